Background: an optimization exercise with open tools, aiming at small area, a short achievable clock period and few clock cycles per item. Do not read the settings as production practice. Where RTL was checked, it was by simulation tests only, not by an equivalence proof against the original. Order is by start time. A run may have started before the one above it ended, and the first run may already hold edits. Not every run is shown, and edits may drop behaviour that the tests do not exercise. No functional check of the RTL was part of runs 3 to 6, 12, 15, 18, 24 and 26.

### design.v
module demosaic(clk, reset, in_en, data_in, wr_r, addr_r, wdata_r, rdata_r, wr_g, addr_g, wdata_g, rdata_g, wr_b, addr_b, wdata_b, rdata_b, done);
input clk;
input reset;
input in_en;
input [7:0] data_in;
output reg wr_r;
output reg [13:0] addr_r;
output reg [7:0] wdata_r;
input [7:0] rdata_r;
output reg wr_g;
output reg [13:0] addr_g;
output reg [7:0] wdata_g;
input [7:0] rdata_g;
output reg wr_b;
output reg [13:0] addr_b;
output reg [7:0] wdata_b;
input [7:0] rdata_b;
output reg done;
localparam INIT = 0;
localparam READ_DATA = 1;
localparam Bilinear = 2;
localparam type_a = 3;
localparam type_b = 4;
localparam type_c = 5;
localparam type_d = 6;
localparam dobeter = 7;
localparam FINISH = 8;
reg [3:0] state, nextState;
reg [13:0] center;  
reg [2:0] counter; 
reg [9:0] r_Sum, g_Sum, b_Sum;  
wire [6:0] x_add1,x_minus1,y_add1,y_minus1;
wire [13:0] center_delay;
assign center_delay = center - 14'd1;
assign x_add1 = center_delay[13:7] + 7'd1;
assign x_minus1 = center_delay[13:7] - 7'd1;
assign y_add1 = center_delay[6:0] + 7'd1 ;
assign y_minus1 = center_delay[6:0] - 7'd1;
always @(posedge clk or posedge reset) begin
	if(reset) state <= INIT;
	else state <= nextState;
end
always @(*) begin
	case (state)
		INIT: nextState = (in_en)? READ_DATA : INIT;
		READ_DATA: nextState = (center == 14'd16383)? Bilinear : READ_DATA;
		Bilinear:begin
			if ( center==14'd16383 ) begin 
				nextState = FINISH;
			end
			else if ( center[13:7]==7'd0 || center[13:7]==7'd127 || center[6:0]==7'd0 || center[6:0]==7'd127 ) begin 
				nextState = Bilinear;
			end
			else if ( center[7]==1'd1 && center[0]==1'd0 ) begin 
				nextState = type_b;
			end
			else if ( center[7]==1'd0 && center[0]==1'd0 ) begin 
				nextState = type_d;
			end
			else if ( center[7]==1'd1 && center[0]==1'd1 ) begin 
				nextState = type_a;
			end
			else if ( center[7]==1'd0 && center[0]==1'd1 ) begin 
				nextState = type_c;
			end
			else begin
				nextState = Bilinear;
			end
		end
		type_b: nextState = (counter == 3'd5)? Bilinear : type_b;
		type_d: nextState = (counter == 3'd3)? Bilinear : type_d;
		type_a: nextState = (counter == 3'd3)? Bilinear : type_a;
		type_c: nextState = (counter == 3'd5)? Bilinear : type_c;
		FINISH: nextState = FINISH;
		default: nextState = INIT;
	endcase
end
always @(posedge clk or posedge reset) begin
	if (reset) begin
		done <= 1'd0;
		wr_r <= 1'd0;
		wr_g <= 1'd0;
		wr_b <= 1'd0;
		addr_r <= 14'd0;
		addr_g <= 14'd0;
		addr_b <= 14'd0;
		wdata_r <= 8'd0;
		wdata_g <= 8'd0;
		wdata_b <= 8'd0;
		center <= {7'd0 , 7'd0};
		counter <= 3'd0;
		r_Sum <= 9'd0; 
		g_Sum <= 9'd0; 
		b_Sum <= 9'd0; 
	end
	else begin
		case (state)
			INIT:begin
				if (in_en) begin
					done <= 1'd0;
				end
				wr_g <= 1'd1;
				addr_g <= 14'd0;
				wdata_g <= data_in;
			end
			READ_DATA:begin
				wr_r <= 1'd0;
				wr_g <= 1'd0;
				wr_b <= 1'd0;
				addr_r <= 14'd0;
				addr_g <= 14'd0;
				addr_b <= 14'd0;
				wdata_r <= 8'd0;
				wdata_g <= 8'd0;
				wdata_b <= 8'd0;
				if (center==14'd0) begin
					center <= 14'd2;
					wr_r <= 1'd1;
					addr_r <= 14'd1;
					wdata_r <= data_in;
				end
				else begin
					if ( (center[7]==1'd0 && center[0]==1'd0) || (center[7]==1'd1 && center[0]==1'd1) ) begin
						wr_g <= 1'd1;
						addr_g <= center;
						wdata_g <= data_in;
					end
					else if ( center[7]==1'd1 ) begin
						wr_b <= 1'd1;
						addr_b <= center;
						wdata_b <= data_in;
					end
					else begin
						wr_r <= 1'd1;
						addr_r <= center;
						wdata_r <= data_in;
					end
					center <= center + 14'd1;
				end
			end
			Bilinear: begin
				wr_r <= 1'd0;
				wr_g <= 1'd0;
				wr_b <= 1'd0;
				counter <= 3'd0;
				center <= center + 14'd1;
				r_Sum <= 10'd0;
				g_Sum <= 10'd0;
				b_Sum <= 10'd0;
			end
			type_b: begin
				wr_r <= 1'd0;
				wr_g <= 1'd0;
				wr_b <= 1'd0;
				addr_r <= 14'd0;
				addr_g <= 14'd0;
				addr_b <= 14'd0;
				wdata_r <= 8'd0;
				wdata_g <= 8'd0;
				wdata_b <= 8'd0;
				if ( counter==3'd0 ) begin
					r_Sum <= 1'd0;
					g_Sum <= 1'd0;
					addr_r <= {x_minus1, y_minus1};
					addr_g <= {x_minus1, center_delay[6:0]};
				end
				else if ( counter==3'd1 ) begin
					r_Sum <= rdata_r;
					g_Sum <= rdata_g;
					addr_r <= {x_add1, y_minus1};
					addr_g <= {x_add1, center_delay[6:0]};
				end
				else if ( counter==3'd2 ) begin
					r_Sum <= r_Sum + rdata_r;
					g_Sum <= g_Sum + rdata_g;
					addr_r <= {x_minus1, y_add1};
					addr_g <= {center_delay[13:7], y_minus1};
				end
				else if ( counter==3'd3 ) begin
					r_Sum <= r_Sum + rdata_r;
					g_Sum <= g_Sum + rdata_g;
					addr_r <= {x_add1, y_add1};
					addr_g <= {center_delay[13:7], y_add1};
				end
				else if ( counter==3'd4 ) begin
					wr_r <= 1'd1;
					addr_r <= center_delay;
					wdata_r <= (r_Sum + rdata_r)>>2;
					wr_g <= 1'd1;
					addr_g <= center_delay;
					wdata_g <= (g_Sum + rdata_g)>>2;
				end
				counter <= counter + 3'd1;
			end
			type_d: begin
				wr_r <= 1'd0;
				wr_g <= 1'd0;
				wr_b <= 1'd0;
				addr_r <= 14'd0;
				addr_g <= 14'd0;
				addr_b <= 14'd0;
				wdata_r <= 8'd0;
				wdata_g <= 8'd0;
				wdata_b <= 8'd0;
				if ( counter==3'd0 ) begin
					r_Sum <= 1'd0;
					b_Sum <= 1'd0;
					addr_r <= {center_delay[13:7], y_minus1};
					addr_b <= {x_minus1, center_delay[6:0]};
				end
				else if ( counter==3'd1 ) begin
					r_Sum <= rdata_r;
					b_Sum <= rdata_b;
					addr_r <= {center_delay[13:7], y_add1};
					addr_b <= {x_add1, center_delay[6:0]};
				end
				else if ( counter==3'd2 ) begin
					wr_r <= 1'd1;
					addr_r <= center_delay;
					wdata_r <= (r_Sum + rdata_r)>>1;
					wr_b <= 1'd1;
					addr_b <= center_delay;
					wdata_b <= (b_Sum + rdata_b)>>1;
				end
				counter <= counter + 3'd1;
			end
			type_a: begin
				wr_r <= 1'd0;
				wr_g <= 1'd0;
				wr_b <= 1'd0;
				addr_r <= 14'd0;
				addr_g <= 14'd0;
				addr_b <= 14'd0;
				wdata_r <= 8'd0;
				wdata_g <= 8'd0;
				wdata_b <= 8'd0;
				if ( counter==3'd0 ) begin
					r_Sum <= 1'd0;
					b_Sum <= 1'd0;
					addr_r <= {x_minus1, center_delay[6:0]};
					addr_b <= {center_delay[13:7], y_minus1};
				end
				else if ( counter==3'd1 ) begin
					r_Sum <= rdata_r;
					b_Sum <= rdata_b;
					addr_r <= {x_add1, center_delay[6:0]};
					addr_b <= {center_delay[13:7], y_add1};
				end
				else if ( counter==3'd2 ) begin
					wr_r <= 1'd1;
					addr_r <= center_delay;
					wdata_r <= (r_Sum + rdata_r)>>1;
					wr_b <= 1'd1;
					addr_b <= center_delay;
					wdata_b <= (b_Sum + rdata_b)>>1;
				end
				counter <= counter + 3'd1;
			end
			type_c: begin
				wr_r <= 1'd0;
				wr_g <= 1'd0;
				wr_b <= 1'd0;
				addr_r <= 14'd0;
				addr_g <= 14'd0;
				addr_b <= 14'd0;
				wdata_r <= 8'd0;
				wdata_g <= 8'd0;
				wdata_b <= 8'd0;
				if ( counter==3'd0 ) begin
					g_Sum <= 1'd0;
					b_Sum <= 1'd0;
					addr_g <= {x_minus1, center_delay[6:0]};
					addr_b <= {x_minus1, y_minus1};
				end
				else if ( counter==3'd1 ) begin
					g_Sum <= rdata_g;
					b_Sum <= rdata_b;
					addr_g <= {x_add1, center_delay[6:0]};
					addr_b <= {x_add1, y_minus1};
				end
				else if ( counter==3'd2 ) begin
					g_Sum <= g_Sum + rdata_g;
					b_Sum <= b_Sum + rdata_b;
					addr_g <= {center_delay[13:7], y_minus1};
					addr_b <= {x_minus1, y_add1};
				end
				else if ( counter==3'd3 ) begin
					g_Sum <= g_Sum + rdata_g;
					b_Sum <= b_Sum + rdata_b;
					addr_g <= {center_delay[13:7], y_add1};
					addr_b <= {x_add1, y_add1};
				end
				else if ( counter==3'd4 ) begin
					wr_g <= 1'd1;
					addr_g <= center_delay;
					wdata_g <= (g_Sum + rdata_g)>>2;
					wr_b <= 1'd1;
					addr_b <= center_delay;
					wdata_b <= (b_Sum + rdata_b)>>2;
				end
				counter <= counter + 3'd1;
			end
			FINISH: begin
				done <= 1'd1;
			end
		endcase
	end
end
endmodule
### run.sh
#!/bin/bash
# synth_recipe.tcl (not shown) runs the flow's synth.tcl, then flattens the netlist and writes it again
# the make line also repeats each setting of config.mk as NAME=value (left out here)
make -C /OpenROAD-flow-scripts/flow DESIGN_CONFIG=/design/flow/config.mk WORK_HOME=/design/flow/orfs CLKGATE_MAP_FILE= SYNTH_SCRIPT=/design/flow/synth_recipe.tcl finish
### config.mk
export PLATFORM = sky130hd
export DESIGN_NAME = demosaic
export DESIGN_NICKNAME = demosaic
export VERILOG_FILES = /design/flow/design.v
export SDC_FILE = /design/flow/constraint.sdc
export NUM_CORES = 4
export LEC_CHECK = 0
export CAP_MARGIN = 20
export CORE_MARGIN = 2
export CORE_UTILIZATION = 40
export SLEW_MARGIN = 20
### constraint.sdc
create_clock -name core_clock -period 5.0 [get_ports {clk}]
set_input_delay 1.0000 -clock core_clock [delete_from_list [all_inputs] [get_ports {clk}]]
set_output_delay 1.0000 -clock core_clock [all_outputs]
set_load 0.01 [all_outputs]
==> impl_metrics.ini, run 1 <==
[outcome]
status = timing/DRC/antenna clean

[sta]
rsz0062_at_grt = no
drv_slew = 0
setup_viol_count_final = 0
finalSetupTns_ns = 0
hold_viol_final = 0
slew_headroom_pct = 22.4
max_freq_mhz = 227
skew_ns = 0.00855
period_needed_ns = 4.40
min_period_over_period_pct = 88.0
worstMarginPinSlew_ns = 1.16

[clock_network]
clockRootBuffer = clkbuf_16
cts_sinks = 121
post_cts_buffers = 0
path_clk_slew_ns = 0.06
cts_tree = done
h-tree-depth = 4
ctsResizeCount = 0
cts_buffers = 17
hold_buffers = 0
clk_path_buf_depth = 2
clkLatencyLatePin_ns = 0.44

[global_route]
first_global_vias = 9195
grt_first_pass_wirelength_um = 54300
grt-ovfl-total = 0
grt_antenna_before_repair = 0
grt_max_degree = 76
grt_use_total_pct = 29.3

[synth]
ys_ff_latch = 121
synth_edf_count = 0
synth_top_area_cell = dfrtp_1
async_flop_share_pct = 100
synth.distinct_cells = 84
syn_inst = 1108
syn-num-nets = 1186
synth_ff_type = dfrtp_1
yosysWarnings = 1
synth_top_area_share_pct = 32.9
yosys-top-cells-area = dfrtp_1, ha_1, a21oi_1
synthesis.area_mm2 = 0.00920
seq_area_frac_synth_pct = 32.9
syn_avg_cell_area_um2 = 8.30

[hold_path]
hp-class = reg2reg

[critical_path]
crit_fanout = 21
required_ns = 5.33
worstSetupStartpointType = flop
reg2reg_slack_ns = 0.60
arrival_ns = 4.72
path_class = reg2reg
worstSetupEndpointType = flop

[floorplanning]
die_y_um = 156
ios = 105
die_area_mm2 = 0.0242
rows = 55
core_mm2 = 0.0226
start_util_pct = 40.6
die_w_um = 156

[cells_and_area]
drive_gt1_share_pct = 6.90
antenna_cells = 0
finalNetCount = 1254
areaGrowthSynthToFinish_pct = 21.0
final_common_cell = dfrtp_1
final_cell_mix = dfrtp_1, nand2_1, clkdlybuf4s50_1, nor2_1, a21oi_1
fillers = 2176

[drt]
drc = 0
dr.pass1.iters = 7
viasPerCell = 6.53
wl_um = 35700
drtIter0Drc = 1244
vias = 9630
drtAntennaViolNets = 0
wl_per_cell_um = 24.2

[placed_design]
port_buffers = 104
dp_hpwl_um = 25400
place_congestion = 0.978

[job]
drv_cap = 0
## per-stage QoR
step                util (%)  cell area (um2)  hold WS [ns]  cells  worst slack, ns
finish                  49.2            11100         0.486   1474            0.602
global route            49.2            11100         0.520   1474            0.208
CTS                     49.1            11100         0.492   1474            0.765
detailed placement      46.3            10500         0.479   1442            0.793
global placement        46.3            10500         0.469   1442            0.892
floorplan                  -             9200         0.454   1108            0.786
## sequential cells by signal (all words and copies together) (netlist names), 3 cells and up
register,count
r_Sum,10
addr_r,14
counter,3
addr_b,14
wdata_g,8
addr_g,14
wdata_b,8
center,14
wdata_r,8
b_Sum,10
state,4
g_Sum,10
## cell families after synthesis
kind of cell | Yosys count | synth area share (%)
fa+ha+maj | 43 | 6.09
flops | 121 | 32.9
xor+xnor | 58 | 5.82
simple gates | 369 | 19.6
buf+inv | 117 | 4.96
compound gates | 385 | 28.8
mux | 15 | 1.80
## Yosys cell counts, drive strengths merged (14+ instances only)
cell	number
dfrtp	121
nand2	116
nor2	91
o21ai	90
a21oi	89
clkbuf	64
xnor2	41
ha	40
inv	36
nand3	34
nor3	23
a22oi	22
a222oi	20
and3	17
buf	16
a221oi	15
xor2	15
a221o	14
## critical path, cell delays in order, from the launching register on
cell and delay, ns:
dfrtp_1 0.62, inv_1 0.37, ha_1 0.37, or3b_1 0.59
o31ai_1 0.35, nand2_1 0.21, inv_1 0.15, ha_1 0.20
o31ai_1 0.10, nor4b_1 0.55, xnor2_1 0.20, o211ai_1 0.20
o211ai_1 0.14, o221ai_1 0.22
## layer usage
metal	GRT usage [%]	routed length (um)
met1	39.5	14800
met3	6.86	3680
met2	46.1	15900
met5	0	0
met4	10.2	1210
## cell type report
| cell class | count | area (um2) | area share [%] |
|---|---|---|---|
| multi-input cells | 870 | 5740 | 51.5 |
| flip-flops and latches | 121 | 3030 | 27.2 |
| repair buffers | 129 | 1230 | 11.0 |
| clock buffers | 17 | 425 | 3.82 |
| well taps | 285 | 357 | 3.20 |
| clock inverters | 15 | 214 | 1.92 |
| inverters | 37 | 144 | 1.29 |
## path summary, 6_finish.rpt
kind | from | to | cells after the start
worst max-delay path | center[0] | addr_r[11] | 13
worst min-delay path | addr_r[9] | addr_r[9] | 2
worst max register to register | center[0] | addr_r[11] | 13
worst min register to register | addr_r[9] | addr_r[9] | 2
max in group asynchronous | reset | g_Sum[2] | 3
min in group asynchronous | reset | r_Sum[0] | 2
Testbench counts, summed over its fixed seeds: cycles 897,200, images 8.
Power of run 1 is not shown: the default activity estimate is doubtful for this run.
==> inputs of run 2 (changes only) <==
==> design.v (replaced) <==
module demosaic(clk, reset, in_en, data_in, wr_r, addr_r, wdata_r, rdata_r, wr_g, addr_g, wdata_g, rdata_g, wr_b, addr_b, wdata_b, rdata_b, done);
input clk;
input reset;
input in_en;
input [7:0] data_in;
output reg wr_r;
output reg [13:0] addr_r;
output reg [7:0] wdata_r;
input [7:0] rdata_r;
output reg wr_g;
output reg [13:0] addr_g;
output reg [7:0] wdata_g;
input [7:0] rdata_g;
output reg wr_b;
output reg [13:0] addr_b;
output reg [7:0] wdata_b;
input [7:0] rdata_b;
output reg done;
localparam IDLE = 2'd0, P1 = 2'd1, P2 = 2'd2, FIN = 2'd3;
reg [1:0] state;
reg [6:0] row, col;      
reg [1:0] mid_sel;       
reg [8:0] s_old, s_new;
reg [7:0] m_old, m_new;
wire [7:0] mid_v = (mid_sel == 2'd0) ? rdata_r : (mid_sel == 2'd1) ? rdata_g : rdata_b;
wire [7:0] tb_a  = (mid_sel == 2'd0) ? rdata_g : rdata_r;
wire [7:0] tb_b  = (mid_sel == 2'd2) ? rdata_g : rdata_b;
wire [8:0] s_in  = tb_a + tb_b;
wire [8:0] horiz_s = m_old + mid_v;
wire [9:0] gsum_s  = s_new + m_old + mid_v;
wire [9:0] diag_s  = s_old + tb_a + tb_b;
wire [7:0] horiz = horiz_s[8:1];
wire [7:0] vert  = s_new[8:1];
wire [7:0] gsum  = gsum_s[9:2];
wire [7:0] diag  = diag_s[9:2];
wire r0 = row[0];
wire c0 = col[0];
wire own_g = (r0 == c0);
wire own_r = ~r0 & c0;
wire own_b = r0 & ~c0;
wire [13:0] a_own = {row, col};
wire [6:0] col2 = col - 7'd2;
wire [6:0] vrow = row - ((col == 7'd0) ? 7'd2 : (col == 7'd1) ? 7'd1 : 7'd0);
wire [13:0] a_v = {vrow, col2};
wire [13:0] a_t = {vrow + 7'd1, col2};
wire c126 = (col == 7'd126);
wire c127 = (col == 7'd127);
wire [13:0] a_k = {row, col};
wire [13:0] a_pr = c126 ? {row, 7'd0} : {row + 7'd1, col};
wire pr_r = own_r;
wire pr_g = own_g;
wire pr_b = c127 | own_b;
wire [13:0] a_c1_hi = {row + 7'd1, 7'd1};
wire [13:0] a_c1_lo = {row, 7'd1};
wire [1:0] mid_next = c126 ? 2'd0 :
                      c127 ? (r0 ? 2'd0 : 2'd1) :
                      (r0 == c0) ? (r0 ? 2'd0 : 2'd2) : 2'd1;
wire last_pix = (row == 7'd127) && (col == 7'd127);
wire last_step = (row == 7'd126) && c127;
always @(posedge clk or posedge reset) begin
	if (reset) begin
		state <= IDLE;
		done <= 1'b0;
		wr_r <= 1'b0;
		wr_g <= 1'b0;
		wr_b <= 1'b0;
	end else begin
		case (state)
			IDLE, P1: begin
				if (in_en) begin
					wr_r <= ~((col == 7'd1) & r0);
					wr_g <= ~((col == 7'd1) & ~r0);
					wr_b <= 1'b1;
					state <= last_pix ? P2 : P1;
				end else begin
					wr_r <= 1'b0;
					wr_g <= 1'b0;
					wr_b <= 1'b0;
				end
			end
			P2: begin
				if (last_step) begin
					wr_r <= 1'b0;
					wr_g <= 1'b0;
					wr_b <= 1'b0;
					done <= 1'b1;
					state <= FIN;
				end else begin
					wr_r <= ~own_r & ~c127;
					wr_g <= ~own_g & ~c127;
					wr_b <= ~own_b & ~c127;
				end
			end
			default: begin
				wr_r <= 1'b0;
				wr_g <= 1'b0;
				wr_b <= 1'b0;
			end
		endcase
	end
end
always @(posedge clk) begin
	s_old <= s_new;
	m_old <= m_new;
	s_new <= s_in;
	m_new <= mid_v;
	case (state)
		IDLE, P1: begin
			if (state == IDLE) begin
				row <= 7'd0;
				col <= 7'd0;
			end
			if (in_en) begin
				addr_r <= own_r ? a_own : (~c0 ? a_t : a_v);
				addr_g <= own_g ? a_own : a_v;
				addr_b <= own_b ? a_own : (((~r0 & ~c0) | (col == 7'd1)) ? a_v : a_t);
				wdata_r <= data_in;
				wdata_g <= data_in;
				wdata_b <= data_in;
				if (state == IDLE) begin
					col <= 7'd1;
				end else if (last_pix) begin
					row <= 7'd0;
					col <= 7'd126;
				end else begin
					{row, col} <= {row, col} + 14'd1;
				end
			end
		end
		P2: begin
			addr_r <= c127 ? (r0 ? a_c1_hi : a_c1_lo) : pr_r ? a_pr : a_k;
			addr_g <= c127 ? (r0 ? a_c1_lo : a_c1_hi) : pr_g ? a_pr : a_k;
			addr_b <= pr_b ? a_pr : a_k;
			mid_sel <= mid_next;
			wdata_r <= (r0 == c0) ? (r0 ? vert : horiz) : diag;
			wdata_g <= gsum;
			wdata_b <= (r0 == c0) ? (r0 ? horiz : vert) : diag;
			{row, col} <= {row, col} + 14'd1;
		end
		default: ;
	endcase
end
endmodule
==> impl_metrics.ini, run 2 <==
[synth]
yosys-top-cells-area = edfxtp_1, dfxtp_1, ha_1
synth.distinct_cells = 78
synthMostInstantiatedCell = edfxtp_1
seq_area_frac_synth_pct = 40.1
synth_ff_type = edfxtp_1
synth_top_area_cell = edfxtp_1
synth_top_area_share_pct = 30.0
ys_ff_latch = 122
syn_avg_cell_area_um2 = 9.60
syn_inst = 855
yosysWarnings = 1
async_flop_share_pct = 4.92
synth_common_cells = edfxtp_1, nand2_1, inv_1, o21ai_0, nor2_1
synth_edf_count = 82
syn-num-nets = 955
synthesis.area_mm2 = 0.00820

[floorplanning]
die_y_um = 147
start_util_pct = 40.7
die_w_um = 147
die_area_mm2 = 0.0217
rows = 52
core_mm2 = 0.0202
ios = 105

[critical_path]
worstSetupEndpointType = flop
worstReg2RegEnd = addr_r[13]
r2r_cells = 12
cp.depth = 12
cp_num_buf_inv = 1
crit_path_end = addr_r[13]
crit_fanout = 14
cp_cell_sequence = nor4_4 > nand3_1 > nor2_1 > ha_1 > inv_1 > fa_1 > or4_4 > o22ai_2 > a22o_4 > nand3_2 > a21boi_1 > or3_1
arrival_ns = 4.34
startpoint = col[3]
worst_path_max_delay_cell = or4_4
r2r_start = col[3]
reg2reg_slack_ns = 0.84
cp_top_family = simple AND/OR/NAND/NOR gates
slowest_delay_ns = 0.63
required_ns = 5.18
worstSetupStartpointType = flop
path_class = reg2reg

[clock_network]
clockRootBuffer = clkbuf_16
ctsResizeCount = 0
clkLatencyLatePin_ns = 0.43
path_clk_slew_ns = 0.06
post_cts_buffers = 0
h-tree-depth = 4
hold_buffers = 0
cts_buffers = 17
clk_path_buf_depth = 2
cts_sinks = 122
cts_tree = done

[sta]
max_freq_mhz = 240
finalSetupTns_ns = 0
rsz0062_at_grt = no
setup_viol_count_final = 0
hold_viol_final = 0
worstMarginPinSlew_ns = 0.938
drv_slew = 0
min_period_over_period_pct = 83.3
period_needed_ns = 4.16
skew_ns = 0.00990
slew_headroom_pct = 37.3

[placed_design]
port_buffers = 104
place_congestion = 0.917
dp_hpwl_um = 15900

[outcome]
status = timing/DRC/antenna clean

[drt]
vias = 6577
wl_per_cell_um = 17.2
drtIter0Drc = 389
drtAntennaViolNets = 0
dr.pass1.iters = 5
drc = 0
viasPerCell = 5.35
wl_um = 21100

[global_route]
grt_first_pass_wirelength_um = 34100
first_global_vias = 6522
grt_max_degree = 38
grt_antenna_before_repair = 0
grt-ovfl-total = 0
grt_use_total_pct = 20.1

[cells_and_area]
finalNetCount = 1046
antenna_cells = 0
drive_gt1_share_pct = 8.34
top_regs = addr_b x14, addr_g x14, addr_r x14
final_common_cell = clkdlybuf4s50_1
areaGrowthSynthToFinish_pct = 22.8
final_cell_mix = clkdlybuf4s50_1, edfxtp_1, nand2_1, inv_1, o21ai_0
final_util_pct = 49.9

[job]
drv_cap = 0

[hold_path]
hp-class = reg2reg
## run 2: kinds of logic after synthesis
family,count (synthesis),share of synthesized area [%]
adders and majority gates,65,11.7
xor gates and xnor gates,47,5.25
buffers and inverters,123,6.12
DFF,122,40.1
muxes,38,4.82
AOI/OAI and AO/OA,232,18.7
and+or+nand+nor,228,13.4
## run 2: routing by layer
metal / routed length (um) / GRT usage, % / up-vias
met3: 1080 / 4.01 / 39
met5: 0 / 0 / -
li1: - / - / 3271
met4: 490 / 7.07 / 0
met1: 9100 / 24.7 / 3048
met2: 10400 / 35.2 / 219
## run 2: how the worst min path moves through the flow
stage	slack (ns)	start	endpoint	cells past startpoint
final	0.33	m_new[0]	m_old[0]	0
after global routing	0.33	m_new[1]	m_old[1]	0
after CTS	0.33	m_new[0]	m_old[0]	0
after detailed placement	0.31	m_new[2]	m_old[2]	0
after global placement	0.31	m_new[4]	m_old[4]	0
after floorplan	0.31	m_new[0]	m_old[0]	0
## run 2: metrics by stage
| step | instances | setup slack (ns) | area [um2] | hold slack, ns |
|---|---|---|---|---|
| 6_report | 1229 | 0.836 | 10100 | 0.326 |
| 5_1_grt | 1229 | 0.614 | 10100 | 0.330 |
| 4_1_cts | 1229 | 0.863 | 10100 | 0.328 |
| 3_5_place_dp | 1197 | 0.495 | 9480 | 0.313 |
| 3_3_place_gp | 1197 | 0.516 | 9480 | 0.310 |
| 2_1_floorplan | 855 | 1.41 | 8200 | 0.310 |
## run 2: cell type report
type,count,area [um2]
tap,270,338
sequential,122,3290
timing repair buffer,119,1150
clock inverter,13,114
fill,1900,10100
multi-input combinational,610,4410
clock buffer,19,475
inverter,76,285
Testbench counts for the RTL of run 2, summed over its fixed seeds: cycles 260,120, images 8.
Power of run 2 is not shown: the default activity estimate is doubtful for this run.
==> inputs of run 3 (changes only) <==
==> design.v (replaced) <==
module demosaic(clk, reset, in_en, data_in, wr_r, addr_r, wdata_r, rdata_r, wr_g, addr_g, wdata_g, rdata_g, wr_b, addr_b, wdata_b, rdata_b, done);
input clk;
input reset;
input in_en;
input [7:0] data_in;
output reg wr_r;
output reg [13:0] addr_r;
output reg [7:0] wdata_r;
input [7:0] rdata_r;
output reg wr_g;
output reg [13:0] addr_g;
output reg [7:0] wdata_g;
input [7:0] rdata_g;
output reg wr_b;
output reg [13:0] addr_b;
output reg [7:0] wdata_b;
input [7:0] rdata_b;
output reg done;
reg p1, p2;              
reg [6:0] row, col;      
reg f0, f1, f126, f127;  
reg [1:0] mid_sel;       
reg [8:0] s_old, s_new;
reg [7:0] m_old, m_new;
wire [7:0] mid_v = (mid_sel == 2'd0) ? rdata_r : (mid_sel == 2'd1) ? rdata_g : rdata_b;
wire [7:0] tb_a  = (mid_sel == 2'd0) ? rdata_g : rdata_r;
wire [7:0] tb_b  = (mid_sel == 2'd2) ? rdata_g : rdata_b;
wire [8:0] s_in  = tb_a + tb_b;
wire [8:0] horiz_s = m_old + mid_v;
wire [9:0] gsum_s  = s_new + m_old + mid_v;
wire [9:0] diag_s  = s_old + tb_a + tb_b;
wire [7:0] horiz = horiz_s[8:1];
wire [7:0] vert  = s_new[8:1];
wire [7:0] gsum  = gsum_s[9:2];
wire [7:0] diag  = diag_s[9:2];
wire r0 = row[0];
wire c0 = col[0];
wire own_g = (r0 == c0);
wire own_r = ~r0 & c0;
wire own_b = r0 & ~c0;
wire [6:0] rm2 = row - 7'd2;
wire [6:0] rm1 = row - 7'd1;
wire [6:0] rp1 = row + 7'd1;
wire [6:0] col2 = col - 7'd2;
wire [13:0] a_own = {row, col};
wire [6:0] vrow = f0 ? rm2 : f1 ? rm1 : row;
wire [6:0] trow = f0 ? rm1 : f1 ? row : rp1;
wire [13:0] a_v = {vrow, col2};
wire [13:0] a_t = {trow, col2};
wire [13:0] a_k = {row, col};
wire [13:0] a_pr = f126 ? {row, 7'd0} : {rp1, col};
wire [13:0] a_c1_hi = {rp1, 7'd1};
wire [13:0] a_c1_lo = {row, 7'd1};
wire [1:0] mid_next = f126 ? 2'd0 :
                      f127 ? (r0 ? 2'd0 : 2'd1) :
                      (r0 == c0) ? (r0 ? 2'd0 : 2'd2) : 2'd1;
wire last_pix = (row == 7'd127) & f127;
wire last_step = (row == 7'd126) & f127;
wire idle = ~p1 & ~p2 & ~done;
always @(posedge clk or posedge reset) begin
	if (reset) begin
		p1 <= 1'b0;
		p2 <= 1'b0;
		done <= 1'b0;
		wr_r <= 1'b0;
		wr_g <= 1'b0;
		wr_b <= 1'b0;
	end else begin
		if (p2) begin
			wr_r <= ~own_r & ~f127 & ~last_step;
			wr_g <= ~own_g & ~f127 & ~last_step;
			wr_b <= ~own_b & ~f127 & ~last_step;
			if (last_step) begin
				p2 <= 1'b0;
				done <= 1'b1;
			end
		end else if (in_en & ~done) begin
			wr_r <= ~(f1 & r0);
			wr_g <= ~(f1 & ~r0);
			wr_b <= 1'b1;
			p1 <= ~last_pix;
			p2 <= last_pix;
		end else begin
			wr_r <= 1'b0;
			wr_g <= 1'b0;
			wr_b <= 1'b0;
		end
	end
end
always @(posedge clk) begin
	s_old <= s_new;
	m_old <= m_new;
	s_new <= s_in;
	m_new <= mid_v;
	mid_sel <= mid_next;
	if (idle) begin
		row <= 7'd0;
		col <= {6'd0, in_en};
		f0 <= ~in_en;
		f1 <= in_en;
		f126 <= 1'b0;
		f127 <= 1'b0;
	end else if (p1 & last_pix) begin
		row <= 7'd0;
		col <= 7'd126;
		f0 <= 1'b0;
		f1 <= 1'b0;
		f126 <= 1'b1;
		f127 <= 1'b0;
	end else begin
		col <= col + 7'd1;
		if (f127)
			row <= rp1;
		f0 <= f127;
		f1 <= f0;
		f126 <= (col == 7'd125);
		f127 <= f126;
	end
	if (p2) begin
		addr_r <= f127 ? (r0 ? a_c1_hi : a_c1_lo) : own_r ? a_pr : a_k;
		addr_g <= f127 ? (r0 ? a_c1_lo : a_c1_hi) : own_g ? a_pr : a_k;
		addr_b <= (f127 | own_b) ? a_pr : a_k;
		wdata_r <= own_g ? (r0 ? vert : horiz) : diag;
		wdata_g <= gsum;
		wdata_b <= own_g ? (r0 ? horiz : vert) : diag;
	end else begin
		addr_r <= own_r ? a_own : (~c0 ? a_t : a_v);
		addr_g <= own_g ? a_own : a_v;
		addr_b <= own_b ? a_own : (((~r0 & ~c0) | f1) ? a_v : a_t);
		wdata_r <= data_in;
		wdata_g <= data_in;
		wdata_b <= data_in;
	end
end
endmodule
==> impl_metrics.ini, run 3 <==
[cells_and_area]
ff_latch_area_mm2 = 0.00255
multi_input_area_mm2 = 0.00412
final_cell_mix = dfxtp_1, clkdlybuf4s50_1, nand2_1, o21ai_0, inv_1
fillers = 1676
antenna_cells = 0
top_regs = addr_b x14, addr_g x14, addr_r x14
drive_gt1_share_pct = 6.40
areaGrowthSynthToFinish_pct = 25.7
finalNetCount = 1024
final_common_cell = dfxtp_1

[job]
drv_cap = 0

[drt]
dr.pass1.iters = 6
wl_per_cell_um = 15.9
wl_um = 18500
drtAntennaViolNets = 0
viasPerCell = 5.32
drtIter0Drc = 332
drc = 0
vias = 6178

[clock_network]
clk_path_buf_depth = 2
cts_tree = done
h-tree-depth = 4
path_clk_slew_ns = 0.06
post_cts_buffers = 0
clockRootBuffer = clkbuf_16
clkLatencyLatePin_ns = 0.42
hold_buffers = 0
cts_sinks = 126
cts_buffers = 17
ctsResizeCount = 0

[placed_design]
place_congestion = 0.858
port_buffers = 104
dp_hpwl_um = 13700

[critical_path]
cp_top_family = buffers and inverters
worstReg2RegEnd = addr_g[1]
slowest_delay_ns = 1.06
worstSetupEndpointType = flop
r2r_start = row[0]
cp_num_buf_inv = 3
crit_fanout = 29
worstSetupStartpointType = flop
crit_path_frequent_cell = clkinv_1
path_class = reg2reg
cp_cell_sequence = buf_4 > clkinv_1 > ha_1 > clkinv_1 > a21oi_1 > a21o_1 > nand2_1 > o21ai_0
worst_path_max_delay_cell = ha_1
reg2reg_slack_ns = 1.15
startpoint = row[0]
r2r_cells = 8
required_ns = 5.34
arrival_ns = 4.19

[sta]
period_needed_ns = 3.85
worstMarginPinSlew_ns = 1.02
finalSetupTns_ns = 0
max_freq_mhz = 260
min_period_over_period_pct = 77.1
rsz0062_at_grt = no
skew_ns = 0.00882
slew_headroom_pct = 32.1
hold_viol_final = 0
setup_viol_count_final = 0
drv_slew = 0

[hold_path]
worstHoldPathCells = 0
whs_endpoint = m_old[0]
min_from = m_new[0]
hp-class = reg2reg

[synth]
synth_top_area_share_pct = 33.8
synth.distinct_cells = 64
syn_inst = 839
synthesis.area_mm2 = 0.00711
synth_ff_type = dfxtp_1
yosys-top-cells-area = dfxtp_1, ha_1, o21ai_0
seq_area_frac_synth_pct = 35.9
syn-num-nets = 938
synthMostInstantiatedCell = dfxtp_1
yosysWarnings = 1
synth_common_cells = dfxtp_1, nand2_1, o21ai_0, inv_1, nor2_1
async_flop_share_pct = 4.76
synth_top_area_cell = dfxtp_1
ys_ff_latch = 126
synth_edf_count = 0
syn_avg_cell_area_um2 = 8.47

[global_route]
grt-ovfl-total = 0
grt_first_pass_wirelength_um = 29800
grt_antenna_before_repair = 0
grt_use_total_pct = 20.7
grt_max_degree = 59
first_global_vias = 5837

[floorplanning]
core_mm2 = 0.0174
die_area_mm2 = 0.0188
start_util_pct = 40.9
rows = 48
die_y_um = 137
ios = 105
die_w_um = 137

[outcome]
status = timing/DRC/antenna clean
run 3: metrics by stage:
step	hold slack [ns]	area [um2]	instances	worst slack, ns	utilization (%)
after floorplan	0.310	7110	839	1.67	-
after global placement	0.310	8300	1131	0.908	47.8
after detailed placement	0.313	8300	1131	0.841	47.8
after CTS	0.327	8930	1162	1.18	51.4
after global routing	0.329	8930	1162	0.898	51.4
final	0.326	8930	1162	1.15	51.4
run 3: per-layer routing:
metal	part of all wire, %	track usage (%)	routed length (um)	vias to the layer above
met2	48	35.0	8930	180
li1	-	-	-	3071
met1	45	26.0	8400	2898
met3	4.1	3.46	765	29
met4	2.3	8.71	433	0
met5	0	0	0	-
run 3: cells by family after synthesis:
| logic type | synth area share [%] |
|---|---|
| simple gates | 14.3 |
| compound gates | 19.2 |
| fa+ha+maj | 13.2 |
| buf+inv | 6.09 |
| flops | 35.9 |
| mux | 5.69 |
| xor+xnor | 5.67 |
run 3: final cells by class:
| type | count | area share (%) |
|---|---|---|
| sequential | 126 | 28.6 |
| clock inverter | 12 | 2.05 |
| clock buffer | 19 | 4.96 |
| tap | 225 | 3.15 |
| multi-input combinational | 601 | 46.2 |
| inverter | 68 | 2.86 |
| timing repair buffer | 111 | 12.2 |
run 3: worst max path at each step:
stage	endpoint	slack (ns)	cells after the start
3_5_place_dp	wdata_b[7]	0.84	13
2_1_floorplan	wdata_b[7]	1.67	14
6_report	addr_g[1]	1.15	8
3_3_place_gp	wdata_g[7]	0.91	12
4_1_cts	wdata_r[7]	1.18	14
5_1_grt	wdata_b[7]	0.90	14
Power of run 3 is not shown: the default activity estimate is doubtful for this run.
==> inputs of run 4 (changes only) <==
--- a/config.mk
+++ b/config.mk
@@ -5,7 +5,9 @@
 export SDC_FILE = /design/flow/constraint.sdc
 export NUM_CORES = 4
 export LEC_CHECK = 0
+export ABC_CLOCK_PERIOD_IN_PS = 2000
 export CAP_MARGIN = 20
 export CORE_MARGIN = 2
 export CORE_UTILIZATION = 40
+export SETUP_SLACK_MARGIN = 2.6
 export SLEW_MARGIN = 20
==> impl_metrics.ini, run 4 <==
[cells_and_area]
drive_gt1_share_pct = 22.9
final_cell_mix = dfxtp_1, nand2_1, clkdlybuf4s50_1, o21ai_0, nor2_1
top_regs = addr_b x14, addr_g x14, addr_r x14
final_common_cell = dfxtp_1
finalNetCount = 1069
antenna_cells = 0
fin_area_mm2 = 0.00990
fillers = 1577
areaGrowthSynthToFinish_pct = 39.3

[synth]
syn_inst = 839
synthMostInstantiatedCell = dfxtp_1
seq_area_frac_synth_pct = 35.9
synth_top_area_cell = dfxtp_1
ys_ff_latch = 126
syn_avg_cell_area_um2 = 8.47
syn-num-nets = 938
async_flop_share_pct = 4.76
synth_common_cells = dfxtp_1, nand2_1, o21ai_0, inv_1, nor2_1
synth_edf_count = 0
synth_ff_type = dfxtp_1
synth_top_area_share_pct = 33.8
yosys-top-cells-area = dfxtp_1, ha_1, o21ai_0
synth.distinct_cells = 64
synthesis.area_mm2 = 0.00711
yosysWarnings = 1

[floorplanning]
core_mm2 = 0.0174
ios = 105
die_y_um = 137
die_area_mm2 = 0.0188
start_util_pct = 40.9
rows = 48
die_w_um = 137

[critical_path]
slowest_delay_ns = 0.41
cp_top_family = compound AO/OA/AOI/OAI gates
worstReg2RegEnd = wdata_r[2]
worstSetupStartpointType = flop
r2r_cells = 15
cp.depth = 15
r2r_start = mid_sel[1]
worstSetupEndpointType = flop
arrival_ns = 3.52
path_class = reg2reg
cp_cell_sequence = buf_12 > nor2_4 > mux2_4 > inv_2 > fa_1 > buf_4 > inv_1 > ha_4 > a31oi_4 > nor2b_4 > a41o_4 > nor2_4 > xnor2_2 > o22ai_2 > a21oi_2
startpoint = mid_sel[1]
reg2reg_slack_ns = 1.83
required_ns = 5.35
crit_path_end = wdata_r[2]
crit_fanout = 5
worst_path_max_delay_cell = fa_1
cp_num_buf_inv = 4
crit_path_frequent_cell = nor2_4

[job]
drv_cap = 0

[sta]
drv_slew = 0
holdWs_ns = 0.328
worstMarginPinSlew_ns = 0.596
finalSetupTns_ns = 0
rsz0062_at_grt = yes
setup_viol_count_final = 0
period_needed_ns = 3.17
slew_headroom_pct = 60.0
hold_viol_final = 0
max_freq_mhz = 315
min_period_over_period_pct = 63.4
skew_ns = 0.0112

[global_route]
grt_antenna_before_repair = 0
first_global_vias = 6249
grt_max_degree = 50
grt_use_total_pct = 22.2
grt_first_pass_wirelength_um = 32000
grt-ovfl-total = 0

[hold_path]
hp-class = reg2reg

[clock_network]
path_clk_slew_ns = 0.06
clkLatencyLatePin_ns = 0.43
cts_tree = done
clockRootBuffer = clkbuf_16
cts_buffers = 17
cts_sinks = 126
clk_path_buf_depth = 2
h-tree-depth = 4

[drt]
wl_um = 20100
wl_per_cell_um = 16.7
viasPerCell = 5.31
vias = 6411
drc = 0
drtAntennaViolNets = 0
dr.pass1.iters = 4
drtIter0Drc = 390

[placed_design]
place_congestion = 0.891
dp_hpwl_um = 14000
placed_area_mm2 = 0.00839
port_buffers = 104

[outcome]
status = timing/DRC/antenna clean
-- run 4: cell count changes in the layout (fill, tap and decap cells not counted), sizes merged, moves of 2 or more --
| cell | before | now |
|---|---|---|
| buf | 7 | 60 |
| dlygate4sd2 | 0 | 9 |
| clkinv | 7 | 11 |
| clkdlybuf4s50 | 104 | 79 |
| clkbuf | 19 | 21 |
| bufinv | 4 | 1 |
| clkdlybuf4s15 | 0 | 5 |
-- run 4: cell families (layout without fill, tap and decap cells) --
group	Yosys count	in the layout	share of synthesized area, %
AOI/OAI and AO/OA	227	227	19.2
xor gates and xnor gates	46	46	5.67
adders and majority gates	64	64	13.2
buffers and inverters	112	256	6.09
DFF	126	126	35.9
muxes	38	38	5.69
and+or+nand+nor	226	226	14.3
-- run 4: layout make-up --
| class | count | area, um2 | area share [%] |
|---|---|---|---|
| Clock buffer | 19 | 433 | 4.37 |
| Clock inverter | 13 | 115 | 1.16 |
| Inverter | 68 | 270 | 2.73 |
| Multi-Input combinational cell | 601 | 4750 | 47.9 |
| Sequential cell | 126 | 2570 | 25.9 |
| Tap cell | 225 | 282 | 2.84 |
| Timing Repair Buffer | 156 | 1490 | 15.0 |
-- run 4: worst min-delay path by stage --
stage | start | end | slack [ns] | cells after the start
floorplan | m_new[0] | m_old[0] | 0.31 | 0
global placement | m_new[7] | m_old[7] | 0.31 | 0
detailed placement | m_new[6] | m_old[6] | 0.31 | 0
CTS | m_new[0] | m_old[0] | 0.33 | 0
global route | m_new[3] | m_old[3] | 0.34 | 0
finish | m_new[0] | m_old[0] | 0.33 | 0
-- run 4: routing by layer --
metal	global-route usage, %	part of all wire (%)	vias to the layer above
li1	-	-	3163
met5	0	0	-
met4	10.7	3.3	0
met2	38.8	50	187
met1	26.7	43	3020
met3	3.31	4.2	41
-- run 4: stage by stage --
| step | setup WS (ns) | utilization, % | std cells |
|---|---|---|---|
| finish | 1.83 | 57.0 | 1208 |
| global route | 1.72 | 57.0 | 1208 |
| CTS | 1.86 | 55.5 | 1196 |
| detailed placement | 1.01 | 48.3 | 1130 |
| global placement | 1.03 | 48.3 | 1130 |
| floorplan | 1.80 | - | 839 |
-- run 4: worst reg2reg max path: cells and delay by family, from the launching register on --
family,cells,cell delay (ns)
compound gates,4,0.78
mux,1,0.34
xor+xnor,1,0.13
simple gates,3,0.41
fa+ha+maj,2,0.63
buf+inv,4,0.44
flops,1,0.36
-- run 4: what timing repair did --
item / in CTS / in global routing
setup buffers: 33 / 12
pin swaps: 59 / 33
resized for setup: 164 / 49
cloned: 1 / 0
endpoints found under the setup margin: 85 / 61
hold buffers: 0 / 0
Power of run 4 is not shown: the default activity estimate is doubtful for this run.
==> inputs of run 5 (changes only) <==
--- a/design.v
+++ b/design.v
@@ -26,13 +26,13 @@
 wire [7:0] tb_a  = (mid_sel == 2'd0) ? rdata_g : rdata_r;
 wire [7:0] tb_b  = (mid_sel == 2'd2) ? rdata_g : rdata_b;
 wire [8:0] s_in  = tb_a + tb_b;
-wire [8:0] horiz_s = m_old + mid_v;
-wire [9:0] gsum_s  = s_new + m_old + mid_v;
-wire [9:0] diag_s  = s_old + tb_a + tb_b;
+wire [8:0] horiz_s = m_old + rdata_g;
+wire [9:0] diag_rg = s_old + rdata_r + rdata_g;
+wire [9:0] diag_gb = s_old + rdata_g + rdata_b;
+wire [9:0] sm      = s_new + m_old;
+wire [9:0] gsum_s  = sm + (row[0] ? rdata_r : rdata_b);
 wire [7:0] horiz = horiz_s[8:1];
 wire [7:0] vert  = s_new[8:1];
-wire [7:0] gsum  = gsum_s[9:2];
-wire [7:0] diag  = diag_s[9:2];
 wire r0 = row[0];
 wire c0 = col[0];
 wire own_g = (r0 == c0);
@@ -120,9 +120,9 @@
 		addr_r <= f127 ? (r0 ? a_c1_hi : a_c1_lo) : own_r ? a_pr : a_k;
 		addr_g <= f127 ? (r0 ? a_c1_lo : a_c1_hi) : own_g ? a_pr : a_k;
 		addr_b <= (f127 | own_b) ? a_pr : a_k;
-		wdata_r <= own_g ? (r0 ? vert : horiz) : diag;
-		wdata_g <= gsum;
-		wdata_b <= own_g ? (r0 ? horiz : vert) : diag;
+		wdata_r <= own_g ? (r0 ? vert : horiz) : diag_gb[9:2];
+		wdata_g <= gsum_s[9:2];
+		wdata_b <= own_g ? (r0 ? horiz : vert) : diag_rg[9:2];
 	end else begin
 		addr_r <= own_r ? a_own : (~c0 ? a_t : a_v);
 		addr_g <= own_g ? a_own : a_v;
--- a/config.mk
+++ b/config.mk
@@ -5,7 +5,6 @@
 export SDC_FILE = /design/flow/constraint.sdc
 export NUM_CORES = 4
 export LEC_CHECK = 0
-export ABC_CLOCK_PERIOD_IN_PS = 2000
 export CAP_MARGIN = 20
 export CORE_MARGIN = 2
 export CORE_UTILIZATION = 40
==> impl_metrics.ini, run 5 <==
[synth]
synth_common_cells = dfxtp_1, nand2_1, o21ai_0, nor2_1, a21oi_1
synth_top_area_cell = dfxtp_1
ys_ff_latch = 126
seq_area_frac_synth_pct = 33.2
yosysWarnings = 1
syn_inst = 900
synthMostInstantiatedCell = dfxtp_1
async_flop_share_pct = 4.76
synth_ff_type = dfxtp_1
synth_top_area_share_pct = 31.3
syn-num-nets = 1015
synth.distinct_cells = 62
synth_edf_count = 0
synthesis.area_mm2 = 0.00768
syn_avg_cell_area_um2 = 8.53
yosys-top-cells-area = dfxtp_1, ha_1, fa_1

[sta]
setup_viol_count_final = 0
hold_viol_final = 0
rsz0062_at_grt = yes
slew_headroom_pct = 31.4
max_freq_mhz = 352
drv_slew = 0
min_period_over_period_pct = 56.9
skew_ns = 0.00768
worstMarginPinSlew_ns = 1.03
finalSetupTns_ns = 0
period_needed_ns = 2.84

[critical_path]
reg2reg_slack_ns = 2.29
required_ns = 5.32
crit_path_frequent_cell = fa_2
r2r_cells = 10
worstSetupStartpointType = input port
worstReg2RegEnd = wdata_g[5]
worstSetupEndpointType = flop
crit_fanout = 3
slowest_delay_ns = 0.56
worst_path_max_delay_cell = fa_2
cp_cell_sequence = buf_8 > mux2_4 > fa_2 > inv_2 > fa_2 > nor2b_2 > o21ai_2 > a21boi_2 > o31ai_2 > a31o_2
arrival_ns = 3.17
r2r_start = row[0]
path_class = in2reg

[clock_network]
h-tree-depth = 4
clockRootBuffer = clkbuf_16
cts_sinks = 126
path_clk_slew_ns = 0.06
cts_tree = done
clk_path_buf_depth = 2
hold_buffers = 0
cts_buffers = 17
clkLatencyLatePin_ns = 0.43

[outcome]
status = timing/DRC/antenna clean

[drt]
drtAntennaViolNets = 0
viasPerCell = 5.60
wl_per_cell_um = 18.2
dr.pass1.iters = 5
drc = 0
vias = 7080
wl_um = 23000
drtIter0Drc = 678

[floorplanning]
rows = 50
core_mm2 = 0.0188
die_w_um = 143
die_area_mm2 = 0.0203
die_y_um = 143
start_util_pct = 40.9
ios = 105

[cells_and_area]
final_common_cell = dfxtp_1
drive_gt1_share_pct = 22.0
areaGrowthSynthToFinish_pct = 36.8
antenna_cells = 0
final_cell_mix = dfxtp_1, nand2_1, clkdlybuf4s50_1, nor2_1, o21ai_0
top_regs = addr_b x14, addr_g x14, addr_r x14
finalNetCount = 1133

[hold_path]
whs_endpoint = m_old[4]
worstHoldPathCells = 0
hp-class = reg2reg
min_from = m_new[4]

[global_route]
grt_use_total_pct = 22.5
grt_first_pass_wirelength_um = 35500
grt_max_degree = 59
grt_antenna_before_repair = 0
grt-ovfl-total = 0
first_global_vias = 6649

[placed_design]
place_congestion = 0.896
port_buffers = 104
dp_hpwl_um = 15900

[job]
drv_cap = 0
## run 5: changes by cell type after synthesis, sizes merged, moves of 6 or more
cell / previous run / this run
fa: 18 / 26
ha: 46 / 54
o31ai: 7 / 13
o21ai: 93 / 87
nand2b: 5 / 15
a21oi: 50 / 74
o21a: 9 / 2
nor2: 57 / 80
inv: 65 / 29
buf: 10 / 17
## run 5: final cells by class
type / instances / area [um2]
fillers: 1683 / 8260
multi-input cells: 696 / 5460
flip-flops and latches: 126 / 2560
repair buffers: 147 / 1410
clock buffers: 18 / 429
well taps: 234 / 293
clock inverters: 14 / 205
inverters: 30 / 149
## run 5: metrics by stage
stage	setup WS [ns]	hold WS (ns)	instances	utilization (%)	area (um2)
after global placement	1.07	0.310	1195	48.1	9030
after floorplan	1.98	0.310	900	-	7890
after CTS	2.15	0.323	1251	54.4	10200
final	2.16	0.324	1265	56.0	10500
after detailed placement	1.01	0.312	1195	48.1	9030
after global routing	2.08	0.334	1265	56.0	10500
## run 5: critical path, delay by kind of cell
family	cells	cell delay (ns)
fa+ha+maj	2	0.97
compound gates	4	0.65
buf+inv	2	0.15
mux	1	0.27
simple gates	1	0.13
## run 5: what timing repair did
item	CTS	global route
endpoints found under the setup margin	83	58
pin swaps	52	37
resized for setup	167	45
cloned	0	0
buffers inserted	24	14
## run 5: layer usage
metal	vias to the layer above	GRT usage (%)	share of wire (%)
li1	3437	-	-
met1	3308	28.4	42
met2	287	38.8	50
met3	48	3.57	5.3
met4	0	8.34	2.6
met5	-	0	0
## run 5: cells by family after synthesis
group / share of synthesized area [%]
AND/OR/NAND/NOR: 16.6
flip-flops: 33.2
XOR/XNOR: 5.47
multiplexers: 5.52
adder cells (fa/ha/maj): 15.6
AO/OA/AOI/OAI: 19.5
buffers and inverters: 4.15
## run 5: how the worst max path moves through the flow
| stage | endpoint | slack, ns | from | cells after the start |
|---|---|---|---|---|
| final | wdata_g[5] | 2.16 | rdata_b[2] | 10 |
| after global routing | wdata_g[5] | 2.08 | rdata_b[2] | 10 |
| after CTS | wdata_g[5] | 2.15 | rdata_b[2] | 10 |
| after detailed placement | wdata_b[5] | 1.01 | rdata_g[1] | 11 |
| after global placement | wdata_b[5] | 1.07 | rdata_g[1] | 11 |
| after floorplan | wdata_g[5] | 1.98 | rdata_b[2] | 9 |
Power of run 5 is not shown: the default activity estimate is doubtful for this run.
==> inputs of run 6 (changes only) <==
==> flow/run.sh (new file) <==
#!/bin/bash
# Standard layout, with a small buffer on each port instead of the default one.
set -euo pipefail
echo 'export BUFFER_PORTS_ARGS = -buffer_cell sky130_fd_sc_hd__buf_1' >> config.mk
bash standard.sh > flow.log 2>&1
==> standard.sh (new file) <==
#!/bin/bash
# synth_recipe.tcl (not shown) runs the flow's synth.tcl, then flattens the netlist and writes it again
# the make line also repeats each setting of config.mk as NAME=value (left out here)
make -C /OpenROAD-flow-scripts/flow DESIGN_CONFIG=/design/flow/config.mk WORK_HOME=/design/flow/orfs CLKGATE_MAP_FILE= SYNTH_SCRIPT=/design/flow/synth_recipe.tcl "${@:-finish}"
--- a/config.mk
+++ b/config.mk
@@ -10,3 +10,4 @@
 export CORE_UTILIZATION = 40
 export SETUP_SLACK_MARGIN = 2.6
 export SLEW_MARGIN = 20
+export BUFFER_PORTS_ARGS = -buffer_cell sky130_fd_sc_hd__buf_1
removed: run.sh
==> impl_metrics.ini, run 6 <==
[sta]
period_needed_ns = 2.89
worstMarginPinSlew_ns = 0.997
setup_viol_count_final = 0
rsz0062_at_grt = yes
hold_viol_final = 0
max_freq_mhz = 346
min_period_over_period_pct = 57.8
drv_slew = 0
skew_ns = 0.00940
finalSetupTns_ns = 0
slew_headroom_pct = 33.4

[synth]
seq_area_frac_synth_pct = 33.2
yosysWarnings = 1
syn_avg_cell_area_um2 = 8.53
ys_ff_latch = 126
synth.distinct_cells = 62
synth_common_cells = dfxtp_1, nand2_1, o21ai_0, nor2_1, a21oi_1
syn_inst = 900
syn-num-nets = 1015
synthMostInstantiatedCell = dfxtp_1
synth_edf_count = 0
synth_ff_type = dfxtp_1
synth_top_area_share_pct = 31.3
synthesis.area_mm2 = 0.00768
synth_top_area_cell = dfxtp_1
async_flop_share_pct = 4.76
yosys-top-cells-area = dfxtp_1, ha_1, fa_1

[drt]
wl_um = 22900
dr.pass1.iters = 5
drtIter0Drc = 493
drtAntennaViolNets = 0
drc = 0
vias = 7013
wl_per_cell_um = 18.1
viasPerCell = 5.54

[cells_and_area]
top_regs = addr_b x14, addr_g x14, addr_r x14
areaGrowthSynthToFinish_pct = 27.8
final_common_cell = dfxtp_1
final_util_pct = 52.3
finalNetCount = 1135
fin_area_mm2 = 0.00981
final_cell_mix = dfxtp_1, nand2_1, buf_1, nor2_1, o21ai_0
antenna_cells = 0
drive_gt1_share_pct = 20.9

[floorplanning]
die_y_um = 143
core_mm2 = 0.0188
die_area_mm2 = 0.0203
rows = 50
start_util_pct = 40.9
die_w_um = 143
ios = 105

[critical_path]
r2r_start = row[0]
reg2reg_slack_ns = 2.29
worstReg2RegEnd = wdata_g[6]
crit_path_frequent_cell = fa_2
cp_cell_sequence = buf_8 > mux2_4 > fa_2 > inv_2 > fa_2 > nor2b_1 > o21ai_2 > a21boi_4 > buf_4 > nor2_2 > a21o_1
slowest_delay_ns = 0.58
path_class = in2reg
worstSetupEndpointType = flop
arrival_ns = 3.22
r2r_cells = 8
required_ns = 5.33
cp_top_family = adder cells
cp_num_buf_inv = 3
worstSetupStartpointType = input port
crit_fanout = 3
worst_path_max_delay_cell = fa_2
cp.depth = 11

[hold_path]
hp-class = reg2reg
worstHoldPathCells = 0
whs_endpoint = m_old[5]
min_from = m_new[5]

[outcome]
status = timing/DRC/antenna clean

[placed_design]
placed_area_mm2 = 0.00839
dp_hpwl_um = 16000
port_buffers = 104
place_congestion = 0.899

[global_route]
grt-ovfl-total = 0
grt_max_degree = 39
grt_first_pass_wirelength_um = 34900
grt_use_total_pct = 22.3
first_global_vias = 6433
grt_antenna_before_repair = 0

[clock_network]
path_clk_slew_ns = 0.06
cts_buffers = 17
hold_buffers = 0
clkLatencyLatePin_ns = 0.43
cts_tree = done
clk_path_buf_depth = 2
cts_sinks = 126
clockRootBuffer = clkbuf_16
h-tree-depth = 4

[job]
drv_cap = 0
-- run 6: layer usage --
layer | up-vias | global-route usage, % | part of all wire, %
met1 | 3317 | 28.7 | 45
li1 | 3430 | - | -
met4 | 0 | 8.23 | 2.4
met3 | 43 | 3.67 | 4.0
met2 | 223 | 37.8 | 49
met5 | - | 0 | 0
-- run 6: repair_timing --
item                                    CTS  global route
pin swaps                                48            34
buffers inserted                         21            18
endpoints found under the setup margin   79            61
gates resized for setup                  87            49
-- run 6: cells by family after synthesis --
kind of cell    count (synthesis)  synth area share, %
fa+ha+maj                      80                 15.6
mux                            40                 5.52
compound gates                252                 19.5
buf+inv                        78                 4.15
simple gates                  276                 16.6
xor+xnor                       48                 5.47
flops                         126                 33.2
-- run 6: stage by stage --
step	worst slack (ns)	cells	hold slack (ns)
3_5_place_dp	1.40	1196	0.312
3_3_place_gp	1.44	1196	0.310
6_report	2.11	1266	0.326
5_1_grt	2.02	1266	0.328
2_1_floorplan	1.98	900	0.310
4_1_cts	2.13	1248	0.325
-- run 6: cell type report --
class | count | area, um2
well taps | 234 | 293
clock inverters | 12 | 111
multi-input cells | 696 | 5360
fillers | 1750 | 8950
repair buffers | 149 | 871
inverters | 30 | 155
clock buffers | 19 | 454
flip-flops and latches | 126 | 2560
-- run 6: how the worst max path moves through the flow --
stage                       endpoint        from
final                     wdata_g[3]  rdata_b[2]
after detailed placement  wdata_b[5]  rdata_g[1]
after global placement    wdata_b[5]  rdata_g[1]
after CTS                 wdata_g[6]  rdata_b[2]
after global routing      wdata_g[5]  rdata_b[3]
after floorplan           wdata_g[5]  rdata_b[2]
Power of run 6 is not shown: the default activity estimate is doubtful for this run.
==> inputs of run 7 (changes only) <==
--- a/design.v
+++ b/design.v
@@ -38,22 +38,17 @@
 wire own_g = (r0 == c0);
 wire own_r = ~r0 & c0;
 wire own_b = r0 & ~c0;
-wire [6:0] rm2 = row - 7'd2;
-wire [6:0] rm1 = row - 7'd1;
+wire lo = f0 | f1;       
 wire [6:0] rp1 = row + 7'd1;
 wire [6:0] col2 = col - 7'd2;
 wire [13:0] a_own = {row, col};
-wire [6:0] vrow = f0 ? rm2 : f1 ? rm1 : row;
-wire [6:0] trow = f0 ? rm1 : f1 ? row : rp1;
-wire [13:0] a_v = {vrow, col2};
-wire [13:0] a_t = {trow, col2};
+wire [13:0] a_v = {lo ? row - 7'd2 : row, col2};
+wire [13:0] a_t = {lo ? row - 7'd1 : rp1, col2};
+wire hi = f126 | f127;   
 wire [13:0] a_k = {row, col};
-wire [13:0] a_pr = f126 ? {row, 7'd0} : {rp1, col};
-wire [13:0] a_c1_hi = {rp1, 7'd1};
-wire [13:0] a_c1_lo = {row, 7'd1};
-wire [1:0] mid_next = f126 ? 2'd0 :
-                      f127 ? (r0 ? 2'd0 : 2'd1) :
-                      (r0 == c0) ? (r0 ? 2'd0 : 2'd2) : 2'd1;
+wire [13:0] a_pr = hi ? {row, 6'd0, f127} : {rp1, col};
+wire [1:0] mid_next = hi ? {f127, 1'b0} :
+                      own_g ? (r0 ? 2'd0 : 2'd2) : 2'd1;
 wire last_pix = (row == 7'd127) & f127;
 wire last_step = (row == 7'd126) & f127;
 wire idle = ~p1 & ~p2 & ~done;
@@ -75,8 +70,8 @@
 				done <= 1'b1;
 			end
 		end else if (in_en & ~done) begin
-			wr_r <= ~(f1 & r0);
-			wr_g <= ~(f1 & ~r0);
+			wr_r <= 1'b1;
+			wr_g <= 1'b1;
 			wr_b <= 1'b1;
 			p1 <= ~last_pix;
 			p2 <= last_pix;
@@ -117,16 +112,16 @@
 		f127 <= f126;
 	end
 	if (p2) begin
-		addr_r <= f127 ? (r0 ? a_c1_hi : a_c1_lo) : own_r ? a_pr : a_k;
-		addr_g <= f127 ? (r0 ? a_c1_lo : a_c1_hi) : own_g ? a_pr : a_k;
-		addr_b <= (f127 | own_b) ? a_pr : a_k;
+		addr_r <= own_r ? a_pr : a_k;
+		addr_g <= own_g ? a_pr : a_k;
+		addr_b <= own_b ? a_pr : a_k;
 		wdata_r <= own_g ? (r0 ? vert : horiz) : diag_gb[9:2];
 		wdata_g <= gsum_s[9:2];
 		wdata_b <= own_g ? (r0 ? horiz : vert) : diag_rg[9:2];
 	end else begin
-		addr_r <= own_r ? a_own : (~c0 ? a_t : a_v);
+		addr_r <= own_r ? a_own : (c0 ? a_v : a_t);
 		addr_g <= own_g ? a_own : a_v;
-		addr_b <= own_b ? a_own : (((~r0 & ~c0) | f1) ? a_v : a_t);
+		addr_b <= own_b ? a_own : (own_g & ~r0 ? a_v : a_t);
 		wdata_r <= data_in;
 		wdata_g <= data_in;
 		wdata_b <= data_in;
--- a/config.mk
+++ b/config.mk
@@ -8,6 +8,6 @@
 export CAP_MARGIN = 20
 export CORE_MARGIN = 2
 export CORE_UTILIZATION = 40
-export SETUP_SLACK_MARGIN = 2.6
+export SETUP_SLACK_MARGIN = 3.2
 export SLEW_MARGIN = 20
 export BUFFER_PORTS_ARGS = -buffer_cell sky130_fd_sc_hd__buf_1
==> impl_metrics.ini, run 7 <==
[sta]
skew_ns = 0.00909
setup_viol_count_final = 0
finalSetupTns_ns = 0
hold_viol_final = 0
min_period_over_period_pct = 57.5
drv_slew = 0
rsz0062_at_grt = yes
max_freq_mhz = 348
slew_headroom_pct = 45.0
period_needed_ns = 2.87
worstMarginPinSlew_ns = 0.816

[drt]
drtAntennaViolNets = 0
drtIter0Drc = 579
drc = 0
dr.pass1.iters = 5
wl_um = 23100
wl_per_cell_um = 17.7
vias = 7033
viasPerCell = 5.41

[synth]
synth_common_cells = dfxtp_1, nand2_1, nor2_1, a21oi_1, o21ai_0
synth.area.mux_share_pct = 5.17
synthesis.area_mm2 = 0.00773
syn-num-nets = 992
yosys-top-cells-area = dfxtp_1, ha_1, fa_1
synthAdderAreaFrac_pct = 15.2
synth-simple-area-share_pct = 16.0
synth_edf_count = 0
synth_compound_area_share_pct = 19.7
syn_avg_cell_area_um2 = 8.79
synth_ff_type = dfxtp_1
synth_top_family_by_area = compound AO/OA/AOI/OAI gates
yosysWarnings = 1
async_flop_share_pct = 4.76
synth_xor_area_share_pct = 5.33
synth.distinct_cells = 72
synthMostInstantiatedCell = dfxtp_1
synth_top_area_share_pct = 31.1
synth_top_area_cell = dfxtp_1
ys_ff_latch = 126
seq_area_frac_synth_pct = 33.0
syn_inst = 879

[cells_and_area]
drive_gt1_share_pct = 37.9
final_cell_mix = nand2_1, dfxtp_1, buf_4, nor2_1, a21oi_1
top_regs = addr_b x14, addr_g x14, addr_r x14
finalNetCount = 1140
final_util_pct = 56.8
final_common_cell = nand2_1
areaGrowthSynthToFinish_pct = 38.4
antenna_cells = 0

[clock_network]
h-tree-depth = 4
clockRootBuffer = clkbuf_16
clk_path_buf_depth = 2
cts_buffers = 17
path_clk_slew_ns = 0.06
clkLatencyLatePin_ns = 0.43
cts_sinks = 126
cts_tree = done

[critical_path]
arrival_ns = 3.23
worstSetupStartpointType = input port
worstSetupEndpointType = flop
cp_cell_sequence = buf_12 > inv_12 > fa_1 > or2_4 > fa_2 > nand2b_4 > a21oi_4 > o21ai_2 > mux2_2 > a21o_1 > a22oi_2
slowest_delay_ns = 0.47
crit_fanout = 2
path_class = in2reg
worst_path_max_delay_cell = fa_1
required_ns = 5.35

[floorplanning]
die_area_mm2 = 0.0204
die_w_um = 143
rows = 50
start_util_pct = 41.0
ios = 105
core_mm2 = 0.0188
die_y_um = 143

[placed_design]
port_buffers = 104
dp_hpwl_um = 15100
place_congestion = 0.840

[hold_path]
hp-class = reg2reg

[global_route]
grt_first_pass_wirelength_um = 35200
grt-ovfl-total = 0
first_global_vias = 6618
grt_use_total_pct = 22.2
grt_antenna_before_repair = 0
grt_max_degree = 59

[job]
drv_cap = 0

[outcome]
status = timing/DRC/antenna clean
run 7: cell count changes after synthesis, sizes merged, moves of 7 or more:
| cell | previous run | this run |
|---|---|---|
| o22ai | 12 | 5 |
| o21ai | 87 | 65 |
| a21oi | 74 | 67 |
| nor2 | 80 | 67 |
| nand2 | 95 | 102 |
| buf | 17 | 34 |
| clkbuf | 31 | 23 |
run 7: timing repair:
item / in CTS / in global routing
setup endpoints to repair: 168 / 149
gates cloned: 0 / 1
hold buffers: 0 / 0
pin swaps: 60 / 46
gates resized for setup: 232 / 127
setup buffers: 35 / 41
run 7: worst max-delay path: cells and delay by family:
kind	cells	cell delay, ns
muxes	1	0.27
and+or+nand+nor	2	0.40
adders and majority gates	2	0.82
AOI/OAI and AO/OA	4	0.60
buffers and inverters	2	0.12
run 7: cell families after synthesis:
logic type,after synthesis
AOI/OAI and AO/OA,235
muxes,37
buffers and inverters,90
xor gates and xnor gates,47
DFF,126
and+or+nand+nor,266
adders and majority gates,78
run 7: final timing paths:
| path | end | slack (ns) | start | cells after the start |
|---|---|---|---|---|
| worst max-delay path | wdata_r[5] | 2.13 | rdata_g[1] | 11 |
| worst min-delay path | m_old[1] | 0.33 | m_new[1] | 0 |
| min in group asynchronous | wr_b | 0.44 | reset | 2 |
| worst max register to register | wdata_g[6] | 2.31 | row[0] | 9 |
| max in group asynchronous | p2 | 4.35 | reset | 2 |
| worst min register to register | m_old[1] | 0.33 | m_new[1] | 0 |
run 7: metrics by stage:
stage	cell area (um2)	setup WS, ns	hold WS (ns)	cells
4_1_cts	9870	2.08	0.327	1258
3_5_place_dp	8320	1.33	0.312	1191
3_3_place_gp	8320	1.34	0.310	1191
5_1_grt	10700	2.05	0.335	1300
2_1_floorplan	7910	1.94	0.310	879
6_report	10700	2.13	0.327	1300
run 7: area by class of cell:
class | count | area [um2]
inverters | 33 | 179
multi-input cells | 664 | 5500
clock buffers | 17 | 425
flip-flops and latches | 126 | 2610
repair buffers | 185 | 1510
well taps | 260 | 325
clock inverters | 15 | 145
fillers | 1637 | 8140
run 7: layer usage:
layer / GRT usage [%] / vias to the layer above / share of wire (%)
li1: - / 3405 / -
met1: 28.7 / 3340 / 43
met2: 36.8 / 248 / 50
met3: 4.36 / 40 / 5.5
met4: 8.18 / 0 / 2.2
met5: 0 / - / 0
Testbench counts for the RTL of run 7, summed over its fixed seeds: cycles 260,120, images 8.
Power of run 7 is not shown: the default activity estimate is doubtful for this run.
==> inputs of run 8 (changes only) <==
--- a/config.mk
+++ b/config.mk
@@ -8,6 +8,6 @@
 export CAP_MARGIN = 20
 export CORE_MARGIN = 2
 export CORE_UTILIZATION = 40
-export SETUP_SLACK_MARGIN = 3.2
+export SETUP_SLACK_MARGIN = 2.6
 export SLEW_MARGIN = 20
 export BUFFER_PORTS_ARGS = -buffer_cell sky130_fd_sc_hd__buf_1
==> impl_metrics.ini, run 8 <==
[outcome]
status = timing/DRC/antenna clean

[synth]
synth_edf_count = 0
yosysWarnings = 1
syn_avg_cell_area_um2 = 8.79
ys_ff_latch = 126
synth_ff_type = dfxtp_1
synth_top_area_cell = dfxtp_1
yosys-top-cells-area = dfxtp_1, ha_1, fa_1
seq_area_frac_synth_pct = 33.0
synthesis.area_mm2 = 0.00773
async_flop_share_pct = 4.76
synth_top_area_share_pct = 31.1
syn_inst = 879
syn-num-nets = 992
synth.distinct_cells = 72
synthMostInstantiatedCell = dfxtp_1
synth_common_cells = dfxtp_1, nand2_1, nor2_1, a21oi_1, o21ai_0

[sta]
skew_ns = 0.0104
period_needed_ns = 2.86
max_freq_mhz = 350
hold_viol_final = 0
slew_headroom_pct = 31.3
drv_slew = 0
min_period_over_period_pct = 57.1
holdWs_ns = 0.325
rsz0062_at_grt = yes
finalSetupTns_ns = 0
setup_viol_count_final = 0
worstMarginPinSlew_ns = 1.03

[critical_path]
reg2reg_slack_ns = 2.27
required_ns = 5.29
worstSetupEndpointType = flop
path_class = in2reg
worst_path_max_delay_cell = fa_1
cp_cell_sequence = buf_2 > mux2_4 > fa_1 > ha_4 > nor2b_4 > o21a_1 > o21ai_4 > nand2b_1 > a211oi_2 > o31ai_2
r2r_start = row[0]
worstSetupStartpointType = input port
slowest_delay_ns = 0.55
crit_fanout = 4
r2r_cells = 9
worstReg2RegEnd = wdata_g[6]
arrival_ns = 3.14

[global_route]
first_global_vias = 6351
grt_max_degree = 59
grt-ovfl-total = 0
grt_antenna_before_repair = 0
grt_use_total_pct = 21.1
grt_first_pass_wirelength_um = 33400

[drt]
drc = 0
viasPerCell = 5.32
dr.pass1.iters = 5
wl_um = 21000
wl_per_cell_um = 16.8
vias = 6673
drtIter0Drc = 505
drtAntennaViolNets = 0

[hold_path]
min_from = m_new[1]
worstHoldPathCells = 0
hp-class = reg2reg
whs_endpoint = m_old[1]

[clock_network]
clkLatencyLatePin_ns = 0.43
clockRootBuffer = clkbuf_16
path_clk_slew_ns = 0.06
h-tree-depth = 4
cts_sinks = 126
cts_tree = done
cts_buffers = 17
clk_path_buf_depth = 2

[cells_and_area]
final_cell_mix = dfxtp_1, nand2_1, buf_1, nor2_1, a21oi_1
final_common_cell = dfxtp_1
drive_gt1_share_pct = 20.8
antenna_cells = 0
fillers = 1784
areaGrowthSynthToFinish_pct = 24.5
finalNetCount = 1094
top_regs = addr_b x14, addr_g x14, addr_r x14

[floorplanning]
core_mm2 = 0.0188
die_area_mm2 = 0.0204
die_y_um = 143
start_util_pct = 41.0
die_w_um = 143
ios = 105
rows = 50

[placed_design]
dp_hpwl_um = 15000
place_congestion = 0.848
port_buffers = 104

[job]
drv_cap = 0
## run 8: cell counts after synthesis
Identical to the previous run, type by type.
## run 8: cell families (layout without fill, tap and decap cells)
kind of cell               after synthesis  count (layout)  share of synthesized area (%)
AOI/OAI and AO/OA                      235             235                           19.7
and+or+nand+nor                        266             266                           16.0
DFF                                    126             126                           33.0
buffers and inverters                   90             205                           5.59
adders and majority gates               78              78                           15.2
xor gates and xnor gates                47              47                           5.33
muxes                                   37              37                           5.17
## run 8: how the worst max path moves through the flow
stage                          start         end  depth (start not counted)  slack [ns]
after floorplan           rdata_b[1]  wdata_r[5]                         10        1.94
after global routing      rdata_r[3]  wdata_g[5]                         10        2.11
final                     rdata_r[3]  wdata_g[5]                         10        2.15
after detailed placement  rdata_g[1]  wdata_b[7]                         11        1.34
after CTS                 rdata_b[2]  wdata_g[6]                         10        2.14
after global placement    rdata_g[1]  wdata_r[5]                         11        1.37
## run 8: critical path: cells and delay by family
kind,cells,cell delay (ns)
AOI/OAI and AO/OA,4,0.72
adders and majority gates,2,0.78
buffers and inverters,1,0.13
muxes,1,0.26
and+or+nand+nor,2,0.24
## run 8: what timing repair did
| item | 4_1_cts | 5_1_grt |
|---|---|---|
| gates cloned | 0 | 0 |
| setup buffers | 11 | 17 |
| pin swaps | 39 | 32 |
| gates resized for setup | 92 | 47 |
| setup endpoints to repair | 75 | 42 |
| hold buffers | 0 | 0 |
## run 8: metal layers
metal | track usage [%] | routed length (um) | up-vias
met5 | 0 | 0 | -
met4 | 8.91 | 553 | 0
met3 | 4.02 | 800 | 37
met2 | 34.6 | 10100 | 177
met1 | 27.3 | 9510 | 3156
li1 | - | - | 3303
## run 8: layout make-up
cell class	instances	area [um2]	area share (%)
multi-input combinational	663	5210	54.2
sequential	126	2560	26.7
timing repair buffer	140	801	8.32
clock buffer	18	439	4.57
tap	260	325	3.38
inverter	33	146	1.52
clock inverter	14	131	1.37
## run 8: stage by stage
step           setup WS (ns)  utilization, %  cell area, um2  std cells
2_1_floorplan           1.94               -            7860        879
3_3_place_gp            1.37            44.2            8320       1194
3_5_place_dp            1.34            44.2            8320       1194
4_1_cts                 2.14            49.4            9300       1237
5_1_grt                 2.11            51.1            9620       1254
6_report                2.15            51.1            9620       1254
Power of run 8 is not shown: the default activity estimate is doubtful for this run.
==> inputs of run 9 (changes only) <==
==> run.sh (new file) <==
#!/bin/bash
# synth_recipe.tcl (not shown) runs the flow's synth.tcl, then flattens the netlist and writes it again
# the make line also repeats each setting of config.mk as NAME=value (left out here)
make -C /OpenROAD-flow-scripts/flow DESIGN_CONFIG=/design/flow/config.mk WORK_HOME=/design/flow/orfs CLKGATE_MAP_FILE= SYNTH_SCRIPT=/design/flow/synth_recipe.tcl finish
--- a/config.mk
+++ b/config.mk
@@ -10,4 +10,3 @@
 export CORE_UTILIZATION = 40
 export SETUP_SLACK_MARGIN = 2.6
 export SLEW_MARGIN = 20
-export BUFFER_PORTS_ARGS = -buffer_cell sky130_fd_sc_hd__buf_1
removed: flow/run.sh
removed: standard.sh
==> impl_metrics.ini, run 9 <==
[sta]
max_freq_mhz = 341
skew_ns = 0.00814
drv_slew = 0
worstMarginPinSlew_ns = 1.02
min_period_over_period_pct = 58.6
finalSetupTns_ns = 0
rsz0062_at_grt = yes
setup_viol_count_final = 0
period_needed_ns = 2.93
slew_headroom_pct = 32.1
hold_viol_final = 0

[global_route]
grt_use_total_pct = 21.7
grt_max_degree = 59
grt_antenna_before_repair = 0
first_global_vias = 6409
grt-ovfl-total = 0
grt_first_pass_wirelength_um = 34500

[hold_path]
whs_endpoint = m_old[3]
worstHoldPathCells = 0
min_from = m_new[3]
hp-class = reg2reg

[clock_network]
cts_tree = done
clockRootBuffer = clkbuf_16
hold_buffers = 0
path_clk_slew_ns = 0.06
h-tree-depth = 4
clk_path_buf_depth = 2
cts_buffers = 17
cts_sinks = 126
clkLatencyLatePin_ns = 0.43

[synth]
syn_inst = 879
syn_avg_cell_area_um2 = 8.79
async_flop_share_pct = 4.76
seq_area_frac_synth_pct = 33.0
ys_ff_latch = 126
syn-num-nets = 992
synth_edf_count = 0
synth_top_area_share_pct = 31.1
synth_common_cells = dfxtp_1, nand2_1, nor2_1, a21oi_1, o21ai_0
synth_ff_type = dfxtp_1
synth.distinct_cells = 72
yosys-top-cells-area = dfxtp_1, ha_1, fa_1
synth_top_area_cell = dfxtp_1
synthMostInstantiatedCell = dfxtp_1
yosysWarnings = 1
synthesis.area_mm2 = 0.00773

[drt]
drc = 0
viasPerCell = 5.36
vias = 6761
drtAntennaViolNets = 0
dr.pass1.iters = 6
drtIter0Drc = 499
wl_per_cell_um = 17.4
wl_um = 22000

[outcome]
status = timing/DRC/antenna clean

[critical_path]
worstSetupEndpointType = flop
worstSetupStartpointType = input port
path_class = in2reg
worstReg2RegEnd = wdata_g[7]
reg2reg_slack_ns = 2.09
crit_fanout = 3
required_ns = 5.35
arrival_ns = 3.28
r2r_cells = 12
r2r_start = row[0]

[cells_and_area]
top_regs = addr_b x14, addr_g x14, addr_r x14
final_common_cell = dfxtp_1
antenna_cells = 0
finalNetCount = 1103
final_cell_mix = dfxtp_1, nand2_1, clkdlybuf4s50_1, nor2_1, a21oi_1
drive_gt1_share_pct = 23.7
areaGrowthSynthToFinish_pct = 34.9

[placed_design]
place_congestion = 0.870
dp_hpwl_um = 15100
port_buffers = 104

[floorplanning]
start_util_pct = 41.0
die_y_um = 143
die_w_um = 143
core_mm2 = 0.0188
ios = 105
die_area_mm2 = 0.0204
rows = 50

[job]
drv_cap = 0
==> run 9: cell count changes in the layout (fill, tap and decap cells not counted), sizes merged <==
cell	change
clkdlybuf4s50	+79
clkinvlp	-3
buf	-79
inv	-2
clkinv	+1
bufinv	+3
dlygate4sd2	+4
dlymetal6s2s	+1
clkdlybuf4s15	+4
==> run 9: worst max-delay path, cell delays in order <==
cell	delay, ns
buf_8	0.10
mux2_4	0.27
fa_2	0.58
buf_6	0.11
inv_2	0.03
fa_2	0.38
nor2b_4	0.13
o21a_1	0.18
o21ai_4	0.09
a21oi_2	0.15
o21ai_1	0.07
a31oi_1	0.17
==> run 9: through the flow <==
stage          setup WS [ns]  util [%]  area [um2]  hold slack, ns  cells
4_1_cts                 2.08      53.8       10100           0.323   1250
3_3_place_gp            1.02      47.6        8970           0.310   1193
5_1_grt                 2.01      55.4       10400           0.331   1262
3_5_place_dp           0.989      47.6        8970           0.312   1193
6_report                2.07      55.4       10400           0.323   1262
2_1_floorplan           1.94         -        7860           0.310    879
==> run 9: layout make-up <==
type	instances	area, um2
Multi-Input combinational cell	663	5350
Tap cell	260	325
Clock inverter	13	190
Sequential cell	126	2570
Timing Repair Buffer	149	1420
Clock buffer	18	429
Fill cell	1721	8400
Inverter	33	146
==> run 9: how the worst max path moves through the flow <==
stage / from / to / slack (ns) / depth (start not counted)
CTS: rdata_b[2] / wdata_g[6] / 2.08 / 10
floorplan: rdata_b[1] / wdata_r[5] / 1.94 / 10
finish: rdata_b[2] / wdata_g[7] / 2.07 / 12
detailed placement: rdata_g[1] / wdata_r[5] / 0.99 / 11
global route: rdata_b[2] / wdata_g[7] / 2.01 / 12
global placement: rdata_g[1] / wdata_r[5] / 1.02 / 11
==> run 9: layer usage <==
layer  global-route usage, %  up-vias  wire length (um)  part of all wire [%]
li1                        -     3327                 -                     -
met1                    27.6     3219              9760                    44
met2                    37.3      177             10900                    49
met3                    3.92       38               853                   3.9
met4                    6.77        0               494                   2.2
met5                       0        -                 0                     0
==> run 9: kinds of logic after synthesis <==
family / count (synthesis) / synth area share [%]
flops: 126 / 33.0
xor+xnor: 47 / 5.33
buf+inv: 90 / 5.59
compound gates: 235 / 19.7
simple gates: 266 / 16.0
mux: 37 / 5.17
fa+ha+maj: 78 / 15.2
==> run 9: timing repair <==
item	in CTS	in global routing
resized for setup	172	53
setup buffers	26	12
pin swaps	53	48
endpoints found under the setup margin	68	39
Power of run 9 is not shown: the default activity estimate is doubtful for this run.
==> inputs of run 10 (changes only) <==
==> design.v (replaced) <==
module demosaic(clk, reset, in_en, data_in, wr_r, addr_r, wdata_r, rdata_r, wr_g, addr_g, wdata_g, rdata_g, wr_b, addr_b, wdata_b, rdata_b, done);
input clk;
input reset;
input in_en;
input [7:0] data_in;
output reg wr_r;
output reg [13:0] addr_r;
output reg [7:0] wdata_r;
input [7:0] rdata_r;
output reg wr_g;
output reg [13:0] addr_g;
output reg [7:0] wdata_g;
input [7:0] rdata_g;
output reg wr_b;
output reg [13:0] addr_b;
output reg [7:0] wdata_b;
input [7:0] rdata_b;
output reg done;
reg p1, p2;              
reg [6:0] row, col;      
reg bub;                 
reg f0, f126, f127;      
reg [1:0] mid_sel;       
reg [8:0] s0, s1, s2;
reg [7:0] m0, m1;
wire [7:0] mid_v = (mid_sel == 2'd0) ? rdata_r : (mid_sel == 2'd1) ? rdata_g : rdata_b;
wire [7:0] tb_a  = (mid_sel == 2'd0) ? rdata_g : rdata_r;
wire [7:0] tb_b  = (mid_sel == 2'd2) ? rdata_g : rdata_b;
wire [8:0] s_in  = tb_a + tb_b;
wire [8:0] horiz_s = m0 + (row[0] ? rdata_r : rdata_b);
wire [9:0] sm      = s1 + m0;
wire [9:0] gsum_s  = sm + rdata_g;
wire [9:0] diag_s  = s0 + s2;
wire [7:0] horiz = horiz_s[8:1];
wire [7:0] vert  = s1[8:1];
wire [7:0] gsum  = gsum_s[9:2];
wire [7:0] diag  = diag_s[9:2];
wire r0 = row[0];
wire c0 = col[0];
wire own_g = (r0 == c0);
wire own_r = ~r0 & c0;
wire own_b = r0 & ~c0;
wire [6:0] rp1 = row + 7'd1;
wire [6:0] rp2 = row + 7'd2;
wire [6:0] rm1 = row - 7'd1;
wire [13:0] a_own = {row, col};
wire [13:0] a_x = f0 ? {row, 7'd126} : {rp1, col - 7'd3};
wire [13:0] a_y = own_g ? {rm1, col - 7'd3} : {row, col - 7'd2};
wire x_wr = (row != 7'd127);
wire gen = ~f126 & ~f127;
wire [13:0] a_k   = {row, col};
wire [13:0] a_rc1 = {rp1, col + 7'd1};
wire [13:0] a_rc2 = {row, col + 7'd2};
wire [13:0] p2_r = gen ? (own_r ? a_rc1 : a_k) :
                   f126 ? a_k :
                   ~bub ? (r0 ? {rp1, 7'd126} : {row, 7'd1}) :
                          (r0 ? {rp1, 7'd1} : {rp1, 7'd127});
wire [13:0] p2_g = gen ? (own_g ? a_rc2 : a_k) :
                   f126 ? (r0 ? a_k : {rp2, 7'd0}) :
                   ~bub ? (r0 ? {row, 7'd1} : {rp1, 7'd126}) :
                          (r0 ? {rp1, 7'd127} : {rp1, 7'd1});
wire [13:0] p2_b = gen ? (own_b ? a_rc1 : a_k) :
                   f126 ? (r0 ? {rp2, 7'd0} : a_k) :
                   ~bub ? (r0 ? {rp1, 7'd126} : {rp2, 7'd127}) :
                          (r0 ? {rp2, 7'd2} : {rp1, 7'd127});
wire [1:0] mid_next = gen ? (own_g ? 2'd1 : own_r ? 2'd2 : 2'd0) :
                      f126 ? (r0 ? 2'd1 : 2'd2) :
                      (r0 ? 2'd0 : 2'd1);
wire last_pix = (row == 7'd127) & f127;
wire last_step = (row == 7'd126) & f127 & ~bub;
wire idle = ~p1 & ~p2 & ~done;
always @(posedge clk or posedge reset) begin
	if (reset) begin
		p1 <= 1'b0;
		p2 <= 1'b0;
		done <= 1'b0;
		wr_r <= 1'b0;
		wr_g <= 1'b0;
		wr_b <= 1'b0;
	end else begin
		if (p2) begin
			wr_r <= ~own_r & ~f127 & ~last_step;
			wr_g <= ~own_g & ~f127 & ~last_step;
			wr_b <= ~own_b & ~f127 & ~last_step;
			if (last_step) begin
				p2 <= 1'b0;
				done <= 1'b1;
			end
		end else if (in_en & ~done) begin
			wr_r <= ~own_g | x_wr;
			wr_g <= own_g | x_wr;
			wr_b <= 1'b1;
			p1 <= ~last_pix;
			p2 <= last_pix;
		end else begin
			wr_r <= 1'b0;
			wr_g <= 1'b0;
			wr_b <= 1'b0;
		end
	end
end
always @(posedge clk) begin
	s0 <= s1;
	s1 <= s2;
	s2 <= s_in;
	m0 <= m1;
	m1 <= mid_v;
	mid_sel <= mid_next;
	if (idle) begin
		row <= 7'd0;
		col <= {6'd0, in_en};
		bub <= 1'b0;
		f0 <= ~in_en;
		f126 <= 1'b0;
		f127 <= 1'b0;
	end else if (p1 & last_pix) begin
		row <= 7'd0;
		col <= 7'd126;
		bub <= 1'b0;
		f0 <= 1'b0;
		f126 <= 1'b1;
		f127 <= 1'b0;
	end else if (p2 & f127 & ~bub) begin
		bub <= 1'b1;
	end else begin
		col <= col + 7'd1;
		if (f127)
			row <= rp1;
		bub <= 1'b0;
		f0 <= f127;
		f126 <= (col == 7'd125);
		f127 <= f126;
	end
	if (p2) begin
		addr_r <= p2_r;
		addr_g <= p2_g;
		addr_b <= p2_b;
		wdata_r <= own_g ? (r0 ? vert : horiz) : diag;
		wdata_g <= gsum;
		wdata_b <= own_g ? (r0 ? horiz : vert) : diag;
	end else begin
		addr_r <= own_r ? a_own : own_g ? a_x : a_y;
		addr_g <= own_g ? a_own : a_x;
		addr_b <= own_b ? a_own : a_y;
		wdata_r <= data_in;
		wdata_g <= data_in;
		wdata_b <= data_in;
	end
end
endmodule
==> flow/run.sh (new file) <==
#!/bin/bash
# Standard layout, with a small buffer on each port instead of the default one.
set -euo pipefail
echo 'export BUFFER_PORTS_ARGS = -buffer_cell sky130_fd_sc_hd__buf_1' >> config.mk
bash standard.sh > flow.log 2>&1
==> standard.sh (new file) <==
#!/bin/bash
# synth_recipe.tcl (not shown) runs the flow's synth.tcl, then flattens the netlist and writes it again
# the make line also repeats each setting of config.mk as NAME=value (left out here)
make -C /OpenROAD-flow-scripts/flow DESIGN_CONFIG=/design/flow/config.mk WORK_HOME=/design/flow/orfs CLKGATE_MAP_FILE= SYNTH_SCRIPT=/design/flow/synth_recipe.tcl "${@:-finish}"
--- a/config.mk
+++ b/config.mk
@@ -10,3 +10,4 @@
 export CORE_UTILIZATION = 40
 export SETUP_SLACK_MARGIN = 2.6
 export SLEW_MARGIN = 20
+export BUFFER_PORTS_ARGS = -buffer_cell sky130_fd_sc_hd__buf_1
removed: run.sh
==> impl_metrics.ini, run 10 <==
[job]
drv_cap = 0

[clock_network]
cts_tree = done
cts_buffers = 17
hold_buffers = 0
path_clk_slew_ns = 0.06
clockRootBuffer = clkbuf_16
h-tree-depth = 4
clk_path_buf_depth = 2
cts_sinks = 135
clkLatencyLatePin_ns = 0.43

[cells_and_area]
finalNetCount = 1143
fin_area_mm2 = 0.00975
fillers = 1847
areaGrowthSynthToFinish_pct = 22.7
final_common_cell = dfxtp_1
drive_gt1_share_pct = 15.5
top_regs = addr_b x14, addr_g x14, addr_r x14
final_cell_mix = dfxtp_1, buf_1, nor2_1, nand2_1, a21oi_1
antenna_cells = 0

[floorplanning]
ios = 105
start_util_pct = 40.8
die_y_um = 145
die_w_um = 145
rows = 51
core_mm2 = 0.0195
die_area_mm2 = 0.0210

[sta]
slew_headroom_pct = 35.7
worstMarginPinSlew_ns = 0.964
fin_ws_ns = 2.22
setup_viol_count_final = 0
hold_viol_final = 0
rsz0062_at_grt = yes
max_freq_mhz = 360
holdWs_ns = 0.324
min_period_over_period_pct = 55.6
period_needed_ns = 2.78
finalSetupTns_ns = 0
skew_ns = 0.0108
drv_slew = 0

[critical_path]
startpoint = rdata_g[1]
r2r_start = mid_sel[1]
required_ns = 5.32
cp.depth = 11
reg2reg_slack_ns = 2.41
crit_fanout = 3
arrival_ns = 3.10
slowest_delay_ns = 0.45
worstSetupStartpointType = input port
cp_cell_sequence = buf_8 > inv_8 > fa_1 > or2_4 > fa_2 > nor2b_2 > o21ai_2 > a21boi_2 > o31a_1 > a211oi_2 > a21o_1
r2r_cells = 9
cp_top_family = adder cells
path_class = in2reg
worstSetupEndpointType = flop
cp_num_buf_inv = 2
worst_path_max_delay_cell = fa_1

[drt]
viasPerCell = 5.69
vias = 7518
drtIter0Drc = 671
drtAntennaViolNets = 0
drc = 0
wl_um = 24000
wl_per_cell_um = 18.2
dr.pass1.iters = 5

[outcome]
status = timing/DRC/antenna clean

[global_route]
grt_antenna_before_repair = 0
grt_use_total_pct = 23.1
first_global_vias = 6984
grt_first_pass_wirelength_um = 37400
grt_max_degree = 64
grt-ovfl-total = 0

[synth]
yosys-top-cells-area = dfxtp_1, ha_1, a21oi_1
syn_inst = 953
synth_common_cells = dfxtp_1, nor2_1, nand2_1, a21oi_1, o21ai_0
synth_top_area_share_pct = 32.0
syn_avg_cell_area_um2 = 8.33
synth.distinct_cells = 74
synth_top_area_cell = dfxtp_1
synth_edf_count = 2
synth_ff_type = dfxtp_1
syn-num-nets = 1052
seq_area_frac_synth_pct = 34.7
ys_ff_latch = 135
yosysWarnings = 1
async_flop_share_pct = 4.44
synthMostInstantiatedCell = dfxtp_1
synthesis.area_mm2 = 0.00794

[placed_design]
dp_hpwl_um = 15900
placed_area_mm2 = 0.00856
dp_worst_setup_slack_ns = 1.56
port_buffers = 104
place_congestion = 0.871

[hold_path]
hp-class = reg2reg
worstHoldPathCells = 0
min_from = m1[7]
-- run 10: cell count changes after synthesis, moves of 7 or more --
cell	before	now
buf_1	6	15
nand2b_1	18	4
nor2_1	66	90
mux2_1	0	9
clkbuf_1	20	34
a21oi_1	65	76
dfxtp_1	120	127
nand2_1	102	82
o21ai_1	3	41
fa_1	26	10
inv_1	32	23
xor2_1	23	15
-- run 10: final timing paths --
check | endpoint
hold reg to reg | m0[7]
setup reg to reg | s2[8]
min in group asynchronous | done
max in group asynchronous | p2
setup / recovery | wdata_g[5]
hold / removal | m0[7]
-- run 10: cells by family after synthesis --
group                    after synthesis  share of synthesized area, %
AO/OA/AOI/OAI                        296                          23.1
adder cells (fa/ha/maj)               64                          11.0
buffers and inverters                 93                          4.63
multiplexers                          43                          5.85
AND/OR/NAND/NOR                      280                          16.1
XOR/XNOR                              42                          4.63
flip-flops                           135                          34.7
-- run 10: worst register-to-register path: stages, from the launching register on --
cell	delay, ns
dfxtp_2	0.56
nand2b_2	0.26
mux2_4	0.37
ha_4	0.17
fa_2	0.34
a21o_1	0.18
a21oi_2	0.16
o21bai_1	0.09
a21oi_1	0.21
o21ai_1	0.13
-- run 10: routing by layer --
metal / up-vias / GRT usage [%] / part of all wire, %
met5: - / 0 / 0
met4: 0 / 8.74 / 2.9
met3: 54 / 4.41 / 6.3
met2: 323 / 37.9 / 48
met1: 3505 / 30.3 / 43
li1: 3636 / - / -
-- run 10: stage by stage --
step                      util [%]  std cells
final                         50.1       1322
after global routing          50.1       1322
after CTS                     49.0       1314
after detailed placement      44.0       1266
after global placement        44.0       1266
after floorplan                  -        953
-- run 10: area by class of cell --
cell class / count / area (um2) / share of cell area, %
sequential: 135 / 2770 / 28.4
multi-input combinational: 725 / 5170 / 53.1
clock buffer: 18 / 439 / 4.51
tap: 265 / 332 / 3.40
clock inverter: 14 / 171 / 1.76
timing repair buffer: 136 / 742 / 7.61
inverter: 29 / 119 / 1.22
-- run 10: what timing repair did --
item / in CTS / in global routing
cloned: 0 / 0
pin swaps: 26 / 18
setup endpoints to repair: 83 / 52
endpoints found under the hold margin: 0 / 0
setup buffers: 16 / 8
gates resized for setup: 56 / 38
Testbench counts for the RTL of run 10, summed over its fixed seeds: cycles 261,128, images 8.
Power of run 10 is not shown: the default activity estimate is doubtful for this run.
==> inputs of run 11 (changes only) <==
--- a/config.mk
+++ b/config.mk
@@ -8,6 +8,6 @@
 export CAP_MARGIN = 20
 export CORE_MARGIN = 2
 export CORE_UTILIZATION = 40
-export SETUP_SLACK_MARGIN = 2.6
+export SETUP_SLACK_MARGIN = 3.0
 export SLEW_MARGIN = 20
 export BUFFER_PORTS_ARGS = -buffer_cell sky130_fd_sc_hd__buf_1
==> impl_metrics.ini, run 11 <==
[synth]
synthesis.area_mm2 = 0.00794
yosysWarnings = 1
synth_common_cells = dfxtp_1, nor2_1, nand2_1, a21oi_1, o21ai_0
synth_top_area_cell = dfxtp_1
yosys-top-cells-area = dfxtp_1, ha_1, a21oi_1
syn-num-nets = 1052
seq_area_frac_synth_pct = 34.7
syn_avg_cell_area_um2 = 8.33
synth_top_area_share_pct = 32.0
syn_inst = 953
async_flop_share_pct = 4.44
synthMostInstantiatedCell = dfxtp_1
ys_ff_latch = 135
synth.distinct_cells = 74
synth_edf_count = 2
synth_ff_type = dfxtp_1

[clock_network]
path_clk_slew_ns = 0.06
cts_tree = done
h-tree-depth = 4
cts_sinks = 135
clk_path_buf_depth = 2
hold_buffers = 0
cts_buffers = 17
clockRootBuffer = clkbuf_16
clkLatencyLatePin_ns = 0.43

[cells_and_area]
finalNetCount = 1241
top_regs = addr_b x14, addr_g x14, addr_r x14
final_util_pct = 59.1
fin_area_mm2 = 0.0115
areaGrowthSynthToFinish_pct = 44.9
drive_gt1_share_pct = 31.3
final_cell_mix = dfxtp_1, buf_1, nor2_1, buf_4, nand2_1
antenna_cells = 0
final_common_cell = dfxtp_1

[sta]
finalSetupTns_ns = 0
period_needed_ns = 2.70
max_freq_mhz = 370
drv_slew = 0
min_period_over_period_pct = 54.1
rsz0062_at_grt = yes
setup_viol_count_final = 0
skew_ns = 0.0100
worstMarginPinSlew_ns = 0.990
hold_viol_final = 0
slew_headroom_pct = 33.5

[critical_path]
worstSetupEndpointType = flop
arrival_ns = 3.03
path_class = in2reg
required_ns = 5.33
reg2reg_slack_ns = 2.51
crit_fanout = 3
worstReg2RegEnd = wdata_g[5]
startpoint = rdata_g[1]
r2r_start = s1[1]
r2r_cells = 10
worstSetupStartpointType = input port

[floorplanning]
die_area_mm2 = 0.0210
rows = 51
core_mm2 = 0.0195
ios = 105
die_w_um = 145
start_util_pct = 40.8
die_y_um = 145

[hold_path]
hp-class = reg2reg
whs_endpoint = m0[2]
worstHoldPathCells = 0
min_from = m1[2]

[placed_design]
place_congestion = 0.875
placed_area_mm2 = 0.00864
dp_hpwl_um = 15900
port_buffers = 104

[drt]
drtIter0Drc = 801
viasPerCell = 5.77
vias = 8192
drc = 0
wl_per_cell_um = 19.3
dr.pass1.iters = 7
wl_um = 27400
drtAntennaViolNets = 0

[global_route]
first_global_vias = 7837
grt_antenna_before_repair = 0
grt_max_degree = 74
grt_first_pass_wirelength_um = 41000
grt_use_total_pct = 25.5
grt-ovfl-total = 0

[job]
drv_cap = 0

[outcome]
status = timing/DRC/antenna clean
-- run 11: changes by cell type in the layout (fill, tap and decap cells not counted), sizes merged --
cell      change
clkinvlp      +2
buf          +98
clkinv        -3
bufinv        -1
clkbuf        +2
-- run 11: worst max-delay path: stages --
cell and delay [ns]:
buf_8 0.09, inv_8 0.03, fa_1 0.48, or2_4 0.24, fa_2 0.37, nor2b_4 0.14, o21ai_2 0.08, a21boi_2 0.19
o31a_1 0.17, a211oi_1 0.05, a21o_1 0.18
-- run 11: worst max path at each step --
stage	to	slack, ns	cells after the start
after global routing	wdata_g[5]	2.21	11
final	wdata_g[5]	2.30	11
after floorplan	wdata_g[5]	2.04	10
after global placement	wdata_g[5]	1.60	11
after detailed placement	wdata_g[5]	1.54	11
after CTS	wdata_g[5]	2.33	11
-- run 11: logic make-up (layout without fill, tap and decap cells) --
group,after synthesis,in the layout,share of synthesized area (%)
AOI/OAI and AO/OA,296,296,23.1
xor gates and xnor gates,42,42,4.63
adders and majority gates,64,64,11.0
buffers and inverters,93,295,4.63
DFF,135,135,34.7
muxes,43,43,5.85
and+or+nand+nor,280,280,16.1
-- run 11: through the flow --
stage | setup slack (ns) | std cells | hold WS, ns
4_1_cts | 2.33 | 1389 | 0.326
6_report | 2.30 | 1420 | 0.327
2_1_floorplan | 2.04 | 953 | 0.310
3_3_place_gp | 1.60 | 1263 | 0.311
3_5_place_dp | 1.54 | 1263 | 0.312
5_1_grt | 2.21 | 1420 | 0.330
-- run 11: what timing repair did --
action | in CTS | in global routing
gates cloned | 4 | 0
endpoints found under the setup margin | 102 | 90
gates resized for setup | 188 | 105
buffers inserted | 90 | 31
pin swaps | 82 | 70
-- run 11: cell type report --
type                            count  area, um2
Clock inverter                     12        139
Sequential cell                   135       2790
Fill cell                        1671       7950
Tap cell                          265        332
Multi-Input combinational cell    725       5760
Timing Repair Buffer              234       1870
Clock buffer                       20        478
Inverter                           29        136
-- run 11: metal layers --
metal | GRT usage, % | part of all wire, %
met1 | 31.4 | 41
met2 | 41.8 | 48
met3 | 5.50 | 7.1
met4 | 13.2 | 3.8
met5 | 0 | 0
Power of run 11 is not shown: the default activity estimate is doubtful for this run.
==> inputs of run 12 (changes only) <==
--- a/design.v
+++ b/design.v
@@ -21,17 +21,18 @@
 reg bub;                 
 reg f0, f126, f127;      
 reg [1:0] mid_sel;       
-reg [8:0] s0, s1, s2;
+reg [8:0] s0, s1;
+reg [7:0] t2, b2;
 reg [7:0] m0, m1;
+reg [9:0] sm;
 wire [7:0] mid_v = (mid_sel == 2'd0) ? rdata_r : (mid_sel == 2'd1) ? rdata_g : rdata_b;
 wire [7:0] tb_a  = (mid_sel == 2'd0) ? rdata_g : rdata_r;
 wire [7:0] tb_b  = (mid_sel == 2'd2) ? rdata_g : rdata_b;
-wire [8:0] s_in  = tb_a + tb_b;
-wire [8:0] horiz_s = m0 + (row[0] ? rdata_r : rdata_b);
-wire [9:0] sm      = s1 + m0;
+wire [8:0] s2    = t2 + b2;
+wire [8:0] horiz_b = m0 + rdata_b;
+wire [8:0] horiz_r = m0 + rdata_r;
 wire [9:0] gsum_s  = sm + rdata_g;
-wire [9:0] diag_s  = s0 + s2;
-wire [7:0] horiz = horiz_s[8:1];
+wire [9:0] diag_s  = s0 + t2 + b2;
 wire [7:0] vert  = s1[8:1];
 wire [7:0] gsum  = gsum_s[9:2];
 wire [7:0] diag  = diag_s[9:2];
@@ -102,9 +103,11 @@
 always @(posedge clk) begin
 	s0 <= s1;
 	s1 <= s2;
-	s2 <= s_in;
+	t2 <= tb_a;
+	b2 <= tb_b;
 	m0 <= m1;
 	m1 <= mid_v;
+	sm <= s2 + m1;
 	mid_sel <= mid_next;
 	if (idle) begin
 		row <= 7'd0;
@@ -135,9 +138,9 @@
 		addr_r <= p2_r;
 		addr_g <= p2_g;
 		addr_b <= p2_b;
-		wdata_r <= own_g ? (r0 ? vert : horiz) : diag;
+		wdata_r <= own_g ? (r0 ? vert : horiz_b[8:1]) : diag;
 		wdata_g <= gsum;
-		wdata_b <= own_g ? (r0 ? horiz : vert) : diag;
+		wdata_b <= own_g ? (r0 ? horiz_r[8:1] : vert) : diag;
 	end else begin
 		addr_r <= own_r ? a_own : own_g ? a_x : a_y;
 		addr_g <= own_g ? a_own : a_x;
--- a/config.mk
+++ b/config.mk
@@ -8,6 +8,6 @@
 export CAP_MARGIN = 20
 export CORE_MARGIN = 2
 export CORE_UTILIZATION = 40
-export SETUP_SLACK_MARGIN = 3.0
+export SETUP_SLACK_MARGIN = 2.6
 export SLEW_MARGIN = 20
 export BUFFER_PORTS_ARGS = -buffer_cell sky130_fd_sc_hd__buf_1
==> impl_metrics.ini, run 12 <==
[outcome]
status = timing/DRC/antenna clean

[placed_design]
dp_worst_setup_slack_ns = 1.86
place_congestion = 0.901
placed_area_mm2 = 0.00938
dp_hpwl_um = 18100
port_buffers = 104

[critical_path]
arrival_ns = 2.91
path_class = reg2reg
cp_cell_sequence = ha_4 > fa_2 > xor2_1 > ha_1 > a21o_1 > a21oi_1 > nor2b_1 > o21ai_2 > nor2b_1 > xnor2_1
cp_num_buf_inv = 0
worstSetupStartpointType = flop
required_ns = 5.35
worst_path_max_delay_cell = fa_2
worstSetupEndpointType = flop
cp_top_family = adder cells
crit_path_frequent_cell = nor2b_1
crit_fanout = 3
slowest_delay_ns = 0.35

[global_route]
grt_use_total_pct = 21.8
grt_max_degree = 46
first_global_vias = 7522
grt_first_pass_wirelength_um = 40700
grt-ovfl-total = 0
grt_antenna_before_repair = 0

[job]
drv_cap = 0

[floorplanning]
die_y_um = 152
die_area_mm2 = 0.0231
rows = 54
ios = 105
die_w_um = 152
core_mm2 = 0.0216
start_util_pct = 40.5

[synth]
synthesis.area_mm2 = 0.00875
synth_top_area_share_pct = 32.9
synth_top_area_cell = dfxtp_1
yosysWarnings = 1
synth_edf_count = 2
async_flop_share_pct = 3.95
synth.distinct_cells = 73
synthMostInstantiatedCell = dfxtp_1
syn_avg_cell_area_um2 = 8.63
syn-num-nets = 1129
ys_ff_latch = 152
yosys-top-cells-area = dfxtp_1, ha_1, a21oi_1
syn_inst = 1014
synth_ff_type = dfxtp_1
synth_common_cells = dfxtp_1, a21oi_1, o21ai_0, nor2_1, nand2_1
seq_area_frac_synth_pct = 35.3

[drt]
drtIter0Drc = 685
viasPerCell = 5.65
drtAntennaViolNets = 0
drc = 0
wl_per_cell_um = 18.5
wl_um = 25700
vias = 7816
dr.pass1.iters = 7

[sta]
max_freq_mhz = 391
holdWs_ns = 0.329
skew_ns = 0.0119
rsz0062_at_grt = yes
worstMarginPinSlew_ns = 0.859
drv_slew = 0
finalSetupTns_ns = 0
period_needed_ns = 2.56
slew_headroom_pct = 42.6
setup_viol_count_final = 0
min_period_over_period_pct = 51.2
hold_viol_final = 0
fin_ws_ns = 2.44

[clock_network]
clockRootBuffer = clkbuf_16
cts_tree = done
cts_sinks = 152
clk_path_buf_depth = 2
clkLatencyLatePin_ns = 0.43
h-tree-depth = 4
path_clk_slew_ns = 0.07
cts_buffers = 17

[cells_and_area]
fin_area_mm2 = 0.0103
top_regs = addr_b x14, addr_g x14, addr_r x14
finalNetCount = 1206
antenna_cells = 0
final_cell_mix = dfxtp_1, buf_1, a21oi_1, o21ai_0, nand2_1
areaGrowthSynthToFinish_pct = 18.2
fillers = 2140
drive_gt1_share_pct = 13.7
final_common_cell = dfxtp_1

[hold_path]
hp-class = reg2reg
==> run 12: through the flow <==
stage,cells,utilization (%)
floorplan,1014,-
global placement,1338,43.4
detailed placement,1338,43.4
CTS,1378,47.0
global route,1384,47.8
finish,1384,47.8
==> run 12: logic make-up (layout without fill, tap and decap cells) <==
logic type,Yosys count,in the layout,synth area share (%)
AO/OA/AOI/OAI,315,315,22.0
multiplexers,39,39,4.76
buffers and inverters,90,180,4.29
AND/OR/NAND/NOR,274,274,14.7
XOR/XNOR,64,64,6.41
flip-flops,152,152,35.3
adder cells (fa/ha/maj),80,80,12.5
==> run 12: cell type report <==
type | instances | area [um2] | share of cell area [%]
clock inverters | 14 | 159 | 1.54
inverters | 24 | 103 | 0.992
flip-flops and latches | 152 | 3110 | 30.0
well taps | 280 | 350 | 3.39
multi-input cells | 772 | 5640 | 54.5
clock buffers | 18 | 439 | 4.25
repair inverters | 1 | 5.00 | 0.0484
repair buffers | 123 | 539 | 5.21
==> run 12: final timing paths <==
check | start | depth (start not counted) | endpoint | slack, ns
min in group asynchronous | reset | 2 | wr_r | 0.48
hold / removal | s1[0] | 0 | s0[0] | 0.33
max in group asynchronous | reset | 2 | p2 | 4.29
setup reg to reg | t2[0] | 10 | sm[6] | 2.44
setup / recovery | t2[0] | 10 | sm[6] | 2.44
hold reg to reg | s1[0] | 0 | s0[0] | 0.33
==> run 12: routing by layer <==
metal / vias up / GRT usage [%] / part of all wire [%]
met1: 3632 / 28.9 / 43
met2: 322 / 36.1 / 48
met5: - / 0 / 0
li1: 3805 / - / -
met4: 0 / 6.90 / 2.7
met3: 57 / 3.91 / 6.3
==> run 12: worst register-to-register path, cell delays in order, from the launching register on <==
cell     delay [ns]
dfxtp_2        0.34
ha_4           0.16
fa_2           0.35
xor2_1         0.29
ha_1           0.32
a21o_1         0.20
a21oi_1        0.22
nor2b_1        0.10
o21ai_2        0.19
nor2b_1        0.18
xnor2_1        0.13
==> run 12: what timing repair did <==
action,4_1_cts,5_1_grt
pin swaps,10,10
setup buffers,7,6
endpoints found under the setup margin,86,51
hold buffers,0,0
gates cloned,1,0
gates resized for setup,41,30
Power of run 12 is not shown: the default activity estimate is doubtful for this run.
==> inputs of run 13 (changes only) <==
--- a/design.v
+++ b/design.v
@@ -21,18 +21,17 @@
 reg bub;                 
 reg f0, f126, f127;      
 reg [1:0] mid_sel;       
-reg [8:0] s0, s1;
-reg [7:0] t2, b2;
+reg [8:0] s0, s1, s2;
 reg [7:0] m0, m1;
-reg [9:0] sm;
 wire [7:0] mid_v = (mid_sel == 2'd0) ? rdata_r : (mid_sel == 2'd1) ? rdata_g : rdata_b;
 wire [7:0] tb_a  = (mid_sel == 2'd0) ? rdata_g : rdata_r;
 wire [7:0] tb_b  = (mid_sel == 2'd2) ? rdata_g : rdata_b;
-wire [8:0] s2    = t2 + b2;
-wire [8:0] horiz_b = m0 + rdata_b;
-wire [8:0] horiz_r = m0 + rdata_r;
+wire [8:0] s_in  = tb_a + tb_b;
+wire [8:0] horiz_s = m0 + (row[0] ? rdata_r : rdata_b);
+wire [9:0] sm      = s1 + m0;
 wire [9:0] gsum_s  = sm + rdata_g;
-wire [9:0] diag_s  = s0 + t2 + b2;
+wire [9:0] diag_s  = s0 + s2;
+wire [7:0] horiz = horiz_s[8:1];
 wire [7:0] vert  = s1[8:1];
 wire [7:0] gsum  = gsum_s[9:2];
 wire [7:0] diag  = diag_s[9:2];
@@ -103,11 +102,9 @@
 always @(posedge clk) begin
 	s0 <= s1;
 	s1 <= s2;
-	t2 <= tb_a;
-	b2 <= tb_b;
+	s2 <= s_in;
 	m0 <= m1;
 	m1 <= mid_v;
-	sm <= s2 + m1;
 	mid_sel <= mid_next;
 	if (idle) begin
 		row <= 7'd0;
@@ -138,9 +135,9 @@
 		addr_r <= p2_r;
 		addr_g <= p2_g;
 		addr_b <= p2_b;
-		wdata_r <= own_g ? (r0 ? vert : horiz_b[8:1]) : diag;
+		wdata_r <= own_g ? (r0 ? vert : horiz) : diag;
 		wdata_g <= gsum;
-		wdata_b <= own_g ? (r0 ? horiz_r[8:1] : vert) : diag;
+		wdata_b <= own_g ? (r0 ? horiz : vert) : diag;
 	end else begin
 		addr_r <= own_r ? a_own : own_g ? a_x : a_y;
 		addr_g <= own_g ? a_own : a_x;
--- a/config.mk
+++ b/config.mk
@@ -8,6 +8,6 @@
 export CAP_MARGIN = 20
 export CORE_MARGIN = 2
 export CORE_UTILIZATION = 40
-export SETUP_SLACK_MARGIN = 2.6
+export SETUP_SLACK_MARGIN = 2.0
 export SLEW_MARGIN = 20
 export BUFFER_PORTS_ARGS = -buffer_cell sky130_fd_sc_hd__buf_1
==> impl_metrics.ini, run 13 <==
[outcome]
status = timing/DRC/antenna clean

[clock_network]
cts_tree = done
cts_buffers = 17
hold_buffers = 0
clkLatencyLatePin_ns = 0.43
clockRootBuffer = clkbuf_16
clk_path_buf_depth = 2
post_cts_buffers = 0
h-tree-depth = 4
cts_sinks = 135
path_clk_slew_ns = 0.07

[drt]
drc = 0
drtIter0Drc = 644
viasPerCell = 5.67
dr.pass1.iters = 5
wl_per_cell_um = 18.0
vias = 7354
drtAntennaViolNets = 0
wl_um = 23400

[sta]
period_needed_ns = 2.85
worstMarginPinSlew_ns = 1.01
min_period_over_period_pct = 57.1
rsz0062_at_grt = yes
hold_viol_final = 0
max_freq_mhz = 350
setup_viol_count_final = 0
skew_ns = 0.00880
finalSetupTns_ns = 0
slew_headroom_pct = 32.9
drv_slew = 0

[cells_and_area]
fillers = 1935
multi_input_area_mm2 = 0.00485
finalNetCount = 1118
final_cell_mix = dfxtp_1, buf_1, nor2_1, nand2_1, a21oi_1
final_cells = 1297
final_util_pct = 46.5
ff_latch_area_mm2 = 0.00277
top_regs = addr_b x14, addr_g x14, addr_r x14
drive_gt1_share_pct = 7.56
areaGrowthSynthToFinish_pct = 14.1
final_common_cell = dfxtp_1
antenna_cells = 0

[critical_path]
worst_path_max_delay_cell = fa_1
crit_fanout = 4
required_ns = 5.30
cp_num_buf_inv = 1
path_class = in2reg
cp_cell_sequence = buf_1 > fa_1 > ha_1 > nand2_1 > o31ai_2 > nor4_1 > o41ai_1 > xnor2_1 > o21ai_1
worstSetupStartpointType = input port
worstSetupEndpointType = flop
cp_top_family = compound AO/OA/AOI/OAI gates
arrival_ns = 3.15
slowest_delay_ns = 0.49

[placed_design]
port_buffers = 104
dp_hpwl_um = 16600
numPlacedInstances = 1265
place_congestion = 0.922

[floorplanning]
die_y_um = 145
core_mm2 = 0.0195
die_area_mm2 = 0.0210
start_util_pct = 40.8
die_w_um = 145
ios = 105
rows = 51

[synth]
syn-num-nets = 1052
synth_edf_count = 2
synthesis.area_mm2 = 0.00794
syn_inst = 953
synth_top_area_cell = dfxtp_1
yosysWarnings = 1
ys_ff_latch = 135
synth_common_cells = dfxtp_1, nor2_1, nand2_1, a21oi_1, o21ai_0
yosys-top-cells-area = dfxtp_1, ha_1, a21oi_1
synth_top_area_share_pct = 32.0
seq_area_frac_synth_pct = 34.7
synthMostInstantiatedCell = dfxtp_1
syn_avg_cell_area_um2 = 8.33
async_flop_share_pct = 4.44
synth_ff_type = dfxtp_1
synth.distinct_cells = 74

[global_route]
grt_max_degree = 51
grt-ovfl-total = 0
grt_first_pass_wirelength_um = 36900
first_global_vias = 6827
grt_use_total_pct = 22.9
grt_antenna_before_repair = 0

[job]
drv_cap = 0

[hold_path]
hp-class = reg2reg
run 13: kinds of logic after synthesis:
logic type      synth area share, %
compound gates                 23.1
xor+xnor                       4.63
fa+ha+maj                      11.0
buf+inv                        4.63
flops                          34.7
mux                            5.85
simple gates                   16.1
run 13: what timing repair did:
item / CTS / global route
setup endpoints to repair: 30 / 26
resized for setup: 6 / 10
pin swaps: 0 / 3
run 13: per-layer routing:
layer / GRT usage (%) / routed length (um)
met3: 4.90 / 1470
met5: 0 / 0
met2: 37.3 / 11200
met1: 29.9 / 10200
met4: 8.02 / 518
run 13: worst paths after layout:
kind / from / to / slack (ns) / cells after the start
min in group asynchronous: reset / wr_g / 0.44 / 2
worst max-delay path: rdata_g[3] / wdata_g[6] / 2.15 / 9
worst min-delay path: m1[3] / m0[3] / 0.33 / 0
max in group asynchronous: reset / p2 / 4.37 / 2
worst min register to register: m1[3] / m0[3] / 0.33 / 0
worst max register to register: row[0] / addr_r[4] / 2.21 / 8
run 13: worst reg2reg max path: cells and delay by family, from the launching register on:
family | cells | cell delay [ns]
flip-flops | 1 | 0.56
buffers and inverters | 2 | 0.70
AO/OA/AOI/OAI | 3 | 0.55
AND/OR/NAND/NOR | 2 | 0.25
adder cells (fa/ha/maj) | 1 | 0.59
run 13: cell type report:
cell class / instances / share of cell area (%)
Clock buffer: 19 / 4.78
Sequential cell: 135 / 30.5
Multi-Input combinational cell: 725 / 53.6
Timing Repair Buffer: 111 / 4.90
Clock inverter: 13 / 1.37
Tap cell: 265 / 3.66
Inverter: 29 / 1.20
run 13: per-stage QoR:
stage                     hold WS, ns  cell area [um2]  setup slack, ns
after floorplan                 0.310             7940             1.99
after global placement          0.310             8460             1.65
after detailed placement        0.314             8460             1.57
after CTS                       0.329             9030             2.03
after global routing            0.335             9060             1.98
final                           0.328             9060             2.15
Testbench counts for the RTL of run 13, summed over its fixed seeds: cycles 261,128, images 8.
Power of run 13 is not shown: the default activity estimate is doubtful for this run.
==> inputs of run 14 (changes only) <==
--- a/config.mk
+++ b/config.mk
@@ -8,6 +8,6 @@
 export CAP_MARGIN = 20
 export CORE_MARGIN = 2
 export CORE_UTILIZATION = 40
-export SETUP_SLACK_MARGIN = 2.0
+export SETUP_SLACK_MARGIN = 1.5
 export SLEW_MARGIN = 20
 export BUFFER_PORTS_ARGS = -buffer_cell sky130_fd_sc_hd__buf_1
==> impl_metrics.ini, run 14 <==
[outcome]
status = timing/DRC/antenna clean

[synth]
syn_avg_cell_area_um2 = 8.33
synth.distinct_cells = 74
synth_top_area_cell = dfxtp_1
syn_inst = 953
seq_area_frac_synth_pct = 34.7
yosys-top-cells-area = dfxtp_1, ha_1, a21oi_1
synth_top_area_share_pct = 32.0
yosysWarnings = 1
async_flop_share_pct = 4.44
synth_common_cells = dfxtp_1, nor2_1, nand2_1, a21oi_1, o21ai_0
synthesis.area_mm2 = 0.00794
syn-num-nets = 1052
synthMostInstantiatedCell = dfxtp_1
synth_edf_count = 2
ys_ff_latch = 135
synth_ff_type = dfxtp_1

[sta]
worstMarginPinSlew_ns = 0.996
holdWs_ns = 0.325
period_needed_ns = 3.13
setup_viol_count_final = 0
finalSetupTns_ns = 0
max_freq_mhz = 320
min_period_over_period_pct = 62.6
rsz0062_at_grt = no
skew_ns = 0.0100
slew_headroom_pct = 33.1
drv_slew = 0
hold_viol_final = 0

[drt]
wl_per_cell_um = 17.6
wl_um = 22900
dr.pass1.iters = 5
vias = 7438
viasPerCell = 5.73
drc = 0
drtIter0Drc = 709
drtAntennaViolNets = 0

[critical_path]
cp_cell_sequence = buf_4 > mux2_2 > ha_1 > nor2b_1 > o31a_1 > o31a_1 > o21ai_1 > nor3b_1 > o41ai_1
slowest_delay_ns = 0.48
cp.depth = 9
cp_num_buf_inv = 1
worst_path_max_delay_cell = buf_4
worstSetupStartpointType = flop
path_class = reg2reg
arrival_ns = 3.42
cp_top_family = compound AO/OA/AOI/OAI gates
required_ns = 5.29
worstSetupEndpointType = flop
crit_path_frequent_cell = o31a_1
crit_fanout = 37
r2r_cells = 9

[placed_design]
port_buffers = 104
dp_hpwl_um = 16300
place_congestion = 0.872

[global_route]
first_global_vias = 6646
top_usage_layer = met2
use_met3_pct = 4.48
grt_use_total_pct = 21.7
grt_first_pass_wirelength_um = 35300
grt_util_met2_pct = 35.7
grtUsageMet1_pct = 28.5
grt-ovfl-total = 0
grt_max_degree = 43
grt_antenna_before_repair = 0

[clock_network]
clockRootBuffer = clkbuf_16
cts_tree = done
clkLatencyLatePin_ns = 0.43
post_cts_buffers = 0
ctsResizeCount = 0
path_clk_slew_ns = 0.06
hold_buffers = 0
clk_path_buf_depth = 2
cts_buffers = 17
cts_sinks = 135
h-tree-depth = 4

[floorplanning]
die_y_um = 145
core_mm2 = 0.0195
ios = 105
start_util_pct = 40.8
rows = 51
die_area_mm2 = 0.0210
die_w_um = 145

[cells_and_area]
fillers = 1936
final_cell_mix = dfxtp_1, buf_1, nor2_1, nand2_1, a21oi_1
antenna_cells = 0
ff_latch_area_mm2 = 0.00276
top_regs = addr_b x14, addr_g x14, addr_r x14
multi_input_area_mm2 = 0.00482
finalNetCount = 1121
final_common_cell = dfxtp_1
drive_gt1_share_pct = 6.48
areaGrowthSynthToFinish_pct = 15.0

[hold_path]
hp-class = reg2reg
worstHoldPathCells = 0

[job]
drv_cap = 0
[run 14: cell counts after synthesis]
Identical to the previous run, type by type.
[run 14: path summary, 6_finish.rpt]
kind / startpoint / slack, ns / end
min in group asynchronous: reset / 0.44 / wr_r
setup / recovery: row[0] / 1.87 / wdata_b[7]
hold / removal: m1[7] / 0.33 / m0[7]
setup reg to reg: row[0] / 1.87 / wdata_b[7]
max in group asynchronous: reset / 4.35 / p2
hold reg to reg: m1[7] / 0.33 / m0[7]
[run 14: through the flow]
step	util (%)	cell area, um2	cells	setup slack (ns)
finish	46.9	9130	1299	1.87
global route	46.9	9130	1299	1.68
global placement	43.6	8480	1268	1.58
detailed placement	43.6	8480	1268	1.54
floorplan	-	7940	953	1.92
CTS	46.9	9130	1299	1.88
[run 14: cells by family after synthesis]
| family | Yosys count | share of synthesized area, % |
|---|---|---|
| XOR/XNOR | 42 | 4.63 |
| buffers and inverters | 93 | 4.63 |
| AND/OR/NAND/NOR | 280 | 16.1 |
| multiplexers | 43 | 5.85 |
| AO/OA/AOI/OAI | 296 | 23.1 |
| adder cells (fa/ha/maj) | 64 | 11.0 |
| flip-flops | 135 | 34.7 |
[run 14: layer usage]
| metal | share of wire, % | vias up |
|---|---|---|
| met1 | 43 | 3527 |
| met3 | 6.3 | 44 |
| met5 | 0 | - |
| met2 | 48 | 295 |
| met4 | 2.2 | 0 |
| li1 | - | 3572 |
[run 14: cell type report]
class,instances,area share (%)
Tap cell,265,3.63
Sequential cell,135,30.2
Clock inverter,5,1.17
Clock buffer,26,5.92
Multi-Input combinational cell,725,52.8
Timing Repair Buffer,114,5.10
Inverter,29,1.19
Power of run 14 is not shown: the default activity estimate is doubtful for this run.
==> inputs of run 15 (changes only) <==
--- a/design.v
+++ b/design.v
@@ -21,17 +21,18 @@
 reg bub;                 
 reg f0, f126, f127;      
 reg [1:0] mid_sel;       
-reg [8:0] s0, s1, s2;
+reg [8:0] s0, s1;
+reg [7:0] t2, b2;
 reg [7:0] m0, m1;
+reg [9:0] sm;
 wire [7:0] mid_v = (mid_sel == 2'd0) ? rdata_r : (mid_sel == 2'd1) ? rdata_g : rdata_b;
 wire [7:0] tb_a  = (mid_sel == 2'd0) ? rdata_g : rdata_r;
 wire [7:0] tb_b  = (mid_sel == 2'd2) ? rdata_g : rdata_b;
-wire [8:0] s_in  = tb_a + tb_b;
-wire [8:0] horiz_s = m0 + (row[0] ? rdata_r : rdata_b);
-wire [9:0] sm      = s1 + m0;
+wire [8:0] s2    = t2 + b2;
+wire [8:0] horiz_b = m0 + rdata_b;
+wire [8:0] horiz_r = m0 + rdata_r;
 wire [9:0] gsum_s  = sm + rdata_g;
-wire [9:0] diag_s  = s0 + s2;
-wire [7:0] horiz = horiz_s[8:1];
+wire [9:0] diag_s  = s0 + t2 + b2;
 wire [7:0] vert  = s1[8:1];
 wire [7:0] gsum  = gsum_s[9:2];
 wire [7:0] diag  = diag_s[9:2];
@@ -102,9 +103,11 @@
 always @(posedge clk) begin
 	s0 <= s1;
 	s1 <= s2;
-	s2 <= s_in;
+	t2 <= tb_a;
+	b2 <= tb_b;
 	m0 <= m1;
 	m1 <= mid_v;
+	sm <= s2 + m1;
 	mid_sel <= mid_next;
 	if (idle) begin
 		row <= 7'd0;
@@ -135,9 +138,9 @@
 		addr_r <= p2_r;
 		addr_g <= p2_g;
 		addr_b <= p2_b;
-		wdata_r <= own_g ? (r0 ? vert : horiz) : diag;
+		wdata_r <= own_g ? (r0 ? vert : horiz_b[8:1]) : diag;
 		wdata_g <= gsum;
-		wdata_b <= own_g ? (r0 ? horiz : vert) : diag;
+		wdata_b <= own_g ? (r0 ? horiz_r[8:1] : vert) : diag;
 	end else begin
 		addr_r <= own_r ? a_own : own_g ? a_x : a_y;
 		addr_g <= own_g ? a_own : a_x;
--- a/config.mk
+++ b/config.mk
@@ -8,6 +8,6 @@
 export CAP_MARGIN = 20
 export CORE_MARGIN = 2
 export CORE_UTILIZATION = 40
-export SETUP_SLACK_MARGIN = 1.5
+export SETUP_SLACK_MARGIN = 2.0
 export SLEW_MARGIN = 20
 export BUFFER_PORTS_ARGS = -buffer_cell sky130_fd_sc_hd__buf_1
==> impl_metrics.ini, run 15 <==
[cells_and_area]
antenna_cells = 0
drive_gt1_share_pct = 7.33
ff_latch_area_mm2 = 0.00310
fillers = 2173
multi_input_area_mm2 = 0.00530
final_common_cell = dfxtp_1
finalNetCount = 1195
final_cell_mix = dfxtp_1, buf_1, a21oi_1, o21ai_0, nor2_1
top_regs = addr_b x14, addr_g x14, addr_r x14
areaGrowthSynthToFinish_pct = 13.0

[floorplanning]
die_y_um = 152
start_util_pct = 40.5
die_area_mm2 = 0.0231
ios = 105
rows = 54
die_w_um = 152
core_mm2 = 0.0216

[synth]
ys_ff_latch = 152
synthesis.area_mm2 = 0.00875
synthMostInstantiatedCell = dfxtp_1
synth_edf_count = 2
synth_top_area_cell = dfxtp_1
yosysWarnings = 1
syn-num-nets = 1129
async_flop_share_pct = 3.95
yosys-top-cells-area = dfxtp_1, ha_1, a21oi_1
synth_top_area_share_pct = 32.9
syn_inst = 1014
synth_common_cells = dfxtp_1, a21oi_1, o21ai_0, nor2_1, nand2_1
seq_area_frac_synth_pct = 35.3
synth_ff_type = dfxtp_1
synth.distinct_cells = 73
syn_avg_cell_area_um2 = 8.63

[drt]
wl_per_cell_um = 18.2
drtAntennaViolNets = 0
drtIter0Drc = 660
dr.pass1.iters = 7
vias = 7805
viasPerCell = 5.69
wl_um = 24900
drc = 0

[critical_path]
worst_path_max_delay_cell = a2111oi_1
required_ns = 5.30
cp_top_family = compound AO/OA/AOI/OAI gates
worstSetupStartpointType = flop
worstSetupEndpointType = flop
arrival_ns = 3.17
slowest_delay_ns = 0.48
path_class = reg2reg
crit_fanout = 4
cp_cell_sequence = ha_1 > fa_1 > a21o_1 > a21oi_2 > xnor2_1 > ha_1 > nand2_1 > o21ai_0 > o21ai_0 > a2111oi_1
cp_num_buf_inv = 0

[clock_network]
cts_buffers = 17
cts_sinks = 152
clockRootBuffer = clkbuf_16
hold_buffers = 0
clk_path_buf_depth = 2
clkLatencyLatePin_ns = 0.44
cts_tree = done
path_clk_slew_ns = 0.07
h-tree-depth = 4

[sta]
drv_slew = 0
slew_headroom_pct = 33.8
rsz0062_at_grt = yes
min_period_over_period_pct = 57.5
setup_viol_count_final = 0
period_needed_ns = 2.88
worstMarginPinSlew_ns = 0.982
max_freq_mhz = 348
skew_ns = 0.00848
finalSetupTns_ns = 0
hold_viol_final = 0

[global_route]
grt-ovfl-total = 0
grt_antenna_before_repair = 0
grt_first_pass_wirelength_um = 39500
grt_max_degree = 86
first_global_vias = 7231
grt_use_total_pct = 21.4

[placed_design]
dp_hpwl_um = 18000
place_congestion = 0.875
port_buffers = 104

[outcome]
status = timing/DRC/antenna clean

[hold_path]
hp-class = reg2reg

[job]
drv_cap = 0
-- run 15: changes by cell type after synthesis, moves of 14 or more --
cell / change
o21ai_1: -40
dfxtp_1: +17
ha_1: +14
xnor2_1: +17
a21oi_1: +20
o21ai_0: +25
-- run 15: area by class of cell --
cell class,instances,share of cell area (%)
sequential,152,31.3
clock buffer,17,4.30
timing repair buffer,113,4.63
inverter,24,0.924
tap,280,3.54
clock inverter,14,1.68
multi-input combinational,772,53.6
-- run 15: what timing repair did --
item,4_1_cts,5_1_grt
resized for setup,2,5
setup buffers,0,1
endpoints found under the setup margin,2,7
pin swaps,0,3
-- run 15: logic make-up (layout without fill, tap and decap cells) --
group                    Yosys count  in the layout  share of synthesized area (%)
adder cells (fa/ha/maj)           80             80                           12.5
multiplexers                      39             39                           4.76
buffers and inverters             90            168                           4.29
AO/OA/AOI/OAI                    315            315                           22.0
flip-flops                       152            152                           35.3
XOR/XNOR                          64             64                           6.41
AND/OR/NAND/NOR                  274            274                           14.7
-- run 15: per-stage QoR --
| step | utilization [%] | hold slack, ns | cell area (um2) | instances | setup WS (ns) |
|---|---|---|---|---|---|
| final | 45.7 | 0.334 | 9890 | 1372 | 2.12 |
| after global routing | 45.7 | 0.350 | 9890 | 1372 | 1.97 |
| after CTS | 45.6 | 0.339 | 9860 | 1371 | 2.04 |
| after detailed placement | 42.9 | 0.323 | 9270 | 1340 | 1.82 |
| after global placement | 42.9 | 0.310 | 9270 | 1340 | 1.87 |
| after floorplan | - | 0.310 | 8750 | 1014 | 2.29 |
-- run 15: per-layer routing --
| layer | routed length [um] | track usage [%] | share of wire, % | up-vias |
|---|---|---|---|---|
| met3 | 1610 | 4.28 | 6.5 | 64 |
| met4 | 673 | 7.12 | 2.7 | 0 |
| met5 | 0 | 0 | 0 | - |
| li1 | - | - | - | 3779 |
| met2 | 11600 | 34.4 | 47 | 341 |
| met1 | 11000 | 29.0 | 44 | 3621 |
-- run 15: worst paths after layout --
| path | start | to | slack, ns | cells past startpoint |
|---|---|---|---|---|
| max | t2[0] | sm[9] | 2.12 | 10 |
| min in group asynchronous | reset | wr_g | 0.46 | 2 |
| min | s1[0] | s0[0] | 0.33 | 0 |
| min reg2reg | s1[0] | s0[0] | 0.33 | 0 |
| max reg2reg | t2[0] | sm[9] | 2.12 | 10 |
| max in group asynchronous | reset | p2 | 4.33 | 2 |
-- run 15: worst register-to-register path, cell delays in order, from the launching register on --
cell and delay, ns:
dfxtp_1 0.32, ha_1 0.22, fa_1 0.41, a21o_1 0.19, a21oi_2 0.17, xnor2_1 0.10, ha_1 0.34, nand2_1 0.06
o21ai_0 0.26, o21ai_0 0.19, a2111oi_1 0.48
Power of run 15 is not shown: the default activity estimate is doubtful for this run.
==> inputs of run 16 (changes only) <==
--- a/design.v
+++ b/design.v
@@ -21,18 +21,17 @@
 reg bub;                 
 reg f0, f126, f127;      
 reg [1:0] mid_sel;       
-reg [8:0] s0, s1;
-reg [7:0] t2, b2;
+reg [8:0] s0, s1, s2;
 reg [7:0] m0, m1;
-reg [9:0] sm;
 wire [7:0] mid_v = (mid_sel == 2'd0) ? rdata_r : (mid_sel == 2'd1) ? rdata_g : rdata_b;
 wire [7:0] tb_a  = (mid_sel == 2'd0) ? rdata_g : rdata_r;
 wire [7:0] tb_b  = (mid_sel == 2'd2) ? rdata_g : rdata_b;
-wire [8:0] s2    = t2 + b2;
-wire [8:0] horiz_b = m0 + rdata_b;
-wire [8:0] horiz_r = m0 + rdata_r;
+wire [8:0] s_in  = tb_a + tb_b;
+wire [8:0] horiz_s = m0 + (row[0] ? rdata_r : rdata_b);
+wire [9:0] sm      = s1 + m0;
 wire [9:0] gsum_s  = sm + rdata_g;
-wire [9:0] diag_s  = s0 + t2 + b2;
+wire [9:0] diag_s  = s0 + s2;
+wire [7:0] horiz = horiz_s[8:1];
 wire [7:0] vert  = s1[8:1];
 wire [7:0] gsum  = gsum_s[9:2];
 wire [7:0] diag  = diag_s[9:2];
@@ -103,11 +102,9 @@
 always @(posedge clk) begin
 	s0 <= s1;
 	s1 <= s2;
-	t2 <= tb_a;
-	b2 <= tb_b;
+	s2 <= s_in;
 	m0 <= m1;
 	m1 <= mid_v;
-	sm <= s2 + m1;
 	mid_sel <= mid_next;
 	if (idle) begin
 		row <= 7'd0;
@@ -138,9 +135,9 @@
 		addr_r <= p2_r;
 		addr_g <= p2_g;
 		addr_b <= p2_b;
-		wdata_r <= own_g ? (r0 ? vert : horiz_b[8:1]) : diag;
+		wdata_r <= own_g ? (r0 ? vert : horiz) : diag;
 		wdata_g <= gsum;
-		wdata_b <= own_g ? (r0 ? horiz_r[8:1] : vert) : diag;
+		wdata_b <= own_g ? (r0 ? horiz : vert) : diag;
 	end else begin
 		addr_r <= own_r ? a_own : own_g ? a_x : a_y;
 		addr_g <= own_g ? a_own : a_x;
==> flow/run.sh (replaced) <==
#!/bin/bash
# Standard layout, with a small buffer on each port instead of the default
# one, and adders left to abc as plain gates (no full/half adder cells).
set -euo pipefail
cat >> config.mk <<'MK'
export BUFFER_PORTS_ARGS = -buffer_cell sky130_fd_sc_hd__buf_1
export DONT_USE_CELLS += sky130_fd_sc_hd__fa_1 sky130_fd_sc_hd__fa_2 sky130_fd_sc_hd__fa_4 sky130_fd_sc_hd__ha_1 sky130_fd_sc_hd__ha_2 sky130_fd_sc_hd__ha_4
MK
bash standard.sh > flow.log 2>&1
--- a/config.mk
+++ b/config.mk
@@ -11,3 +11,4 @@
 export SETUP_SLACK_MARGIN = 2.0
 export SLEW_MARGIN = 20
 export BUFFER_PORTS_ARGS = -buffer_cell sky130_fd_sc_hd__buf_1
+export DONT_USE_CELLS += sky130_fd_sc_hd__fa_1 sky130_fd_sc_hd__fa_2 sky130_fd_sc_hd__fa_4 sky130_fd_sc_hd__ha_1 sky130_fd_sc_hd__ha_2 sky130_fd_sc_hd__ha_4
==> impl_metrics.ini, run 16 <==
[floorplanning]
die_w_um = 143
ios = 105
start_util_pct = 40.9
core_mm2 = 0.0188
die_y_um = 143
die_area_mm2 = 0.0203
rows = 50

[synth]
async_flop_share_pct = 4.44
synth_edf_count = 2
syn-num-nets = 1007
synthMostInstantiatedCell = dfxtp_1
synth_common_cells = dfxtp_1, nor2_1, nand2_1, a21oi_1, o21ai_0
synth_top_area_cell = dfxtp_1
seq_area_frac_synth_pct = 35.8
ys_ff_latch = 135
synthesis.area_mm2 = 0.00768
yosysWarnings = 1
syn_avg_cell_area_um2 = 7.90
synth_top_area_share_pct = 33.1
synth_ff_type = dfxtp_1
synth.distinct_cells = 69
syn_inst = 972
yosys-top-cells-area = dfxtp_1, xnor2_1, nor2_1

[global_route]
grt_max_degree = 73
top_usage_layer = met2
grt-ovfl-total = 0
grt_first_pass_wirelength_um = 32000
grtUsageMet1_pct = 25.9
first_global_vias = 6260
use_met3_pct = 3.80
grt_antenna_before_repair = 0
grt_use_total_pct = 20.0
grt_util_met2_pct = 32.7

[clock_network]
cts_sinks = 135
clkLatencyLatePin_ns = 0.44
cts_tree = done
clockRootBuffer = clkbuf_16
clk_path_buf_depth = 2
h-tree-depth = 4
path_clk_slew_ns = 0.06
cts_buffers = 17

[critical_path]
crit_fanout = 7
worstSetupEndpointType = flop
r2r_start = col[0]
worstSetupStartpointType = input port
cp_cell_sequence = clkbuf_2 > maj3_2 > o21a_1 > a221o_1 > and2_4 > buf_4 > o311a_1 > a311o_1 > and3b_1
path_class = in2reg
worst_path_max_delay_cell = a221o_1
r2r_cells = 8
required_ns = 5.33
reg2reg_slack_ns = 2.21
slowest_delay_ns = 0.44
worstReg2RegEnd = addr_g[11]
arrival_ns = 3.29

[sta]
hold_viol_final = 0
min_period_over_period_pct = 59.1
setup_viol_count_final = 0
rsz0062_at_grt = no
skew_ns = 0.00840
finalSetupTns_ns = 0
slew_headroom_pct = 40.5
drv_slew = 0
period_needed_ns = 2.96
max_freq_mhz = 338
worstMarginPinSlew_ns = 0.892

[drt]
wl_per_cell_um = 15.9
dr.pass1.iters = 6
drtIter0Drc = 514
drc = 0
drtAntennaViolNets = 0
viasPerCell = 5.61
vias = 7186
wl_um = 20300

[hold_path]
hp-class = reg2reg
min_from = m1[5]
worstHoldPathCells = 0
whs_endpoint = m0[5]

[placed_design]
dp_hpwl_um = 14400
place_congestion = 0.893
port_buffers = 104

[job]
drv_cap = 0

[cells_and_area]
finalNetCount = 1069
antenna_cells = 0
drive_gt1_share_pct = 8.12
final_cell_mix = dfxtp_1, nor2_1, buf_1, nand2_1, a21oi_1
top_regs = addr_b x14, addr_g x14, addr_r x14
final_common_cell = dfxtp_1
areaGrowthSynthToFinish_pct = 15.6

[outcome]
status = timing/DRC/antenna clean
==> run 16: cell types whose count changed in the layout (fill, tap and decap cells not counted), sizes merged, moves of 15 or more <==
| cell | before | now |
|---|---|---|
| nor2 | 80 | 114 |
| xor2 | 20 | 35 |
| a21oi | 96 | 80 |
| ha | 68 | 0 |
| xnor2 | 44 | 62 |
| maj3 | 0 | 18 |
| dfxtp | 144 | 127 |
==> run 16: timing repair <==
item,CTS,global route
resized for setup,1,13
pin swaps,0,5
endpoints found under the setup margin,10,18
setup buffers,1,5
hold buffers,0,0
==> run 16: logic make-up after synthesis <==
kind of cell / Yosys count / synth area share, %
AO/OA/AOI/OAI: 284 / 23.3
XOR/XNOR: 99 / 11.7
adder cells (fa/ha/maj): 18 / 2.38
buffers and inverters: 97 / 4.87
flip-flops: 135 / 35.8
multiplexers: 29 / 3.94
AND/OR/NAND/NOR: 310 / 18.0
==> run 16: cell type report <==
type                       count  area (um2)
inverter                      23        86.3
timing repair buffer         117         490
tap                          234         293
multi-input combinational    740        4650
clock buffer                  22         485
sequential                   135        2760
fill                        1914        9880
clock inverter                10         119
==> run 16: worst max path at each step <==
stage | start | endpoint | slack (ns) | cells after the start
floorplan | rdata_g[0] | wdata_g[3] | 1.88 | 9
CTS | rdata_g[5] | wdata_g[5] | 2.05 | 9
global route | rdata_g[0] | wdata_g[3] | 2.00 | 9
global placement | rdata_g[1] | wdata_g[3] | 1.65 | 9
detailed placement | rdata_g[1] | wdata_g[3] | 1.60 | 9
finish | rdata_g[0] | wdata_g[3] | 2.04 | 9
==> run 16: critical path: cells and delay by family <==
kind | cells | cell delay (ns)
simple gates | 2 | 0.39
buf+inv | 2 | 0.27
fa+ha+maj | 1 | 0.34
compound gates | 4 | 1.29
==> run 16: metrics by stage <==
stage                     hold slack [ns]  utilization, %  setup WS (ns)  instance area (um2)  std cells
final                               0.325            47.3           2.04                 8890       1281
after global routing                0.331            47.3           2.00                 8890       1281
after CTS                           0.326            46.9           2.05                 8790       1276
after detailed placement            0.312            43.6           1.60                 8180       1243
after global placement              0.310            43.6           1.65                 8180       1243
after floorplan                     0.310               -           1.88                 7730        972
==> run 16: per-layer routing <==
layer	share of wire, %	routed length [um]	up-vias
li1	-	-	3572
met1	44	8980	3317
met2	47	9630	249
met3	5.8	1170	48
met4	2.7	544	0
met5	0	0	-
Testbench counts for the RTL of run 16, summed over its fixed seeds: cycles 261,128, images 8.
Power of run 16 is not shown: the default activity estimate is doubtful for this run.
==> inputs of run 17 (changes only) <==
--- a/config.mk
+++ b/config.mk
@@ -5,6 +5,7 @@
 export SDC_FILE = /design/flow/constraint.sdc
 export NUM_CORES = 4
 export LEC_CHECK = 0
+export ABC_CLOCK_PERIOD_IN_PS = 2000
 export CAP_MARGIN = 20
 export CORE_MARGIN = 2
 export CORE_UTILIZATION = 40
==> impl_metrics.ini, run 17 <==
[outcome]
status = timing/DRC/antenna clean

[sta]
skew_ns = 0.00840
min_period_over_period_pct = 59.1
drv_slew = 0
slew_headroom_pct = 40.5
rsz0062_at_grt = no
finalSetupTns_ns = 0
hold_viol_final = 0
setup_viol_count_final = 0
max_freq_mhz = 338
period_needed_ns = 2.96
worstMarginPinSlew_ns = 0.892

[synth]
synth_top_area_share_pct = 33.1
seq_area_frac_synth_pct = 35.8
ys_ff_latch = 135
synthMostInstantiatedCell = dfxtp_1
synth_edf_count = 2
synth_ff_type = dfxtp_1
yosysWarnings = 1
syn-num-nets = 1007
synth_top_area_cell = dfxtp_1
synth_common_cells = dfxtp_1, nor2_1, nand2_1, a21oi_1, o21ai_0
synthesis.area_mm2 = 0.00768
synth.distinct_cells = 69
syn_avg_cell_area_um2 = 7.90
async_flop_share_pct = 4.44
syn_inst = 972
yosys-top-cells-area = dfxtp_1, xnor2_1, nor2_1

[clock_network]
h-tree-depth = 4
cts_tree = done
cts_buffers = 17
clockRootBuffer = clkbuf_16
clk_path_buf_depth = 2
hold_buffers = 0
path_clk_slew_ns = 0.06
clkLatencyLatePin_ns = 0.44
cts_sinks = 135

[drt]
drtAntennaViolNets = 0
vias = 7186
drtIter0Drc = 514
drc = 0
wl_um = 20300
dr.pass1.iters = 6
viasPerCell = 5.61
wl_per_cell_um = 15.9

[hold_path]
whs_endpoint = m0[5]
worstHoldPathCells = 0
hp-class = reg2reg
min_from = m1[5]

[job]
drv_cap = 0

[global_route]
grt_max_degree = 73
first_global_vias = 6260
grt_first_pass_wirelength_um = 32000
grt_antenna_before_repair = 0
grt_use_total_pct = 20.0
grt-ovfl-total = 0

[cells_and_area]
ff_latch_area_mm2 = 0.00276
fin_area_mm2 = 0.00889
fillers = 1914
final_cells = 1281
finalNetCount = 1069
final_common_cell = dfxtp_1
final_cell_mix = dfxtp_1, nor2_1, buf_1, nand2_1, a21oi_1
top_regs = addr_b x14, addr_g x14, addr_r x14
final_util_pct = 47.3
areaGrowthSynthToFinish_pct = 15.6
drive_gt1_share_pct = 8.12
antenna_cells = 0
multi_input_area_mm2 = 0.00465

[placed_design]
place_congestion = 0.893
port_buffers = 104
dp_hpwl_um = 14400
numPlacedInstances = 1243
placed_area_mm2 = 0.00818

[floorplanning]
die_w_um = 143
ios = 105
core_mm2 = 0.0188
die_y_um = 143
rows = 50
die_area_mm2 = 0.0203
start_util_pct = 40.9

[critical_path]
reg2reg_slack_ns = 2.21
arrival_ns = 3.29
worstSetupStartpointType = input port
path_class = in2reg
required_ns = 5.33
worstReg2RegEnd = addr_g[11]
crit_fanout = 7
r2r_cells = 8
worstSetupEndpointType = flop
r2r_start = col[0]
==> run 17: worst max-delay path by stage <==
stage / slack, ns / start / cells after the start / endpoint
floorplan: 1.88 / rdata_g[0] / 9 / wdata_g[3]
global placement: 1.65 / rdata_g[1] / 9 / wdata_g[3]
detailed placement: 1.60 / rdata_g[1] / 9 / wdata_g[3]
CTS: 2.05 / rdata_g[5] / 9 / wdata_g[5]
global route: 2.00 / rdata_g[0] / 9 / wdata_g[3]
finish: 2.04 / rdata_g[0] / 9 / wdata_g[3]
==> run 17: logic make-up after synthesis <==
logic type      synth area share, %
simple gates                   18.0
buf+inv                        4.87
fa+ha+maj                      2.38
flops                          35.8
xor+xnor                       11.7
mux                            3.94
compound gates                 23.3
==> run 17: stage by stage <==
stage          hold WS (ns)  worst slack, ns
3_5_place_dp          0.312             1.60
5_1_grt               0.331             2.00
3_3_place_gp          0.310             1.65
4_1_cts               0.326             2.05
6_report              0.325             2.04
2_1_floorplan         0.310             1.88
==> run 17: worst max-delay path: stages <==
cell      delay [ns]
clkbuf_2        0.13
maj3_2          0.34
o21a_1          0.23
a221o_1         0.44
and2_4          0.23
buf_4           0.14
o311a_1         0.36
a311o_1         0.26
and3b_1         0.16
==> run 17: cell type report <==
class / instances / share of cell area (%)
clock inverter: 10 / 1.34
clock buffer: 22 / 5.46
tap: 234 / 3.29
inverter: 23 / 0.972
multi-input combinational: 740 / 52.4
timing repair buffer: 117 / 5.52
sequential: 135 / 31.0
==> run 17: routing by layer <==
metal  share of wire, %  wire length [um]  vias to the layer above  global-route usage (%)
met5                  0                 0                        -                       0
met4                2.7               544                        0                    8.34
met3                5.8              1170                       48                    3.80
met2                 47              9630                      249                    32.7
met1                 44              8980                     3317                    25.9
li1                   -                 -                     3572                       -
==> run 17: timing repair <==
action,in CTS,in global routing
endpoints found under the hold margin,0,0
setup buffers,1,5
pin swaps,0,5
gates cloned,0,0
gates resized for setup,1,13
endpoints found under the setup margin,10,18
Power of run 17 is not shown: the default activity estimate is doubtful for this run.
==> inputs of run 18 (changes only) <==
--- a/design.v
+++ b/design.v
@@ -21,17 +21,18 @@
 reg bub;                 
 reg f0, f126, f127;      
 reg [1:0] mid_sel;       
-reg [8:0] s0, s1, s2;
+reg [8:0] s0, s1;
+reg [7:0] t2, b2;
 reg [7:0] m0, m1;
+reg [9:0] sm;
 wire [7:0] mid_v = (mid_sel == 2'd0) ? rdata_r : (mid_sel == 2'd1) ? rdata_g : rdata_b;
 wire [7:0] tb_a  = (mid_sel == 2'd0) ? rdata_g : rdata_r;
 wire [7:0] tb_b  = (mid_sel == 2'd2) ? rdata_g : rdata_b;
-wire [8:0] s_in  = tb_a + tb_b;
-wire [8:0] horiz_s = m0 + (row[0] ? rdata_r : rdata_b);
-wire [9:0] sm      = s1 + m0;
+wire [8:0] s2    = t2 + b2;
+wire [8:0] horiz_b = m0 + rdata_b;
+wire [8:0] horiz_r = m0 + rdata_r;
 wire [9:0] gsum_s  = sm + rdata_g;
-wire [9:0] diag_s  = s0 + s2;
-wire [7:0] horiz = horiz_s[8:1];
+wire [9:0] diag_s  = s0 + t2 + b2;
 wire [7:0] vert  = s1[8:1];
 wire [7:0] gsum  = gsum_s[9:2];
 wire [7:0] diag  = diag_s[9:2];
@@ -102,9 +103,11 @@
 always @(posedge clk) begin
 	s0 <= s1;
 	s1 <= s2;
-	s2 <= s_in;
+	t2 <= tb_a;
+	b2 <= tb_b;
 	m0 <= m1;
 	m1 <= mid_v;
+	sm <= s2 + m1;
 	mid_sel <= mid_next;
 	if (idle) begin
 		row <= 7'd0;
@@ -135,9 +138,9 @@
 		addr_r <= p2_r;
 		addr_g <= p2_g;
 		addr_b <= p2_b;
-		wdata_r <= own_g ? (r0 ? vert : horiz) : diag;
+		wdata_r <= own_g ? (r0 ? vert : horiz_b[8:1]) : diag;
 		wdata_g <= gsum;
-		wdata_b <= own_g ? (r0 ? horiz : vert) : diag;
+		wdata_b <= own_g ? (r0 ? horiz_r[8:1] : vert) : diag;
 	end else begin
 		addr_r <= own_r ? a_own : own_g ? a_x : a_y;
 		addr_g <= own_g ? a_own : a_x;
--- a/config.mk
+++ b/config.mk
@@ -5,7 +5,6 @@
 export SDC_FILE = /design/flow/constraint.sdc
 export NUM_CORES = 4
 export LEC_CHECK = 0
-export ABC_CLOCK_PERIOD_IN_PS = 2000
 export CAP_MARGIN = 20
 export CORE_MARGIN = 2
 export CORE_UTILIZATION = 40
==> impl_metrics.ini, run 18 <==
[floorplanning]
core_mm2 = 0.0201
start_util_pct = 40.6
ios = 105
die_y_um = 147
die_w_um = 147
die_area_mm2 = 0.0216
rows = 52

[critical_path]
worst_path_max_delay_cell = maj3_1
worstSetupEndpointType = flop
crit_fanout = 5
cp_num_buf_inv = 1
crit_path_frequent_cell = maj3_1
cp.depth = 9
cp_top_family = compound AO/OA/AOI/OAI gates
arrival_ns = 3.05
worstSetupStartpointType = input port
slowest_delay_ns = 0.46
cp_cell_sequence = buf_1 > a31oi_1 > o31ai_1 > maj3_1 > a211oi_2 > o221ai_2 > maj3_1 > xnor2_1 > a21oi_1
r2r_cells = 8
path_class = in2reg
required_ns = 5.29

[drt]
drtAntennaViolNets = 0
vias = 6953
dr.pass1.iters = 5
viasPerCell = 5.32
wl_per_cell_um = 15.9
drc = 0
wl_um = 20800
drtIter0Drc = 471

[synth]
synthesis.area_mm2 = 0.00816
syn_inst = 965
syn-num-nets = 1000
synth.distinct_cells = 81
synth_common_cells = dfxtp_1, nand2_1, nor2_1, xnor2_1
yosys-top-cells-area = dfxtp_1, xnor2_1, nand2_1
async_flop_share_pct = 3.95
ys_ff_latch = 152
synth_edf_count = 2
synth_top_area_share_pct = 35.3
synthMostInstantiatedCell = dfxtp_1
syn_avg_cell_area_um2 = 8.46
synth_top_area_cell = dfxtp_1
seq_area_frac_synth_pct = 37.9
synth_ff_type = dfxtp_1
yosysWarnings = 1

[cells_and_area]
areaGrowthSynthToFinish_pct = 13.8
final_cell_mix = dfxtp_1, buf_1, nand2_1, nor2_1, xnor2_1
final_util_pct = 46.2
drive_gt1_share_pct = 8.78
antenna_cells = 0
final_common_cell = dfxtp_1
finalNetCount = 1059
top_regs = addr_b x14, addr_g x14, addr_r x14

[clock_network]
path_clk_slew_ns = 0.06
clockRootBuffer = clkbuf_16
clkLatencyLatePin_ns = 0.43
h-tree-depth = 4
clk_path_buf_depth = 2
cts_buffers = 17
cts_sinks = 152
cts_tree = done

[sta]
slew_headroom_pct = 44.8
worstMarginPinSlew_ns = 0.825
max_freq_mhz = 362
hold_viol_final = 0
min_period_over_period_pct = 55.3
rsz0062_at_grt = no
skew_ns = 0.00892
period_needed_ns = 2.76
drv_slew = 0
finalSetupTns_ns = 0
setup_viol_count_final = 0

[hold_path]
worstHoldPathCells = 0
hp-class = reg2reg

[global_route]
first_global_vias = 6528
grt_max_degree = 70
grt-ovfl-total = 0
grt_antenna_before_repair = 0
grt_use_total_pct = 19.4
grt_first_pass_wirelength_um = 33500

[placed_design]
dp_hpwl_um = 15100
place_congestion = 0.851
port_buffers = 104

[outcome]
status = timing/DRC/antenna clean

[job]
drv_cap = 0
==> run 18: cell types whose count changed in the layout (fill, tap and decap cells not counted), sizes merged, moves of 7 or more <==
cell	delta
o2111ai	-7
o21ai	-10
nor3	-7
xnor2	+21
a21oi	-14
nor2	-28
dfxtp	+17
nand2	+11
mux2i	-9
mux2	+11
==> run 18: final cells by class <==
cell class                      instances  area, um2
Fill cell                            2016      10800
Multi-Input combinational cell        721       4720
Sequential cell                       152       3100
Timing Repair Buffer                  111        443
Clock buffer                           17        425
Tap cell                              270        338
Clock inverter                         15        191
Inverter                               21       78.8
==> run 18: layer usage <==
layer	GRT usage, %	vias to the layer above	wire (um)
li1	-	3492	-
met1	24.3	3268	9310
met2	33.5	160	10300
met3	3.14	33	711
met4	7.67	0	486
met5	0	-	0
==> run 18: logic make-up (layout without fill, tap and decap cells) <==
group | after synthesis | in the layout | share of synthesized area (%)
compound gates | 261 | 261 | 20.9
xor+xnor | 123 | 123 | 14.1
fa+ha+maj | 24 | 24 | 3.00
buf+inv | 92 | 164 | 4.46
flops | 152 | 152 | 37.9
mux | 31 | 31 | 4.12
simple gates | 282 | 282 | 15.5
==> run 18: final timing paths <==
kind | startpoint | to | slack (ns)
max in group asynchronous | reset | p2 | 4.32
min | s1[0] | s0[0] | 0.34
min in group asynchronous | reset | p1 | 0.46
max reg2reg | col[0] | addr_r[4] | 2.28
min reg2reg | s1[0] | s0[0] | 0.34
max | rdata_g[0] | wdata_g[6] | 2.24
==> run 18: what timing repair did <==
action / in CTS / in global routing
gates resized for setup: 0 / 4
endpoints found under the setup margin: 0 / 5
hold buffers: 0 / 0
buffers inserted: 0 / 1
==> run 18: stage by stage <==
step	setup slack (ns)	cells	hold WS [ns]	area, um2
final	2.24	1307	0.336	9290
after global routing	2.05	1307	0.344	9290
after CTS	2.09	1306	0.346	9270
after detailed placement	1.64	1274	0.333	8650
after global placement	1.71	1274	0.326	8650
after floorplan	2.11	965	0.310	8160
Power of run 18 is not shown: the default activity estimate is doubtful for this run.
==> inputs of run 19 (changes only) <==
--- a/design.v
+++ b/design.v
@@ -21,18 +21,17 @@
 reg bub;                 
 reg f0, f126, f127;      
 reg [1:0] mid_sel;       
-reg [8:0] s0, s1;
-reg [7:0] t2, b2;
+reg [8:0] s0, s1, s2;
 reg [7:0] m0, m1;
-reg [9:0] sm;
 wire [7:0] mid_v = (mid_sel == 2'd0) ? rdata_r : (mid_sel == 2'd1) ? rdata_g : rdata_b;
 wire [7:0] tb_a  = (mid_sel == 2'd0) ? rdata_g : rdata_r;
 wire [7:0] tb_b  = (mid_sel == 2'd2) ? rdata_g : rdata_b;
-wire [8:0] s2    = t2 + b2;
-wire [8:0] horiz_b = m0 + rdata_b;
-wire [8:0] horiz_r = m0 + rdata_r;
+wire [8:0] s_in  = tb_a + tb_b;
+wire [8:0] horiz_s = m0 + (row[0] ? rdata_r : rdata_b);
+wire [9:0] sm      = s1 + m0;
 wire [9:0] gsum_s  = sm + rdata_g;
-wire [9:0] diag_s  = s0 + t2 + b2;
+wire [9:0] diag_s  = s0 + s2;
+wire [7:0] horiz = horiz_s[8:1];
 wire [7:0] vert  = s1[8:1];
 wire [7:0] gsum  = gsum_s[9:2];
 wire [7:0] diag  = diag_s[9:2];
@@ -103,11 +102,9 @@
 always @(posedge clk) begin
 	s0 <= s1;
 	s1 <= s2;
-	t2 <= tb_a;
-	b2 <= tb_b;
+	s2 <= s_in;
 	m0 <= m1;
 	m1 <= mid_v;
-	sm <= s2 + m1;
 	mid_sel <= mid_next;
 	if (idle) begin
 		row <= 7'd0;
@@ -138,9 +135,9 @@
 		addr_r <= p2_r;
 		addr_g <= p2_g;
 		addr_b <= p2_b;
-		wdata_r <= own_g ? (r0 ? vert : horiz_b[8:1]) : diag;
+		wdata_r <= own_g ? (r0 ? vert : horiz) : diag;
 		wdata_g <= gsum;
-		wdata_b <= own_g ? (r0 ? horiz_r[8:1] : vert) : diag;
+		wdata_b <= own_g ? (r0 ? horiz : vert) : diag;
 	end else begin
 		addr_r <= own_r ? a_own : own_g ? a_x : a_y;
 		addr_g <= own_g ? a_own : a_x;
==> flow/run.sh (replaced) <==
#!/bin/bash
# Standard layout, with a small buffer on each port instead of the default one.
set -euo pipefail
echo 'export BUFFER_PORTS_ARGS = -buffer_cell sky130_fd_sc_hd__buf_1' >> config.mk
bash standard.sh > flow.log 2>&1
--- a/config.mk
+++ b/config.mk
@@ -8,7 +8,9 @@
 export CAP_MARGIN = 20
 export CORE_MARGIN = 2
 export CORE_UTILIZATION = 40
+export CTS_BUF_LIST = sky130_fd_sc_hd__clkbuf_8
+export CTS_CLUSTER_DIAMETER = 80
+export CTS_CLUSTER_SIZE = 30
 export SETUP_SLACK_MARGIN = 2.0
 export SLEW_MARGIN = 20
 export BUFFER_PORTS_ARGS = -buffer_cell sky130_fd_sc_hd__buf_1
-export DONT_USE_CELLS += sky130_fd_sc_hd__fa_1 sky130_fd_sc_hd__fa_2 sky130_fd_sc_hd__fa_4 sky130_fd_sc_hd__ha_1 sky130_fd_sc_hd__ha_2 sky130_fd_sc_hd__ha_4
==> impl_metrics.ini, run 19 <==
[outcome]
status = timing/DRC/antenna clean

[placed_design]
port_buffers = 104
place_congestion = 0.922
dp_hpwl_um = 16600

[cells_and_area]
areaGrowthSynthToFinish_pct = 11.7
fillers = 1965
final_cell_mix = dfxtp_1, buf_1, nor2_1, nand2_1, a21oi_1
top_regs = addr_b x14, addr_g x14, addr_r x14
final_common_cell = dfxtp_1
drive_gt1_share_pct = 7.45
finalNetCount = 1119
antenna_cells = 0

[sta]
hold_viol_final = 0
min_period_over_period_pct = 57.1
skew_ns = 0.0162
period_needed_ns = 2.86
slew_headroom_pct = 30.6
rsz0062_at_grt = yes
drv_slew = 0
max_freq_mhz = 350
worstMarginPinSlew_ns = 1.04
finalSetupTns_ns = 0
setup_viol_count_final = 0

[clock_network]
cts_tree = done
hold_buffers = 0
clockRootBuffer = clkbuf_8
path_clk_slew_ns = 0.08
h-tree-depth = 4
cts_sinks = 135
clkLatencyLatePin_ns = 0.47
cts_buffers = 17
clk_path_buf_depth = 2

[critical_path]
worstSetupStartpointType = input port
cp_cell_sequence = buf_1 > inv_1 > fa_1 > or2_2 > fa_2 > nor2b_1 > o21ai_1 > a21boi_2 > o31a_1 > a211oi_1 > a21o_1
crit_fanout = 3
slowest_delay_ns = 0.51
path_class = in2reg
required_ns = 5.36
arrival_ns = 3.22
worstSetupEndpointType = flop
worst_path_max_delay_cell = fa_1

[synth]
async_flop_share_pct = 4.44
synth_edf_count = 2
syn_inst = 953
syn-num-nets = 1052
synthMostInstantiatedCell = dfxtp_1
yosys-top-cells-area = dfxtp_1, ha_1, a21oi_1
synth.distinct_cells = 74
ys_ff_latch = 135
synth_common_cells = dfxtp_1, nor2_1, nand2_1, a21oi_1, o21ai_0
syn_avg_cell_area_um2 = 8.33
seq_area_frac_synth_pct = 34.7
yosysWarnings = 1
synthesis.area_mm2 = 0.00794
synth_top_area_share_pct = 32.0
synth_ff_type = dfxtp_1
synth_top_area_cell = dfxtp_1

[floorplanning]
core_mm2 = 0.0195
start_util_pct = 40.8
die_y_um = 145
ios = 105
die_w_um = 145
die_area_mm2 = 0.0210
rows = 51

[drt]
drc = 0
viasPerCell = 5.68
dr.pass1.iters = 6
vias = 7370
wl_per_cell_um = 17.9
wl_um = 23300
drtAntennaViolNets = 0
drtIter0Drc = 781

[global_route]
grt_first_pass_wirelength_um = 36800
grt-ovfl-total = 0
grt_max_degree = 51
grt_antenna_before_repair = 0
grt_use_total_pct = 22.8
first_global_vias = 6851

[job]
drv_cap = 0

[hold_path]
hp-class = reg2reg
==> run 19: cell count changes after synthesis, moves of 14 or more <==
cell	before	now
ha_1	0	54
maj3_1	20	0
nand2_1	103	82
clkbuf_1	58	34
dfxtp_1	144	127
a22oi_1	15	1
o21ai_1	5	41
xnor2_1	80	27
xor2_1	36	15
==> run 19: through the flow <==
stage / hold WS, ns / setup slack [ns] / std cells / instance area, um2 / utilization, %
5_1_grt: 0.341 / 1.98 / 1298 / 8870 / 45.6
3_5_place_dp: 0.314 / 1.57 / 1265 / 8460 / 43.5
6_report: 0.332 / 2.14 / 1298 / 8870 / 45.6
3_3_place_gp: 0.310 / 1.65 / 1265 / 8460 / 43.5
2_1_floorplan: 0.310 / 1.99 / 953 / 7940 / -
4_1_cts: 0.335 / 2.06 / 1297 / 8840 / 45.4
==> run 19: worst paths after layout <==
kind,from,to,slack (ns),cells past startpoint
worst max-delay path,rdata_g[1],wdata_g[5],2.14,11
worst min-delay path,m1[3],m0[3],0.33,0
worst max register to register,row[0],wdata_r[7],2.14,8
worst min register to register,m1[3],m0[3],0.33,0
max in group asynchronous,reset,p2,4.41,2
min in group asynchronous,reset,wr_r,0.40,2
==> run 19: kinds of logic (layout without fill, tap and decap cells) <==
family                   Yosys count  count (layout)  share of synthesized area (%)
AO/OA/AOI/OAI                    296             296                           23.1
adder cells (fa/ha/maj)           64              64                           11.0
buffers and inverters             93             173                           4.63
AND/OR/NAND/NOR                  280             280                           16.1
multiplexers                      43              43                           5.85
flip-flops                       135             135                           34.7
XOR/XNOR                          42              42                           4.63
==> run 19: worst max-delay path: cells and delay by family <==
family          cells  cell delay [ns]
fa+ha+maj           2             0.87
compound gates      5             0.69
simple gates        2             0.44
buf+inv             2             0.20
==> run 19: routing by layer <==
| metal | wire length, um | global-route usage [%] | vias to the layer above | share of wire [%] |
|---|---|---|---|---|
| met2 | 11100 | 37.2 | 312 | 48 |
| met4 | 692 | 9.56 | 0 | 3.0 |
| li1 | - | - | 3571 | - |
| met3 | 1330 | 4.15 | 58 | 5.7 |
| met1 | 10200 | 29.8 | 3429 | 44 |
| met5 | 0 | 0 | - | 0 |
==> run 19: timing repair <==
item | in CTS | in global routing
endpoints found under the setup margin | 30 | 26
setup buffers | 0 | 1
resized for setup | 6 | 7
==> run 19: area by class of cell <==
class | count | area, um2 | area share (%)
well taps | 265 | 332 | 3.74
repair buffers | 112 | 450 | 5.08
multi-input cells | 725 | 4850 | 54.6
clock inverters | 15 | 131 | 1.48
clock buffers | 17 | 234 | 2.64
flip-flops and latches | 135 | 2760 | 31.2
inverters | 29 | 113 | 1.27
Testbench counts for the RTL of run 19, summed over its fixed seeds: cycles 261,128, images 8.
Power of run 19 is not shown: the default activity estimate is doubtful for this run.
==> inputs of run 20 (changes only) <==
==> flow/run.sh (replaced) <==
#!/bin/bash
# Standard layout, with a small buffer on each port instead of the default
# one, and adders left to abc as plain gates (no full/half adder cells).
set -euo pipefail
cat >> config.mk <<'MK'
export BUFFER_PORTS_ARGS = -buffer_cell sky130_fd_sc_hd__buf_1
export DONT_USE_CELLS += sky130_fd_sc_hd__fa_1 sky130_fd_sc_hd__fa_2 sky130_fd_sc_hd__fa_4 sky130_fd_sc_hd__ha_1 sky130_fd_sc_hd__ha_2 sky130_fd_sc_hd__ha_4
MK
bash standard.sh > flow.log 2>&1
--- a/config.mk
+++ b/config.mk
@@ -14,3 +14,4 @@
 export SETUP_SLACK_MARGIN = 2.0
 export SLEW_MARGIN = 20
 export BUFFER_PORTS_ARGS = -buffer_cell sky130_fd_sc_hd__buf_1
+export DONT_USE_CELLS += sky130_fd_sc_hd__fa_1 sky130_fd_sc_hd__fa_2 sky130_fd_sc_hd__fa_4 sky130_fd_sc_hd__ha_1 sky130_fd_sc_hd__ha_2 sky130_fd_sc_hd__ha_4
==> impl_metrics.ini, run 20 <==
[clock_network]
clockRootBuffer = clkbuf_8
cts_buffers = 17
cts_sinks = 135
path_clk_slew_ns = 0.08
cts_tree = done
h-tree-depth = 4
clk_path_buf_depth = 2
clkLatencyLatePin_ns = 0.48

[drt]
viasPerCell = 5.61
dr.pass1.iters = 5
wl_um = 20400
wl_per_cell_um = 15.9
drc = 0
vias = 7187
drtAntennaViolNets = 0
drtIter0Drc = 561

[floorplanning]
ios = 105
die_y_um = 143
die_w_um = 143
die_area_mm2 = 0.0203
rows = 50
core_mm2 = 0.0188
start_util_pct = 40.9

[synth]
yosysWarnings = 1
synth_top_area_share_pct = 33.1
synth-simple-area-share_pct = 18.0
syn-num-nets = 1007
synth_top_area_cell = dfxtp_1
yosys-top-cells-area = dfxtp_1, xnor2_1, nor2_1
synth_xor_area_share_pct = 11.7
synth_ff_type = dfxtp_1
synth_edf_count = 2
synthAdderAreaFrac_pct = 2.38
synthesis.area_mm2 = 0.00768
synthMostInstantiatedCell = dfxtp_1
async_flop_share_pct = 4.44
synth_common_cells = dfxtp_1, nor2_1, nand2_1, a21oi_1, o21ai_0
synth.area.mux_share_pct = 3.94
syn_inst = 972
synth_top_family_by_area = compound AO/OA/AOI/OAI gates
ys_ff_latch = 135
syn_avg_cell_area_um2 = 7.90
synth_compound_area_share_pct = 23.3
seq_area_frac_synth_pct = 35.8
synth.distinct_cells = 69

[global_route]
grt_max_degree = 73
grt_use_total_pct = 19.9
grt-ovfl-total = 0
grt_antenna_before_repair = 0
first_global_vias = 6272
grt_first_pass_wirelength_um = 31900

[cells_and_area]
final_cell_mix = dfxtp_1, nor2_1, buf_1, nand2_1, a21oi_1
final_cells = 1281
final_util_pct = 46.2
drive_gt1_share_pct = 8.02
areaGrowthSynthToFinish_pct = 13.0
antenna_cells = 0
top_regs = addr_b x14, addr_g x14, addr_r x14
multi_input_area_mm2 = 0.00463
fillers = 1948
final_common_cell = dfxtp_1
finalNetCount = 1069
ff_latch_area_mm2 = 0.00276

[critical_path]
reg2reg_slack_ns = 2.24
crit_path_frequent_cell = buf_4
startpoint = rdata_g[0]
cp_num_buf_inv = 3
crit_fanout = 7
r2r_cells = 7
worst_path_max_delay_cell = a221o_1
required_ns = 5.37
worstSetupEndpointType = flop
worstSetupStartpointType = input port
slowest_delay_ns = 0.38
arrival_ns = 3.28
path_class = in2reg
crit_path_end = wdata_g[3]
worstReg2RegEnd = addr_g[6]
r2r_start = col[0]
cp.depth = 10
cp_top_family = compound AO/OA/AOI/OAI gates
cp_cell_sequence = clkbuf_2 > maj3_2 > buf_4 > a21o_1 > a221o_1 > and2_4 > buf_4 > o311a_1 > a311o_1 > and3b_1

[sta]
finalSetupTns_ns = 0
drv_slew = 0
period_needed_ns = 2.91
hold_viol_final = 0
slew_headroom_pct = 39.8
min_period_over_period_pct = 58.1
skew_ns = 0.0135
worstMarginPinSlew_ns = 0.902
setup_viol_count_final = 0
rsz0062_at_grt = yes
max_freq_mhz = 344

[job]
drv_cap = 0

[placed_design]
place_congestion = 0.893
numPlacedInstances = 1243
port_buffers = 104
dp_hpwl_um = 14400

[outcome]
status = timing/DRC/antenna clean

[hold_path]
hp-class = reg2reg
==> run 20: changes by cell type after synthesis, sizes merged, moves of 11 or more <==
| cell | previous run | this run |
|---|---|---|
| buf | 30 | 13 |
| o21ai | 106 | 81 |
| a22oi | 1 | 13 |
| ha | 54 | 0 |
| xnor2 | 27 | 62 |
| and2 | 2 | 13 |
| xor2 | 15 | 35 |
| clkbuf | 34 | 61 |
| nor2 | 91 | 114 |
| maj3 | 0 | 18 |
| mux2 | 24 | 10 |
==> run 20: stage by stage <==
stage                     setup slack (ns)  instance area, um2  hold WS, ns
after global placement                1.65                8180        0.310
after CTS                             2.06                8610        0.330
after global routing                  1.99                8680        0.336
after floorplan                       1.88                7730        0.310
final                                 2.09                8680        0.329
after detailed placement              1.60                8180        0.312
==> run 20: layout make-up <==
class / count / area share (%)
clock inverters: 13 / 1.80
well taps: 234 / 3.37
flip-flops and latches: 135 / 31.8
inverters: 23 / 0.995
repair buffers: 117 / 5.65
multi-input cells: 740 / 53.3
clock buffers: 19 / 3.01
==> run 20: cell families (layout without fill, tap and decap cells) <==
group | Yosys count | after routing
adder cells (fa/ha/maj) | 18 | 18
buffers and inverters | 97 | 172
AND/OR/NAND/NOR | 310 | 310
AO/OA/AOI/OAI | 284 | 284
XOR/XNOR | 99 | 99
flip-flops | 135 | 135
multiplexers | 29 | 29
==> run 20: worst register-to-register path: stages, from the launching register on <==
cell and delay (ns):
edfxtp_1 0.67, clkinv_1 0.38, nor2_2 0.38, nor2_1 0.25
buf_4 0.25, or3_1 0.41, o221ai_1 0.18, o21ai_0 0.11
==> run 20: what timing repair did <==
| item | 4_1_cts | 5_1_grt |
|---|---|---|
| cloned | 0 | 0 |
| setup buffers | 1 | 5 |
| hold endpoints to repair | 0 | 0 |
| gates resized for setup | 1 | 11 |
| hold buffers | 0 | 0 |
| endpoints found under the setup margin | 10 | 19 |
| pin swaps | 0 | 5 |
==> run 20: how the worst min path moves through the flow <==
stage / start / endpoint / cells after the start
final: m1[0] / m0[0] / 0
after global routing: m1[2] / m0[2] / 0
after CTS: m1[7] / m0[7] / 0
after detailed placement: m1[0] / m0[0] / 0
after global placement: m1[7] / m0[7] / 0
after floorplan: m1[0] / m0[0] / 0
==> run 20: metal layers <==
metal | share of wire (%) | track usage, % | routed length, um
met4 | 2.5 | 8.49 | 503
met3 | 5.1 | 3.67 | 1040
met1 | 45 | 25.8 | 9130
met2 | 48 | 32.6 | 9680
met5 | 0 | 0 | 0
Power of run 20 is not shown: the default activity estimate is doubtful for this run.
==> inputs of run 21 (changes only) <==
==> flow/run.sh (replaced) <==
#!/bin/bash
# Standard layout, with a small buffer on each port instead of the default one.
set -euo pipefail
echo 'export BUFFER_PORTS_ARGS = -buffer_cell sky130_fd_sc_hd__buf_1' >> config.mk
bash standard.sh > flow.log 2>&1
==> config.mk (replaced) <==
export PLATFORM = sky130hd
export DESIGN_NAME = demosaic
export DESIGN_NICKNAME = demosaic
export VERILOG_FILES = /design/flow/design.v
export SDC_FILE = /design/flow/constraint.sdc
export NUM_CORES = 4
export LEC_CHECK = 0
export CAP_MARGIN = 20
export CORE_MARGIN = 2
export CORE_UTILIZATION = 60
export CTS_BUF_LIST = sky130_fd_sc_hd__clkbuf_8
export CTS_CLUSTER_DIAMETER = 80
export CTS_CLUSTER_SIZE = 30
export SETUP_SLACK_MARGIN = 2.0
export SLEW_MARGIN = 20
export BUFFER_PORTS_ARGS = -buffer_cell sky130_fd_sc_hd__buf_1
==> impl_metrics.ini, run 21 <==
[outcome]
status = timing/DRC/antenna clean

[synth]
syn_avg_cell_area_um2 = 8.33
ys_ff_latch = 135
synthesis.area_mm2 = 0.00794
async_flop_share_pct = 4.44
seq_area_frac_synth_pct = 34.7
synth_top_area_cell = dfxtp_1
synth_top_area_share_pct = 32.0
syn_inst = 953
synth_edf_count = 2
yosys-top-cells-area = dfxtp_1, ha_1, a21oi_1
synthMostInstantiatedCell = dfxtp_1
syn-num-nets = 1052
synth.distinct_cells = 74
synth_ff_type = dfxtp_1
synth_common_cells = dfxtp_1, nor2_1, nand2_1, a21oi_1, o21ai_0
yosysWarnings = 1

[hold_path]
hp-class = reg2reg
whs_endpoint = m0[7]
worstHoldPathCells = 0
min_from = m1[7]

[clock_network]
cts_tree = done
clk_path_buf_depth = 2
h-tree-depth = 4
clkLatencyLatePin_ns = 0.46
hold_buffers = 0
cts_buffers = 17
clockRootBuffer = clkbuf_8
path_clk_slew_ns = 0.08
cts_sinks = 135

[cells_and_area]
final_common_cell = dfxtp_1
finalNetCount = 1120
fillers = 1143
top_regs = addr_b x14, addr_g x14, addr_r x14
final_cell_mix = dfxtp_1, buf_1, nor2_1, nand2_1, a21oi_1
antenna_cells = 0
areaGrowthSynthToFinish_pct = 11.0
drive_gt1_share_pct = 7.55

[sta]
setup_viol_count_final = 0
drv_slew = 0
period_needed_ns = 2.84
finalSetupTns_ns = 0
worstMarginPinSlew_ns = 0.960
slew_headroom_pct = 35.9
hold_viol_final = 0
rsz0062_at_grt = no
skew_ns = 0.0115
min_period_over_period_pct = 56.8
max_freq_mhz = 352

[critical_path]
reg2reg_slack_ns = 2.16
crit_fanout = 3
r2r_start = row[0]
r2r_cells = 9
worstSetupStartpointType = input port
worstReg2RegEnd = wdata_b[7]
path_class = in2reg
worstSetupEndpointType = flop
arrival_ns = 3.20
required_ns = 5.36

[drt]
routed.top_layer = met4
route.met2.wl_um = 10200
drtIter0Drc = 864
vias = 7257
wl_per_cell_um = 17.4
drc = 0
dr.pass1.iters = 6
met1_length_um = 8880
drtAntennaViolNets = 0
wl_um = 21000
viasPerCell = 6.00
wl_met3_um = 1460

[floorplanning]
die_y_um = 119
die_area_mm2 = 0.0142
core_mm2 = 0.0131
start_util_pct = 60.7
ios = 105
die_w_um = 119
rows = 42

[global_route]
grt_max_degree = 53
first_global_vias = 6768
grt-ovfl-total = 0
grt_first_pass_wirelength_um = 34300
grt_use_total_pct = 30.2
grt_antenna_before_repair = 0

[job]
drv_cap = 0

[placed_design]
place_congestion = 0.898
port_buffers = 104
dp_hpwl_um = 14900
run 21: cells by family (layout without fill, tap and decap cells):
family | count (synthesis) | after routing | synth area share (%)
AO/OA/AOI/OAI | 296 | 296 | 23.1
XOR/XNOR | 42 | 42 | 4.63
adder cells (fa/ha/maj) | 64 | 64 | 11.0
buffers and inverters | 93 | 173 | 4.63
flip-flops | 135 | 135 | 34.7
multiplexers | 43 | 43 | 5.85
AND/OR/NAND/NOR | 280 | 280 | 16.1
run 21: worst max path at each step:
stage / from / to / slack [ns]
floorplan: rdata_g[1] / wdata_g[5] / 1.99
global placement: rdata_g[1] / wdata_g[5] / 1.66
detailed placement: rdata_g[1] / wdata_g[5] / 1.64
CTS: row[0] / addr_r[12] / 2.02
global route: row[0] / addr_r[4] / 1.99
finish: rdata_g[1] / wdata_g[5] / 2.16
run 21: cell type report:
cell class                 instances  area (um2)  area share [%]
multi-input combinational        725        4850            55.0
sequential                       135        2760            31.3
timing repair buffer             113         463            5.25
clock buffer                      19         262            2.97
tap                              176         220            2.50
clock inverter                    12         151            1.72
inverter                          29         109            1.23
run 21: metrics by stage:
stage	area [um2]	setup WS [ns]	instances	util, %	hold slack, ns
finish	8820	2.16	1209	67.4	0.331
global route	8820	1.99	1209	67.4	0.336
CTS	8760	2.02	1206	67.0	0.332
detailed placement	8340	1.64	1175	63.8	0.313
global placement	8340	1.66	1175	63.8	0.311
floorplan	7940	1.99	953	-	0.310
run 21: metal layers:
| metal | global-route usage [%] | vias up |
|---|---|---|
| met2 | 50.7 | 327 |
| met3 | 5.60 | 45 |
| met5 | 0 | - |
| met1 | 38.8 | 3313 |
| li1 | - | 3572 |
| met4 | 11.2 | 0 |
run 21: critical path, stage by stage:
cell	delay [ns]
clkbuf_2	0.10
inv_1	0.07
fa_1	0.49
or2_2	0.33
fa_2	0.36
nor2b_1	0.12
o21ai_1	0.10
a21boi_2	0.21
o31a_1	0.19
a211oi_2	0.05
a21o_1	0.17
run 21: what timing repair did:
action | in CTS | in global routing
endpoints found under the setup margin | 3 | 33
gates resized for setup | 4 | 11
pin swaps | 0 | 4
buffers inserted | 0 | 3
Power of run 21 is not shown: the default activity estimate is doubtful for this run.
==> inputs of run 22 (changes only) <==
--- a/design.v
+++ b/design.v
@@ -17,9 +17,11 @@
 input [7:0] rdata_b;
 output reg done;
 reg p1, p2;              
-reg [6:0] row, col;      
-reg bub;                 
+reg [6:0] row;           
+reg [7:0] col8;          
 reg f0, f126, f127;      
+wire [6:0] col = col8[6:0];
+wire bub = col8[7];
 reg [1:0] mid_sel;       
 reg [8:0] s0, s1, s2;
 reg [7:0] m0, m1;
@@ -47,7 +49,7 @@
 wire [13:0] a_x = f0 ? {row, 7'd126} : {rp1, col - 7'd3};
 wire [13:0] a_y = own_g ? {rm1, col - 7'd3} : {row, col - 7'd2};
 wire x_wr = (row != 7'd127);
-wire gen = ~f126 & ~f127;
+wire gen = ~f126 & ~f127 & ~bub;
 wire [13:0] a_k   = {row, col};
 wire [13:0] a_rc1 = {rp1, col + 7'd1};
 wire [13:0] a_rc2 = {row, col + 7'd2};
@@ -66,8 +68,9 @@
 wire [1:0] mid_next = gen ? (own_g ? 2'd1 : own_r ? 2'd2 : 2'd0) :
                       f126 ? (r0 ? 2'd1 : 2'd2) :
                       (r0 ? 2'd0 : 2'd1);
+wire wrap = bub | (~p2 & f127);
 wire last_pix = (row == 7'd127) & f127;
-wire last_step = (row == 7'd126) & f127 & ~bub;
+wire last_step = (row == 7'd126) & f127;
 wire idle = ~p1 & ~p2 & ~done;
 always @(posedge clk or posedge reset) begin
 	if (reset) begin
@@ -79,9 +82,9 @@
 		wr_b <= 1'b0;
 	end else begin
 		if (p2) begin
-			wr_r <= ~own_r & ~f127 & ~last_step;
-			wr_g <= ~own_g & ~f127 & ~last_step;
-			wr_b <= ~own_b & ~f127 & ~last_step;
+			wr_r <= ~own_r & ~f127 & ~bub & ~last_step;
+			wr_g <= ~own_g & ~f127 & ~bub & ~last_step;
+			wr_b <= ~own_b & ~f127 & ~bub & ~last_step;
 			if (last_step) begin
 				p2 <= 1'b0;
 				done <= 1'b1;
@@ -108,27 +111,22 @@
 	mid_sel <= mid_next;
 	if (idle) begin
 		row <= 7'd0;
-		col <= {6'd0, in_en};
-		bub <= 1'b0;
+		col8 <= {7'd0, in_en};
 		f0 <= ~in_en;
 		f126 <= 1'b0;
 		f127 <= 1'b0;
 	end else if (p1 & last_pix) begin
 		row <= 7'd0;
-		col <= 7'd126;
-		bub <= 1'b0;
+		col8 <= 8'd126;
 		f0 <= 1'b0;
 		f126 <= 1'b1;
 		f127 <= 1'b0;
-	end else if (p2 & f127 & ~bub) begin
-		bub <= 1'b1;
 	end else begin
-		col <= col + 7'd1;
-		if (f127)
+		col8 <= wrap ? 8'd0 : col8 + 8'd1;
+		if (wrap)
 			row <= rp1;
-		bub <= 1'b0;
-		f0 <= f127;
-		f126 <= (col == 7'd125);
+		f0 <= wrap;
+		f126 <= (col8 == 8'd125);
 		f127 <= f126;
 	end
 	if (p2) begin
==> flow/run.sh (replaced) <==
#!/bin/bash
# Standard layout, with a small buffer on each port instead of the default
# one, and adders left to abc as plain gates (no full/half adder cells).
set -euo pipefail
cat >> config.mk <<'MK'
export BUFFER_PORTS_ARGS = -buffer_cell sky130_fd_sc_hd__buf_1
export DONT_USE_CELLS += sky130_fd_sc_hd__fa_1 sky130_fd_sc_hd__fa_2 sky130_fd_sc_hd__fa_4 sky130_fd_sc_hd__ha_1 sky130_fd_sc_hd__ha_2 sky130_fd_sc_hd__ha_4
MK
bash standard.sh > flow.log 2>&1
--- a/config.mk
+++ b/config.mk
@@ -7,10 +7,11 @@
 export LEC_CHECK = 0
 export CAP_MARGIN = 20
 export CORE_MARGIN = 2
-export CORE_UTILIZATION = 60
+export CORE_UTILIZATION = 40
 export CTS_BUF_LIST = sky130_fd_sc_hd__clkbuf_8
 export CTS_CLUSTER_DIAMETER = 80
 export CTS_CLUSTER_SIZE = 30
 export SETUP_SLACK_MARGIN = 2.0
 export SLEW_MARGIN = 20
 export BUFFER_PORTS_ARGS = -buffer_cell sky130_fd_sc_hd__buf_1
+export DONT_USE_CELLS += sky130_fd_sc_hd__fa_1 sky130_fd_sc_hd__fa_2 sky130_fd_sc_hd__fa_4 sky130_fd_sc_hd__ha_1 sky130_fd_sc_hd__ha_2 sky130_fd_sc_hd__ha_4
==> impl_metrics.ini, run 22 <==
[global_route]
grt-ovfl-total = 0
grt_use_total_pct = 18.9
top_usage_layer = met2
grt_util_met2_pct = 30.6
grt_antenna_before_repair = 0
grtUsageMet1_pct = 25.1
grt_first_pass_wirelength_um = 29800
first_global_vias = 5928
grt_max_degree = 63
use_met3_pct = 3.84

[cells_and_area]
final_common_cell = dfxtp_1
final_cell_mix = dfxtp_1, nor2_1, buf_1, nand2_1, o21ai_0
drive_gt1_share_pct = 7.54
multi_input_area_mm2 = 0.00449
ff_latch_area_mm2 = 0.00274
top_regs = addr_b x14, addr_g x14, addr_r x14
fin_area_mm2 = 0.00848
areaGrowthSynthToFinish_pct = 13.0
finalNetCount = 1030
antenna_cells = 0
fillers = 1925

[sta]
finalSetupTns_ns = 0
max_freq_mhz = 349
fin_ws_ns = 2.13
skew_ns = 0.0165
min_period_over_period_pct = 57.4
drv_slew = 0
rsz0062_at_grt = no
hold_viol_final = 0
period_needed_ns = 2.87
slew_headroom_pct = 45.4
setup_viol_count_final = 0
worstMarginPinSlew_ns = 0.813

[critical_path]
required_ns = 5.37
arrival_ns = 3.24
r2r_cells = 9
crit_fanout = 5
startpoint = rdata_g[0]
worstSetupEndpointType = flop
worstSetupStartpointType = input port
path_class = in2reg
worstReg2RegEnd = wdata_b[7]
reg2reg_slack_ns = 2.19
r2r_start = row[0]

[placed_design]
place_congestion = 0.844
placed_area_mm2 = 0.00801
dp_worst_setup_slack_ns = 1.55
dp_hpwl_um = 13600
port_buffers = 104

[clock_network]
h-tree-depth = 4
clockRootBuffer = clkbuf_8
clkLatencyLatePin_ns = 0.46
hold_buffers = 0
clk_path_buf_depth = 2
cts_tree = done
path_clk_slew_ns = 0.08
cts_sinks = 135
cts_buffers = 17

[synth]
syn_avg_cell_area_um2 = 8.05
synthMostInstantiatedCell = dfxtp_1
yosysWarnings = 1
seq_area_frac_synth_pct = 36.4
syn-num-nets = 967
syn_inst = 932
synthesis.area_mm2 = 0.00750
synth.distinct_cells = 67
synth_top_area_share_pct = 34.4
yosys-top-cells-area = dfxtp_1, xnor2_1, nor2_1
ys_ff_latch = 135
async_flop_share_pct = 4.44
synth_top_area_cell = dfxtp_1
synth_common_cells = dfxtp_1, nor2_1, nand2_1, o21ai_0, xnor2_1
synth_ff_type = dfxtp_1
synth_edf_count = 0

[floorplanning]
start_util_pct = 40.4
die_area_mm2 = 0.0199
rows = 50
die_y_um = 141
ios = 105
core_mm2 = 0.0186
die_w_um = 141

[hold_path]
whs_endpoint = m0[6]
min_from = m1[6]
hp-class = reg2reg
worstHoldPathCells = 0

[drt]
viasPerCell = 5.41
drtAntennaViolNets = 0
wl_um = 19000
wl_per_cell_um = 15.3
dr.pass1.iters = 5
vias = 6716
drtIter0Drc = 603
drc = 0

[job]
drv_cap = 0

[outcome]
status = timing/DRC/antenna clean
## run 22: cell count changes in the layout (fill, tap and decap cells not counted), moves of 9 or more
cell and change:
inv_1 -11, o21ai_1 -39, a22oi_1 +14, ha_1 -52, a21oi_1 -14, nor2_1 +28, xnor2_1 +49, nand2b_1 +11
xor2_1 +13, maj3_1 +12, fa_1 -9, a211oi_1 +10, mux2_1 -9, o21ai_0 +15
## run 22: per-stage QoR
step	utilization, %	hold slack (ns)	std cells
after floorplan	-	0.310	932
after global placement	43.1	0.310	1209
after detailed placement	43.1	0.312	1209
after CTS	45.4	0.327	1241
after global routing	45.6	0.331	1242
final	45.6	0.324	1242
## run 22: how the worst max path moves through the flow
| stage | to | slack (ns) | depth (start not counted) |
|---|---|---|---|
| after floorplan | s2[5] | 2.00 | 9 |
| after detailed placement | wdata_b[5] | 1.55 | 9 |
| after global routing | wdata_b[7] | 2.00 | 9 |
| final | wdata_g[3] | 2.13 | 10 |
| after CTS | wdata_b[7] | 2.08 | 9 |
| after global placement | wdata_r[5] | 1.55 | 9 |
## run 22: cell families after synthesis
| family | Yosys count | synth area share, % |
|---|---|---|
| AO/OA/AOI/OAI | 255 | 21.7 |
| multiplexers | 31 | 4.34 |
| AND/OR/NAND/NOR | 308 | 18.6 |
| adder cells (fa/ha/maj) | 14 | 1.90 |
| XOR/XNOR | 106 | 12.8 |
| flip-flops | 135 | 36.4 |
| buffers and inverters | 83 | 4.30 |
## run 22: cell type report
| type | instances | share of cell area, % |
|---|---|---|
| Sequential cell | 135 | 32.3 |
| Timing Repair Buffer | 113 | 5.55 |
| Multi-Input combinational cell | 714 | 53.0 |
| Clock inverter | 14 | 2.17 |
| Tap cell | 234 | 3.45 |
| Inverter | 14 | 0.620 |
| Clock buffer | 18 | 2.92 |
## run 22: layer usage
metal | routed length, um | up-vias
li1 | - | 3383
met1 | 8920 | 3116
met2 | 8840 | 187
met3 | 860 | 30
met4 | 407 | 0
met5 | 0 | -
## run 22: worst max-delay path, cell delays in order
cell and delay (ns):
buf_1 0.13, maj3_1 0.43, o21a_1 0.28, a221oi_4 0.34
buf_12 0.16, o21ai_2 0.06, a211oi_1 0.27, nor3_1 0.10
o2111a_1 0.28, a211oi_1 0.19
## run 22: timing repair
| item | CTS | global route |
|---|---|---|
| buffers inserted | 0 | 1 |
| resized for setup | 2 | 5 |
| pin swaps | 0 | 1 |
| endpoints found under the setup margin | 9 | 9 |
Testbench counts for the RTL of run 22, summed over its fixed seeds: cycles 261,128, images 8.
Power of run 22 is not shown: the default activity estimate is doubtful for this run.
==> inputs of run 23 (changes only) <==
--- a/config.mk
+++ b/config.mk
@@ -11,7 +11,7 @@
 export CTS_BUF_LIST = sky130_fd_sc_hd__clkbuf_8
 export CTS_CLUSTER_DIAMETER = 80
 export CTS_CLUSTER_SIZE = 30
-export SETUP_SLACK_MARGIN = 2.0
+export SETUP_SLACK_MARGIN = 2.5
 export SLEW_MARGIN = 20
 export BUFFER_PORTS_ARGS = -buffer_cell sky130_fd_sc_hd__buf_1
 export DONT_USE_CELLS += sky130_fd_sc_hd__fa_1 sky130_fd_sc_hd__fa_2 sky130_fd_sc_hd__fa_4 sky130_fd_sc_hd__ha_1 sky130_fd_sc_hd__ha_2 sky130_fd_sc_hd__ha_4
==> impl_metrics.ini, run 23 <==
[outcome]
status = timing/DRC/antenna clean

[synth]
synth_common_cells = dfxtp_1, nor2_1, nand2_1, o21ai_0, xnor2_1
syn-num-nets = 967
syn_avg_cell_area_um2 = 8.05
synth_top_area_cell = dfxtp_1
synth_edf_count = 0
seq_area_frac_synth_pct = 36.4
yosysWarnings = 1
synthMostInstantiatedCell = dfxtp_1
async_flop_share_pct = 4.44
synth.distinct_cells = 67
synth_ff_type = dfxtp_1
synthesis.area_mm2 = 0.00750
yosys-top-cells-area = dfxtp_1, xnor2_1, nor2_1
syn_inst = 932
synth_top_area_share_pct = 34.4
ys_ff_latch = 135

[job]
drv_cap = 0

[cells_and_area]
final_cell_mix = dfxtp_1, nor2_1, nand2_1, buf_1, o21ai_0
finalNetCount = 1059
final_common_cell = dfxtp_1
top_regs = addr_b x14, addr_g x14, addr_r x14
final_cells = 1271
drive_gt1_share_pct = 15.2
areaGrowthSynthToFinish_pct = 20.1
antenna_cells = 0

[critical_path]
worst_path_max_delay_cell = a311o_1
r2r_start = mid_sel[1]
arrival_ns = 3.07
required_ns = 5.35
crit_fanout = 6
cp_cell_sequence = buf_12 > mux2i_4 > buf_6 > o21ai_4 > a311o_1 > a311o_1 > buf_4 > o21ai_4 > a22oi_2 > maj3_2 > a21o_1
path_class = in2reg
worstSetupStartpointType = input port
startpoint = rdata_b[0]
slowest_delay_ns = 0.35
worstSetupEndpointType = flop

[sta]
hold_viol_final = 0
period_needed_ns = 2.72
min_period_over_period_pct = 54.4
skew_ns = 0.0111
setup_viol_count_final = 0
worstMarginPinSlew_ns = 0.775
slew_headroom_pct = 48.2
holdWs_ns = 0.330
rsz0062_at_grt = yes
drv_slew = 0
max_freq_mhz = 368
finalSetupTns_ns = 0

[drt]
wl_um = 19700
drtAntennaViolNets = 0
drc = 0
viasPerCell = 5.35
wl_per_cell_um = 15.5
vias = 6800
dr.pass1.iters = 6
drtIter0Drc = 609

[global_route]
grt_first_pass_wirelength_um = 31400
grt-ovfl-total = 0
grt_antenna_before_repair = 0
grt_use_total_pct = 19.7
grt_max_degree = 64
first_global_vias = 6108

[clock_network]
clockRootBuffer = clkbuf_8
clkLatencyLatePin_ns = 0.45
clk_path_buf_depth = 2
cts_sinks = 135
h-tree-depth = 4
hold_buffers = 0
cts_buffers = 17
path_clk_slew_ns = 0.08
cts_tree = done

[floorplanning]
die_area_mm2 = 0.0199
ios = 105
die_w_um = 141
rows = 50
start_util_pct = 40.4
core_mm2 = 0.0186
die_y_um = 141

[placed_design]
numPlacedInstances = 1210
place_congestion = 0.870
dp_hpwl_um = 13800
port_buffers = 104

[hold_path]
hp-class = reg2reg
min_from = m1[3]
==> run 23: cell count changes in the layout (fill, tap and decap cells not counted), moves of 6 or more <==
cell,previous run,this run
maj3_2,2,8
buf_4,8,32
buf_12,1,7
clkbuf_2,0,6
maj3_1,12,6
buf_1,104,89
==> run 23: per-layer routing <==
metal / routed length [um] / vias to the layer above / track usage (%)
li1: - / 3437 / -
met1: 8770 / 3147 / 25.9
met2: 9650 / 191 / 33.1
met3: 947 / 25 / 3.36
met4: 328 / 0 / 6.32
met5: 0 / - / 0
==> run 23: final timing paths <==
check	to	slack, ns	cells after the start
setup / recovery	s2[8]	2.28	11
hold reg to reg	m0[3]	0.33	0
max in group asynchronous	p2	4.37	2
setup reg to reg	s2[8]	2.36	11
min in group asynchronous	p1	0.42	2
hold / removal	m0[3]	0.33	0
==> run 23: kinds of logic after synthesis <==
| group | count (synthesis) | synth area share (%) |
|---|---|---|
| and+or+nand+nor | 308 | 18.6 |
| buffers and inverters | 83 | 4.30 |
| AOI/OAI and AO/OA | 255 | 21.7 |
| muxes | 31 | 4.34 |
| DFF | 135 | 36.4 |
| adders and majority gates | 14 | 1.90 |
| xor gates and xnor gates | 106 | 12.8 |
==> run 23: area by class of cell <==
cell class	count	area [um2]
clock inverter	13	130
inverter	14	55.1
multi-input combinational	714	4680
sequential	135	2740
tap	234	293
timing repair buffer	142	847
clock buffer	19	262
fill	1823	9570
==> run 23: critical path: cells and delay by family <==
family	cells	cell delay (ns)
multiplexers	1	0.20
AO/OA/AOI/OAI	6	1.13
adder cells (fa/ha/maj)	1	0.32
buffers and inverters	3	0.40
==> run 23: what timing repair did <==
action | CTS | global route
endpoints found under the setup margin | 58 | 31
pin swaps | 22 | 24
resized for setup | 55 | 35
buffers inserted | 15 | 13
cloned | 1 | 0
==> run 23: per-stage QoR <==
stage                     setup slack, ns  instance area, um2  util [%]
after floorplan                      2.01                7670         -
after global placement               1.76                8060      43.4
after detailed placement             1.72                8060      43.4
after CTS                            2.35                8790      47.3
after global routing                 2.23                9010      48.5
final                                2.28                9010      48.5
Power of run 23 is not shown: the default activity estimate is doubtful for this run.
==> inputs of run 24 (changes only) <==
--- a/design.v
+++ b/design.v
@@ -23,17 +23,18 @@
 wire [6:0] col = col8[6:0];
 wire bub = col8[7];
 reg [1:0] mid_sel;       
-reg [8:0] s0, s1, s2;
+reg [8:0] s0, s1;
+reg [7:0] t2, b2;
 reg [7:0] m0, m1;
+reg [9:0] sm;
 wire [7:0] mid_v = (mid_sel == 2'd0) ? rdata_r : (mid_sel == 2'd1) ? rdata_g : rdata_b;
 wire [7:0] tb_a  = (mid_sel == 2'd0) ? rdata_g : rdata_r;
 wire [7:0] tb_b  = (mid_sel == 2'd2) ? rdata_g : rdata_b;
-wire [8:0] s_in  = tb_a + tb_b;
-wire [8:0] horiz_s = m0 + (row[0] ? rdata_r : rdata_b);
-wire [9:0] sm      = s1 + m0;
+wire [8:0] s2    = t2 + b2;
+wire [8:0] horiz_b = m0 + rdata_b;
+wire [8:0] horiz_r = m0 + rdata_r;
 wire [9:0] gsum_s  = sm + rdata_g;
 wire [9:0] diag_s  = s0 + s2;
-wire [7:0] horiz = horiz_s[8:1];
 wire [7:0] vert  = s1[8:1];
 wire [7:0] gsum  = gsum_s[9:2];
 wire [7:0] diag  = diag_s[9:2];
@@ -105,9 +106,11 @@
 always @(posedge clk) begin
 	s0 <= s1;
 	s1 <= s2;
-	s2 <= s_in;
+	t2 <= tb_a;
+	b2 <= tb_b;
 	m0 <= m1;
 	m1 <= mid_v;
+	sm <= s2 + m1;
 	mid_sel <= mid_next;
 	if (idle) begin
 		row <= 7'd0;
@@ -133,9 +136,9 @@
 		addr_r <= p2_r;
 		addr_g <= p2_g;
 		addr_b <= p2_b;
-		wdata_r <= own_g ? (r0 ? vert : horiz) : diag;
+		wdata_r <= own_g ? (r0 ? vert : horiz_b[8:1]) : diag;
 		wdata_g <= gsum;
-		wdata_b <= own_g ? (r0 ? horiz : vert) : diag;
+		wdata_b <= own_g ? (r0 ? horiz_r[8:1] : vert) : diag;
 	end else begin
 		addr_r <= own_r ? a_own : own_g ? a_x : a_y;
 		addr_g <= own_g ? a_own : a_x;
--- a/config.mk
+++ b/config.mk
@@ -11,7 +11,7 @@
 export CTS_BUF_LIST = sky130_fd_sc_hd__clkbuf_8
 export CTS_CLUSTER_DIAMETER = 80
 export CTS_CLUSTER_SIZE = 30
-export SETUP_SLACK_MARGIN = 2.5
+export SETUP_SLACK_MARGIN = 2.0
 export SLEW_MARGIN = 20
 export BUFFER_PORTS_ARGS = -buffer_cell sky130_fd_sc_hd__buf_1
 export DONT_USE_CELLS += sky130_fd_sc_hd__fa_1 sky130_fd_sc_hd__fa_2 sky130_fd_sc_hd__fa_4 sky130_fd_sc_hd__ha_1 sky130_fd_sc_hd__ha_2 sky130_fd_sc_hd__ha_4
==> impl_metrics.ini, run 24 <==
[floorplanning]
ios = 105
die_area_mm2 = 0.0204
core_mm2 = 0.0188
die_y_um = 143
die_w_um = 143
rows = 50
start_util_pct = 41.0

[clock_network]
cts_sinks = 152
clockRootBuffer = clkbuf_8
cts_tree = done
clkLatencyLatePin_ns = 0.47
hold_buffers = 0
h-tree-depth = 4
cts_buffers = 17
path_clk_slew_ns = 0.09
clk_path_buf_depth = 2

[cells_and_area]
areaGrowthSynthToFinish_pct = 16.5
drive_gt1_share_pct = 13.8
finalNetCount = 1030
fillers = 1884
antenna_cells = 0
top_regs = addr_b x14, addr_g x14, addr_r x14
final_common_cell = dfxtp_1
final_cell_mix = dfxtp_1, buf_1, nor2_1, nand2_1, xnor2_1

[drt]
viasPerCell = 5.41
drtIter0Drc = 433
wl_per_cell_um = 16.2
wl_um = 20200
drc = 0
drtAntennaViolNets = 0
vias = 6724
dr.pass1.iters = 5

[synth]
synth_ff_type = dfxtp_1
ys_ff_latch = 152
synth.distinct_cells = 74
synthMostInstantiatedCell = dfxtp_1
syn-num-nets = 934
synth_top_area_share_pct = 38.0
synth_edf_count = 0
synthesis.area_mm2 = 0.00769
yosysWarnings = 1
seq_area_frac_synth_pct = 39.9
async_flop_share_pct = 3.95
yosys-top-cells-area = dfxtp_1, xnor2_1, xor2_1
syn_avg_cell_area_um2 = 8.56
synth_common_cells = dfxtp_1, nor2_1, nand2_1, xnor2_1, o21ai_0
syn_inst = 899
synth_top_area_cell = dfxtp_1

[sta]
hold_viol_final = 0
worstMarginPinSlew_ns = 0.823
max_freq_mhz = 340
finalSetupTns_ns = 0
rsz0062_at_grt = yes
skew_ns = 0.0193
slew_headroom_pct = 45.0
min_period_over_period_pct = 58.9
drv_slew = 0
setup_viol_count_final = 0
period_needed_ns = 2.95

[critical_path]
reg2reg_slack_ns = 2.08
path_class = in2reg
worstReg2RegEnd = sm[8]
crit_fanout = 5
r2r_start = t2[0]
startpoint = rdata_r[0]
arrival_ns = 3.30
worstSetupEndpointType = flop
r2r_cells = 11
worstSetupStartpointType = input port
required_ns = 5.35

[job]
drv_cap = 0

[global_route]
grt_antenna_before_repair = 0
grt_first_pass_wirelength_um = 32000
first_global_vias = 6148
grt_use_total_pct = 20.0
grt_max_degree = 58
grt-ovfl-total = 0

[outcome]
status = timing/DRC/antenna clean

[placed_design]
port_buffers = 104
dp_hpwl_um = 14100
place_congestion = 0.848

[hold_path]
hp-class = reg2reg
worstHoldPathCells = 0
whs_endpoint = s0[0]
min_from = s1[0]
==> run 24: final cells by class <==
class                           instances  area (um2)  share of cell area, %
Multi-Input combinational cell        675        4510                   50.3
Clock buffer                           17         234                   2.61
Tap cell                              234         293                   3.27
Sequential cell                       152        3080                   34.4
Timing Repair Buffer                  136         651                   7.26
Inverter                               13        48.8                  0.545
Clock inverter                         15         141                   1.58
==> run 24: routing by layer <==
metal / GRT usage, % / vias to the layer above / routed length [um]
met3: 4.23 / 36 / 930
met4: 7.87 / 0 / 414
met1: 25.4 / 3154 / 8870
li1: - / 3368 / -
met2: 33.4 / 166 / 9950
met5: 0 / - / 0
==> run 24: worst max path at each step <==
stage	endpoint	slack (ns)	depth (start not counted)
final	wdata_b[6]	2.05	11
after floorplan	wdata_b[6]	1.77	10
after CTS	wdata_r[6]	2.00	11
after global placement	wdata_b[6]	1.49	11
after global routing	sm[8]	1.92	10
after detailed placement	wdata_b[6]	1.46	11
==> run 24: worst max-delay path: stages <==
cell and delay [ns]:
buf_6 0.11, a31oi_4 0.20, nor2_4 0.06, maj3_2 0.30, maj3_2 0.32, maj3_2 0.31
maj3_2 0.33, maj3_2 0.32, xnor2_1 0.13, a22oi_1 0.14, a21oi_1 0.08
==> run 24: repair_timing <==
item / CTS / global route
gates cloned: 0 / 0
endpoints found under the hold margin: 0 / 0
resized for setup: 26 / 11
endpoints found under the setup margin: 10 / 9
buffers inserted: 15 / 8
pin swaps: 15 / 17
==> run 24: metrics by stage <==
stage	setup WS, ns	hold slack [ns]	util, %	instances	cell area [um2]
4_1_cts	2.00	0.342	47.1	1234	8850
2_1_floorplan	1.77	0.310	-	899	7710
3_3_place_gp	1.49	0.311	43.9	1187	8240
3_5_place_dp	1.46	0.319	43.9	1187	8240
6_report	2.05	0.341	47.7	1242	8960
5_1_grt	1.92	0.353	47.7	1242	8960
==> run 24: kinds of logic (layout without fill, tap and decap cells) <==
group | count (synthesis) | after routing | share of synthesized area, %
muxes | 31 | 31 | 4.36
and+or+nand+nor | 263 | 263 | 15.6
xor gates and xnor gates | 116 | 116 | 13.6
DFF | 152 | 152 | 39.9
buffers and inverters | 72 | 181 | 3.61
AOI/OAI and AO/OA | 246 | 246 | 20.3
adders and majority gates | 19 | 19 | 2.57
Power of run 24 is not shown: the default activity estimate is doubtful for this run.
==> inputs of run 25 (changes only) <==
--- a/design.v
+++ b/design.v
@@ -23,18 +23,17 @@
 wire [6:0] col = col8[6:0];
 wire bub = col8[7];
 reg [1:0] mid_sel;       
-reg [8:0] s0, s1;
-reg [7:0] t2, b2;
+reg [8:0] s0, s1, s2;
 reg [7:0] m0, m1;
-reg [9:0] sm;
 wire [7:0] mid_v = (mid_sel == 2'd0) ? rdata_r : (mid_sel == 2'd1) ? rdata_g : rdata_b;
 wire [7:0] tb_a  = (mid_sel == 2'd0) ? rdata_g : rdata_r;
 wire [7:0] tb_b  = (mid_sel == 2'd2) ? rdata_g : rdata_b;
-wire [8:0] s2    = t2 + b2;
-wire [8:0] horiz_b = m0 + rdata_b;
-wire [8:0] horiz_r = m0 + rdata_r;
+wire [8:0] s_in  = tb_a + tb_b;
+wire [8:0] horiz_s = m0 + (row[0] ? rdata_r : rdata_b);
+wire [9:0] sm      = s1 + m0;
 wire [9:0] gsum_s  = sm + rdata_g;
 wire [9:0] diag_s  = s0 + s2;
+wire [7:0] horiz = horiz_s[8:1];
 wire [7:0] vert  = s1[8:1];
 wire [7:0] gsum  = gsum_s[9:2];
 wire [7:0] diag  = diag_s[9:2];
@@ -106,11 +105,9 @@
 always @(posedge clk) begin
 	s0 <= s1;
 	s1 <= s2;
-	t2 <= tb_a;
-	b2 <= tb_b;
+	s2 <= s_in;
 	m0 <= m1;
 	m1 <= mid_v;
-	sm <= s2 + m1;
 	mid_sel <= mid_next;
 	if (idle) begin
 		row <= 7'd0;
@@ -136,9 +133,9 @@
 		addr_r <= p2_r;
 		addr_g <= p2_g;
 		addr_b <= p2_b;
-		wdata_r <= own_g ? (r0 ? vert : horiz_b[8:1]) : diag;
+		wdata_r <= own_g ? (r0 ? vert : horiz) : diag;
 		wdata_g <= gsum;
-		wdata_b <= own_g ? (r0 ? horiz_r[8:1] : vert) : diag;
+		wdata_b <= own_g ? (r0 ? horiz : vert) : diag;
 	end else begin
 		addr_r <= own_r ? a_own : own_g ? a_x : a_y;
 		addr_g <= own_g ? a_own : a_x;
--- a/config.mk
+++ b/config.mk
@@ -13,5 +13,6 @@
 export CTS_CLUSTER_SIZE = 30
 export SETUP_SLACK_MARGIN = 2.0
 export SLEW_MARGIN = 20
+export TNS_END_PERCENT = 5
 export BUFFER_PORTS_ARGS = -buffer_cell sky130_fd_sc_hd__buf_1
 export DONT_USE_CELLS += sky130_fd_sc_hd__fa_1 sky130_fd_sc_hd__fa_2 sky130_fd_sc_hd__fa_4 sky130_fd_sc_hd__ha_1 sky130_fd_sc_hd__ha_2 sky130_fd_sc_hd__ha_4
==> impl_metrics.ini, run 25 <==
[drt]
wl_per_cell_um = 15.3
dr.pass1.iters = 5
drc = 0
drtIter0Drc = 585
drtAntennaViolNets = 0
viasPerCell = 5.44
vias = 6758
wl_um = 19000

[synth]
synth.distinct_cells = 67
syn_inst = 932
synth_common_cells = dfxtp_1, nor2_1, nand2_1, o21ai_0, xnor2_1
async_flop_share_pct = 4.44
synthesis.area_mm2 = 0.00750
yosysWarnings = 1
synth_top_area_share_pct = 34.4
synthMostInstantiatedCell = dfxtp_1
syn_avg_cell_area_um2 = 8.05
yosys-top-cells-area = dfxtp_1, xnor2_1, nor2_1
synth_top_area_cell = dfxtp_1
synth_ff_type = dfxtp_1
syn-num-nets = 967
seq_area_frac_synth_pct = 36.4
synth_edf_count = 0
ys_ff_latch = 135

[sta]
rsz0062_at_grt = yes
drv_slew = 0
period_needed_ns = 2.91
finalSetupTns_ns = 0
slew_headroom_pct = 32.2
setup_viol_count_final = 0
skew_ns = 0.0112
max_freq_mhz = 344
hold_viol_final = 0
min_period_over_period_pct = 58.2
worstMarginPinSlew_ns = 1.01

[clock_network]
clk_path_buf_depth = 2
cts_sinks = 135
cts_buffers = 17
hold_buffers = 0
h-tree-depth = 4
path_clk_slew_ns = 0.07
clkLatencyLatePin_ns = 0.46
cts_tree = done
clockRootBuffer = clkbuf_8

[cells_and_area]
finalNetCount = 1030
drive_gt1_share_pct = 7.34
top_regs = addr_b x14, addr_g x14, addr_r x14
final_cell_mix = dfxtp_1, nor2_1, buf_1, nand2_1, o21ai_0
antenna_cells = 0
ff_latch_area_mm2 = 0.00274
final_common_cell = dfxtp_1
fillers = 1858
multi_input_area_mm2 = 0.00448
areaGrowthSynthToFinish_pct = 12.2

[floorplanning]
rows = 50
die_area_mm2 = 0.0199
die_w_um = 141
core_mm2 = 0.0186
start_util_pct = 40.4
ios = 105
die_y_um = 141

[placed_design]
port_buffers = 104
dp_hpwl_um = 13700
place_congestion = 0.835

[critical_path]
crit_path_end = wdata_g[6]
crit_fanout = 5
required_ns = 5.31
worst_path_max_delay_cell = maj3_1
r2r_cells = 8
worstReg2RegEnd = wdata_r[5]
cp_cell_sequence = buf_1 > maj3_1 > o21a_1 > a221oi_4 > buf_4 > nor4_4 > o31ai_1 > maj3_2 > a21bo_1 > a31oi_1
arrival_ns = 3.22
startpoint = rdata_g[0]
path_class = in2reg
worstSetupStartpointType = input port
r2r_start = row[0]
slowest_delay_ns = 0.44
worstSetupEndpointType = flop
reg2reg_slack_ns = 2.17

[global_route]
first_global_vias = 6082
grt_use_total_pct = 19.3
grt_first_pass_wirelength_um = 30700
grt_antenna_before_repair = 0
grt_max_degree = 63
grt-ovfl-total = 0

[outcome]
status = timing/DRC/antenna clean

[hold_path]
hp-class = reg2reg

[job]
drv_cap = 0
[run 25: cell types whose count changed after synthesis, sizes merged, moves of 11 or more]
cell    delta
mux2      -11
xor2      -15
clkbuf    +14
dfxtp     -17
nor2      +25
o21ai     +14
mux2i     +11
[run 25: cell families after synthesis]
group	after synthesis	synth area share, %
AOI/OAI and AO/OA	255	21.7
xor gates and xnor gates	106	12.8
adders and majority gates	14	1.90
buffers and inverters	83	4.30
DFF	135	36.4
muxes	31	4.34
and+or+nand+nor	308	18.6
[run 25: worst max-delay path, delay by kind of cell]
kind / cells / cell delay [ns]
buffers and inverters: 2 / 0.33
adder cells (fa/ha/maj): 2 / 0.67
AND/OR/NAND/NOR: 1 / 0.05
AO/OA/AOI/OAI: 5 / 1.15
[run 25: worst min-delay path by stage]
stage               cells past startpoint  slack, ns   from  endpoint
finish                                  0       0.33  m1[1]     m0[1]
detailed placement                      0       0.31  m1[4]     m0[4]
global placement                        0       0.31  m1[3]     m0[3]
CTS                                     0       0.33  m1[0]     m0[0]
global route                            0       0.33  m1[4]     m0[4]
floorplan                               0       0.31  m1[0]     m0[0]
[run 25: repair_timing]
action	4_1_cts	5_1_grt
pin swaps	0	2
resized for setup	2	2
setup endpoints to repair	9	11
setup buffers	0	2
endpoints found under the hold margin	0	0
[run 25: cell type report]
class	count	share of cell area (%)
Timing Repair Buffer	113	5.44
Tap cell	234	3.48
Inverter	14	0.624
Sequential cell	135	32.5
Clock inverter	13	1.59
Multi-Input combinational cell	714	53.3
Clock buffer	19	3.11
[run 25: layer usage]
layer,GRT usage [%],share of wire [%],vias up
li1,-,-,3387
met1,25.3,46,3132
met2,31.6,47,203
met3,3.19,4.1,36
met4,8.21,2.8,0
met5,0,0,-
[run 25: stage by stage]
stage          hold slack (ns)  util, %  setup WS (ns)  cells  cell area, um2
3_3_place_gp             0.310     43.1           1.54   1208            8000
6_report                 0.329     45.3           2.09   1242            8420
5_1_grt                  0.334     45.3           1.93   1242            8420
4_1_cts                  0.330     45.2           1.98   1240            8400
3_5_place_dp             0.312     43.1           1.52   1208            8000
2_1_floorplan            0.310        -           2.00    932            7550
Testbench counts for the RTL of run 25, summed over its fixed seeds: cycles 261,128, images 8.
Power of run 25 is not shown: the default activity estimate is doubtful for this run.
==> inputs of run 26 (changes only) <==
--- a/design.v
+++ b/design.v
@@ -23,17 +23,18 @@
 wire [6:0] col = col8[6:0];
 wire bub = col8[7];
 reg [1:0] mid_sel;       
-reg [8:0] s0, s1, s2;
+reg [8:0] s0, s1;
+reg [7:0] t2, b2;
 reg [7:0] m0, m1;
+reg [9:0] sm;
 wire [7:0] mid_v = (mid_sel == 2'd0) ? rdata_r : (mid_sel == 2'd1) ? rdata_g : rdata_b;
 wire [7:0] tb_a  = (mid_sel == 2'd0) ? rdata_g : rdata_r;
 wire [7:0] tb_b  = (mid_sel == 2'd2) ? rdata_g : rdata_b;
-wire [8:0] s_in  = tb_a + tb_b;
-wire [8:0] horiz_s = m0 + (row[0] ? rdata_r : rdata_b);
-wire [9:0] sm      = s1 + m0;
+wire [8:0] s2    = t2 + b2;
+wire [8:0] horiz_b = m0 + rdata_b;
+wire [8:0] horiz_r = m0 + rdata_r;
 wire [9:0] gsum_s  = sm + rdata_g;
 wire [9:0] diag_s  = s0 + s2;
-wire [7:0] horiz = horiz_s[8:1];
 wire [7:0] vert  = s1[8:1];
 wire [7:0] gsum  = gsum_s[9:2];
 wire [7:0] diag  = diag_s[9:2];
@@ -105,9 +106,11 @@
 always @(posedge clk) begin
 	s0 <= s1;
 	s1 <= s2;
-	s2 <= s_in;
+	t2 <= tb_a;
+	b2 <= tb_b;
 	m0 <= m1;
 	m1 <= mid_v;
+	sm <= s2 + m1;
 	mid_sel <= mid_next;
 	if (idle) begin
 		row <= 7'd0;
@@ -133,9 +136,9 @@
 		addr_r <= p2_r;
 		addr_g <= p2_g;
 		addr_b <= p2_b;
-		wdata_r <= own_g ? (r0 ? vert : horiz) : diag;
+		wdata_r <= own_g ? (r0 ? vert : horiz_b[8:1]) : diag;
 		wdata_g <= gsum;
-		wdata_b <= own_g ? (r0 ? horiz : vert) : diag;
+		wdata_b <= own_g ? (r0 ? horiz_r[8:1] : vert) : diag;
 	end else begin
 		addr_r <= own_r ? a_own : own_g ? a_x : a_y;
 		addr_g <= own_g ? a_own : a_x;
--- a/config.mk
+++ b/config.mk
@@ -11,8 +11,7 @@
 export CTS_BUF_LIST = sky130_fd_sc_hd__clkbuf_8
 export CTS_CLUSTER_DIAMETER = 80
 export CTS_CLUSTER_SIZE = 30
-export SETUP_SLACK_MARGIN = 2.0
+export SETUP_SLACK_MARGIN = 2.8
 export SLEW_MARGIN = 20
-export TNS_END_PERCENT = 5
 export BUFFER_PORTS_ARGS = -buffer_cell sky130_fd_sc_hd__buf_1
 export DONT_USE_CELLS += sky130_fd_sc_hd__fa_1 sky130_fd_sc_hd__fa_2 sky130_fd_sc_hd__fa_4 sky130_fd_sc_hd__ha_1 sky130_fd_sc_hd__ha_2 sky130_fd_sc_hd__ha_4
==> impl_metrics.ini, run 26 <==
[cells_and_area]
multi_input_area_mm2 = 0.00482
areaGrowthSynthToFinish_pct = 24.2
drive_gt1_share_pct = 20.7
final_common_cell = dfxtp_1
ff_latch_area_mm2 = 0.00311
fillers = 1792
finalNetCount = 1041
final_cell_mix = dfxtp_1, buf_1, nor2_1, nand2_1, xnor2_1
top_regs = addr_b x14, addr_g x14, addr_r x14
antenna_cells = 0

[floorplanning]
die_w_um = 143
ios = 105
core_mm2 = 0.0188
die_y_um = 143
rows = 50
start_util_pct = 41.0
die_area_mm2 = 0.0204

[hold_path]
hp-class = reg2reg

[drt]
dr.pass1.iters = 5
wl_um = 21500
drtAntennaViolNets = 0
wl_per_cell_um = 17.1
viasPerCell = 5.49
drtIter0Drc = 676
drc = 0
vias = 6878

[critical_path]
crit_fanout = 5
arrival_ns = 3.32
r2r_start = b2[0]
worstSetupEndpointType = flop
cp_cell_sequence = buf_6 > a31oi_4 > nor2_4 > maj3_2 > maj3_2 > maj3_2 > maj3_2 > maj3_2 > xnor2_1 > a22oi_1 > a21oi_1
r2r_cells = 11
required_ns = 5.35
crit_path_frequent_cell = maj3_2
worstReg2RegEnd = sm[8]
crit_path_end = wdata_b[6]
path_class = in2reg
startpoint = rdata_r[1]
worstSetupStartpointType = input port
reg2reg_slack_ns = 2.03
worst_path_max_delay_cell = maj3_2
slowest_delay_ns = 0.32

[synth]
seq_area_frac_synth_pct = 39.9
synth_common_cells = dfxtp_1, nor2_1, nand2_1, xnor2_1, o21ai_0
synth.distinct_cells = 74
async_flop_share_pct = 3.95
synth_ff_type = dfxtp_1
syn_inst = 899
ys_ff_latch = 152
synth_top_area_cell = dfxtp_1
synth_top_area_share_pct = 38.0
syn-num-nets = 934
yosysWarnings = 1
synth_edf_count = 0
yosys-top-cells-area = dfxtp_1, xnor2_1, xor2_1
syn_avg_cell_area_um2 = 8.56
synthesis.area_mm2 = 0.00769
synthMostInstantiatedCell = dfxtp_1

[sta]
setup_viol_count_final = 0
hold_viol_final = 0
drv_slew = 0
skew_ns = 0.0183
min_period_over_period_pct = 59.3
worstMarginPinSlew_ns = 0.850
rsz0062_at_grt = yes
finalSetupTns_ns = 0
period_needed_ns = 2.97
max_freq_mhz = 337
slew_headroom_pct = 43.2

[global_route]
grt_first_pass_wirelength_um = 33200
grt-ovfl-total = 0
grt_use_total_pct = 21.0
grt_max_degree = 58
grt_antenna_before_repair = 0
first_global_vias = 6200

[clock_network]
cts_buffers = 17
cts_sinks = 152
h-tree-depth = 4
clk_path_buf_depth = 2
clkLatencyLatePin_ns = 0.47
hold_buffers = 0
cts_tree = done
path_clk_slew_ns = 0.09
clockRootBuffer = clkbuf_8

[placed_design]
port_buffers = 104
place_congestion = 0.850
dp_hpwl_um = 14200

[outcome]
status = timing/DRC/antenna clean

[job]
drv_cap = 0
==> run 26: what timing repair did <==
action | CTS | global route
setup buffers | 22 | 11
resized for setup | 64 | 66
pin swaps | 29 | 46
cloned | 1 | 2
endpoints found under the setup margin | 47 | 57
==> run 26: worst max-delay path, delay by kind of cell <==
kind / cells / cell delay (ns)
fa+ha+maj: 5 / 1.57
compound gates: 3 / 0.44
xor+xnor: 1 / 0.13
buf+inv: 1 / 0.11
simple gates: 1 / 0.07
==> run 26: worst min path at each step <==
stage | slack [ns] | endpoint | depth (start not counted) | start
global placement | 0.31 | s0[0] | 0 | s1[0]
floorplan | 0.31 | s0[0] | 0 | s1[0]
CTS | 0.34 | s0[0] | 0 | s1[0]
finish | 0.34 | s0[0] | 0 | s1[0]
detailed placement | 0.31 | s0[0] | 0 | s1[0]
global route | 0.35 | s0[0] | 0 | s1[0]
==> run 26: per-stage QoR <==
step	instances	hold WS, ns	util, %	area (um2)	worst slack (ns)
global placement	1185	0.310	44.1	8280	1.49
global route	1253	0.352	50.9	9550	1.89
finish	1253	0.339	50.9	9550	2.03
floorplan	899	0.310	-	7770	1.77
CTS	1240	0.343	48.7	9150	1.98
detailed placement	1185	0.314	44.1	8280	1.45
==> run 26: layout make-up <==
cell class,count,area share [%]
multi-input combinational,675,50.5
sequential,152,32.5
timing repair buffer,146,9.07
tap,234,3.07
clock buffer,17,2.45
clock inverter,15,1.78
inverter,13,0.550
timing repair inverter,1,0.0524
==> run 26: cell families (layout without fill, tap and decap cells) <==
family | after synthesis | after routing | share of synthesized area (%)
buf+inv | 72 | 192 | 3.61
fa+ha+maj | 19 | 19 | 2.57
flops | 152 | 152 | 39.9
compound gates | 246 | 246 | 20.3
xor+xnor | 116 | 116 | 13.6
mux | 31 | 31 | 4.36
simple gates | 263 | 263 | 15.6
==> run 26: routing by layer <==
| metal | routed length [um] | GRT usage, % | vias to the layer above |
|---|---|---|---|
| li1 | - | - | 3385 |
| met1 | 9450 | 27.1 | 3281 |
| met2 | 10700 | 34.9 | 181 |
| met3 | 946 | 4.16 | 31 |
| met4 | 351 | 7.35 | 0 |
| met5 | 0 | 0 | - |
Power of run 26 is not shown: the default activity estimate is doubtful for this run.
==> inputs of run 27 (changes only) <==
--- a/design.v
+++ b/design.v
@@ -23,18 +23,17 @@
 wire [6:0] col = col8[6:0];
 wire bub = col8[7];
 reg [1:0] mid_sel;       
-reg [8:0] s0, s1;
-reg [7:0] t2, b2;
+reg [8:0] s0, s1, s2;
 reg [7:0] m0, m1;
-reg [9:0] sm;
 wire [7:0] mid_v = (mid_sel == 2'd0) ? rdata_r : (mid_sel == 2'd1) ? rdata_g : rdata_b;
 wire [7:0] tb_a  = (mid_sel == 2'd0) ? rdata_g : rdata_r;
 wire [7:0] tb_b  = (mid_sel == 2'd2) ? rdata_g : rdata_b;
-wire [8:0] s2    = t2 + b2;
-wire [8:0] horiz_b = m0 + rdata_b;
-wire [8:0] horiz_r = m0 + rdata_r;
+wire [8:0] s_in  = tb_a + tb_b;
+wire [8:0] horiz_s = m0 + (row[0] ? rdata_r : rdata_b);
+wire [9:0] sm      = s1 + m0;
 wire [9:0] gsum_s  = sm + rdata_g;
 wire [9:0] diag_s  = s0 + s2;
+wire [7:0] horiz = horiz_s[8:1];
 wire [7:0] vert  = s1[8:1];
 wire [7:0] gsum  = gsum_s[9:2];
 wire [7:0] diag  = diag_s[9:2];
@@ -106,11 +105,9 @@
 always @(posedge clk) begin
 	s0 <= s1;
 	s1 <= s2;
-	t2 <= tb_a;
-	b2 <= tb_b;
+	s2 <= s_in;
 	m0 <= m1;
 	m1 <= mid_v;
-	sm <= s2 + m1;
 	mid_sel <= mid_next;
 	if (idle) begin
 		row <= 7'd0;
@@ -136,9 +133,9 @@
 		addr_r <= p2_r;
 		addr_g <= p2_g;
 		addr_b <= p2_b;
-		wdata_r <= own_g ? (r0 ? vert : horiz_b[8:1]) : diag;
+		wdata_r <= own_g ? (r0 ? vert : horiz) : diag;
 		wdata_g <= gsum;
-		wdata_b <= own_g ? (r0 ? horiz_r[8:1] : vert) : diag;
+		wdata_b <= own_g ? (r0 ? horiz : vert) : diag;
 	end else begin
 		addr_r <= own_r ? a_own : own_g ? a_x : a_y;
 		addr_g <= own_g ? a_own : a_x;
--- a/config.mk
+++ b/config.mk
@@ -5,13 +5,14 @@
 export SDC_FILE = /design/flow/constraint.sdc
 export NUM_CORES = 4
 export LEC_CHECK = 0
+export ABC_AREA = 1
 export CAP_MARGIN = 20
 export CORE_MARGIN = 2
 export CORE_UTILIZATION = 40
 export CTS_BUF_LIST = sky130_fd_sc_hd__clkbuf_8
 export CTS_CLUSTER_DIAMETER = 80
 export CTS_CLUSTER_SIZE = 30
-export SETUP_SLACK_MARGIN = 2.8
+export SETUP_SLACK_MARGIN = 2.0
 export SLEW_MARGIN = 20
 export BUFFER_PORTS_ARGS = -buffer_cell sky130_fd_sc_hd__buf_1
 export DONT_USE_CELLS += sky130_fd_sc_hd__fa_1 sky130_fd_sc_hd__fa_2 sky130_fd_sc_hd__fa_4 sky130_fd_sc_hd__ha_1 sky130_fd_sc_hd__ha_2 sky130_fd_sc_hd__ha_4
==> impl_metrics.ini, run 27 <==
[floorplanning]
die_y_um = 145
rows = 51
core_mm2 = 0.0195
start_util_pct = 40.8
die_area_mm2 = 0.0211
ios = 105
die_w_um = 145

[critical_path]
worstSetupEndpointType = flop
reg2reg_slack_ns = 2.22
slowest_delay_ns = 0.75
required_ns = 5.31
path_class = reg2reg
cp_top_family = simple AND/OR/NAND/NOR gates
worst_path_max_delay_cell = dfxtp_1
worstReg2RegEnd = addr_b[3]
cp_num_buf_inv = 2
crit_fanout = 25
worstSetupStartpointType = flop
r2r_start = f126
arrival_ns = 3.09
r2r_cells = 7
crit_path_frequent_cell = inv_1
cp_cell_sequence = nor2_2 > nand2_2 > inv_1 > nor2_1 > inv_1 > a221oi_1 > a21oi_1

[clock_network]
ctsResizeCount = 0
post_cts_buffers = 0
clkLatencyLatePin_ns = 0.47
cts_buffers = 17
cts_tree = done
h-tree-depth = 4
cts_sinks = 135
clk_path_buf_depth = 2
clockRootBuffer = clkbuf_8
hold_buffers = 0
path_clk_slew_ns = 0.08

[drt]
drtIter0Drc = 895
dr.pass1.iters = 6
wl_um = 24800
drc = 0
drtAntennaViolNets = 0
viasPerCell = 5.14
wl_per_cell_um = 15.3
vias = 8355

[hold_path]
whs_endpoint = m0[6]
hp-class = reg2reg
worstHoldPathCells = 0
min_from = m1[6]

[cells_and_area]
final_common_cell = nand2_1
multi_input_area_mm2 = 0.00441
fillers = 2153
areaGrowthSynthToFinish_pct = 11.3
finalNetCount = 1382
top_regs = addr_b x14, addr_g x14, addr_r x14
ff_latch_area_mm2 = 0.00273
final_cell_mix = nand2_1, inv_1, dfxtp_1, nor2_1, buf_1
drive_gt1_share_pct = 6.33
antenna_cells = 0

[sta]
skew_ns = 0.00652
worstMarginPinSlew_ns = 0.888
drv_slew = 0
max_freq_mhz = 360
rsz0062_at_grt = no
hold_viol_final = 0
setup_viol_count_final = 0
period_needed_ns = 2.78
slew_headroom_pct = 40.7
finalSetupTns_ns = 0
min_period_over_period_pct = 55.5

[global_route]
first_global_vias = 7603
grt_use_total_pct = 23.7
grt_max_degree = 65
grt-ovfl-total = 0
grt_first_pass_wirelength_um = 40000
grt_antenna_before_repair = 0

[synth]
synthesis.area_mm2 = 0.00796
synth_top_family_by_area = simple AND/OR/NAND/NOR gates
synthAdderAreaFrac_pct = 0
yosysWarnings = 1
yosys-top-cells-area = dfxtp_1, nand2_1, inv_1
async_flop_share_pct = 4.44
synth_edf_count = 0
ys_ff_latch = 135
syn_inst = 1267
synth.area.mux_share_pct = 0
synth.distinct_cells = 54
synth_ff_type = dfxtp_1
syn-num-nets = 1302
synth_common_cells = nand2_1, inv_1, dfxtp_1, nor2_1
synth_top_area_cell = dfxtp_1
synth_top_area_share_pct = 32.4
seq_area_frac_synth_pct = 34.3
syn_avg_cell_area_um2 = 6.28
synth_xor_area_share_pct = 2.53
synth_compound_area_share_pct = 18.4
synth-simple-area-share_pct = 34.4
synthMostInstantiatedCell = nand2_1

[placed_design]
port_buffers = 104
dp_hpwl_um = 18400
place_congestion = 0.932

[job]
drv_cap = 0

[outcome]
status = timing/DRC/antenna clean
## run 27: changes by cell type in the layout (fill, tap and decap cells not counted), sizes merged, moves of 12 or more
cell,change
nand2,+340
inv,+139
nand3,+75
xnor2,-67
o21ai,+45
buf,-36
nor2,+29
xor2,-26
mux2,-20
maj3,-19
dfxtp,-17
and2,-12
## run 27: through the flow
stage	utilization (%)	setup slack [ns]	cells	instance area [um2]	hold slack [ns]
after floorplan	-	2.89	1267	7960	0.310
after global placement	43.3	2.26	1593	8460	0.310
after detailed placement	43.3	2.04	1593	8460	0.312
after CTS	45.4	2.03	1624	8860	0.332
after global routing	45.4	2.07	1624	8860	0.335
final	45.4	2.22	1624	8860	0.331
## run 27: kinds of logic (layout without fill, tap and decap cells)
logic type | after synthesis | after routing
xor+xnor | 23 | 23
flops | 135 | 135
buf+inv | 201 | 293
simple gates | 659 | 659
compound gates | 249 | 249
## run 27: how the worst max path moves through the flow
stage               slack [ns]  depth (start not counted)  startpoint         end
finish                    2.22                          7        f126   addr_b[3]
global route              2.07                          7        f126   addr_b[3]
CTS                       2.03                         11     col8[0]  addr_r[10]
detailed placement        2.04                         11     col8[0]  addr_r[10]
global placement          2.26                         11     col8[0]  addr_r[10]
floorplan                 2.89                         11  rdata_g[4]  wdata_g[5]
## run 27: routing by layer
metal | share of wire (%) | GRT usage (%)
met5 | 0 | 0
met4 | 1.8 | 6.91
met3 | 8.2 | 5.13
met2 | 41 | 34.5
met1 | 49 | 34.9
## run 27: layout make-up
type / count / area share (%)
clock buffers: 17 / 2.64
clock inverters: 14 / 1.82
inverters: 155 / 6.57
multi-input cells: 931 / 49.7
flip-flops and latches: 135 / 30.8
well taps: 265 / 3.74
repair buffers: 107 / 4.66
Testbench counts for the RTL of run 27, summed over its fixed seeds: cycles 261,128, images 8.
Power of run 27 is not shown: the default activity estimate is doubtful for this run.
==> inputs of run 28 (changes only) <==
--- a/config.mk
+++ b/config.mk
@@ -5,13 +5,12 @@
 export SDC_FILE = /design/flow/constraint.sdc
 export NUM_CORES = 4
 export LEC_CHECK = 0
-export ABC_AREA = 1
 export CAP_MARGIN = 20
 export CORE_MARGIN = 2
 export CORE_UTILIZATION = 40
 export CTS_BUF_LIST = sky130_fd_sc_hd__clkbuf_8
-export CTS_CLUSTER_DIAMETER = 80
-export CTS_CLUSTER_SIZE = 30
+export CTS_CLUSTER_DIAMETER = 150
+export CTS_CLUSTER_SIZE = 50
 export SETUP_SLACK_MARGIN = 2.0
 export SLEW_MARGIN = 20
 export BUFFER_PORTS_ARGS = -buffer_cell sky130_fd_sc_hd__buf_1
==> impl_metrics.ini, run 28 <==
[outcome]
status = timing/DRC/antenna clean

[sta]
setup_viol_count_final = 0
hold_viol_final = 0
min_period_over_period_pct = 57.4
skew_ns = 0.0165
holdWs_ns = 0.324
max_freq_mhz = 349
worstMarginPinSlew_ns = 0.813
drv_slew = 0
slew_headroom_pct = 45.4
finalSetupTns_ns = 0
rsz0062_at_grt = no
period_needed_ns = 2.87

[floorplanning]
rows = 50
die_area_mm2 = 0.0199
die_y_um = 141
ios = 105
core_mm2 = 0.0186
start_util_pct = 40.4
die_w_um = 141

[synth]
synth_ff_type = dfxtp_1
synth_edf_count = 0
async_flop_share_pct = 4.44
syn_inst = 932
synth.distinct_cells = 67
syn_avg_cell_area_um2 = 8.05
synth_common_cells = dfxtp_1, nor2_1, nand2_1, o21ai_0, xnor2_1
yosys-top-cells-area = dfxtp_1, xnor2_1, nor2_1
synth_top_area_cell = dfxtp_1
synthMostInstantiatedCell = dfxtp_1
synth_top_area_share_pct = 34.4
synthesis.area_mm2 = 0.00750
syn-num-nets = 967
seq_area_frac_synth_pct = 36.4
ys_ff_latch = 135
yosysWarnings = 1

[clock_network]
cts_tree = done
cts_sinks = 135
path_clk_slew_ns = 0.08
clk_path_buf_depth = 2
clkLatencyLatePin_ns = 0.46
cts_buffers = 17
clockRootBuffer = clkbuf_8
h-tree-depth = 4

[drt]
drtIter0Drc = 603
dr.pass1.iters = 5
wl_per_cell_um = 15.3
drc = 0
viasPerCell = 5.41
vias = 6716
drtAntennaViolNets = 0
wl_um = 19000

[critical_path]
reg2reg_slack_ns = 2.19
worstSetupStartpointType = input port
path_class = in2reg
required_ns = 5.37
worstSetupEndpointType = flop
crit_fanout = 5
arrival_ns = 3.24

[global_route]
grt_first_pass_wirelength_um = 29800
grt_max_degree = 63
first_global_vias = 5928
grt-ovfl-total = 0
grt_antenna_before_repair = 0
grt_use_total_pct = 18.9

[placed_design]
placed_area_mm2 = 0.00801
place_congestion = 0.844
port_buffers = 104
dp_hpwl_um = 13600

[cells_and_area]
final_cell_mix = dfxtp_1, nor2_1, buf_1, nand2_1, o21ai_0
finalNetCount = 1030
top_regs = addr_b x14, addr_g x14, addr_r x14
fin_area_mm2 = 0.00848
antenna_cells = 0
final_common_cell = dfxtp_1
areaGrowthSynthToFinish_pct = 13.0
fillers = 1925
drive_gt1_share_pct = 7.54

[hold_path]
hp-class = reg2reg

[job]
drv_cap = 0
[run 28: cell types whose count changed after synthesis, moves of 11 or more]
cell / delta
a211oi_1: +13
buf_2: -12
clkbuf_1: +41
inv_1: -127
inv_2: -16
maj3_1: +12
mux2i_1: +21
nand2_1: -322
nand2b_1: +14
nand3_1: -68
o21ai_1: -19
o22ai_1: -12
xnor2_1: +70
xor2_1: +11
[run 28: critical path: stages]
cell and delay (ns):
buf_1 0.13, maj3_1 0.43, o21a_1 0.28, a221oi_4 0.34
buf_12 0.16, o21ai_2 0.06, a211oi_1 0.27, nor3_1 0.10
o2111a_1 0.28, a211oi_1 0.19
[run 28: path summary, 6_finish.rpt]
path	end	from	cells after the start
min in group asynchronous	p1	reset	2
max in group asynchronous	p2	reset	2
worst max register to register	wdata_b[7]	row[0]	9
worst min-delay path	m0[6]	m1[6]	0
worst min register to register	m0[6]	m1[6]	0
worst max-delay path	wdata_g[3]	rdata_g[0]	10
[run 28: final cells by class]
cell class                      instances  area [um2]  share of cell area [%]
Timing Repair Buffer                  113         470                    5.55
Tap cell                              234         293                    3.45
Multi-Input combinational cell        714        4490                    53.0
Clock inverter                         14         184                    2.17
Inverter                               14        52.6                   0.620
Clock buffer                           18         248                    2.92
Sequential cell                       135        2740                    32.3
[run 28: kinds of logic after synthesis]
| kind of cell | Yosys count | share of synthesized area (%) |
|---|---|---|
| compound gates | 255 | 21.7 |
| xor+xnor | 106 | 12.8 |
| fa+ha+maj | 14 | 1.90 |
| buf+inv | 83 | 4.30 |
| flops | 135 | 36.4 |
| mux | 31 | 4.34 |
| simple gates | 308 | 18.6 |
[run 28: routing by layer]
layer / part of all wire [%] / GRT usage, % / vias to the layer above / routed length (um)
li1: - / - / 3383 / -
met1: 47 / 25.1 / 3116 / 8920
met2: 46 / 30.6 / 187 / 8840
met3: 4.5 / 3.84 / 30 / 860
met4: 2.1 / 6.79 / 0 / 407
met5: 0 / 0 / - / 0
[run 28: what timing repair did]
action                                  CTS  global route
hold buffers                              0             0
endpoints found under the setup margin    9             9
gates cloned                              0             0
resized for setup                         2             5
setup buffers                             0             1
pin swaps                                 0             1
[run 28: through the flow]
step	utilization, %	std cells	worst slack, ns
after CTS	45.4	1241	2.08
final	45.6	1242	2.13
after floorplan	-	932	2.00
after global placement	43.1	1209	1.55
after global routing	45.6	1242	2.00
after detailed placement	43.1	1209	1.55
Power of run 28 is not shown: the default activity estimate is doubtful for this run.
==> inputs of run 29 (changes only) <==
--- a/config.mk
+++ b/config.mk
@@ -9,9 +9,9 @@
 export CORE_MARGIN = 2
 export CORE_UTILIZATION = 40
 export CTS_BUF_LIST = sky130_fd_sc_hd__clkbuf_8
-export CTS_CLUSTER_DIAMETER = 150
-export CTS_CLUSTER_SIZE = 50
-export SETUP_SLACK_MARGIN = 2.0
+export CTS_CLUSTER_DIAMETER = 80
+export CTS_CLUSTER_SIZE = 30
+export SETUP_SLACK_MARGIN = 2.2
 export SLEW_MARGIN = 20
 export BUFFER_PORTS_ARGS = -buffer_cell sky130_fd_sc_hd__buf_1
 export DONT_USE_CELLS += sky130_fd_sc_hd__fa_1 sky130_fd_sc_hd__fa_2 sky130_fd_sc_hd__fa_4 sky130_fd_sc_hd__ha_1 sky130_fd_sc_hd__ha_2 sky130_fd_sc_hd__ha_4
==> impl_metrics.ini, run 29 <==
[placed_design]
place_congestion = 0.840
numPlacedInstances = 1210
dp_hpwl_um = 13600
dp_worst_setup_slack_ns = 1.70
port_buffers = 104

[critical_path]
crit_fanout = 6
arrival_ns = 3.03
worstReg2RegEnd = s2[8]
r2r_start = mid_sel[1]
r2r_cells = 9
path_class = in2reg
reg2reg_slack_ns = 2.39
worstSetupStartpointType = input port
startpoint = rdata_g[3]
required_ns = 5.31
worstSetupEndpointType = flop

[synth]
yosys-top-cells-area = dfxtp_1, xnor2_1, nor2_1
synth_top_area_cell = dfxtp_1
yosysWarnings = 1
seq_area_frac_synth_pct = 36.4
syn_avg_cell_area_um2 = 8.05
synth_ff_type = dfxtp_1
synth_top_area_share_pct = 34.4
synth_common_cells = dfxtp_1, nor2_1, nand2_1, o21ai_0, xnor2_1
synth.distinct_cells = 67
ys_ff_latch = 135
synth_edf_count = 0
synthMostInstantiatedCell = dfxtp_1
syn-num-nets = 967
async_flop_share_pct = 4.44
synthesis.area_mm2 = 0.00750
syn_inst = 932

[drt]
dr.pass1.iters = 5
viasPerCell = 5.35
drtAntennaViolNets = 0
wl_per_cell_um = 15.1
wl_um = 18800
vias = 6655
drtIter0Drc = 486
drc = 0

[clock_network]
clkLatencyLatePin_ns = 0.47
clk_path_buf_depth = 2
clockRootBuffer = clkbuf_8
path_clk_slew_ns = 0.07
cts_sinks = 135
cts_tree = done
cts_buffers = 17
h-tree-depth = 4

[sta]
slew_headroom_pct = 33.1
holdWs_ns = 0.330
hold_viol_final = 0
drv_slew = 0
min_period_over_period_pct = 54.4
rsz0062_at_grt = yes
skew_ns = 0.0141
finalSetupTns_ns = 0
period_needed_ns = 2.72
setup_viol_count_final = 0
fin_ws_ns = 2.28
max_freq_mhz = 368
worstMarginPinSlew_ns = 1.00

[floorplanning]
ios = 105
die_w_um = 141
core_mm2 = 0.0186
die_y_um = 141
die_area_mm2 = 0.0199
start_util_pct = 40.4
rows = 50

[global_route]
grt_use_total_pct = 19.1
grt_antenna_before_repair = 0
grt_first_pass_wirelength_um = 30500
first_global_vias = 5935
grt_max_degree = 63
grt-ovfl-total = 0

[cells_and_area]
drive_gt1_share_pct = 9.50
areaGrowthSynthToFinish_pct = 13.1
final_cell_mix = dfxtp_1, nor2_1, buf_1, nand2_1, o21ai_0
finalNetCount = 1033
top_regs = addr_b x14, addr_g x14, addr_r x14
final_common_cell = dfxtp_1
final_cells = 1245
antenna_cells = 0

[hold_path]
worstHoldPathCells = 0
min_from = m1[1]
whs_endpoint = m0[1]
hp-class = reg2reg

[job]
drv_cap = 0

[outcome]
status = timing/DRC/antenna clean
## run 29: metal layers
metal	vias up	share of wire (%)	track usage, %
met3	30	3.8	3.29
met4	0	2.1	7.21
met5	-	0	0
met2	155	47	30.3
li1	3392	-	-
met1	3078	47	26.1
## run 29: how the worst max path moves through the flow
stage	cells past startpoint	end	slack, ns
floorplan	9	s2[5]	2.01
global placement	9	wdata_r[5]	1.75
detailed placement	9	wdata_b[7]	1.70
CTS	9	wdata_b[7]	2.20
global route	7	wdata_b[7]	2.15
finish	10	wdata_g[5]	2.28
## run 29: kinds of logic after synthesis
group	synth area share, %
XOR/XNOR	12.8
multiplexers	4.34
AO/OA/AOI/OAI	21.7
flip-flops	36.4
adder cells (fa/ha/maj)	1.90
AND/OR/NAND/NOR	18.6
buffers and inverters	4.30
## run 29: worst max-delay path, stage by stage
cell and delay [ns]:
buf_2 0.15, xor3_2 0.47, a21o_2 0.24, a221oi_4 0.26
buf_6 0.16, a211oi_2 0.06, nor3_2 0.27, a21oi_1 0.14
xnor2_1 0.19, a21oi_1 0.09
## run 29: layout make-up
type	count	area, um2
clock buffer	17	234
clock inverter	15	131
fill	1877	10100
inverter	14	52.6
multi-input combinational	714	4530
sequential	135	2740
tap	234	293
timing repair buffer	116	510
## run 29: metrics by stage
stage,instance area (um2),utilization [%]
global placement,8030,43.2
CTS,8400,45.2
global route,8480,45.7
detailed placement,8030,43.2
finish,8480,45.7
floorplan,7600,-
## run 29: what timing repair did
item | in CTS | in global routing
endpoints found under the setup margin | 2 | 14
pin swaps | 0 | 8
endpoints found under the hold margin | 0 | 0
setup buffers | 0 | 3
hold buffers | 0 | 0
resized for setup | 1 | 28
Power of run 29 is not shown: the default activity estimate is doubtful for this run.
==> inputs of run 30 (changes only) <==
--- a/config.mk
+++ b/config.mk
@@ -11,7 +11,7 @@
 export CTS_BUF_LIST = sky130_fd_sc_hd__clkbuf_8
 export CTS_CLUSTER_DIAMETER = 80
 export CTS_CLUSTER_SIZE = 30
-export SETUP_SLACK_MARGIN = 2.2
+export SETUP_SLACK_MARGIN = 2.4
 export SLEW_MARGIN = 20
 export BUFFER_PORTS_ARGS = -buffer_cell sky130_fd_sc_hd__buf_1
 export DONT_USE_CELLS += sky130_fd_sc_hd__fa_1 sky130_fd_sc_hd__fa_2 sky130_fd_sc_hd__fa_4 sky130_fd_sc_hd__ha_1 sky130_fd_sc_hd__ha_2 sky130_fd_sc_hd__ha_4
==> impl_metrics.ini, run 30 <==
[cells_and_area]
final_cells = 1261
areaGrowthSynthToFinish_pct = 19.5
fillers = 1819
drive_gt1_share_pct = 13.9
top_regs = addr_b x14, addr_g x14, addr_r x14
finalNetCount = 1049
antenna_cells = 0
final_cell_mix = dfxtp_1, nor2_1, buf_1, nand2_1, o21ai_0
final_common_cell = dfxtp_1

[synth]
syn_avg_cell_area_um2 = 8.05
synth_common_cells = dfxtp_1, nor2_1, nand2_1, o21ai_0, xnor2_1
synth_top_family_by_area = compound AO/OA/AOI/OAI gates
yosysWarnings = 1
synth_top_area_cell = dfxtp_1
synth.distinct_cells = 67
synth-simple-area-share_pct = 18.6
synth_xor_area_share_pct = 12.8
ys_ff_latch = 135
yosys-top-cells-area = dfxtp_1, xnor2_1, nor2_1
synth.area.mux_share_pct = 4.34
synthesis.area_mm2 = 0.00750
synth_compound_area_share_pct = 21.7
synth_ff_type = dfxtp_1
synth_edf_count = 0
syn_inst = 932
synthAdderAreaFrac_pct = 1.90
seq_area_frac_synth_pct = 36.4
syn-num-nets = 967
synthMostInstantiatedCell = dfxtp_1
async_flop_share_pct = 4.44
synth_top_area_share_pct = 34.4

[drt]
dr.pass1.iters = 5
wl_per_cell_um = 15.8
wl_um = 19900
drc = 0
viasPerCell = 5.39
drtIter0Drc = 494
vias = 6795
drtAntennaViolNets = 0

[sta]
min_period_over_period_pct = 53.1
fin_ws_ns = 2.35
rsz0062_at_grt = yes
period_needed_ns = 2.65
hold_viol_final = 0
worstMarginPinSlew_ns = 0.906
finalSetupTns_ns = 0
setup_viol_count_final = 0
drv_slew = 0
slew_headroom_pct = 39.0
max_freq_mhz = 377
skew_ns = 0.0145

[critical_path]
worstReg2RegEnd = s2[5]
worstSetupStartpointType = input port
arrival_ns = 3.05
crit_fanout = 6
worstSetupEndpointType = flop
r2r_start = mid_sel[1]
r2r_cells = 9
reg2reg_slack_ns = 2.40
path_class = in2reg
required_ns = 5.40

[global_route]
grt_antenna_before_repair = 0
first_global_vias = 6062
grt_use_total_pct = 19.6
grt-ovfl-total = 0
grt_max_degree = 63
grt_first_pass_wirelength_um = 31200

[outcome]
status = timing/DRC/antenna clean

[placed_design]
numPlacedInstances = 1210
place_congestion = 0.870
dp_hpwl_um = 13900
dp_worst_setup_slack_ns = 1.73
port_buffers = 104

[clock_network]
cts_buffers = 17
cts_sinks = 135
path_clk_slew_ns = 0.08
h-tree-depth = 4
clkLatencyLatePin_ns = 0.46
cts_tree = done
clk_path_buf_depth = 2
clockRootBuffer = clkbuf_8

[hold_path]
min_from = m1[6]
worstHoldPathCells = 0
whs_endpoint = m0[6]
hp-class = reg2reg

[floorplanning]
die_area_mm2 = 0.0199
start_util_pct = 40.4
die_w_um = 141
die_y_um = 141
core_mm2 = 0.0186
rows = 50
ios = 105

[job]
drv_cap = 0
## run 30: cell count changes in the layout (fill, tap and decap cells not counted), sizes merged
cell	before	now
clkbuf	23	21
clkinv	9	7
buf	110	128
bufinv	1	2
bufbuf	0	1
## run 30: layer usage
metal  track usage [%]  wire [um]
met5                 0          0
met4              6.89        346
met3              2.96        871
met2              32.2       9640
met1              26.4       9050
## run 30: per-stage QoR
step                      hold WS, ns  cell area, um2  utilization [%]
after floorplan                 0.310            7640                -
after global placement          0.310            8060             43.4
after detailed placement        0.312            8060             43.4
after CTS                       0.329            8740             47.0
after global routing            0.334            8960             48.2
final                           0.328            8960             48.2
## run 30: cell type report
cell class	count	area, um2	share of cell area, %
Tap cell	234	293	3.27
Inverter	14	52.6	0.587
Clock buffer	18	248	2.76
Multi-Input combinational cell	714	4670	52.1
Clock inverter	14	151	1.69
Timing Repair Buffer	132	803	8.97
Sequential cell	135	2740	30.6
## run 30: worst max-delay path, cell delays in order
cell	delay [ns]
buf_12	0.11
mux2i_4	0.20
o31ai_4	0.10
a311o_1	0.35
a311o_1	0.37
or2_1	0.26
maj3_2	0.31
o221ai_2	0.21
xnor2_1	0.13
## run 30: cells by family (layout without fill, tap and decap cells)
group                    Yosys count  count (layout)
AND/OR/NAND/NOR                  308             308
adder cells (fa/ha/maj)           14              14
multiplexers                      31              31
flip-flops                       135             135
buffers and inverters             83             178
XOR/XNOR                         106             106
AO/OA/AOI/OAI                    255             255
## run 30: how the worst max path moves through the flow
stage                    start          to  slack [ns]  depth (start not counted)
CTS                 rdata_b[0]       s2[5]        2.39                          9
finish              rdata_r[1]       s2[5]        2.35                          9
floorplan           rdata_b[0]       s2[5]        2.01                          9
detailed placement  rdata_g[3]  wdata_g[3]        1.73                          9
global route        rdata_b[2]       s2[5]        2.30                          9
global placement    rdata_g[3]  wdata_g[3]        1.78                          9
## run 30: repair_timing
item                       4_1_cts  5_1_grt
setup endpoints to repair        8       33
pin swaps                       14       26
cloned                           1        1
hold buffers                     0        0
gates resized for setup         49       41
setup buffers                   10        7
Power of run 30 is not shown: the default activity estimate is doubtful for this run.
==> inputs of run 31 (changes only) <==
--- a/config.mk
+++ b/config.mk
@@ -11,7 +11,7 @@
 export CTS_BUF_LIST = sky130_fd_sc_hd__clkbuf_8
 export CTS_CLUSTER_DIAMETER = 80
 export CTS_CLUSTER_SIZE = 30
-export SETUP_SLACK_MARGIN = 2.4
+export SETUP_SLACK_MARGIN = 2.3
 export SLEW_MARGIN = 20
 export BUFFER_PORTS_ARGS = -buffer_cell sky130_fd_sc_hd__buf_1
 export DONT_USE_CELLS += sky130_fd_sc_hd__fa_1 sky130_fd_sc_hd__fa_2 sky130_fd_sc_hd__fa_4 sky130_fd_sc_hd__ha_1 sky130_fd_sc_hd__ha_2 sky130_fd_sc_hd__ha_4
==> impl_metrics.ini, run 31 <==
[outcome]
status = timing/DRC/antenna clean

[placed_design]
placed_area_mm2 = 0.00804
numPlacedInstances = 1210
place_congestion = 0.854
dp_hpwl_um = 13800
port_buffers = 104

[global_route]
grt_max_degree = 63
grt_antenna_before_repair = 0
grt-ovfl-total = 0
grt_first_pass_wirelength_um = 30600
grt_use_total_pct = 19.3
first_global_vias = 6118

[job]
drv_cap = 0

[synth]
synth.distinct_cells = 67
yosys-top-cells-area = dfxtp_1, xnor2_1, nor2_1
syn_inst = 932
synthesis.area_mm2 = 0.00750
ys_ff_latch = 135
seq_area_frac_synth_pct = 36.4
synth_common_cells = dfxtp_1, nor2_1, nand2_1, o21ai_0, xnor2_1
synth_top_area_share_pct = 34.4
synth_top_area_cell = dfxtp_1
yosysWarnings = 1
synth_edf_count = 0
async_flop_share_pct = 4.44
syn-num-nets = 967
synth_ff_type = dfxtp_1
syn_avg_cell_area_um2 = 8.05
synthMostInstantiatedCell = dfxtp_1

[cells_and_area]
antenna_cells = 0
areaGrowthSynthToFinish_pct = 14.8
final_cell_mix = dfxtp_1, nor2_1, buf_1, nand2_1, o21ai_0
final_common_cell = dfxtp_1
fin_area_mm2 = 0.00861
drive_gt1_share_pct = 10.5
final_cells = 1250
finalNetCount = 1038
top_regs = addr_b x14, addr_g x14, addr_r x14
final_util_pct = 46.4

[critical_path]
required_ns = 5.35
crit_fanout = 7
cp_num_buf_inv = 1
path_class = in2reg
r2r_cells = 9
cp_top_family = compound AO/OA/AOI/OAI gates
cp_cell_sequence = buf_4 > mux2i_4 > o21ai_2 > a311o_1 > a311o_1 > or2_1 > maj3_2 > o221ai_2 > xnor2_1
slowest_delay_ns = 0.39
worstSetupStartpointType = input port
worstReg2RegEnd = s2[5]
startpoint = rdata_r[1]
worstSetupEndpointType = flop
crit_path_frequent_cell = a311o_1
arrival_ns = 3.00
reg2reg_slack_ns = 2.39
r2r_start = mid_sel[0]
worst_path_max_delay_cell = a311o_1

[hold_path]
worstHoldPathCells = 0
whs_endpoint = m0[4]
min_from = m1[4]
hp-class = reg2reg

[clock_network]
cts_sinks = 135
cts_buffers = 17
path_clk_slew_ns = 0.08
h-tree-depth = 4
clkLatencyLatePin_ns = 0.47
cts_tree = done
clk_path_buf_depth = 2
clockRootBuffer = clkbuf_8

[sta]
max_freq_mhz = 377
drv_slew = 0
min_period_over_period_pct = 53.1
hold_viol_final = 0
setup_viol_count_final = 0
worstMarginPinSlew_ns = 0.908
finalSetupTns_ns = 0
skew_ns = 0.0184
slew_headroom_pct = 38.8
rsz0062_at_grt = yes
period_needed_ns = 2.66

[floorplanning]
ios = 105
die_area_mm2 = 0.0199
die_y_um = 141
die_w_um = 141
core_mm2 = 0.0186
start_util_pct = 40.4
rows = 50

[drt]
dr.pass1.iters = 5
drtAntennaViolNets = 0
viasPerCell = 5.32
wl_per_cell_um = 15.3
wl_um = 19100
drtIter0Drc = 552
vias = 6652
drc = 0
## run 31: how the worst max path moves through the flow
stage | slack, ns | end | cells past startpoint
after global placement | 1.77 | s2[8] | 9
after detailed placement | 1.70 | s2[8] | 9
final | 2.34 | s2[5] | 9
after global routing | 2.24 | s2[8] | 9
after CTS | 2.25 | s2[8] | 9
after floorplan | 2.01 | s2[5] | 9
## run 31: cell type report
cell class | count | area, um2
well taps | 234 | 293
clock inverters | 15 | 179
clock buffers | 17 | 234
fillers | 1890 | 9970
multi-input cells | 714 | 4540
repair buffers | 121 | 573
inverters | 14 | 52.6
flip-flops and latches | 135 | 2740
## run 31: worst register-to-register path: cells and delay by family (launching register included)
kind | cells | cell delay (ns)
AO/OA/AOI/OAI | 4 | 1.04
buffers and inverters | 1 | 0.22
adder cells (fa/ha/maj) | 1 | 0.30
XOR/XNOR | 1 | 0.09
flip-flops | 1 | 0.38
AND/OR/NAND/NOR | 2 | 0.46
## run 31: through the flow
stage,worst slack [ns],hold WS (ns)
finish,2.34,0.328
global route,2.24,0.337
CTS,2.25,0.331
detailed placement,1.70,0.312
global placement,1.77,0.310
floorplan,2.01,0.310
## run 31: kinds of logic (layout without fill, tap and decap cells)
family          count (synthesis)  in the layout  share of synthesized area, %
flops                         135            135                          36.4
compound gates                255            255                          21.7
buf+inv                        83            167                          4.30
xor+xnor                      106            106                          12.8
mux                            31             31                          4.34
fa+ha+maj                      14             14                          1.90
simple gates                  308            308                          18.6
## run 31: layer usage
metal	global-route usage (%)	vias up	wire length (um)
li1	-	3398	-
met1	25.1	3055	8850
met2	31.9	167	9090
met3	4.21	32	758
met4	6.68	0	412
met5	0	-	0
## run 31: timing repair
action,in CTS,in global routing
resized for setup,10,33
hold buffers,0,0
pin swaps,2,10
buffers inserted,3,4
endpoints found under the setup margin,9,18
Power of run 31 is not shown: the default activity estimate is doubtful for this run.

[separate check: timing with driven ports]
Ports are ideal in the flow. The routed layouts listed here were re-timed in OpenROAD.
Step 1 assumes that a clkbuf_16 drives the clock port and a buf_2 every other input.
Step 2, shift: input delay + t, output delay - t, t = (earliest + latest rising clock arrival at the registers) / 2. This alone moves slack from input paths to output paths.
a / b / c = ideal / step 1 / step 2; a / b = the first two.
run	t (ns)	slack for setup (ns)	latest minus earliest clock arrival (ns)
run 1	0.484	0.602 / 0.602 / 0.602	0.009 / 0.008
run 2	0.472	0.836 / 0.836 / 0.484	0.010 / 0.010
run 3	0.461	1.147 / 1.147 / 0.805	0.012 / 0.013
run 4	0.468	1.829 / 1.829 / 1.436	0.016 / 0.015
run 5	0.471	2.156 / 2.159 / 1.688	0.008 / 0.008
run 6	0.473	2.112 / 2.119 / 1.646	0.009 / 0.009
run 7	0.474	2.127 / 2.102 / 1.628	0.010 / 0.009
run 8	0.472	2.145 / 2.169 / 1.697	0.013 / 0.013
run 9	0.467	2.071 / 2.075 / 1.608	0.009 / 0.008
run 10	0.473	2.222 / 2.217 / 1.745	0.012 / 0.011
run 11	0.474	2.297 / 2.287 / 1.813	0.015 / 0.014
run 12	0.472	2.441 / 2.441 / 2.145	0.014 / 0.013
run 13	0.473	2.146 / 2.171 / 1.698	0.012 / 0.012
run 14	0.465	1.871 / 1.871 / 1.527	0.010 / 0.010
run 15	0.478	2.125 / 2.125 / 1.786	0.009 / 0.008
run 16	0.475	2.043 / 2.062 / 1.587	0.008 / 0.008
run 17	0.475	2.043 / 2.062 / 1.587	0.008 / 0.008
run 18	0.473	2.236 / 2.258 / 1.785	0.009 / 0.009
run 19	0.505	2.145 / 2.150 / 1.658	0.017 / 0.016
run 20	0.510	2.093 / 2.106 / 1.597	0.014 / 0.013
run 21	0.490	2.158 / 2.158 / 1.676	0.012 / 0.011
run 22	0.493	2.131 / 2.150 / 1.657	0.017 / 0.017
run 23	0.482	2.279 / 2.273 / 1.791	0.011 / 0.012
run 24	0.502	2.055 / 2.063 / 1.560	0.019 / 0.019
run 25	0.495	2.089 / 2.110 / 1.615	0.011 / 0.011
run 26	0.501	2.033 / 2.030 / 1.529	0.019 / 0.018
run 27	0.504	2.223 / 2.223 / 2.195	0.008 / 0.008
run 28	0.493	2.131 / 2.150 / 1.657	0.017 / 0.017
run 29	0.498	2.281 / 2.300 / 1.802	0.014 / 0.015
run 30	0.493	2.345 / 2.334 / 1.841	0.015 / 0.015
run 31	0.496	2.344 / 2.357 / 1.861	0.019 / 0.019
After both steps every run listed still meets setup and hold.
